This design comes from an exercise in tuning for small area, a short achievable clock period and few clock cycles on the open sky130 flow, not from production work.
Where RTL was checked, it was by simulation tests only, not by an equivalence proof against the original.
The runs stand in the order in which they began. Some may have run side by side, so a run need not build on the results above it, and the first need not be the original design.
Some runs may be left out. An edit can pass the tests and still lose a function that they never use.
The RTL of runs 2 to 7, 9, 14, 15, 21, 23, 31, 32 and 37 was laid out without a check of its function.
The clock cells of runs 2 to 39 come from the design's own scripts or RTL, not from TritonCTS.
The flow treats the clock pin as an ideal source. Dropping or thinning the clock tree relies on that and would not hold on a real chip.

===== config.mk =====
export PLATFORM = sky130hd
export DESIGN_NAME = LZ77_Encoder
export DESIGN_NICKNAME = LZ77_Encoder
export VERILOG_FILES = /design/flow/design.v
export SDC_FILE = /design/flow/constraint.sdc
export NUM_CORES = 4
export LEC_CHECK = 0
export CAP_MARGIN = 20
export CORE_MARGIN = 2
export CORE_UTILIZATION = 50
export PLACE_DENSITY = 0.6
export SLEW_MARGIN = 20

===== constraint.sdc =====
create_clock -name core_clock -period 10.0 [get_ports {clk}]
set_input_delay 2.0000 -clock core_clock [delete_from_list [all_inputs] [get_ports {clk}]]
set_output_delay 2.0000 -clock core_clock [all_outputs]
set_load 0.01 [all_outputs]

===== design.v =====
module LZ77_Encoder(clk,reset,chardata,valid,encode,finish,offset,match_len,char_nxt);
input 				clk;
input 				reset;
input 		[7:0] 	chardata;
output  			valid;
output  			encode;
output  			finish;
output 		[3:0] 	offset;
output 		[2:0] 	match_len;
output 	 	[7:0] 	char_nxt;
reg					valid;
reg					finish;
reg			[3:0]	offset;
reg			[2:0]	match_len;
reg			[3:0]	ch;			 
reg					done;		 
reg			[3:0]	H [0:8];	 
reg			[6:0]	E [0:8];	 
reg			[11:0]	cnt;		 
reg			[2:0]	skip;		 
integer 	d, j;
assign encode = valid;
assign char_nxt = {2'b00, done, 1'b0, ch};
wire		inrange = ~cnt[11];			 
always @(posedge clk or posedge reset)
begin
	if (reset)
	begin
		cnt <= 12'd0;
		for (d = 0; d < 9; d = d + 1)
			H[d] <= 4'd3;
	end
	else
	begin
		cnt <= cnt + 12'd1;
		H[0] <= chardata[3:0];
		for (d = 1; d < 9; d = d + 1)
			H[d] <= H[d-1];
	end
end
always @(posedge clk)
begin
	for (d = 0; d < 9; d = d + 1)
		E[d] <= {E[d][5:0], inrange & (chardata[3:0] == H[d])};
end
reg			[7:0]	a [0:8];	 
reg			[7:0]	A;			 
reg			[3:0]	off [1:7];	 
reg			[2:0]	L;
reg			[3:0]	S;
reg			[3:0]	X;			 
wire		[3:0]	C [0:7];	 
reg					last;		 
assign C[7] = chardata[3:0];
assign C[6] = H[0];
assign C[5] = H[1];
assign C[4] = H[2];
assign C[3] = H[3];
assign C[2] = H[4];
assign C[1] = H[5];
assign C[0] = H[6];
always @(*)
begin
	for (d = 0; d < 9; d = d + 1)
	begin
		a[d][0] = 1'b1;
		for (j = 1; j < 8; j = j + 1)
			a[d][j] = a[d][j-1] & E[d][7-j];
	end
	for (j = 0; j < 8; j = j + 1)
	begin
		A[j] = 1'b0;
		for (d = 0; d < 9; d = d + 1)
			A[j] = A[j] | a[d][j];
	end
	for (j = 1; j < 8; j = j + 1)
	begin
		off[j] = 4'd0;
		for (d = 0; d < 9; d = d + 1)
			if (a[d][j]) off[j] = d;
	end
	L = 3'd0;
	S = 4'd0;
	X = C[0];
	for (j = 1; j < 8; j = j + 1)
		if (A[j])
		begin
			L = j;
			S = off[j];
			X = C[j];
		end
	last = cnt[11] & A[~cnt[2:0]];
end
wire		[2:0]	eff = valid ? match_len : skip;
wire				emit = (eff == 3'd0) & ~done;
always @(posedge clk)
begin
	offset <= S;
	match_len <= L;
	ch <= last ? 4'b0100 : X;
end
always @(posedge clk or posedge reset)
begin
	if (reset)
	begin
		skip <= 3'd7;
		valid <= 1'b0;
		done <= 1'b0;
		finish <= 1'b0;
	end
	else
	begin
		skip <= eff - 3'd1;
		valid <= emit;
		done <= done | (emit & last);
		finish <= done;
	end
end
endmodule

===== run.sh =====
#!/bin/bash
# synth_recipe.tcl (not shown) runs the flow's synth.tcl, then flattens the netlist and writes it again
# the make line also repeats each setting of config.mk as NAME=value (left out here)
make -C /OpenROAD-flow-scripts/flow DESIGN_CONFIG=/design/flow/config.mk WORK_HOME=/design/flow/orfs CLKGATE_MAP_FILE= SYNTH_SCRIPT=/design/flow/synth_recipe.tcl finish

==> results of run 1 <==
## cells by family (layout without fill, tap and decap cells)
logic type	after synthesis	in the layout	synth area share (%)
compound gates	108	108	14.6
xor+xnor	32	32	5.52
fa+ha+maj	3	3	0.740
buf+inv	37	68	3.80
flops	128	128	56.3
mux	9	9	1.80
other cells	1	3	0.0739
simple gates	162	162	17.2
## per-stage QoR
stage,hold WS (ps),utilization [%]
2_1_floorplan,324,-
3_3_place_gp,332,54.2
3_5_place_dp,334,54.2
4_1_cts,349,60.6
5_1_grt,357,60.6
6_report,345,60.6
## per-layer routing
metal / vias up / track usage (%)
met5: - / 0
met4: 0 / 10.4
met3: 24 / 5.24
met2: 95 / 37.0
met1: 1817 / 28.4
li1: 1815 / -
## flip-flops by register name, summed over array words and instances (netlist names)
signal and count:
skip 3, H 36, cnt 12, offset 4, valid 1, E 63, ch 4, finish 1
done 1, match_len 3
## area by class of cell
| type | instances | area [um^2] |
|---|---|---|
| fill | 840 | 3870 |
| sequential | 128 | 2860 |
| multi-input combinational | 317 | 2040 |
| clock buffer | 21 | 470 |
| timing repair buffer | 22 | 215 |
| tap | 133 | 166 |
| clock inverter | 11 | 153 |
| inverter | 14 | 52.6 |
## Yosys cell counts (3+ instances only)
cell type and n:
a21o_1 4, clkbuf_1 11, nor2_1 23, nor4_1 7, a22o_1 3, nand4_1 18, buf_4 6, a21oi_1 18
clkinv_1 3, and3_1 15, inv_1 10, a31oi_1 5, a22oi_1 12, mux2i_1 8, and2_1 3, nand2_1 37
dfxtp_1 74, dfrtp_1 33, nor3_1 12, and4_1 7, a211oi_1 7, a21boi_0 5, buf_6 4, o21ai_0 19
xor2_1 11, dfstp_2 21, o211ai_1 3, o22ai_1 13, nand3_1 29, xnor2_1 21, ha_1 3
## final timing paths
path,end,slack (ps),cells after the start
max,encode,6430,1
min,E[7][4],340,0
min in group asynchronous,cnt[8],1970,3
max in group asynchronous,H[1][2],7590,3
min reg2reg,E[7][4],340,0
max reg2reg,ch[2],6830,7
==> results.yml, run 1 <==
setup_path:
  slowest_delay_ps: 580
  reg2reg_from: "E[6][6]"
  critical_path_class: "flip-flop to primary output"
  arrival_ps: 1570
  critPathMaxFanout: 5
  crit_family: "buffers and inverters"
  slowest_stage: "clkdlybuf4s50_1"
  cp-start-kind: "flip-flop"
  crit_path_cell_trace: "clkdlybuf4s50_1"
  path_buf_inv: 1
  required_ps: 8000
  cp-end-kind: "primary output"
  crit_start: "valid"
placement:
  dpl.hpwl_um: 8070
  io_buffer_count: 20
  dpl_cell_area_um2: 5330
  dp_cells: 614
  pre_cts_slack_ps: 6050
  gp_congestion: 0.931
finish:
  final_net_count: 513
  diodes: 0
  design_area_um2: 5950
  area_delta_synth_final_pct: 17.3
  stdcell_count: 646
  layout_common_cells: "dfxtp_1 (74), nand2_1 (37), dfrtp_1 (33), nand3_1 (29), nor2_1 (23)"
  drive_gt1_share_pct: 13.5
  final_common_cell: "dfxtp_1"
floorplan:
  core_um2: 9820
  die_w_um: 105
  die_area_um2: 11000
  io_pins: 28
  initial_core_util_pct: 51.7
  fp-row-count: 36
  die_h_um: 105
synth:
  ys_ff_latch: 128
  syn-cell-area_um2: 5080
  synth-edff-count: 0
  ys_seq_area_share_pct: 56.3
  synth.distinct_cells: 61
  synth_top_area_share_pct: 29.2
  syn-mean-instance-area_um2: 10.6
  ys_warn_count: 5
  synthArstFlopShare_pct: 42.2
  ys.flop_type: "dfxtp_1"
  synthTopCellsByArea: "dfxtp_1 (29%), dfrtp_1 (16%), dfstp_2 (11%), xnor2_1 (3.6%), nand3_1 (2.9%)"
  synth_cells: 480
  synth_top_area_cell: "dfxtp_1"
timing:
  fin_crit_ps: 3570
  grt_setup_unrepaired: "no"
  finalCritPeriodShare_pct: 35.7
  worst_slack_ps: 6430
  fin_skew_ps: 6.11
  tightestPinTransition_ps: 1060
  slew_headroom_pct: 29.6
  maxSlewViolCount: 0
  max_freq_ghz: 0.280
  setup_violations: 0
  finalHoldViolCount: 0
  finalSetupTns_ps: 0
global_routing:
  track_usage_pct: 22.6
  antenna_found_initial: 0
  grt_max_degree: 55
  grt_pass1_wl_um: 19100
  overflow: 0
  grt_pass1_vias: 3732
hold_path:
  min_from: "E[7][3]"
  hp-class: "flip-flop to flip-flop"
clock_tree:
  postCtsSetupBuffers: 0
  worstSkewPairLatency_ps: 530
  clk_pin_slew_worst_paths_ps: 60
  cts_buffers: 17
  cts_sinks: 128
  cts_tree: "done"
  cts_hold_buffers: 0
  root_buffer: "clkbuf_8"
  htreeDepth: 4
  clockBufferDepth: 2
  ctsResizeCount: 0
detailed_routing:
  met3_length_um: 498
  drt-initial-drc-count: 211
  post_drt_wl_per_cell_um: 18.0
  met1_length_um: 5150
  drtPass1Iterations: 4
  drc: 0
  top_layer_used: "met4"
  drtAntennaViolNets: 0
  wl_um: 11700
  wl_met2_um: 5720
  vias: 3751
  routed_via_density: 5.81
outcome:
  status: "finished clean"
run:
  drv_cap: 0
Testbench counts, summed over its fixed seeds: cycles 12,332.
Power of run 1 is not shown: the default activity estimate is doubtful for this run.
==> run 2, diff against run 1 <==
--- a/design.v
+++ b/design.v
@@ -47,3 +47,3 @@
 reg			[7:0]	A;			 
-reg			[3:0]	off [1:7];	 
+reg			[8:0]	M;
 reg			[2:0]	L;
@@ -75,10 +75,13 @@
 	end
-	for (j = 1; j < 8; j = j + 1)
+	for (d = 0; d < 9; d = d + 1)
 	begin
-		off[j] = 4'd0;
-		for (d = 0; d < 9; d = d + 1)
-			if (a[d][j]) off[j] = d;
+		M[d] = 1'b1;
+		for (j = 1; j < 8; j = j + 1)
+			M[d] = M[d] & (a[d][j] | ~A[j]);
 	end
+	S = 4'd0;
+	for (d = 0; d < 9; d = d + 1)
+		if (M[d]) S = d;
+	if (~A[1]) S = 4'd0;
 	L = 3'd0;
-	S = 4'd0;
 	X = C[0];
@@ -88,3 +91,2 @@
 			L = j;
-			S = off[j];
 			X = C[j];
==> flow/run.sh (new file) <==
#!/bin/bash
# Own layout flow: the standard flow (standard.sh), with
#  - port buffers of buf_2 instead of the default clkdlybuf4s50_1,
#  - a larger setup target for ORFS's timing repair,
#  - a one-level clock tree (flow/cts.tcl) in place of TritonCTS.
# Each step's full output goes to a log file of its own in this folder.
set -euo pipefail
export FLOW_DIR_OWN=$PWD/flow
export MCT_COLS=${MCT_COLS:-2}
export MCT_ROWS=${MCT_ROWS:-2}
VARS=("BUFFER_PORTS_ARGS=-buffer_cell sky130_fd_sc_hd__buf_2" "SETUP_SLACK_MARGIN=7")
bash standard.sh "${VARS[@]}" place > flow_place.log 2>&1
bash standard.sh "${VARS[@]}" run RUN_SCRIPT=$PWD/flow/cts.tcl RUN_LOG_NAME_STEM=4_1_cts > flow_cts.log 2>&1
bash standard.sh "${VARS[@]}" finish > flow_finish.log 2>&1
==> flow/clkbuf.tcl (new file) <==
# Manual one-level clock tree: the clock port drives NBUF clkbuf cells, each
# driving the clock pins of one group of registers (split by position).
proc manual_clock_tree { cols rows cell } {
  set db [ord::get_db]
  set block [ord::get_db_block]
  set clk [$block findNet clk]
  set master [$db findMaster $cell]
  set sinks {}
  foreach it [$clk getITerms] {
    set inst [$it getInst]
    set loc [$inst getLocation]
    lappend sinks [list [lindex $loc 0] [lindex $loc 1] $it]
  }
  set n [llength $sinks]
  # split into cols x rows groups of nearly equal size: by x, then by y
  set sinks [lsort -integer -index 0 $sinks]
  set groups {}
  set per [expr {($n + $cols - 1) / $cols}]
  for {set c 0} {$c < $cols} {incr c} {
    set part [lsort -integer -index 1 [lrange $sinks [expr {$c * $per}] [expr {($c + 1) * $per - 1}]]]
    set m [llength $part]
    set per2 [expr {($m + $rows - 1) / $rows}]
    for {set r 0} {$r < $rows} {incr r} {
      lappend groups [lrange $part [expr {$r * $per2}] [expr {($r + 1) * $per2 - 1}]]
    }
  }
  set g 0
  foreach grp $groups {
    if { [llength $grp] == 0 } { continue }
    set sx 0; set sy 0
    foreach s $grp { incr sx [lindex $s 0]; incr sy [lindex $s 1] }
    set cx [expr {$sx / [llength $grp]}]
    set cy [expr {$sy / [llength $grp]}]
    set inst [odb::dbInst_create $block $master "clkbuf_m_$g"]
    set net [odb::dbNet_create $block "clknet_m_$g"]
    $net setSigType CLOCK
    foreach s $grp {
      set it [lindex $s 2]
      $it disconnect
      $it connect $net
    }
    [$inst findITerm A] connect $clk
    [$inst findITerm X] connect $net
    $inst setLocation $cx $cy
    $inst setPlacementStatus PLACED
    incr g
  }
  puts "manual_clock_tree: $n sinks, $g buffers of $cell"
}
==> flow/cts.tcl (new file) <==
# Clock tree step in place of ORFS's cts.tcl: the same steps, but the clock
# tree is one level of clock buffers (see clkbuf.tcl) instead of TritonCTS's
# two-level H-tree.
utl::set_metrics_stage "cts__{}"
source $::env(SCRIPTS_DIR)/load.tcl
set mct_cols $::env(MCT_COLS)
set mct_rows $::env(MCT_ROWS)
erase_non_stage_variables cts
load_design 3_place.odb 3_place.sdc
source $::env(FLOW_DIR_OWN)/clkbuf.tcl

set_dont_use $::env(DONT_USE_CELLS)
manual_clock_tree $mct_cols $mct_rows sky130_fd_sc_hd__clkbuf_16
set_propagated_clock [all_clocks]

estimate_parasitics -placement
set_placement_padding -global \
  -left $::env(CELL_PAD_IN_SITES_DETAIL_PLACEMENT) \
  -right $::env(CELL_PAD_IN_SITES_DETAIL_PLACEMENT)
detailed_placement
estimate_parasitics -placement
report_clock_latency
repair_timing_helper
detailed_placement
check_placement -verbose
report_metrics 4 "cts final"

orfs_write_db $::env(RESULTS_DIR)/4_1_cts.odb
orfs_write_sdc $::env(RESULTS_DIR)/4_cts.sdc
==> standard.sh (new file) <==
#!/bin/bash
# synth_recipe.tcl (not shown) runs the flow's synth.tcl, then flattens the netlist and writes it again
# the make line also repeats each setting of config.mk as NAME=value (left out here)
make -C /OpenROAD-flow-scripts/flow DESIGN_CONFIG=/design/flow/config.mk WORK_HOME=/design/flow/orfs CLKGATE_MAP_FILE= SYNTH_SCRIPT=/design/flow/synth_recipe.tcl "${@:-finish}"
removed: run.sh
==> run 2 against run 1 <==
  * Via count fell by 8.8%
  * Final cell count fell by 7.3%
  * First-iteration DRC count down 52%
  * Register-to-register slack improved by 450 ps
  * Utilization decreased by 6.1 points
  * Die area down 0.60%
  * Synthesized area decreased by 0.62%
  * Sequential cell count unchanged
  * Worst setup slack improved by 700 ps
  * Worst hold slack improved by 4.4 ps
  * Wire length shrank 6.5%
  * Critical path depth up 4
  * Largest cell class unchanged
==> results.yml, run 2 <==
finish:
  area_delta_synth_final_pct: 5.70
  largest_register: "E"
  fillers: 891
  drive_gt1_share_pct: 16.7
  stdcell_count: 599
  largest_reg_flops: 63
  largestRegisters: "E (63), H (36), cnt (12)"
  final_net_count: 481
  diodes: 0
  layout_common_cells: "dfxtp_1 (74), dfrtp_1 (33), nand3_1 (30), nor2_1 (30), inv_1 (22)"
  final_common_cell: "dfxtp_1"
floorplan:
  io_pins: 28
  die_area_um2: 10900
  fp-row-count: 36
  die_h_um: 104
  core_um2: 9770
  die_w_um: 104
  initial_core_util_pct: 51.6
timing:
  slew_headroom_pct: 45.6
  finalHoldViolCount: 0
  setup_violations: 0
  finalSetupTns_ps: 0
  fin_crit_ps: 2870
  maxSlewViolCount: 0
  max_freq_ghz: 0.348
  finalCritPeriodShare_pct: 28.7
  grt_setup_unrepaired: "yes"
  fin_skew_ps: 12.8
  tightestPinTransition_ps: 813
detailed_routing:
  drt-initial-drc-count: 101
  drtPass1Iterations: 5
  post_drt_wl_per_cell_um: 18.2
  drtAntennaViolNets: 0
  wl_um: 10900
  routed_via_density: 5.71
  drc: 0
  vias: 3422
placement:
  dp_cells: 595
  dpl.hpwl_um: 8050
  gp_congestion: 0.861
  io_buffer_count: 20
synth:
  synth_most_common_cell: "dfxtp_1"
  synthArstFlopShare_pct: 42.2
  synthTopCellsByArea: "dfxtp_1 (29%), dfrtp_1 (16%), dfstp_2 (11%), xnor2_1 (3.5%), nand3_1 (3.0%)"
  synth_cells: 456
  ys.flop_type: "dfxtp_1"
  synth_top_area_cell: "dfxtp_1"
  synthTopCellsByCount: "dfxtp_1 (74), dfrtp_1 (33), nand3_1 (30), nor2_1 (30), inv_1 (23)"
  synth_top_area_share_pct: 29.4
  ys_seq_area_share_pct: 56.7
  syn-mean-instance-area_um2: 11.1
  syn-cell-area_um2: 5040
  ys_warn_count: 4
  synth-edff-count: 0
  ys_ff_latch: 128
  synth.distinct_cells: 71
global_routing:
  grt_pass1_wl_um: 17700
  overflow: 0
  grt_max_degree: 55
  antenna_found_initial: 0
  track_usage_pct: 20.0
  grt_pass1_vias: 3439
setup_path:
  arrival_ps: 2990
  crit_start: "chardata[3]"
  required_ps: 10120
  cp-start-kind: "input port"
  cp-end-kind: "flip-flop"
  critical_path_class: "input port to flip-flop"
  critPathMaxFanout: 10
  reg2reg_from: "E[1][6]"
clock_tree:
  worstSkewPairLatency_ps: 180
  postCtsSetupBuffers: 0
  clk_pin_slew_worst_paths_ps: 120
  cts_hold_buffers: 0
run:
  drv_cap: 0
hold_path:
  hp-class: "flip-flop to flip-flop"
  min_from: "E[4][0]"
outcome:
  status: "finished clean"
-- run 2: kinds of logic after synthesis --
logic type / after synthesis / share of synthesized area (%)
xor gates and xnor gates: 32 / 5.56
and+or+nand+nor: 136 / 15.7
buffers and inverters: 42 / 4.07
DFF: 128 / 56.7
muxes: 9 / 2.03
adders and majority gates: 3 / 0.744
other: 1 / 0.0743
AOI/OAI and AO/OA: 105 / 15.1
-- run 2: repair_timing --
| action | CTS | global route |
|---|---|---|
| hold endpoints to repair | 0 | 0 |
| setup endpoints to repair | 2 | 2 |
| resized for setup | 1 | 2 |
-- run 2: final timing paths --
kind / endpoint / slack (ps) / cells after the start
max: E[1][0] / 7130 / 5
min: E[4][1] / 350 / 0
max reg2reg: offset[0] / 7280 / 9
min reg2reg: E[4][1] / 350 / 0
max in group asynchronous: done / 7560 / 3
min in group asynchronous: H[6][3] / 2010 / 3
-- run 2: layer usage --
metal	GRT usage [%]	up-vias	routed length (um)
li1	-	1673	-
met1	27.7	1655	4870
met2	34.1	70	5300
met3	0.877	24	391
met4	5.69	0	330
met5	0	-	0
-- run 2: layout make-up --
type                    instances  area [um^2]  share of cell area, %
flip-flops and latches        128         2860                   53.6
inverters                      25         98.8                   1.85
well taps                     133          166                   3.12
multi-input cells             288         2000                   37.5
plain buffers                   4          100                   1.88
repair buffers                 21          110                   2.06
-- run 2: critical path, cell delays in order --
cell and delay, ps:
buf_2 180, clkinv_2 160, o22ai_1 90, a2111oi_0 370, and2_1 190
-- run 2: through the flow --
step | setup WS, ps | hold slack (ps) | area [um^2] | utilization [%]
final | 7130 | 349 | 5330 | 54.6
after global routing | 6960 | 362 | 5330 | 54.6
after detailed placement | 6700 | 342 | 5220 | 53.4
after global placement | 6740 | 335 | 5220 | 53.4
after floorplan | 7010 | 331 | 5060 | -
Power of run 2 is not shown: the default activity estimate is doubtful for this run.
==> run 3, diff against run 2 <==
--- a/design.v
+++ b/design.v
@@ -15,3 +15,4 @@
 reg			[3:0]	ch;			 
-reg					done;		 
+reg					ch5;		 
+reg			[3:0]	R;			 
 reg			[3:0]	H [0:8];	 
@@ -19,6 +20,8 @@
 reg			[11:0]	cnt;		 
-reg			[2:0]	skip;		 
+reg			[3:0]	skip;		 
+reg					tok;		 
+reg					done;		 
 integer 	d, j;
 assign encode = valid;
-assign char_nxt = {2'b00, done, 1'b0, ch};
+assign char_nxt = {2'b00, ch5, 1'b0, ch};
 wire		inrange = ~cnt[11];			 
@@ -28,5 +31,6 @@
 	begin
-		cnt <= 12'd0;
+		cnt <= 12'hfff;
+		R <= 4'd0;
 		for (d = 0; d < 9; d = d + 1)
-			H[d] <= 4'd3;
+			H[d] <= 4'd0;
 	end
@@ -35,3 +39,4 @@
 		cnt <= cnt + 12'd1;
-		H[0] <= chardata[3:0];
+		R <= chardata[3:0] ^ 4'd3;
+		H[0] <= R;
 		for (d = 1; d < 9; d = d + 1)
@@ -43,3 +48,3 @@
 	for (d = 0; d < 9; d = d + 1)
-		E[d] <= {E[d][5:0], inrange & (chardata[3:0] == H[d])};
+		E[d] <= {E[d][5:0], inrange & (R == H[d])};
 end
@@ -47,3 +52,3 @@
 reg			[7:0]	A;			 
-reg			[8:0]	M;
+reg			[8:0]	M;			 
 reg			[2:0]	L;
@@ -53,3 +58,3 @@
 reg					last;		 
-assign C[7] = chardata[3:0];
+assign C[7] = R;
 assign C[6] = H[0];
@@ -95,4 +100,4 @@
 end
-wire		[2:0]	eff = valid ? match_len : skip;
-wire				emit = (eff == 3'd0) & ~done;
+wire		[3:0]	eff = tok ? {1'b0, match_len} : skip;
+wire				emit = (eff == 4'd0) & ~done;
 always @(posedge clk)
@@ -101,3 +106,4 @@
 	match_len <= L;
-	ch <= last ? 4'b0100 : X;
+	ch <= last ? 4'b0100 : X ^ 4'd3;
+	ch5 <= last;
 end
@@ -107,3 +113,4 @@
 	begin
-		skip <= 3'd7;
+		skip <= 4'd8;
+		tok <= 1'b0;
 		valid <= 1'b0;
@@ -114,3 +121,4 @@
 	begin
-		skip <= eff - 3'd1;
+		skip <= emit ? 4'd0 : eff - 4'd1;
+		tok <= emit & A[1];
 		valid <= emit;
==> run 3 against run 2 <==
  * Global-route usage shrank 0.14 points
  * Still clean
  * Via count grew 1.8%
  * Register-to-register slack got worse by 130 ps
==> results.yml, run 3 <==
timing:
  max_freq_ghz: 0.350
  fin_crit_ps: 2850
  finalCritPeriodShare_pct: 28.5
  tightestPinTransition_ps: 735
  whs_ps: 353
  fin_skew_ps: 12.6
  grt_setup_unrepaired: "no"
  slew_headroom_pct: 50.9
  maxSlewViolCount: 0
  setup_violations: 0
  finalSetupTns_ps: 0
  finalHoldViolCount: 0
clock_tree:
  clk_pin_slew_worst_paths_ps: 110
  worstSkewPairLatency_ps: 180
setup_path:
  crit_start: "E[3][6]"
  worstRegToRegCells: 9
  critPathMaxFanout: 10
  endpoint: "offset[0]"
  critical_path_class: "flip-flop to flip-flop"
  cp-start-kind: "flip-flop"
  slowest_stage: "a2111oi_1"
  reg2reg_from: "E[3][6]"
  cp-end-kind: "flip-flop"
  arrival_ps: 2930
  rrSetupSlack_ps: 7150
  required_ps: 10070
  slowest_delay_ps: 480
  r2r_end: "offset[0]"
  crit_path_cell_trace: "and4_4 -> nand4b_1 -> nor3_2 -> buf_4 -> inv_1 -> a2111oi_1 -> o22a_1 -> a211oi_1 -> o31a_1"
global_routing:
  met3_usage_pct: 1.10
  overflow: 0
  track_usage_pct: 19.8
  grt_use_met2_pct: 33.2
  grt_pass1_vias: 3431
  grt.busiest_layer: "met2"
  use_met1_pct: 28.2
  grt_pass1_wl_um: 17900
  antenna_found_initial: 0
  grt_max_degree: 61
synth:
  synth.distinct_cells: 63
  synth_most_common_cell: "dfxtp_1"
  syn-mean-instance-area_um2: 11.2
  synth_xor_xnor_area_share_pct: 8.07
  ys_seq_area_share_pct: 57.9
  synth_top_area_share_pct: 28.8
  synthArstFlopShare_pct: 44.4
  synth_cells: 465
  synth_top_area_cell: "dfxtp_1"
  synth_compound_area_share_pct: 12.9
  synth_top_family_by_area: "simple AND/OR/NAND/NOR gates"
  syn-cell-area_um2: 5210
  yosys.area_share.simple_pct: 14.8
  synthTopCellsByCount: "dfxtp_1 (75), dfrtp_1 (47), xnor2_1 (35)"
  synth-edff-count: 0
  synth_fa_ha_area_share_pct: 0.720
  ys_ff_latch: 135
  synthTopCellsByArea: "dfxtp_1 (29%), dfrtp_1 (23%), dfstp_2 (6.6%), xnor2_1 (5.9%), nand3_1 (3.1%)"
  ys.flop_type: "dfxtp_1"
  ys_warn_count: 4
  synth_mux_area_share_pct: 2.42
detailed_routing:
  drt-initial-drc-count: 195
  vias: 3482
  routed_via_density: 5.65
  wl_um: 10900
  drtPass1Iterations: 4
  post_drt_wl_per_cell_um: 17.7
  drc: 0
  drtAntennaViolNets: 0
floorplan:
  die_h_um: 106
  die_w_um: 106
  core_um2: 10200
  die_area_um2: 11300
  io_pins: 28
  fp-row-count: 37
  initial_core_util_pct: 50.9
finish:
  drive_gt1_share_pct: 14.8
  design_area_um2: 5570
  layout_common_cells: "dfxtp_1 (75), dfrtp_1 (47), xnor2_1 (35), nand3_1 (32), nor2_1 (28)"
  diodes: 0
  largest_reg_flops: 63
  register_area_um2: 3020
  multiInputGateArea_um2: 2070
  final_net_count: 495
  fillers: 921
  largestRegisters: "E (63), H (36), cnt (12)"
  largest_register: "E"
  final_common_cell: "dfxtp_1"
  area_delta_synth_final_pct: 6.89
outcome:
  status: "finished clean"
hold_path:
  hp-class: "flip-flop to flip-flop"
placement:
  dpl.hpwl_um: 7920
  dpl_cell_area_um2: 5420
  gp_congestion: 0.918
  io_buffer_count: 20
run:
  drv_cap: 0
## run 3: changes by cell type after synthesis, moves of 8 or more
cell | before | now
dfstp_2 | 21 | 13
inv_1 | 23 | 14
dfrtp_1 | 33 | 47
nor3_1 | 6 | 17
a211oi_1 | 13 | 4
xnor2_1 | 20 | 35
o22ai_1 | 16 | 7
## run 3: repair_timing
action / CTS / global route
setup buffers: 0 / 4
hold buffers: 0 / 0
setup endpoints to repair: 1 / 3
pin swaps: 0 / 1
resized for setup: 1 / 4
## run 3: critical path, delay by kind of cell, from the launching register on
| kind | cells | cell delay (ps) |
|---|---|---|
| AND/OR/NAND/NOR | 3 | 820 |
| buffers and inverters | 2 | 400 |
| AO/OA/AOI/OAI | 4 | 1120 |
| flip-flops | 1 | 390 |
## run 3: worst min path at each step
stage | start | end | cells past startpoint
after floorplan | E[8][3] | E[8][4] | 0
after global placement | E[8][3] | E[8][4] | 0
after detailed placement | E[8][3] | E[8][4] | 0
after CTS | E[8][3] | E[8][4] | 0
after global routing | E[0][3] | E[0][4] | 0
final | E[3][3] | E[3][4] | 0
## run 3: cells by family after synthesis
logic type / count (synthesis)
muxes: 11
buffers and inverters: 33
xor gates and xnor gates: 48
other: 1
adders and majority gates: 3
and+or+nand+nor: 145
AOI/OAI and AO/OA: 89
DFF: 135
## run 3: final cells by class
type	count	area share [%]
buffer	4	1.80
inverter	14	1.01
multi-input combinational	299	37.1
sequential	135	54.2
tap	136	3.05
timing repair buffer	28	2.87
## run 3: routing by layer
metal	wire length [um]	share of wire [%]
met4	282	2.6
met5	0	0
met1	5080	47
met2	5190	48
met3	335	3.1
## run 3: stage by stage
| stage | std cells | utilization, % | setup WS, ps |
|---|---|---|---|
| 3_3_place_gp | 608 | 52.9 | 7020 |
| 3_5_place_dp | 608 | 52.9 | 7000 |
| 2_1_floorplan | 467 | - | 7380 |
| 6_report | 616 | 54.5 | 7150 |
| 5_1_grt | 616 | 54.5 | 7000 |
Power of run 3 is not shown: the default activity estimate is doubtful for this run.
==> run 4, diff against run 3 <==
--- a/config.mk
+++ b/config.mk
@@ -9,4 +9,4 @@
 export CORE_MARGIN = 2
-export CORE_UTILIZATION = 50
-export PLACE_DENSITY = 0.6
+export CORE_UTILIZATION = 65
+export PLACE_DENSITY = 0.75
 export SLEW_MARGIN = 20
==> run 4 against run 3 <==
  * Still clean
  * Clock skew is 1.6 ps higher
  * Utilization is 16 points higher
  * Cell area is 1.1% lower
  * Via count is 2.1% higher
  * Critical path depth is 1 lower
  * Global-route usage is 5.9 points higher
  * Sequential share of layout area is 0.62 points higher
  * Worst hold slack better by 5.1 ps
  * Synthesized cell count stayed put
  * Maximum frequency hardly changed
  * Largest cell class unchanged
  * Highest routed layer unchanged
==> results.yml, run 4 <==
setup_path:
  path_depth: 8
  arrival_ps: 2930
  critPathMaxFanout: 10
  cp-end-kind: "flip-flop"
  crit_path_cell_trace: "and4_1 -> and3_1 -> nor3_1 -> and3_1 -> o22ai_1 -> a221oi_1 -> a211oi_1 -> o31a_1"
  crit_family: "simple AND/OR/NAND/NOR gates"
  critical_path_class: "flip-flop to flip-flop"
  crit_path_frequent_cell: "and3_1"
  slowest_stage: "and3_1"
  path_buf_inv: 0
  worstRegToRegCells: 8
  slowest_delay_ps: 530
  required_ps: 10080
  cp-start-kind: "flip-flop"
detailed_routing:
  vias: 3555
  drt-initial-drc-count: 204
  routed_via_density: 6.12
  drtAntennaViolNets: 0
  drtPass1Iterations: 4
  post_drt_wl_per_cell_um: 19.1
  drc: 0
  wl_um: 11100
run:
  drv_cap: 0
synth:
  synthArstFlopShare_pct: 44.4
  synth_top_area_share_pct: 28.8
  synthTopCellsByArea: "dfxtp_1 (29%), dfrtp_1 (23%), dfstp_2 (6.6%), xnor2_1 (5.9%), nand3_1 (3.1%)"
  syn-cell-area_um2: 5210
  yosys.area_share.simple_pct: 14.8
  ys.flop_type: "dfxtp_1"
  ys_seq_area_share_pct: 57.9
  ys_ff_latch: 135
  synth_compound_area_share_pct: 12.9
  ys_warn_count: 4
  synth.distinct_cells: 63
  synth_top_family_by_area: "simple AND/OR/NAND/NOR gates"
  synth-edff-count: 0
  syn-mean-instance-area_um2: 11.2
  synthTopCellsByCount: "dfxtp_1 (75), dfrtp_1 (47), xnor2_1 (35)"
  synth_xor_xnor_area_share_pct: 8.07
  synth_most_common_cell: "dfxtp_1"
  synth_mux_area_share_pct: 2.42
  synth_top_area_cell: "dfxtp_1"
  synth_fa_ha_area_share_pct: 0.720
  synth_cells: 465
finish:
  layout_common_cells: "dfxtp_1 (75), dfrtp_1 (47), xnor2_1 (35), nand3_1 (32), nor2_1 (28)"
  area_delta_synth_final_pct: 5.69
  diodes: 0
  drive_gt1_share_pct: 14.6
  largestRegisters: "E (63), H (36), cnt (12)"
  largest_reg_flops: 63
  final_net_count: 494
  final_common_cell: "dfxtp_1"
  largest_register: "E"
  fillers: 586
hold_path:
  hp-class: "flip-flop to flip-flop"
  min_path_cells: 0
global_routing:
  overflow: 0
  antenna_found_initial: 0
  grt_max_degree: 61
  grt_pass1_wl_um: 17800
  grt_pass1_vias: 3487
  track_usage_pct: 25.7
timing:
  finalHoldViolCount: 0
  grt_setup_unrepaired: "no"
  finalCritPeriodShare_pct: 28.5
  fin_skew_ps: 14.2
  setup_violations: 0
  slew_headroom_pct: 46.8
  maxSlewViolCount: 0
  tightestPinTransition_ps: 796
  max_freq_ghz: 0.351
  fin_crit_ps: 2850
  finalSetupTns_ps: 0
  whs_ps: 358
floorplan:
  core_um2: 7770
  initial_core_util_pct: 67.1
  die_h_um: 93.6
  die_area_um2: 8750
  fp-row-count: 32
  die_w_um: 93.6
  io_pins: 28
clock_tree:
  worstSkewPairLatency_ps: 180
  clk_pin_slew_worst_paths_ps: 120
outcome:
  status: "finished clean"
placement:
  gp_congestion: 0.946
  dpl.hpwl_um: 8040
  io_buffer_count: 20
-- run 4: cell counts after synthesis --
No cell type changed its count.
-- run 4: final timing paths --
check	slack [ps]	start	endpoint
setup / recovery	7150	E[5][6]	offset[0]
hold / removal	360	E[8][0]	E[8][1]
setup reg to reg	7150	E[5][6]	offset[0]
hold reg to reg	360	E[8][0]	E[8][1]
max in group asynchronous	7500	reset	tok
min in group asynchronous	2040	reset	H[3][1]
-- run 4: timing repair --
action | CTS | global route
setup buffers | 0 | 3
setup endpoints to repair | 0 | 3
gates resized for setup | 0 | 4
hold buffers | 0 | 0
-- run 4: layout make-up --
type                            instances  area (um^2)  share of cell area (%)
Tap cell                              102          128                    2.32
Multi-Input combinational cell        299         2050                    37.3
Buffer                                  4          100                    1.82
Sequential cell                       135         3020                    54.8
Inverter                               14         56.3                    1.02
Timing Repair Buffer                   27          153                    2.77
-- run 4: kinds of logic after synthesis --
group                      count (synthesis)
and+or+nand+nor                          145
DFF                                      135
AOI/OAI and AO/OA                         89
xor gates and xnor gates                  48
buffers and inverters                     33
muxes                                     11
adders and majority gates                  3
other                                      1
-- run 4: worst register-to-register path, delay by kind of cell, from the launching register on --
kind	cells	cell delay [ps]
DFF	1	380
AOI/OAI and AO/OA	4	1030
and+or+nand+nor	4	1330
-- run 4: routing by layer --
metal,wire length (um),track usage (%),up-vias
met5,0,0,-
met4,400,8.70,0
met3,521,1.13,22
met2,5220,42.1,114
met1,4990,37.3,1739
li1,-,-,1680
-- run 4: through the flow --
step	cells	util [%]	worst slack [ps]	area (um^2)
after floorplan	467	-	7380	5220
after global placement	574	69.2	7020	5370
after detailed placement	574	69.2	7030	5370
after global routing	581	70.9	7040	5510
final	581	70.9	7150	5510
Power of run 4 is not shown: the default activity estimate is doubtful for this run.
==> run 5, diff against run 4 <==
--- a/flow/run.sh
+++ b/flow/run.sh
@@ -10,3 +10,3 @@
 export MCT_ROWS=${MCT_ROWS:-2}
-VARS=("BUFFER_PORTS_ARGS=-buffer_cell sky130_fd_sc_hd__buf_2" "SETUP_SLACK_MARGIN=7")
+VARS=("BUFFER_PORTS_ARGS=-buffer_cell sky130_fd_sc_hd__buf_2" "SETUP_SLACK_MARGIN=7.4")
 bash standard.sh "${VARS[@]}" place > flow_place.log 2>&1
--- a/config.mk
+++ b/config.mk
@@ -9,4 +9,4 @@
 export CORE_MARGIN = 2
-export CORE_UTILIZATION = 65
-export PLACE_DENSITY = 0.75
+export CORE_UTILIZATION = 50
+export PLACE_DENSITY = 0.6
 export SLEW_MARGIN = 20
==> run 5 against run 4 <==
  * Register-to-register slack gained 230 ps
  * Cell area up 6.0%
  * Critical path depth is 7 lower
==> results.yml, run 5 <==
outcome:
  status: "finished clean"
timing:
  tightestPinTransition_ps: 754
  finalCritPeriodShare_pct: 27.0
  maxSlewViolCount: 0
  grt_setup_unrepaired: "yes"
  fin_crit_ps: 2700
  fin_skew_ps: 11.6
  finalSetupTns_ps: 0
  max_freq_ghz: 0.370
  finalHoldViolCount: 0
  slew_headroom_pct: 49.6
  setup_violations: 0
global_routing:
  track_usage_pct: 20.1
  grt_pass1_wl_um: 18200
  grt_pass1_vias: 3523
  overflow: 0
  antenna_found_initial: 0
  grt_max_degree: 61
finish:
  layout_common_cells: "dfxtp_1 (65), dfrtp_1 (47), xnor2_1 (35), nand3_1 (31), nor2_1 (28)"
  final_net_count: 511
  largest_register: "E"
  largest_reg_flops: 63
  area_delta_synth_final_pct: 12.1
  fillers: 899
  utilization_pct: 57.1
  design_area_um2: 5840
  largestRegisters: "E (63), H (36), cnt (12)"
  final_common_cell: "dfxtp_1"
  register_area_um2: 3030
  diodes: 0
  multiInputGateArea_um2: 2160
  drive_gt1_share_pct: 21.8
setup_path:
  cp-end-kind: "primary output"
  critical_path_class: "flip-flop to primary output"
  cp-start-kind: "flip-flop"
  required_ps: 8000
  arrival_ps: 700
  crit_path_cell_trace: "buf_2"
  critPathMaxFanout: 2
  slowest_delay_ps: 390
  crit_family: "flip-flops"
  path_buf_inv: 1
  slowest_stage: "dfrtp_1"
detailed_routing:
  routed_via_density: 5.69
  vias: 3598
  wl_um: 11400
  drt-initial-drc-count: 189
  drc: 0
  drtAntennaViolNets: 0
  drtPass1Iterations: 5
  post_drt_wl_per_cell_um: 18.0
placement:
  io_buffer_count: 20
  gp_congestion: 0.918
  dpl.hpwl_um: 7920
  dpl_cell_area_um2: 5420
clock_tree:
  cts_hold_buffers: 0
  clk_pin_slew_worst_paths_ps: 120
  worstSkewPairLatency_ps: 180
floorplan:
  die_area_um2: 11300
  die_h_um: 106
  die_w_um: 106
  io_pins: 28
  initial_core_util_pct: 50.9
  fp-row-count: 37
  core_um2: 10200
run:
  drv_cap: 0
synth:
  ys_warn_count: 4
  ys.flop_type: "dfxtp_1"
  ys_ff_latch: 135
  syn-cell-area_um2: 5210
  syn-mean-instance-area_um2: 11.2
  synth.distinct_cells: 63
  synthArstFlopShare_pct: 44.4
  synth_most_common_cell: "dfxtp_1"
  synth_cells: 465
  synth_top_area_share_pct: 28.8
  synth_top_area_cell: "dfxtp_1"
  synth-edff-count: 0
  synthTopCellsByArea: "dfxtp_1 (29%), dfrtp_1 (23%), dfstp_2 (6.6%), xnor2_1 (5.9%), nand3_1 (3.1%)"
  ys_seq_area_share_pct: 57.9
  synthTopCellsByCount: "dfxtp_1 (75), dfrtp_1 (47), xnor2_1 (35)"
hold_path:
  hp-class: "flip-flop to flip-flop"
-- run 5: cell counts after synthesis --
No cell type changed its count.
-- run 5: area by class of cell --
| cell class | count | share of cell area, % |
|---|---|---|
| plain buffers | 4 | 1.71 |
| repair buffers | 44 | 5.53 |
| multi-input cells | 299 | 36.9 |
| flip-flops and latches | 135 | 51.9 |
| inverters | 14 | 1.03 |
| well taps | 136 | 2.91 |
-- run 5: through the flow --
step                      hold slack [ps]  std cells  worst slack, ps
final                                 356        632             7300
after global routing                  362        632             7270
after detailed placement              330        608             7000
after global placement                331        608             7020
after floorplan                       324        467             7380
-- run 5: path summary, 6_finish.rpt --
| path | startpoint | end | slack, ps | cells after the start |
|---|---|---|---|---|
| min | E[8][3] | E[8][4] | 360 | 0 |
| max | valid | encode | 7300 | 1 |
| max in group asynchronous | reset | H[3][2] | 7660 | 3 |
| min reg2reg | E[8][3] | E[8][4] | 360 | 0 |
| max reg2reg | E[3][6] | offset[0] | 7380 | 9 |
| min in group asynchronous | reset | R[3] | 1950 | 3 |
-- run 5: metal layers --
metal / vias to the layer above / track usage, % / share of wire, % / wire [um]
met3: 22 / 1.29 / 3.8 / 437
met1: 1782 / 28.3 / 45 / 5100
met4: 0 / 5.36 / 3.0 / 338
met2: 83 / 34.0 / 48 / 5480
met5: - / 0 / 0 / 0
li1: 1711 / - / - / -
-- run 5: cell families (layout without fill, tap and decap cells) --
group           after synthesis  after routing  synth area share (%)
xor+xnor                     48             48                  8.07
compound gates               89             89                  12.9
flops                       135            135                  57.9
simple gates                145            145                  14.8
mux                          11             11                  2.42
other cells                   1              3                0.0719
fa+ha+maj                     3              3                 0.720
buf+inv                      33             62                  3.07
-- run 5: repair_timing --
action | in CTS | in global routing
buffers inserted | 8 | 12
pin swaps | 4 | 8
resized for setup | 18 | 22
endpoints found under the setup margin | 24 | 70
hold endpoints to repair | 0 | 0
Power of run 5 is not shown: the default activity estimate is doubtful for this run.
==> run 6, diff against run 5 <==
--- a/design.v
+++ b/design.v
@@ -52,3 +52,3 @@
 reg			[7:0]	A;			 
-reg			[8:0]	M;			 
+reg			[3:0]	off [1:7];	 
 reg			[2:0]	L;
@@ -80,13 +80,10 @@
 	end
-	for (d = 0; d < 9; d = d + 1)
+	for (j = 1; j < 8; j = j + 1)
 	begin
-		M[d] = 1'b1;
-		for (j = 1; j < 8; j = j + 1)
-			M[d] = M[d] & (a[d][j] | ~A[j]);
+		off[j] = 4'd0;
+		for (d = 0; d < 9; d = d + 1)
+			if (a[d][j]) off[j] = d;
 	end
+	L = 3'd0;
 	S = 4'd0;
-	for (d = 0; d < 9; d = d + 1)
-		if (M[d]) S = d;
-	if (~A[1]) S = 4'd0;
-	L = 3'd0;
 	X = C[0];
@@ -96,2 +93,3 @@
 			L = j;
+			S = off[j];
 			X = C[j];
==> run 6 against run 5 <==
  * Still clean
  * Maximum frequency increased by 0.20%
  * First-iteration DRC count is 7.9% lower
  * Worst hold slack hardly changed
  * Wire length is 1.5% lower
  * Cell area shrank 2.3%
  * Sequential share of layout area grew 1.1 points
  * Highest routed layer unchanged
==> results.yml, run 6 <==
outcome:
  status: "finished clean"
floorplan:
  die_w_um: 107
  io_pins: 28
  die_h_um: 107
  die_area_um2: 11500
  core_um2: 10300
  fp-row-count: 37
  initial_core_util_pct: 51.7
finish:
  diodes: 0
  layout_common_cells: "dfxtp_1 (71), dfrtp_1 (47), xnor2_1 (27), nand3_1 (26), nand2_1 (23)"
  largest_reg_flops: 63
  largest_register: "E"
  drive_gt1_share_pct: 13.3
  final_common_cell: "dfxtp_1"
  register_area_um2: 3020
  area_delta_synth_final_pct: 6.96
  final_net_count: 512
  largestRegisters: "E (63), H (36), cnt (12)"
  multiInputGateArea_um2: 2150
  fillers: 909
timing:
  max_freq_ghz: 0.371
  finalSetupTns_ps: 0
  finalHoldViolCount: 0
  grt_setup_unrepaired: "yes"
  maxSlewViolCount: 0
  fin_skew_ps: 9.68
  slew_headroom_pct: 49.0
  fin_crit_ps: 2700
  setup_violations: 0
  tightestPinTransition_ps: 763
  finalCritPeriodShare_pct: 27.0
setup_path:
  arrival_ps: 700
  rrSetupSlack_ps: 7500
  cp-start-kind: "flip-flop"
  path_buf_inv: 1
  slowest_delay_ps: 390
  critPathMaxFanout: 2
  worstRegToRegCells: 8
  required_ps: 8000
  r2r_end: "ch[3]"
  path_depth: 1
  slowest_stage: "dfrtp_1"
  cp-end-kind: "primary output"
  crit_family: "flip-flops"
  reg2reg_from: "E[6][6]"
  critical_path_class: "flip-flop to primary output"
  crit_path_cell_trace: "buf_2"
hold_path:
  min_path_cells: 0
  hp-class: "flip-flop to flip-flop"
  min_from: "E[0][1]"
  hold_path_end: "E[0][2]"
synth:
  synth_most_common_cell: "dfxtp_1"
  ys_seq_area_share_pct: 56.6
  synth_top_area_cell: "dfxtp_1"
  synthTopCellsByArea: "dfxtp_1 (28%), dfrtp_1 (22%), dfstp_2 (6.4%), xnor2_1 (4.4%), nand3_1 (2.5%)"
  synthTopCellsByCount: "dfxtp_1 (75), dfrtp_1 (47), nand3_1 (27), xnor2_1 (27), nand2_1 (23)"
  ys_warn_count: 5
  syn-mean-instance-area_um2: 11.0
  syn-cell-area_um2: 5340
  synth_cells: 487
  synth-edff-count: 0
  ys_ff_latch: 135
  synth_top_area_share_pct: 28.1
  synthArstFlopShare_pct: 44.4
  ys.flop_type: "dfxtp_1"
  synth.distinct_cells: 61
global_routing:
  grt_pass1_vias: 3453
  track_usage_pct: 19.7
  overflow: 0
  grt_pass1_wl_um: 18100
  grt_max_degree: 61
  antenna_found_initial: 0
placement:
  gp_congestion: 0.948
  dpl.hpwl_um: 8070
  io_buffer_count: 20
clock_tree:
  cts_hold_buffers: 0
  clk_pin_slew_worst_paths_ps: 120
  worstSkewPairLatency_ps: 180
detailed_routing:
  vias: 3625
  drtAntennaViolNets: 0
  drt-initial-drc-count: 174
  post_drt_wl_per_cell_um: 17.7
  drtPass1Iterations: 4
  routed_via_density: 5.73
  wl_um: 11200
  drc: 0
run:
  drv_cap: 0
-- run 6: through the flow --
| stage | instances | instance area [um^2] | util (%) | hold slack, ps | worst slack (ps) |
|---|---|---|---|---|---|
| after floorplan | 489 | 5350 | - | 324 | 7380 |
| after global placement | 624 | 5510 | 53.4 | 327 | 7000 |
| after detailed placement | 624 | 5510 | 53.4 | 334 | 6960 |
| after global routing | 633 | 5710 | 55.3 | 360 | 7270 |
| final | 633 | 5710 | 55.3 | 355 | 7300 |
-- run 6: worst max path at each step --
stage	startpoint	to	slack [ps]
2_1_floorplan	reset	H[0][0]	7380
6_report	valid	encode	7300
4_1_cts	valid	encode	7300
3_3_place_gp	E[3][6]	ch[3]	7000
5_1_grt	valid	encode	7270
3_5_place_dp	E[3][6]	ch[3]	6960
-- run 6: logic make-up after synthesis --
logic type                 count (synthesis)  synth area share, %
AOI/OAI and AO/OA                        102                 14.0
xor gates and xnor gates                  39                 6.40
adders and majority gates                  3                0.703
buffers and inverters                     44                 3.77
DFF                                      135                 56.6
muxes                                     11                 2.13
other                                      1               0.0703
and+or+nand+nor                          152                 16.4
-- run 6: final cells by class --
class                   instances  area share (%)
flip-flops and latches        135            53.0
inverters                      21            1.45
repair buffers                 27            3.18
plain buffers                   4            1.75
multi-input cells             310            37.7
well taps                     136            2.98
-- run 6: routing by layer --
metal	GRT usage [%]	routed length, um
met1	28.5	5220
met2	33.2	5370
met3	1.21	358
met4	3.80	236
met5	0	0
-- run 6: repair_timing --
| item | 4_1_cts | 5_1_grt |
|---|---|---|
| setup buffers | 4 | 1 |
| cloned | 0 | 0 |
| resized for setup | 9 | 8 |
| pin swaps | 1 | 0 |
| endpoints found under the setup margin | 22 | 68 |
-- run 6: worst register-to-register path, cell delays in order, from the launching register on --
cell,delay [ps]
dfxtp_1,390
a22o_1,290
or4_4,570
a21oi_4,220
buf_4,180
o21a_1,120
a211oi_1,80
o31a_1,320
a2111oi_4,260
Power of run 6 is not shown: the default activity estimate is doubtful for this run.
==> run 7, diff against run 6 <==
--- a/design.v
+++ b/design.v
@@ -11,2 +11,3 @@
 reg					valid;
+reg					encode;		 
 reg					finish;
@@ -19,3 +20,4 @@
 reg			[6:0]	E [0:8];	 
-reg			[11:0]	cnt;		 
+reg			[11:0]	lfsr;		 
+reg					ended;		 
 reg			[3:0]	skip;		 
@@ -24,5 +26,4 @@
 integer 	d, j;
-assign encode = valid;
 assign char_nxt = {2'b00, ch5, 1'b0, ch};
-wire		inrange = ~cnt[11];			 
+wire		inrange = ~ended;			 
 always @(posedge clk or posedge reset)
@@ -31,3 +32,4 @@
 	begin
-		cnt <= 12'hfff;
+		lfsr <= 12'he71;
+		ended <= 1'b0;
 		R <= 4'd0;
@@ -38,3 +40,4 @@
 	begin
-		cnt <= cnt + 12'd1;
+		lfsr <= {lfsr[10:0], lfsr[11] ^ lfsr[10]};
+		ended <= ended | (lfsr == 12'h800);
 		R <= chardata[3:0] ^ 4'd3;
@@ -96,3 +99,6 @@
 		end
-	last = cnt[11] & A[~cnt[2:0]];
+	last = 1'b0;
+	for (j = 0; j < 8; j = j + 1)
+		last = last | (lfsr[j] & A[7-j]);
+	last = last & ended;
 end
@@ -106,2 +112,5 @@
 	ch5 <= last;
+	valid <= emit;
+	finish <= done;
+	encode <= ~done;
 end
@@ -113,5 +122,3 @@
 		tok <= 1'b0;
-		valid <= 1'b0;
 		done <= 1'b0;
-		finish <= 1'b0;
 	end
@@ -121,5 +128,3 @@
 		tok <= emit & A[1];
-		valid <= emit;
 		done <= done | (emit & last);
-		finish <= done;
 	end
--- a/flow/run.sh
+++ b/flow/run.sh
@@ -10,3 +10,3 @@
 export MCT_ROWS=${MCT_ROWS:-2}
-VARS=("BUFFER_PORTS_ARGS=-buffer_cell sky130_fd_sc_hd__buf_2" "SETUP_SLACK_MARGIN=7.4")
+VARS=("BUFFER_PORTS_ARGS=-buffer_cell sky130_fd_sc_hd__buf_2" "SETUP_SLACK_MARGIN=7.35")
 bash standard.sh "${VARS[@]}" place > flow_place.log 2>&1
==> run 7 against run 6 <==
  * Critical path depth is the same
  * Final cell count shrank 2.2%
  * First-iteration DRC count grew 33%
  * Synthesized area shrank 3.1%
  * Die area shrank 3.0%
  * Worst setup slack gained 57 ps
  * Global-route usage grew 0.28 points
  * Synthesized cell count shrank 4.9%
  * Highest routed layer unchanged
==> results.yml, run 7 <==
synth:
  syn-cell-area_um2: 5170
  synth_cells: 463
  ys_warn_count: 5
  synth_top_area_share_pct: 30.2
  ys_seq_area_share_pct: 58.9
  ys_ff_latch: 137
  synth_top_area_cell: "dfxtp_1"
  synth.distinct_cells: 62
  synth-edff-count: 0
  synthArstFlopShare_pct: 43.1
  syn-mean-instance-area_um2: 11.2
  ys.flop_type: "dfxtp_1"
  synthTopCellsByCount: "dfxtp_1 (78), dfrtp_1 (51), xnor2_1 (28)"
  synth_most_common_cell: "dfxtp_1"
  synthTopCellsByArea: "dfxtp_1 (30%), dfrtp_1 (25%), xnor2_1 (4.7%), dfstp_2 (4.1%), nand3_1 (2.6%)"
setup_path:
  crit_family: "flip-flops"
  path_buf_inv: 1
  slowest_stage: "dfxtp_2"
  cp-end-kind: "primary output"
  cp-start-kind: "flip-flop"
  required_ps: 8000
  slowest_delay_ps: 370
  critPathMaxFanout: 2
  arrival_ps: 640
  crit_path_cell_trace: "buf_6"
  critical_path_class: "flip-flop to primary output"
clock_tree:
  clk_pin_slew_worst_paths_ps: 120
  worstSkewPairLatency_ps: 180
global_routing:
  antenna_found_initial: 0
  track_usage_pct: 20.0
  overflow: 0
  grt_pass1_wl_um: 18000
  grt_pass1_vias: 3403
  grt_max_degree: 60
finish:
  diodes: 0
  fillers: 911
  final_common_cell: "dfxtp_1"
  largestRegisters: "E (63), H (36), lfsr (12)"
  layout_common_cells: "dfxtp_1 (64), dfrtp_1 (51), xnor2_1 (28), nand3_1 (27), nor3_1 (20)"
  final_net_count: 498
  area_delta_synth_final_pct: 10.5
  largest_register: "E"
  drive_gt1_share_pct: 17.8
  largest_reg_flops: 63
timing:
  fin_crit_ps: 2640
  tightestPinTransition_ps: 583
  fin_skew_ps: 12.1
  maxSlewViolCount: 0
  slew_headroom_pct: 60.9
  max_freq_ghz: 0.379
  setup_violations: 0
  grt_setup_unrepaired: "yes"
  finalCritPeriodShare_pct: 26.4
  finalHoldViolCount: 0
  finalSetupTns_ps: 0
floorplan:
  die_h_um: 106
  io_pins: 28
  core_um2: 10200
  die_area_um2: 11200
  die_w_um: 106
  initial_core_util_pct: 50.8
  fp-row-count: 37
placement:
  gp_congestion: 0.844
  io_buffer_count: 20
  dpl.hpwl_um: 7920
run:
  drv_cap: 0
detailed_routing:
  drc: 0
  drt-initial-drc-count: 232
  vias: 3416
  drtPass1Iterations: 5
  routed_via_density: 5.52
  drtAntennaViolNets: 0
  wl_um: 11000
  post_drt_wl_per_cell_um: 17.7
outcome:
  status: "finished clean"
hold_path:
  hp-class: "flip-flop to flip-flop"
run 7: area by class of cell:
class | count | area (um^2) | area share (%)
well taps | 136 | 170 | 2.98
repair buffers | 34 | 259 | 4.53
flip-flops and latches | 137 | 3070 | 53.7
multi-input cells | 293 | 2060 | 36.0
inverters | 15 | 60.1 | 1.05
plain buffers | 4 | 100 | 1.75
run 7: worst paths after layout:
kind	start	end	slack (ps)	cells past startpoint
worst max-delay path	match_len[1]	match_len[1]	7360	1
worst min register to register	E[2][1]	E[2][2]	340	0
worst min-delay path	E[2][1]	E[2][2]	340	0
min in group asynchronous	reset	H[1][3]	1940	3
max in group asynchronous	reset	lfsr[5]	7680	3
worst max register to register	E[6][6]	ch[2]	7400	7
run 7: per-layer routing:
layer  up-vias  global-route usage, %  share of wire (%)
met5         -                      0                  0
met4         0                   3.38                1.9
met3        16                   1.55                3.4
met2        54                   34.0                 48
met1      1661                   28.7                 47
li1       1685                      -                  -
run 7: cell families after synthesis:
family | count (synthesis) | share of synthesized area (%)
multiplexers | 6 | 1.16
AND/OR/NAND/NOR | 155 | 17.0
adder cells (fa/ha/maj) | 3 | 0.726
buffers and inverters | 35 | 3.14
AO/OA/AOI/OAI | 88 | 12.5
flip-flops | 137 | 58.9
XOR/XNOR | 38 | 6.43
other | 1 | 0.0725
run 7: repair_timing:
item | CTS | global route
setup endpoints to repair | 10 | 63
setup buffers | 7 | 4
endpoints found under the hold margin | 0 | 0
gates resized for setup | 21 | 21
hold buffers | 0 | 0
pin swaps | 7 | 8
run 7: through the flow:
stage / setup WS, ps / std cells / area (um^2) / hold slack (ps) / utilization (%)
floorplan: 7370 / 465 / 5180 / 324 / -
global placement: 6710 / 604 / 5380 / 329 / 52.8
detailed placement: 6780 / 604 / 5380 / 331 / 52.8
global route: 7330 / 619 / 5720 / 363 / 56.1
finish: 7360 / 619 / 5720 / 341 / 56.1
Power of run 7 is not shown: the default activity estimate is doubtful for this run.
==> run 8, diff against run 7 <==
--- a/design.v
+++ b/design.v
@@ -110,3 +110,3 @@
 	match_len <= L;
-	ch <= last ? 4'b0100 : X ^ 4'd3;
+	ch <= X ^ 4'd3;
 	ch5 <= last;
==> run 8 against run 7 <==
  * Sequential share of layout area grew 2.3 points
  * Synthesized area fell by 0.90%
  * Cell area is 4.7% lower
  * Synthesized cell count increased by 1.1%
  * Die area decreased by 0.86%
  * Still clean on timing, DRC and antenna
  * Highest routed layer unchanged
  * Worst hold slack better by 4.8 ps
  * Final cell count is 2.1% lower
  * Sequential cell count stayed put
  * Global-route usage fell by 1.4 points
  * Via count is 0.35% higher
  * Critical endpoint is now match_len[2]
==> results.yml, run 8 <==
outcome:
  status: "finished clean"
setup_path:
  slowest_stage: "dfxtp_2"
  crit_family: "flip-flops"
  cp-end-kind: "primary output"
  path_buf_inv: 1
  slowest_delay_ps: 370
  cp-start-kind: "flip-flop"
  required_ps: 8000
  crit_path_cell_trace: "buf_6"
  critPathMaxFanout: 3
  critical_path_class: "flip-flop to primary output"
  arrival_ps: 640
detailed_routing:
  drtPass1Iterations: 4
  routed_via_density: 5.66
  vias: 3428
  drtAntennaViolNets: 0
  post_drt_wl_per_cell_um: 17.0
  drc: 0
  drt-initial-drc-count: 223
  wl_um: 10300
finish:
  drive_gt1_share_pct: 11.6
  layout_common_cells: "dfxtp_1 (74), dfrtp_1 (51), nand2_1 (35), nand3_1 (28), xnor2_1 (28)"
  largest_reg_flops: 63
  area_delta_synth_final_pct: 6.30
  final_common_cell: "dfxtp_1"
  largest_register: "E"
  diodes: 0
  largestRegisters: "E (63), H (36), lfsr (12)"
  fillers: 888
  final_net_count: 488
synth:
  ys_seq_area_share_pct: 59.5
  synth_fa_ha_area_share_pct: 0.732
  syn-cell-area_um2: 5130
  yosys.area_share.simple_pct: 18.7
  synth_cells: 468
  synth_mux_area_share_pct: 1.37
  synth.distinct_cells: 64
  synthArstFlopShare_pct: 43.1
  synth_compound_area_share_pct: 10.1
  syn-mean-instance-area_um2: 11.0
  synth_top_family_by_area: "simple AND/OR/NAND/NOR gates"
  synthTopCellsByCount: "dfxtp_1 (78), dfrtp_1 (51), nand2_1 (35)"
  ys.flop_type: "dfxtp_1"
  synthTopCellsByArea: "dfxtp_1 (30%), dfrtp_1 (25%), xnor2_1 (4.8%), dfstp_2 (4.1%), nand3_1 (2.7%)"
  ys_warn_count: 5
  synth_most_common_cell: "dfxtp_1"
  synth_top_area_cell: "dfxtp_1"
  ys_ff_latch: 137
  synth_xor_xnor_area_share_pct: 6.49
  synth_top_area_share_pct: 30.5
  synth-edff-count: 0
hold_path:
  hp-class: "flip-flop to flip-flop"
floorplan:
  fp-row-count: 36
  die_h_um: 105
  die_w_um: 105
  io_pins: 28
  initial_core_util_pct: 52.0
  core_um2: 9860
  die_area_um2: 11100
clock_tree:
  clk_pin_slew_worst_paths_ps: 120
  worstSkewPairLatency_ps: 180
  cts_hold_buffers: 0
global_routing:
  grt_pass1_wl_um: 16800
  overflow: 0
  grt_pass1_vias: 3270
  grt_max_degree: 60
  track_usage_pct: 18.6
  antenna_found_initial: 0
timing:
  tightestPinTransition_ps: 723
  finalHoldViolCount: 0
  finalCritPeriodShare_pct: 26.4
  max_freq_ghz: 0.379
  setup_violations: 0
  grt_setup_unrepaired: "yes"
  fin_crit_ps: 2640
  fin_skew_ps: 15.0
  maxSlewViolCount: 0
  finalSetupTns_ps: 0
  slew_headroom_pct: 51.8
placement:
  gp_congestion: 0.899
  io_buffer_count: 20
  dpl.hpwl_um: 7720
run:
  drv_cap: 0
==> run 8: layout make-up <==
class	count	area [um^2]	share of cell area [%]
Multi-Input combinational cell	299	1940	35.6
Timing Repair Buffer	22	140	2.57
Buffer	4	100	1.84
Inverter	11	47.5	0.873
Sequential cell	137	3050	56.0
Tap cell	133	166	3.05
==> run 8: cell families (layout without fill, tap and decap cells) <==
| logic type | count (synthesis) | count (layout) |
|---|---|---|
| adders and majority gates | 3 | 3 |
| and+or+nand+nor | 176 | 176 |
| other | 1 | 3 |
| muxes | 7 | 7 |
| buffers and inverters | 34 | 37 |
| AOI/OAI and AO/OA | 72 | 72 |
| xor gates and xnor gates | 38 | 38 |
| DFF | 137 | 137 |
==> run 8: worst paths after layout <==
| path | cells after the start | slack (ps) | endpoint | from |
|---|---|---|---|---|
| hold reg to reg | 0 | 350 | E[4][1] | E[4][0] |
| hold / removal | 0 | 350 | E[4][1] | E[4][0] |
| max in group asynchronous | 3 | 7500 | H[3][2] | reset |
| min in group asynchronous | 3 | 2030 | H[8][3] | reset |
| setup reg to reg | 6 | 7490 | ch[0] | E[7][6] |
| setup / recovery | 1 | 7360 | match_len[2] | match_len[2] |
==> run 8: repair_timing <==
action,4_1_cts,5_1_grt
hold endpoints to repair,0,0
endpoints found under the setup margin,7,14
resized for setup,5,8
pin swaps,1,0
buffers inserted,1,0
==> run 8: metal layers <==
metal,GRT usage [%],wire length [um],vias up
met2,31.2,4880,76
met5,0,0,-
met4,2.00,114,0
met1,27.7,4730,1663
met3,1.05,595,10
li1,-,-,1679
==> run 8: per-stage QoR <==
stage	instance area, um^2	util (%)	instances	hold slack, ps	setup WS [ps]
final	5450	55.2	606	346	7360
after floorplan	5140	-	470	323	7390
after global placement	5300	53.7	601	333	7230
after detailed placement	5300	53.7	601	338	7220
after global routing	5450	55.2	606	365	7330
Testbench counts for the RTL of run 8, summed over its fixed seeds: cycles 12,338.
Power of run 8 is not shown: the default activity estimate is doubtful for this run.
==> run 9, diff against run 8 <==
--- a/design.v
+++ b/design.v
@@ -23,3 +23,2 @@
 reg			[3:0]	skip;		 
-reg					tok;		 
 reg					done;		 
@@ -104,4 +103,3 @@
 end
-wire		[3:0]	eff = tok ? {1'b0, match_len} : skip;
-wire				emit = (eff == 4'd0) & ~done;
+wire				emit = (skip == 4'd0) & ~done;
 always @(posedge clk)
@@ -121,3 +119,2 @@
 		skip <= 4'd8;
-		tok <= 1'b0;
 		done <= 1'b0;
@@ -126,4 +123,3 @@
 	begin
-		skip <= emit ? 4'd0 : eff - 4'd1;
-		tok <= emit & A[1];
+		skip <= emit ? {1'b0, L} : skip - 4'd1;
 		done <= done | (emit & last);
==> run 9 against run 8 <==
  * Worst setup slack improved by 13 ps
  * Sequential share of layout area decreased by 1.6 points
  * Sequential cell count decreased by 1
  * Utilization decreased by 0.82 points
  * Via count increased by 2.6%
  * Critical path depth unchanged
  * First-iteration DRC count decreased by 9.0%
  * Highest routed layer unchanged
==> results.yml, run 9 <==
clock_tree:
  clk_pin_slew_worst_paths_ps: 120
  ctsResizeCount: 2
  worstSkewPairLatency_ps: 180
  cts_hold_buffers: 0
  postCtsSetupBuffers: 0
placement:
  dpl.hpwl_um: 7970
  gp_congestion: 0.870
  io_buffer_count: 20
synth:
  synthTopCellsByArea: "dfxtp_1 (30%), dfrtp_1 (24%), xnor2_1 (4.7%), dfstp_2 (4.0%), nand3_1 (2.6%)"
  synthTopCellsByCount: "dfxtp_1 (78), dfrtp_1 (50), xnor2_1 (28)"
  syn-mean-instance-area_um2: 11.3
  synth.distinct_cells: 74
  ys.flop_type: "dfxtp_1"
  ys_warn_count: 5
  syn-cell-area_um2: 5240
  synth_top_area_share_pct: 29.8
  synthArstFlopShare_pct: 42.6
  synth_top_area_cell: "dfxtp_1"
  synth_cells: 463
  ys_seq_area_share_pct: 57.7
  synth_most_common_cell: "dfxtp_1"
  ys_ff_latch: 136
  synth-edff-count: 0
detailed_routing:
  drt-initial-drc-count: 203
  wl_um: 10900
  vias: 3518
  drtPass1Iterations: 4
  post_drt_wl_per_cell_um: 18.0
  drc: 0
  routed_via_density: 5.81
  drtAntennaViolNets: 0
finish:
  layout_common_cells: "dfxtp_1 (72), dfrtp_1 (50), xnor2_1 (28), nand3_1 (27), nand2_1 (22)"
  largest_register: "E"
  area_delta_synth_final_pct: 6.28
  drive_gt1_share_pct: 13.0
  fillers: 875
  largestRegisters: "E (63), H (36), lfsr (12)"
  diodes: 0
  final_net_count: 484
  final_common_cell: "dfxtp_1"
  largest_reg_flops: 63
setup_path:
  arrival_ps: 630
  cp-end-kind: "primary output"
  r2r_end: "ch[2]"
  crit_path_cell_trace: "buf_6"
  slowest_stage: "dfxtp_2"
  rrSetupSlack_ps: 7460
  cp-start-kind: "flip-flop"
  crit_family: "flip-flops"
  required_ps: 8000
  path_buf_inv: 1
  critical_path_class: "flip-flop to primary output"
  worstRegToRegCells: 6
  reg2reg_from: "E[8][6]"
  critPathMaxFanout: 1
  slowest_delay_ps: 340
timing:
  max_freq_ghz: 0.381
  setup_violations: 0
  fin_crit_ps: 2630
  whs_ps: 352
  fin_skew_ps: 8.40
  finalHoldViolCount: 0
  grt_setup_unrepaired: "yes"
  maxSlewViolCount: 0
  finalSetupTns_ps: 0
  slew_headroom_pct: 58.4
  finalCritPeriodShare_pct: 26.3
  tightestPinTransition_ps: 620
global_routing:
  grt_pass1_vias: 3385
  antenna_found_initial: 0
  overflow: 0
  track_usage_pct: 19.4
  grt_max_degree: 59
  grt_pass1_wl_um: 17600
floorplan:
  die_w_um: 106
  die_h_um: 106
  initial_core_util_pct: 51.2
  io_pins: 28
  fp-row-count: 37
  core_um2: 10200
  die_area_um2: 11300
outcome:
  status: "finished clean"
hold_path:
  min_path_cells: 0
  hold_path_end: "E[6][2]"
  min_from: "E[6][1]"
  hp-class: "flip-flop to flip-flop"
run:
  drv_cap: 0
[run 9: changes by cell type in the layout (fill, tap and decap cells not counted), sizes merged, moves of 5 or more]
cell,before,now
a211o,1,6
a211oi,1,7
a21oi,9,20
a22o,1,6
a22oi,7,1
a31oi,5,10
and3,17,6
inv,10,17
nand2,35,24
nor2,27,17
[run 9: area by class of cell]
type	instances	area (um^2)	area share [%]
sequential	136	3030	54.4
inverter	18	71.3	1.28
buffer	4	100	1.80
timing repair buffer	22	156	2.81
multi-input combinational	289	2040	36.6
tap	136	170	3.06
[run 9: worst max path at each step]
stage,startpoint,endpoint,slack [ps],cells after the start
floorplan,reset,H[0][0],7400,1
global placement,reset,R[2],7250,3
detailed placement,reset,R[2],7240,3
CTS,offset[2],offset[2],7350,1
global route,match_len[1],match_len[1],7350,1
finish,offset[2],offset[2],7370,1
[run 9: logic make-up (layout without fill, tap and decap cells)]
logic type	Yosys count	count (layout)	synth area share, %
simple gates	138	138	15.5
flops	136	136	57.7
compound gates	101	101	14.7
buf+inv	40	44	3.77
xor+xnor	38	38	6.35
mux	6	6	1.17
fa+ha+maj	3	3	0.717
other cells	1	3	0.0716
[run 9: routing by layer]
layer | global-route usage (%) | part of all wire, % | vias up
li1 | - | - | 1700
met2 | 32.0 | 46 | 66
met5 | 0 | 0 | -
met3 | 1.53 | 4.3 | 19
met1 | 27.7 | 46 | 1733
met4 | 5.26 | 3.3 | 0
[run 9: through the flow]
stage	setup WS, ps	instances	cell area, um^2	utilization, %
2_1_floorplan	7400	465	5250	-
3_3_place_gp	7250	601	5410	52.8
3_5_place_dp	7240	601	5410	52.8
5_1_grt	7350	605	5570	54.4
6_report	7370	605	5570	54.4
Power of run 9 is not shown: the default activity estimate is doubtful for this run.
==> run 10, diff against run 9 <==
--- a/design.v
+++ b/design.v
@@ -23,2 +23,3 @@
 reg			[3:0]	skip;		 
+reg					tok;		 
 reg					done;		 
@@ -103,3 +104,4 @@
 end
-wire				emit = (skip == 4'd0) & ~done;
+wire		[3:0]	eff = tok ? {1'b0, match_len} : skip;
+wire				emit = (eff == 4'd0) & ~done;
 always @(posedge clk)
@@ -119,2 +121,3 @@
 		skip <= 4'd8;
+		tok <= 1'b0;
 		done <= 1'b0;
@@ -123,3 +126,4 @@
 	begin
-		skip <= emit ? {1'b0, L} : skip - 4'd1;
+		skip <= emit ? 4'd0 : eff - 4'd1;
+		tok <= emit & A[1];
 		done <= done | (emit & last);
--- a/flow/run.sh
+++ b/flow/run.sh
@@ -2,2 +2,4 @@
 # Own layout flow: the standard flow (standard.sh), with
+#  - synthesis by flow/synth.tcl: the standard synthesis script, but ABC
+#    maps the logic with an area-oriented script (flow/abc_area.script),
 #  - port buffers of buf_2 instead of the default clkdlybuf4s50_1,
@@ -8,5 +10,6 @@
 export FLOW_DIR_OWN=$PWD/flow
+export OWN_ABC_SCRIPT=$PWD/flow/abc_area.script
 export MCT_COLS=${MCT_COLS:-2}
 export MCT_ROWS=${MCT_ROWS:-2}
-VARS=("BUFFER_PORTS_ARGS=-buffer_cell sky130_fd_sc_hd__buf_2" "SETUP_SLACK_MARGIN=7.35")
+VARS=("SYNTH_SCRIPT=$PWD/flow/synth.tcl" "BUFFER_PORTS_ARGS=-buffer_cell sky130_fd_sc_hd__buf_2" "SETUP_SLACK_MARGIN=7.35")
 bash standard.sh "${VARS[@]}" place > flow_place.log 2>&1
==> flow/abc_area.script (new file) <==
strash
&get -n
&st
&dch -f
&nf -R 1000 -a
&put
topo
==> flow/synth.tcl (new file) <==
# The standard synthesis (synth_recipe.tcl), with one change: ABC maps the
# logic with flow/abc_area.script instead of ORFS's speed script. Registers are
# not touched by ABC, so they are the standard synthesis's.
proc synth {args} { yosys synth -nofsm -noshare {*}$args }
proc abc {args} {
  set i [lsearch -exact $args -script]
  if { $i >= 0 } { lset args [expr {$i + 1}] $::env(OWN_ABC_SCRIPT) }
  yosys abc {*}$args
}
source $::env(SCRIPTS_DIR)/synth.tcl
# left out here: clear keep_hierarchy, flatten, clean up, hide names made inside functions, write 1_2_yosys.v
==> run 10 against run 9 <==
  * Still clean
  * Via count shrank 6.6%
  * Worst setup slack worse by 13 ps
  * Worst hold slack improved by 2.0 ps
  * Die area is 6.9% lower
  * Utilization rose by 1.7 points
  * Cell area is 3.4% lower
  * Final cell count up 2.0%
  * Sequential cell count rose by 1
  * Wire length down 11%
  * Critical endpoint is now match_len[1]
==> results.yml, run 10 <==
hold_path:
  min_from: "E[8][4]"
  hp-class: "flip-flop to flip-flop"
  min_path_cells: 0
synth:
  synth_cells: 455
  synth-edff-count: 0
  synthTopCellsByCount: "dfxtp_1 (78), dfrtp_1 (51), nand2_1 (48)"
  ys_ff_latch: 137
  syn-mean-instance-area_um2: 10.7
  ys_seq_area_share_pct: 62.6
  ys.flop_type: "dfxtp_1"
  ys_warn_count: 5
  synth.distinct_cells: 38
  synthArstFlopShare_pct: 43.1
  synth_top_area_cell: "dfxtp_1"
  synthTopCellsByArea: "dfxtp_1 (32%), dfrtp_1 (26%), xnor2_1 (6.7%), dfstp_2 (4.3%), nand2_1 (3.7%)"
  synth_top_area_share_pct: 32.1
  synth_most_common_cell: "dfxtp_1"
  syn-cell-area_um2: 4870
timing:
  maxSlewViolCount: 0
  finalHoldViolCount: 0
  tightestPinTransition_ps: 653
  grt_setup_unrepaired: "yes"
  slew_headroom_pct: 56.1
  finalSetupTns_ps: 0
  fin_skew_ps: 11.8
  finalCritPeriodShare_pct: 26.4
  fin_crit_ps: 2640
  setup_violations: 0
  max_freq_ghz: 0.379
detailed_routing:
  drtPass1Iterations: 6
  drtAntennaViolNets: 0
  wl_um: 9680
  routed_via_density: 5.33
  drt-initial-drc-count: 153
  drc: 0
  vias: 3287
  post_drt_wl_per_cell_um: 15.7
clock_tree:
  clk_pin_slew_worst_paths_ps: 120
  cts_hold_buffers: 0
  worstSkewPairLatency_ps: 180
finish:
  area_delta_synth_final_pct: 10.6
  drive_gt1_share_pct: 11.0
  largestRegisters: "E (63), H (36), lfsr (12)"
  fillers: 841
  largest_register: "E"
  diodes: 0
  largest_reg_flops: 63
  final_common_cell: "dfxtp_1"
  layout_common_cells: "dfxtp_1 (71), dfrtp_1 (51), nand2_1 (47), nor2_1 (40), xnor2_1 (37)"
  multiInputGateArea_um2: 1790
  final_net_count: 499
  register_area_um2: 3060
setup_path:
  crit_family: "flip-flops"
  worstRegToRegCells: 12
  slowest_delay_ps: 350
  critPathMaxFanout: 2
  crit_start: "match_len[1]"
  required_ps: 8000
  cp-end-kind: "primary output"
  reg2reg_from: "E[4][6]"
  arrival_ps: 640
  path_depth: 1
  slowest_stage: "dfxtp_2"
  crit_path_cell_trace: "buf_6"
  critical_path_class: "flip-flop to primary output"
  path_buf_inv: 1
  cp-start-kind: "flip-flop"
floorplan:
  initial_core_util_pct: 50.7
  fp-row-count: 36
  die_w_um: 103
  core_um2: 9590
  io_pins: 28
  die_area_um2: 10500
  die_h_um: 103
placement:
  dpl.hpwl_um: 7050
  io_buffer_count: 20
  gp_congestion: 0.844
global_routing:
  grt_pass1_vias: 3066
  antenna_found_initial: 0
  grt_max_degree: 60
  grt_pass1_wl_um: 15200
  overflow: 0
  track_usage_pct: 18.1
run:
  drv_cap: 0
outcome:
  status: "finished clean"
-- run 10: cell count changes after synthesis, moves of 7 or more --
cell / previous run / this run
xor2_1: 10 / 1
inv_1: 17 / 0
and4_1: 8 / 1
o21ai_0: 8 / 18
a21oi_1: 20 / 35
clkinv_1: 0 / 15
xnor2_1: 28 / 37
clkbuf_1: 9 / 0
nor2_1: 17 / 40
nand2_1: 24 / 48
and3_1: 6 / 19
-- run 10: cells by family (layout without fill, tap and decap cells) --
kind of cell | Yosys count | count (layout) | share of synthesized area [%]
AO/OA/AOI/OAI | 77 | 77 | 9.33
XOR/XNOR | 38 | 38 | 6.84
multiplexers | 8 | 8 | 1.67
flip-flops | 137 | 137 | 62.6
other | 1 | 3 | 0.0771
AND/OR/NAND/NOR | 172 | 172 | 16.9
buffers and inverters | 19 | 46 | 1.77
adder cells (fa/ha/maj) | 3 | 3 | 0.771
-- run 10: through the flow --
step	instances	area, um^2	utilization [%]	worst slack, ps	hold WS (ps)
after floorplan	457	4870	-	7450	323
after global placement	609	5130	53.5	6650	329
after detailed placement	609	5130	53.5	6670	332
after global routing	617	5380	56.1	7340	364
final	617	5380	56.1	7360	354
-- run 10: final timing paths --
check	to	slack, ps
worst max-delay path	match_len[1]	7360
worst min-delay path	E[8][5]	350
worst max register to register	ch[0]	7560
worst min register to register	E[8][5]	350
max in group asynchronous	skip[3]	7780
min in group asynchronous	R[0]	1840
-- run 10: routing by layer --
layer	wire [um]	GRT usage, %
met4	73	1.44
met1	4470	25.7
met2	4800	31.9
met5	0	0
met3	329	1.08
-- run 10: repair_timing --
action,CTS,global route
pin swaps,0,1
setup endpoints to repair,24,21
buffers inserted,0,4
resized for setup,9,16
-- run 10: final cells by class --
class | count | area share [%]
tap | 133 | 3.09
sequential | 137 | 56.8
buffer | 4 | 1.86
inverter | 15 | 1.14
timing repair buffer | 27 | 3.88
multi-input combinational | 301 | 33.2
Testbench counts for the RTL of run 10, summed over its fixed seeds: cycles 12,338.
Power of run 10 is not shown: the default activity estimate is doubtful for this run.
==> run 11, diff against run 10 <==
--- a/config.mk
+++ b/config.mk
@@ -10,3 +10,3 @@
 export CORE_UTILIZATION = 50
-export PLACE_DENSITY = 0.6
+export PLACE_DENSITY = 0.85
 export SLEW_MARGIN = 20
==> run 11 against run 10 <==
  * Sequential cell count did not move
  * Sequential share of layout area is 0.082 points lower
  * First-iteration DRC count is 14% higher
  * Via count is 6.8% higher
  * Wire length grew 3.1%
  * Cell area up 0.35%
  * Worst setup slack better by 5.2 ps
  * Synthesized cell count unchanged
  * Critical path type unchanged
  * Highest routed layer unchanged
==> results.yml, run 11 <==
timing:
  fin_crit_ps: 2630
  setup_violations: 0
  grt_setup_unrepaired: "yes"
  finalHoldViolCount: 0
  slew_headroom_pct: 53.4
  fin_skew_ps: 8.86
  maxSlewViolCount: 0
  tightestPinTransition_ps: 699
  finalSetupTns_ps: 0
  max_freq_ghz: 0.380
  finalCritPeriodShare_pct: 26.3
setup_path:
  reg2reg_from: "E[2][6]"
  r2r_end: "ch[3]"
  crit_family: "flip-flops"
  arrival_ps: 630
  worstRegToRegCells: 9
  slowest_stage: "dfxtp_2"
  critical_path_class: "flip-flop to primary output"
  critPathMaxFanout: 2
  path_buf_inv: 1
  cp-end-kind: "primary output"
  required_ps: 8000
  rrSetupSlack_ps: 7530
  cp-start-kind: "flip-flop"
  crit_path_cell_trace: "buf_6"
  slowest_delay_ps: 350
hold_path:
  min_from: "E[0][4]"
  hp-class: "flip-flop to flip-flop"
  hold_path_end: "E[0][5]"
  min_path_cells: 0
finish:
  largest_reg_flops: 63
  final_common_cell: "dfxtp_1"
  diodes: 0
  drive_gt1_share_pct: 12.1
  final_net_count: 496
  fillers: 781
  layout_common_cells: "dfxtp_1 (66), dfrtp_1 (51), nand2_1 (47), nor2_1 (40), xnor2_1 (37)"
  largestRegisters: "E (63), H (36), lfsr (12)"
  largest_register: "E"
  area_delta_synth_final_pct: 11.0
placement:
  dpl.hpwl_um: 6890
  gp_congestion: 0.892
  io_buffer_count: 20
synth:
  ys_ff_latch: 137
  synthTopCellsByCount: "dfxtp_1 (78), dfrtp_1 (51), nand2_1 (48)"
  synth_top_area_share_pct: 32.1
  synth_cells: 455
  syn-mean-instance-area_um2: 10.7
  ys_seq_area_share_pct: 62.6
  synthTopCellsByArea: "dfxtp_1 (32%), dfrtp_1 (26%), xnor2_1 (6.7%), dfstp_2 (4.3%), nand2_1 (3.7%)"
  syn-cell-area_um2: 4870
  synth_most_common_cell: "dfxtp_1"
  synth-edff-count: 0
  synth_top_area_cell: "dfxtp_1"
  synth.distinct_cells: 38
  synthArstFlopShare_pct: 43.1
  ys.flop_type: "dfxtp_1"
  ys_warn_count: 5
floorplan:
  fp-row-count: 36
  io_pins: 28
  initial_core_util_pct: 50.7
  die_area_um2: 10500
  die_h_um: 103
  core_um2: 9590
  die_w_um: 103
global_routing:
  track_usage_pct: 19.0
  grt_max_degree: 60
  antenna_found_initial: 0
  overflow: 0
  grt_pass1_wl_um: 16100
  grt_pass1_vias: 3445
detailed_routing:
  drt-initial-drc-count: 175
  met1_length_um: 4060
  drc: 0
  vias: 3510
  drtPass1Iterations: 7
  drtAntennaViolNets: 0
  wl_um: 9980
  routed_via_density: 5.72
  post_drt_wl_per_cell_um: 16.3
  met3_length_um: 694
  wl_met2_um: 4940
  top_layer_used: "met4"
run:
  drv_cap: 0
clock_tree:
  clk_pin_slew_worst_paths_ps: 110
  worstSkewPairLatency_ps: 180
  cts_hold_buffers: 0
outcome:
  status: "finished clean"
run 11: cells by family (layout without fill, tap and decap cells):
group	Yosys count	in the layout	synth area share [%]
AOI/OAI and AO/OA	77	77	9.33
xor gates and xnor gates	38	38	6.84
adders and majority gates	3	3	0.771
buffers and inverters	19	43	1.77
DFF	137	137	62.6
muxes	8	8	1.67
other	1	3	0.0771
and+or+nand+nor	172	172	16.9
run 11: worst max path at each step:
| stage | from | end | depth (start not counted) |
|---|---|---|---|
| global placement | E[8][6] | ch[2] | 8 |
| CTS | ch[1] | char_nxt[1] | 1 |
| floorplan | E[4][6] | done | 10 |
| global route | match_len[1] | match_len[1] | 1 |
| finish | match_len[2] | match_len[2] | 1 |
| detailed placement | E[8][6] | ch[3] | 8 |
run 11: final cells by class:
| class | count | area (um^2) | area share, % |
|---|---|---|---|
| Sequential cell | 137 | 3060 | 56.7 |
| Multi-Input combinational cell | 301 | 1810 | 33.4 |
| Timing Repair Buffer | 24 | 205 | 3.80 |
| Tap cell | 133 | 166 | 3.08 |
| Buffer | 4 | 100 | 1.85 |
| Inverter | 15 | 58.8 | 1.09 |
run 11: repair_timing:
item	in CTS	in global routing
resized for setup	7	27
setup endpoints to repair	14	22
pin swaps	2	3
buffers inserted	2	1
run 11: through the flow:
step           hold WS [ps]  area, um^2  utilization [%]  std cells  worst slack, ps
6_report                352        5400             56.3        614             7370
5_1_grt                 359        5400             56.3        614             7340
3_5_place_dp            330        5120             53.4        607             6880
3_3_place_gp            327        5120             53.4        607             6930
2_1_floorplan           323        4870                -        457             7450
run 11: routing by layer:
metal  global-route usage [%]  vias to the layer above
met2                     33.7                      132
li1                         -                     1631
met4                     4.92                        0
met3                     1.97                       30
met5                        0                        -
met1                     25.0                     1717
Power of run 11 is not shown: the default activity estimate is doubtful for this run.
==> run 12, diff against run 11 <==
==> flow/abc_area.script (replaced) <==
strash
&get -n
&st
&deepsyn -T 20
&dch -f
&nf -R 1000 -a
&put
topo
==> run 12 against run 11 <==
  * Still clean
  * Wire length increased by 2.9%
  * Critical path depth rose by 10
  * Via count down 2.6%
  * Utilization is 2.6 points higher
  * Maximum frequency decreased by 4.5%
  * Register-to-register slack lost 290 ps
  * Synthesized area down 2.4%
  * Worst setup slack worse by 120 ps
  * Critical path type is now flip-flop to flip-flop
  * Largest cell class unchanged
  * Highest routed layer unchanged
==> results.yml, run 12 <==
finish:
  diodes: 0
  area_delta_synth_final_pct: 14.5
  multiInputGateArea_um2: 1780
  largest_reg_flops: 63
  largest_register: "E"
  final_net_count: 485
  largestRegisters: "E (63), H (36), lfsr (12)"
  fillers: 741
  layout_common_cells: "dfxtp_1 (63), nand2_1 (54), dfrtp_1 (51), xor2_1 (27), nor2_1 (24)"
  drive_gt1_share_pct: 18.5
  register_area_um2: 3080
  final_common_cell: "dfxtp_1"
  design_area_um2: 5440
detailed_routing:
  wl_um: 10300
  vias: 3418
  drc: 0
  drtPass1Iterations: 5
  routed_via_density: 5.71
  drtAntennaViolNets: 0
  drt-initial-drc-count: 152
  post_drt_wl_per_cell_um: 17.1
timing:
  slew_headroom_pct: 54.4
  finalHoldViolCount: 0
  whs_ps: 354
  tightestPinTransition_ps: 683
  finalSetupTns_ps: 0
  max_freq_ghz: 0.363
  fin_skew_ps: 15.3
  finalCritPeriodShare_pct: 27.6
  maxSlewViolCount: 0
  fin_crit_ps: 2760
  setup_violations: 0
  grt_setup_unrepaired: "yes"
global_routing:
  track_usage_pct: 19.6
  grt_max_degree: 60
  grt_pass1_wl_um: 16300
  overflow: 0
  grt_pass1_vias: 3375
  antenna_found_initial: 0
synth:
  syn-mean-instance-area_um2: 10.9
  ys_seq_area_share_pct: 64.2
  ys_ff_latch: 137
  syn-cell-area_um2: 4750
  synthTopCellsByArea: "dfxtp_1 (33%), dfrtp_1 (27%), xor2_1 (5.0%), dfstp_2 (4.4%), nand2_1 (4.3%)"
  ys_warn_count: 5
  synthArstFlopShare_pct: 43.1
  synth-edff-count: 0
  ys.flop_type: "dfxtp_1"
  synth_top_area_share_pct: 32.9
  synth_most_common_cell: "dfxtp_1"
  synth_top_area_cell: "dfxtp_1"
  synth.distinct_cells: 44
  synthTopCellsByCount: "dfxtp_1 (78), nand2_1 (55), dfrtp_1 (51)"
  synth_cells: 434
clock_tree:
  clk_pin_slew_worst_paths_ps: 120
  worstSkewPairLatency_ps: 180
placement:
  io_buffer_count: 20
  gp_congestion: 0.888
  dpl.hpwl_um: 7140
  dpl_cell_area_um2: 4990
hold_path:
  hp-class: "flip-flop to flip-flop"
outcome:
  status: "finished clean"
floorplan:
  io_pins: 28
  die_h_um: 101
  fp-row-count: 35
  die_w_um: 101
  die_area_um2: 10300
  initial_core_util_pct: 51.4
  core_um2: 9240
setup_path:
  critPathMaxFanout: 3
  critical_path_class: "flip-flop to flip-flop"
  cp-end-kind: "flip-flop"
  arrival_ps: 2890
  required_ps: 10130
  cp-start-kind: "flip-flop"
run:
  drv_cap: 0
## run 12: cell count changes after synthesis, moves of 4 or more
cell	change
xnor2_1	-36
xor2_1	+26
nand2_1	+7
a21oi_1	-14
nand3_1	-5
o22ai_1	+11
o21ai_0	+7
mux2i_1	-4
a31oi_1	-4
nor2_1	-15
nand4_1	-6
nor4_1	+11
## run 12: through the flow
| step | setup slack (ps) | std cells | util, % |
|---|---|---|---|
| finish | 7240 | 599 | 58.8 |
| global route | 7190 | 599 | 58.8 |
| detailed placement | 6920 | 581 | 54.1 |
| global placement | 6930 | 581 | 54.1 |
| floorplan | 7370 | 436 | - |
## run 12: cell families (layout without fill, tap and decap cells)
group | after synthesis | after routing | synth area share [%]
and+or+nand+nor | 161 | 161 | 16.5
DFF | 137 | 137 | 64.2
AOI/OAI and AO/OA | 85 | 85 | 11.1
xor gates and xnor gates | 28 | 28 | 5.16
buffers and inverters | 16 | 50 | 1.58
adders and majority gates | 3 | 3 | 0.790
muxes | 3 | 3 | 0.632
other | 1 | 3 | 0.0789
## run 12: cell type report
type	instances	area share, %
inverter	12	0.874
tap	129	2.97
sequential	137	56.6
buffer	4	1.84
multi-input combinational	283	32.8
timing repair buffer	34	4.95
## run 12: worst paths after layout
| path | from | to | slack [ps] | cells after the start |
|---|---|---|---|---|
| worst max-delay path | E[7][6] | offset[0] | 7240 | 11 |
| worst min-delay path | E[4][2] | E[4][3] | 350 | 0 |
| worst max register to register | E[7][6] | offset[0] | 7240 | 11 |
| worst min register to register | E[4][2] | E[4][3] | 350 | 0 |
| max in group asynchronous | reset | H[4][1] | 7630 | 2 |
| min in group asynchronous | reset | H[1][0] | 1930 | 2 |
## run 12: per-layer routing
metal | global-route usage (%) | routed length [um] | vias to the layer above
met5 | 0 | 0 | -
met4 | 5.61 | 272 | 0
met3 | 1.38 | 496 | 19
met2 | 35.9 | 5250 | 127
met1 | 25.2 | 4260 | 1678
li1 | - | - | 1594
## run 12: what timing repair did
| action | in CTS | in global routing |
|---|---|---|
| pin swaps | 11 | 16 |
| hold buffers | 0 | 0 |
| endpoints found under the setup margin | 14 | 71 |
| gates resized for setup | 39 | 34 |
| setup buffers | 8 | 6 |
## run 12: worst max-delay path, stage by stage, from the launching register on
cell      delay [ps]
dfxtp_4          360
and3_4           170
and3_4           170
or4_4            530
or4b_4           540
a21oi_4          150
buf_4            130
a222oi_1          80
o211ai_1         160
a222oi_1         140
a21oi_1          130
o21a_1           140
Power of run 12 is not shown: the default activity estimate is doubtful for this run.
==> run 13, diff against run 12 <==
==> flow/abc_area.script (replaced) <==
strash
&get -n
&st
&dch -f
&nf -R 1000
&put
topo
==> run 13 against run 12 <==
  * Worst hold slack worse by 1.9 ps
  * Wire length decreased by 2.8%
  * Synthesized area rose by 2.4%
  * Synthesized cell count is 4.8% higher
  * Critical path depth fell by 10
  * Via count is 2.7% higher
  * Global-route usage down 0.66 points
  * Highest routed layer unchanged
==> results.yml, run 13 <==
outcome:
  status: "finished clean"
synth:
  syn-mean-instance-area_um2: 10.7
  synth_cells: 455
  synth_top_area_cell: "dfxtp_1"
  ys_seq_area_share_pct: 62.6
  synth_most_common_cell: "dfxtp_1"
  synth_top_area_share_pct: 32.1
  ys_ff_latch: 137
  synthArstFlopShare_pct: 43.1
  syn-cell-area_um2: 4870
  synthTopCellsByArea: "dfxtp_1 (32%), dfrtp_1 (26%), xnor2_1 (6.7%), dfstp_2 (4.3%), nand2_1 (3.7%)"
  ys.flop_type: "dfxtp_1"
  synthTopCellsByCount: "dfxtp_1 (78), dfrtp_1 (51), nand2_1 (48)"
  synth.distinct_cells: 38
  synth-edff-count: 0
  ys_warn_count: 5
floorplan:
  die_area_um2: 10500
  die_w_um: 103
  core_um2: 9590
  io_pins: 28
  die_h_um: 103
  fp-row-count: 36
  initial_core_util_pct: 50.7
finish:
  largest_register: "E"
  drive_gt1_share_pct: 12.1
  largest_reg_flops: 63
  stdcell_count: 614
  design_area_um2: 5400
  area_delta_synth_final_pct: 11.0
  diodes: 0
  final_net_count: 496
  layout_common_cells: "dfxtp_1 (66), dfrtp_1 (51), nand2_1 (47), nor2_1 (40), xnor2_1 (37)"
  largestRegisters: "E (63), H (36), lfsr (12)"
  final_common_cell: "dfxtp_1"
timing:
  maxSlewViolCount: 0
  setup_violations: 0
  fin_crit_ps: 2630
  finalSetupTns_ps: 0
  max_freq_ghz: 0.380
  grt_setup_unrepaired: "yes"
  whs_ps: 352
  fin_skew_ps: 8.86
  finalCritPeriodShare_pct: 26.3
  slew_headroom_pct: 53.4
  finalHoldViolCount: 0
  tightestPinTransition_ps: 699
setup_path:
  crit_family: "flip-flops"
  slowest_delay_ps: 350
  arrival_ps: 630
  critical_path_class: "flip-flop to primary output"
  critPathMaxFanout: 2
  crit_path_cell_trace: "buf_6"
  worstRegToRegCells: 9
  path_buf_inv: 1
  slowest_stage: "dfxtp_2"
  reg2reg_from: "E[2][6]"
  path_depth: 1
  required_ps: 8000
  cp-end-kind: "primary output"
  cp-start-kind: "flip-flop"
  crit_start: "match_len[2]"
hold_path:
  min_path_cells: 0
  hp-class: "flip-flop to flip-flop"
  min_from: "E[0][4]"
detailed_routing:
  drc: 0
  post_drt_wl_per_cell_um: 16.3
  drtPass1Iterations: 7
  wl_um: 9980
  vias: 3510
  drt-initial-drc-count: 175
  routed_via_density: 5.72
  drtAntennaViolNets: 0
placement:
  dp_cells: 607
  gp_congestion: 0.892
  dpl.hpwl_um: 6890
  dpl_cell_area_um2: 5120
  io_buffer_count: 20
global_routing:
  grt_pass1_vias: 3445
  grt_max_degree: 60
  antenna_found_initial: 0
  grt_pass1_wl_um: 16100
  overflow: 0
  track_usage_pct: 19.0
clock_tree:
  clk_pin_slew_worst_paths_ps: 110
  cts_hold_buffers: 0
  worstSkewPairLatency_ps: 180
run:
  drv_cap: 0
## run 13: changes by cell type in the layout (fill, tap and decap cells not counted), sizes merged, moves of 11 or more
| cell | delta |
|---|---|
| xnor2 | +36 |
| xor2 | -26 |
| nor2 | +15 |
| a21oi | +14 |
| nor4 | -11 |
| o22ai | -11 |
## run 13: worst paths after layout
check,to,slack [ps]
max,match_len[2],7370
min,E[0][5],350
max reg2reg,ch[3],7530
min reg2reg,E[0][5],350
max in group asynchronous,tok,7610
min in group asynchronous,lfsr[7],1920
## run 13: cell families (layout without fill, tap and decap cells)
kind of cell	after synthesis	after routing	share of synthesized area [%]
AND/OR/NAND/NOR	172	172	16.9
flip-flops	137	137	62.6
AO/OA/AOI/OAI	77	77	9.33
XOR/XNOR	38	38	6.84
buffers and inverters	19	43	1.77
multiplexers	8	8	1.67
adder cells (fa/ha/maj)	3	3	0.771
other	1	3	0.0771
## run 13: per-stage QoR
step                utilization, %  setup slack (ps)
finish                        56.3              7370
global route                  56.3              7340
detailed placement            53.4              6880
global placement              53.4              6930
floorplan                        -              7450
## run 13: timing repair
action                                 CTS  global route
gates resized for setup                  7            27
setup buffers                            2             1
pin swaps                                2             3
setup endpoints to repair               14            22
endpoints found under the hold margin    0             0
## run 13: routing by layer
metal  track usage, %  vias up  routed length [um]
li1                 -     1631                   -
met3             1.97       30                 694
met1             25.0     1717                4060
met4             4.92        0                 293
met2             33.7      132                4940
met5                0        -                   0
## run 13: area by class of cell
type                            instances  area, um^2
Fill cell                             781        4200
Timing Repair Buffer                   24         205
Inverter                               15        58.8
Sequential cell                       137        3060
Multi-Input combinational cell        301        1810
Tap cell                              133         166
Buffer                                  4         100
Power of run 13 is not shown: the default activity estimate is doubtful for this run.
==> run 14, diff against run 13 <==
--- a/design.v
+++ b/design.v
@@ -11,3 +11,2 @@
 reg					valid;
-reg					encode;		 
 reg					finish;
@@ -26,2 +25,3 @@
 integer 	d, j;
+assign encode = valid;
 assign char_nxt = {2'b00, ch5, 1'b0, ch};
@@ -114,3 +114,2 @@
 	finish <= done;
-	encode <= ~done;
 end
==> flow/abc_area.script (replaced) <==
strash
&get -n
&st
&dch -f
&nf -R 1000 -a
&put
topo
==> run 14 against run 13 <==
  * Via count shrank 3.2%
  * Sequential cell count shrank 1
  * Die area shrank 0.50%
  * Worst hold slack lost 2.6 ps
  * Register-to-register slack lost 130 ps
  * Critical endpoint is now match_len[1]
==> results.yml, run 14 <==
timing:
  grt_setup_unrepaired: "yes"
  max_freq_ghz: 0.379
  finalSetupTns_ps: 0
  whs_ps: 349
  fin_skew_ps: 14.4
  finalHoldViolCount: 0
  tightestPinTransition_ps: 695
  setup_violations: 0
  fin_crit_ps: 2640
  slew_headroom_pct: 53.7
  finalCritPeriodShare_pct: 26.4
  maxSlewViolCount: 0
hold_path:
  hp-class: "flip-flop to flip-flop"
  min_from: "E[1][0]"
setup_path:
  crit_start: "match_len[1]"
  required_ps: 8000
  crit_family: "flip-flops"
  slowest_delay_ps: 350
  cp-start-kind: "flip-flop"
  slowest_stage: "dfxtp_2"
  critPathMaxFanout: 2
  arrival_ps: 640
  crit_path_cell_trace: "buf_6"
  reg2reg_from: "E[8][6]"
  path_buf_inv: 1
  cp-end-kind: "primary output"
  critical_path_class: "flip-flop to primary output"
synth:
  synth_top_area_share_pct: 31.8
  synth_compound_area_share_pct: 10.7
  synth_top_area_cell: "dfxtp_1"
  ys_warn_count: 5
  synth_most_common_cell: "dfxtp_1"
  ys_seq_area_share_pct: 62.5
  syn-cell-area_um2: 4840
  synthArstFlopShare_pct: 43.4
  synth_cells: 451
  synth_top_family_by_area: "simple AND/OR/NAND/NOR gates"
  synth_mux_area_share_pct: 1.50
  synth.distinct_cells: 42
  ys_ff_latch: 136
  synth_fa_ha_area_share_pct: 0.775
  syn-mean-instance-area_um2: 10.7
  synthTopCellsByArea: "dfxtp_1 (32%), dfrtp_1 (26%), xnor2_1 (6.0%), dfstp_2 (4.3%), nand2_1 (3.9%)"
  synthTopCellsByCount: "dfxtp_1 (77), dfrtp_1 (51), nand2_1 (50)"
  synth-edff-count: 0
  synth_xor_xnor_area_share_pct: 6.15
  yosys.area_share.simple_pct: 16.4
  ys.flop_type: "dfxtp_1"
floorplan:
  die_area_um2: 10500
  fp-row-count: 35
  core_um2: 9330
  initial_core_util_pct: 51.9
  die_w_um: 102
  die_h_um: 102
  io_pins: 28
placement:
  dp_cells: 599
  gp_congestion: 0.895
  io_buffer_count: 20
  dpl.hpwl_um: 6920
finish:
  layout_common_cells: "dfxtp_1 (71), dfrtp_1 (51), nand2_1 (49), nor2_1 (38), xnor2_1 (33)"
  largest_register: "E"
  final_net_count: 494
  fillers: 743
  area_delta_synth_final_pct: 10.2
  largestRegisters: "E (63), H (36), lfsr (12)"
  final_common_cell: "dfxtp_1"
  utilization_pct: 57.2
  largest_reg_flops: 63
  drive_gt1_share_pct: 10.9
  stdcell_count: 608
  diodes: 0
clock_tree:
  clk_pin_slew_worst_paths_ps: 120
  worstSkewPairLatency_ps: 180
global_routing:
  overflow: 0
  grt_pass1_vias: 3320
  grt_max_degree: 60
  grt_pass1_wl_um: 15700
  antenna_found_initial: 0
  track_usage_pct: 18.5
detailed_routing:
  post_drt_wl_per_cell_um: 15.7
  vias: 3399
  routed_via_density: 5.59
  drtAntennaViolNets: 0
  drc: 0
  drtPass1Iterations: 5
  drt-initial-drc-count: 261
  wl_um: 9560
run:
  drv_cap: 0
outcome:
  status: "finished clean"
run 14: layout make-up:
class	count	area, um^2	area share [%]
buffer	4	100	1.88
tap	129	161	3.02
timing repair buffer	27	196	3.68
sequential	136	3040	56.9
multi-input combinational	298	1790	33.5
inverter	14	55.1	1.03
run 14: timing repair:
item,4_1_cts,5_1_grt
hold endpoints to repair,0,0
resized for setup,8,16
hold buffers,0,0
setup buffers,3,2
setup endpoints to repair,14,17
pin swaps,1,1
run 14: worst paths after layout:
kind                                end  slack (ps)  cells past startpoint
min                             E[1][1]         350                      0
max reg2reg                        done        7400                     10
min reg2reg                     E[1][1]         350                      0
max                        match_len[1]        7360                      1
max in group asynchronous       H[2][0]        7610                      2
min in group asynchronous       lfsr[2]        1930                      2
run 14: metal layers:
metal / vias up / routed length [um] / part of all wire (%) / track usage, %
met1: 1642 / 4170 / 44 / 25.4
met3: 24 / 401 / 4.2 / 1.37
li1: 1627 / - / - / -
met5: - / 0 / 0 / 0
met4: 0 / 209 / 2.2 / 3.79
met2: 106 / 4790 / 50 / 32.6
run 14: per-stage QoR:
| step | setup slack (ps) | area [um^2] |
|---|---|---|
| 2_1_floorplan | 7380 | 4850 |
| 3_3_place_gp | 6850 | 5100 |
| 3_5_place_dp | 6650 | 5100 |
| 5_1_grt | 7270 | 5340 |
| 6_report | 7360 | 5340 |
run 14: cells by family after synthesis:
logic type,count (synthesis)
other,1
flip-flops,136
AO/OA/AOI/OAI,84
AND/OR/NAND/NOR,167
XOR/XNOR,34
multiplexers,7
buffers and inverters,19
adder cells (fa/ha/maj),3
run 14: worst reg2reg max path, cell delays in order (launching register included):
cell	delay (ps)
dfxtp_1	390
and3_1	280
and2_1	290
a2111oi_4	340
buf_4	200
nand2_4	130
a221oi_1	320
o21ai_0	120
a21oi_1	140
a21boi_0	130
a21o_1	190
Power of run 14 is not shown: the default activity estimate is doubtful for this run.
==> run 15, diff against run 14 <==
--- a/flow/run.sh
+++ b/flow/run.sh
@@ -13,3 +13,3 @@
 export MCT_ROWS=${MCT_ROWS:-2}
-VARS=("SYNTH_SCRIPT=$PWD/flow/synth.tcl" "BUFFER_PORTS_ARGS=-buffer_cell sky130_fd_sc_hd__buf_2" "SETUP_SLACK_MARGIN=7.35")
+VARS=("SYNTH_SCRIPT=$PWD/flow/synth.tcl" "BUFFER_PORTS_ARGS=-buffer_cell sky130_fd_sc_hd__buf_2" "SETUP_SLACK_MARGIN=7.3")
 bash standard.sh "${VARS[@]}" place > flow_place.log 2>&1
==> run 15 against run 14 <==
  * Cell area decreased by 0.94%
  * Worst setup slack got worse by 21 ps
  * Critical path type unchanged
  * Final cell count unchanged
  * Highest routed layer unchanged
  * Critical path depth unchanged
  * Clock skew decreased by 5.7 ps
  * Maximum frequency decreased by 0.79%
  * Die area unchanged
  * Sequential cell count unchanged
  * Still clean on timing, DRC and antenna
  * Synthesized area unchanged
  * Sequential share of layout area increased by 0.42 points
  * Critical endpoint is now match_len[2]
==> results.yml, run 15 <==
global_routing:
  grt_pass1_wl_um: 15700
  track_usage_pct: 18.5
  antenna_found_initial: 0
  grt_max_degree: 60
  grt_pass1_vias: 3320
  overflow: 0
setup_path:
  slowest_delay_ps: 350
  slowest_stage: "dfxtp_1"
  crit_family: "flip-flops"
  cp-start-kind: "flip-flop"
  cp-end-kind: "primary output"
  critical_path_class: "flip-flop to primary output"
  critPathMaxFanout: 2
  required_ps: 8000
  path_buf_inv: 1
  arrival_ps: 660
  crit_path_cell_trace: "buf_2"
timing:
  setup_violations: 0
  finalSetupTns_ps: 0
  finalCritPeriodShare_pct: 26.6
  grt_setup_unrepaired: "yes"
  fin_crit_ps: 2660
  maxSlewViolCount: 0
  tightestPinTransition_ps: 693
  finalHoldViolCount: 0
  whs_ps: 356
  max_freq_ghz: 0.376
  fin_skew_ps: 8.72
  worst_slack_ps: 7340
  slew_headroom_pct: 53.8
finish:
  diodes: 0
  final_net_count: 494
  final_common_cell: "dfxtp_1"
  area_delta_synth_final_pct: 9.20
  drive_gt1_share_pct: 9.81
  largest_register: "E"
  largest_reg_flops: 63
  fillers: 755
  largestRegisters: "E (63), H (36), lfsr (12)"
  utilization_pct: 56.7
  layout_common_cells: "dfxtp_1 (76), dfrtp_1 (51), nand2_1 (49), nor2_1 (38), xnor2_1 (33)"
detailed_routing:
  drc: 0
  drtPass1Iterations: 5
  drtAntennaViolNets: 0
  drt-initial-drc-count: 282
  post_drt_wl_per_cell_um: 15.8
  routed_via_density: 5.58
  vias: 3393
  wl_um: 9610
synth:
  ys_ff_latch: 136
  synthTopCellsByArea: "dfxtp_1 (32%), dfrtp_1 (26%), xnor2_1 (6.0%), dfstp_2 (4.3%), nand2_1 (3.9%)"
  synth_most_common_cell: "dfxtp_1"
  synth.distinct_cells: 42
  ys_warn_count: 5
  synthArstFlopShare_pct: 43.4
  synth-edff-count: 0
  synth_top_area_share_pct: 31.8
  synth_top_area_cell: "dfxtp_1"
  synth_cells: 451
  synthTopCellsByCount: "dfxtp_1 (77), dfrtp_1 (51), nand2_1 (50)"
  ys_seq_area_share_pct: 62.5
  syn-cell-area_um2: 4840
  ys.flop_type: "dfxtp_1"
  syn-mean-instance-area_um2: 10.7
clock_tree:
  worstSkewPairLatency_ps: 180
  clk_pin_slew_worst_paths_ps: 120
  cts_hold_buffers: 0
placement:
  io_buffer_count: 20
  dpl.hpwl_um: 6920
  pre_cts_slack_ps: 6650
  gp_congestion: 0.895
floorplan:
  initial_core_util_pct: 51.9
  io_pins: 28
  core_um2: 9330
  fp-row-count: 35
  die_area_um2: 10500
  die_h_um: 102
  die_w_um: 102
outcome:
  status: "finished clean"
hold_path:
  hp-class: "flip-flop to flip-flop"
run:
  drv_cap: 0
[run 15: logic make-up after synthesis]
family                     share of synthesized area [%]
adders and majority gates                          0.775
DFF                                                 62.5
and+or+nand+nor                                     16.4
xor gates and xnor gates                            6.15
buffers and inverters                               1.86
other                                             0.0775
muxes                                               1.50
AOI/OAI and AO/OA                                   10.7
[run 15: through the flow]
stage,cell area [um^2],std cells
after floorplan,4850,453
after global placement,5100,599
after detailed placement,5100,599
after global routing,5290,608
final,5290,608
[run 15: final timing paths]
| kind | start | to | slack, ps | depth (start not counted) |
|---|---|---|---|---|
| min in group asynchronous | reset | R[0] | 1930 | 2 |
| setup reg to reg | E[8][6] | done | 7400 | 10 |
| max in group asynchronous | reset | H[2][0] | 7620 | 2 |
| setup / recovery | match_len[2] | match_len[2] | 7340 | 1 |
| hold reg to reg | E[4][4] | E[4][5] | 360 | 0 |
| hold / removal | E[4][4] | E[4][5] | 360 | 0 |
[run 15: layer usage]
metal	GRT usage (%)	vias up	part of all wire (%)
met3	1.37	22	4.0
met1	25.4	1641	44
met2	32.6	98	50
met5	0	-	0
li1	-	1632	-
met4	3.79	0	2.0
[run 15: cell type report]
cell class	instances	area, um^2	area share, %
Buffer	4	100	1.89
Sequential cell	136	3030	57.3
Inverter	14	55.1	1.04
Tap cell	129	161	3.05
Multi-Input combinational cell	298	1790	33.8
Timing Repair Buffer	27	153	2.89
[run 15: timing repair]
item,CTS,global route
gates resized for setup,6,5
setup buffers,3,2
pin swaps,1,1
setup endpoints to repair,11,4
Power of run 15 is not shown: the default activity estimate is doubtful for this run.
==> run 16, diff against run 15 <==
--- a/design.v
+++ b/design.v
@@ -16,3 +16,2 @@
 reg					ch5;		 
-reg			[3:0]	R;			 
 reg			[3:0]	H [0:8];	 
@@ -21,3 +20,3 @@
 reg					ended;		 
-reg			[3:0]	skip;		 
+reg			[2:0]	skip;		 
 reg					tok;		 
@@ -32,5 +31,4 @@
 	begin
-		lfsr <= 12'he71;
+		lfsr <= 12'hce2;
 		ended <= 1'b0;
-		R <= 4'd0;
 		for (d = 0; d < 9; d = d + 1)
@@ -42,4 +40,3 @@
 		ended <= ended | (lfsr == 12'h800);
-		R <= chardata[3:0] ^ 4'd3;
-		H[0] <= R;
+		H[0] <= chardata[3:0] ^ 4'd3;
 		for (d = 1; d < 9; d = d + 1)
@@ -51,3 +48,3 @@
 	for (d = 0; d < 9; d = d + 1)
-		E[d] <= {E[d][5:0], inrange & (R == H[d])};
+		E[d] <= {E[d][5:0], inrange & ((chardata[3:0] ^ 4'd3) == H[d])};
 end
@@ -61,3 +58,3 @@
 reg					last;		 
-assign C[7] = R;
+assign C[7] = chardata[3:0] ^ 4'd3;
 assign C[6] = H[0];
@@ -104,4 +101,4 @@
 end
-wire		[3:0]	eff = tok ? {1'b0, match_len} : skip;
-wire				emit = (eff == 4'd0) & ~done;
+wire		[2:0]	eff = tok ? match_len : skip;
+wire				emit = (eff == 3'd0) & ~done;
 always @(posedge clk)
@@ -119,3 +116,3 @@
 	begin
-		skip <= 4'd8;
+		skip <= 3'd7;
 		tok <= 1'b0;
@@ -125,3 +122,3 @@
 	begin
-		skip <= emit ? 4'd0 : eff - 4'd1;
+		skip <= emit ? 3'd0 : eff - 3'd1;
 		tok <= emit & A[1];
--- a/flow/run.sh
+++ b/flow/run.sh
@@ -13,3 +13,3 @@
 export MCT_ROWS=${MCT_ROWS:-2}
-VARS=("SYNTH_SCRIPT=$PWD/flow/synth.tcl" "BUFFER_PORTS_ARGS=-buffer_cell sky130_fd_sc_hd__buf_2" "SETUP_SLACK_MARGIN=7.3")
+VARS=("SYNTH_SCRIPT=$PWD/flow/synth.tcl" "BUFFER_PORTS_ARGS=-buffer_cell sky130_fd_sc_hd__buf_2" "SETUP_SLACK_MARGIN=7.4")
 bash standard.sh "${VARS[@]}" place > flow_place.log 2>&1
==> run 16 against run 15 <==
  * Sequential cell count shrank 5
  * Wire length fell by 2.4%
  * Sequential share of layout area fell by 1.1 points
  * Synthesized area decreased by 3.0%
  * Synthesized cell count is 1.1% lower
  * Largest cell class unchanged
  * Critical endpoint is now match_len[0]
  * Highest routed layer unchanged
  * Worst hold slack worse by 1.7 ps
  * First-iteration DRC count decreased by 26%
==> results.yml, run 16 <==
detailed_routing:
  drtPass1Iterations: 4
  drtAntennaViolNets: 0
  post_drt_wl_per_cell_um: 16.0
  drt-initial-drc-count: 208
  vias: 3321
  routed_via_density: 5.68
  wl_um: 9380
  drc: 0
hold_path:
  min_path_cells: 0
  hp-class: "flip-flop to flip-flop"
setup_path:
  cp-start-kind: "flip-flop"
  cp-end-kind: "primary output"
  critical_path_class: "flip-flop to primary output"
  path_depth: 1
  arrival_ps: 630
  required_ps: 8000
  worstRegToRegCells: 12
  crit_family: "flip-flops"
  slowest_delay_ps: 350
  slowest_stage: "dfxtp_2"
  path_buf_inv: 1
  critPathMaxFanout: 2
  crit_path_cell_trace: "buf_6"
floorplan:
  io_pins: 28
  core_um2: 9200
  die_area_um2: 10200
  fp-row-count: 35
  die_w_um: 101
  die_h_um: 101
  initial_core_util_pct: 51.1
timing:
  fin_crit_ps: 2630
  tightestPinTransition_ps: 662
  finalHoldViolCount: 0
  slew_headroom_pct: 55.6
  worst_slack_ps: 7370
  finalCritPeriodShare_pct: 26.3
  finalSetupTns_ps: 0
  whs_ps: 354
  fin_skew_ps: 14.4
  max_freq_ghz: 0.381
  maxSlewViolCount: 0
  grt_setup_unrepaired: "yes"
  setup_violations: 0
synth:
  ys.flop_type: "dfxtp_1"
  synth.distinct_cells: 39
  synth-edff-count: 0
  synthTopCellsByArea: "dfxtp_1 (33%), dfrtp_1 (24%), dfstp_2 (5.0%), nand2_1 (4.6%), xor2_1 (3.5%)"
  synth_cells: 446
  synth_top_area_cell: "dfxtp_1"
  syn-cell-area_um2: 4700
  ys_ff_latch: 131
  synth_top_area_share_pct: 32.8
  ys_warn_count: 5
  synthArstFlopShare_pct: 41.2
  synth_most_common_cell: "dfxtp_1"
  synthTopCellsByCount: "dfxtp_1 (77), nand2_1 (57), dfrtp_1 (45)"
  ys_seq_area_share_pct: 61.8
  syn-mean-instance-area_um2: 10.5
finish:
  register_area_um2: 2920
  area_delta_synth_final_pct: 10.5
  largestRegisters: "E (63), H (36), lfsr (12)"
  diodes: 0
  drive_gt1_share_pct: 12.7
  fillers: 763
  largest_reg_flops: 63
  multiInputGateArea_um2: 1760
  design_area_um2: 5190
  final_net_count: 489
  largest_register: "E"
  layout_common_cells: "dfxtp_1 (67), nand2_1 (57), dfrtp_1 (45), a21oi_1 (32), nor2_1 (30)"
  final_common_cell: "dfxtp_1"
global_routing:
  grt_max_degree: 55
  grt_pass1_wl_um: 15300
  antenna_found_initial: 0
  overflow: 0
  track_usage_pct: 18.3
  grt_pass1_vias: 3205
placement:
  io_buffer_count: 20
  dpl.hpwl_um: 6570
  pre_cts_slack_ps: 7000
  dpl_cell_area_um2: 4920
  gp_congestion: 0.829
clock_tree:
  worstSkewPairLatency_ps: 180
  clk_pin_slew_worst_paths_ps: 110
outcome:
  status: "finished clean"
run:
  drv_cap: 0
-- run 16: cell count changes in the layout (fill, tap and decap cells not counted), moves of 9 or more --
cell     delta
xor2_1     +17
buf_2      -11
dfxtp_1     -9
dfxtp_2     +9
xnor2_1    -15
-- run 16: metrics by stage --
stage | utilization (%) | cells
after floorplan | - | 448
after global placement | 53.5 | 575
after detailed placement | 53.5 | 575
after global routing | 56.4 | 585
final | 56.4 | 585
-- run 16: cell type report --
type	count	area share, %
sequential	131	56.2
multi-input combinational	299	33.9
timing repair buffer	27	4.29
tap	111	2.68
buffer	4	1.93
inverter	13	0.988
-- run 16: kinds of logic (layout without fill, tap and decap cells) --
logic type | after synthesis | in the layout | synth area share, %
buffers and inverters | 18 | 44 | 1.84
other | 1 | 3 | 0.0798
xor gates and xnor gates | 37 | 37 | 6.90
adders and majority gates | 3 | 3 | 0.799
and+or+nand+nor | 166 | 166 | 16.9
muxes | 6 | 6 | 1.28
DFF | 131 | 131 | 61.8
AOI/OAI and AO/OA | 84 | 84 | 10.4
-- run 16: path summary, 6_finish.rpt --
kind,slack [ps],to,startpoint
worst max-delay path,7370,match_len[0],match_len[0]
worst min-delay path,350,E[2][2],E[2][1]
worst max register to register,7520,offset[3],E[5][6]
worst min register to register,350,E[2][2],E[2][1]
max in group asynchronous,7670,H[8][0],reset
min in group asynchronous,1900,H[0][2],reset
-- run 16: layer usage --
layer | vias up | part of all wire (%) | track usage, %
met3 | 9 | 4.3 | 1.87
met1 | 1651 | 43 | 24.3
met2 | 63 | 51 | 33.0
li1 | 1598 | - | -
met5 | - | 0 | 0
met4 | 0 | 1.4 | 2.81
-- run 16: repair_timing --
item,CTS,global route
hold endpoints to repair,0,0
hold buffers,0,0
gates cloned,0,0
gates resized for setup,17,16
setup endpoints to repair,28,69
pin swaps,2,4
buffers inserted,4,2
Testbench counts for the RTL of run 16, summed over its fixed seeds: cycles 12,332.
Power of run 16 is not shown: the default activity estimate is doubtful for this run.
==> run 17, diff against run 16 <==
--- a/flow/run.sh
+++ b/flow/run.sh
@@ -13,3 +13,3 @@
 export MCT_ROWS=${MCT_ROWS:-2}
-VARS=("SYNTH_SCRIPT=$PWD/flow/synth.tcl" "BUFFER_PORTS_ARGS=-buffer_cell sky130_fd_sc_hd__buf_2" "SETUP_SLACK_MARGIN=7.4")
+VARS=("SYNTH_SCRIPT=$PWD/flow/synth.tcl" "BUFFER_PORTS_ARGS=-buffer_cell sky130_fd_sc_hd__buf_2" "SETUP_SLACK_MARGIN=7.3")
 bash standard.sh "${VARS[@]}" place > flow_place.log 2>&1
==> run 17 against run 16 <==
  * Global-route usage up 0.21 points
  * Via count shrank 1.7%
  * Still clean
  * Sequential share of layout area rose by 0.83 points
  * Utilization fell by 1.1 points
  * Sequential cell count unchanged
  * Critical endpoint unchanged
  * Worst setup slack worse by 33 ps
  * Critical path depth unchanged
  * Critical path type unchanged
  * Worst hold slack improved by 0.67 ps
  * Final cell count is 0.34% higher
  * Synthesized area unchanged
==> results.yml, run 17 <==
outcome:
  status: "finished clean"
finish:
  largestRegisters: "E (63), H (36), lfsr (12)"
  area_delta_synth_final_pct: 8.42
  largest_reg_flops: 63
  largest_register: "E"
  drive_gt1_share_pct: 9.66
  final_net_count: 491
  final_common_cell: "dfxtp_1"
  layout_common_cells: "dfxtp_1 (77), nand2_1 (57), dfrtp_1 (45), a21oi_1 (33), nor2_1 (31)"
  diodes: 0
setup_path:
  critical_path_class: "flip-flop to primary output"
  path_buf_inv: 1
  cp-end-kind: "primary output"
  required_ps: 8000
  slowest_delay_ps: 360
  r2r_end: "ch[3]"
  slowest_stage: "dfxtp_1"
  crit_path_cell_trace: "buf_2"
  crit_family: "flip-flops"
  cp-start-kind: "flip-flop"
  arrival_ps: 660
  reg2reg_from: "E[4][6]"
  critPathMaxFanout: 2
  worstRegToRegCells: 9
  rrSetupSlack_ps: 7490
floorplan:
  die_w_um: 101
  die_area_um2: 10200
  io_pins: 28
  die_h_um: 101
  core_um2: 9200
  initial_core_util_pct: 51.1
  fp-row-count: 35
synth:
  synth.distinct_cells: 39
  synthTopCellsByArea: "dfxtp_1 (33%), dfrtp_1 (24%), dfstp_2 (5.0%), nand2_1 (4.6%), xor2_1 (3.5%)"
  synth-edff-count: 0
  ys_seq_area_share_pct: 61.8
  synth_top_area_cell: "dfxtp_1"
  synthTopCellsByCount: "dfxtp_1 (77), nand2_1 (57), dfrtp_1 (45)"
  synthArstFlopShare_pct: 41.2
  syn-cell-area_um2: 4700
  ys_warn_count: 5
  syn-mean-instance-area_um2: 10.5
  ys_ff_latch: 131
  synth_most_common_cell: "dfxtp_1"
  synth_top_area_share_pct: 32.8
  ys.flop_type: "dfxtp_1"
  synth_cells: 446
timing:
  finalCritPeriodShare_pct: 26.6
  finalHoldViolCount: 0
  maxSlewViolCount: 0
  slew_headroom_pct: 40.6
  tightestPinTransition_ps: 891
  grt_setup_unrepaired: "no"
  fin_crit_ps: 2660
  setup_violations: 0
  max_freq_ghz: 0.376
  finalSetupTns_ps: 0
  fin_skew_ps: 11.6
hold_path:
  min_from: "E[5][4]"
  hp-class: "flip-flop to flip-flop"
  min_path_cells: 0
  hold_path_end: "E[5][5]"
detailed_routing:
  drc: 0
  drt-initial-drc-count: 168
  drtAntennaViolNets: 0
  routed_via_density: 5.56
  drtPass1Iterations: 4
  vias: 3264
  post_drt_wl_per_cell_um: 15.5
  wl_um: 9100
placement:
  dpl.hpwl_um: 6770
  io_buffer_count: 20
  gp_congestion: 0.839
run:
  drv_cap: 0
global_routing:
  antenna_found_initial: 0
  grt_pass1_vias: 3290
  grt_pass1_wl_um: 15500
  overflow: 0
  grt_max_degree: 55
  track_usage_pct: 18.5
clock_tree:
  clk_pin_slew_worst_paths_ps: 110
  worstSkewPairLatency_ps: 180
  cts_hold_buffers: 0
## run 17: cell counts after synthesis
Identical to the previous run, type by type.
## run 17: worst max-delay path by stage
stage | start | end | slack [ps] | depth (start not counted)
CTS | match_len[1] | match_len[1] | 7330 | 1
global route | match_len[2] | match_len[2] | 7300 | 1
global placement | chardata[0] | E[7][0] | 7200 | 4
floorplan | E[4][6] | done | 7380 | 9
finish | match_len[0] | match_len[0] | 7340 | 1
detailed placement | chardata[1] | E[7][0] | 7170 | 4
## run 17: layer usage
layer / wire length, um / vias up / global-route usage [%]
met1: 3940 / 1559 / 24.4
met3: 411 / 10 / 1.25
met4: 129 / 0 / 4.26
met5: 0 / - / 0
li1: - / 1604 / -
met2: 4620 / 91 / 33.3
## run 17: cell families after synthesis
logic type	after synthesis	synth area share (%)
AOI/OAI and AO/OA	84	10.4
xor gates and xnor gates	37	6.90
adders and majority gates	3	0.799
buffers and inverters	18	1.84
DFF	131	61.8
muxes	6	1.28
other	1	0.0798
and+or+nand+nor	166	16.9
## run 17: what timing repair did
item / 4_1_cts / 5_1_grt
pin swaps: 1 / 1
gates resized for setup: 0 / 4
endpoints found under the setup margin: 6 / 9
setup buffers: 4 / 3
## run 17: layout make-up
class,instances,area [um^2]
timing repair buffer,29,170
tap,111,139
buffer,4,100
sequential,131,2900
multi-input combinational,299,1730
fill,780,4100
inverter,13,50.0
## run 17: through the flow
stage | utilization [%] | instance area, um^2 | worst slack, ps | hold slack [ps] | instances
2_1_floorplan | - | 4710 | 7380 | 323 | 448
3_3_place_gp | 53.5 | 4920 | 7200 | 328 | 576
3_5_place_dp | 53.5 | 4920 | 7170 | 331 | 576
5_1_grt | 55.4 | 5090 | 7300 | 362 | 587
6_report | 55.4 | 5090 | 7340 | 355 | 587
Power of run 17 is not shown: the default activity estimate is doubtful for this run.
==> run 18, diff against run 17 <==
--- a/design.v
+++ b/design.v
@@ -21,3 +21,2 @@
 reg			[2:0]	skip;		 
-reg					tok;		 
 reg					done;		 
@@ -101,4 +100,3 @@
 end
-wire		[2:0]	eff = tok ? match_len : skip;
-wire				emit = (eff == 3'd0) & ~done;
+wire				emit = (skip == 3'd0) & ~done;
 always @(posedge clk)
@@ -117,3 +115,2 @@
 		skip <= 3'd7;
-		tok <= 1'b0;
 		done <= 1'b0;
@@ -122,4 +119,3 @@
 	begin
-		skip <= emit ? 3'd0 : eff - 3'd1;
-		tok <= emit & A[1];
+		skip <= emit ? L : skip - 3'd1;
 		done <= done | (emit & last);
==> run 18 against run 17 <==
  * Final cell count fell by 2.9%
  * Synthesized cell count fell by 2.5%
  * Maximum frequency fell by 0.46%
  * Die area decreased by 1.3%
  * Global-route usage rose by 0.11 points
==> results.yml, run 18 <==
synth:
  synthArstFlopShare_pct: 40.8
  ys.flop_type: "dfxtp_1"
  synth_top_area_cell: "dfxtp_1"
  syn-mean-instance-area_um2: 10.7
  ys_warn_count: 5
  synth_cells: 435
  synth.distinct_cells: 40
  ys_ff_latch: 130
  synth-edff-count: 0
  ys_seq_area_share_pct: 62.1
  synthTopCellsByCount: "dfxtp_1 (77), nand2_1 (51), dfrtp_1 (44)"
  syn-cell-area_um2: 4630
  synthTopCellsByArea: "dfxtp_1 (33%), dfrtp_1 (24%), dfstp_2 (5.1%), nand2_1 (4.1%), xnor2_1 (3.6%)"
  synth_top_area_share_pct: 33.3
  synth_most_common_cell: "dfxtp_1"
detailed_routing:
  vias: 3289
  routed_via_density: 5.77
  drtAntennaViolNets: 0
  wl_um: 9300
  post_drt_wl_per_cell_um: 16.3
  drc: 0
  drt-initial-drc-count: 312
  drtPass1Iterations: 5
setup_path:
  critical_path_class: "input port to flip-flop"
  reg2reg_from: "E[8][6]"
  worstRegToRegCells: 10
  path_depth: 4
  crit_path_cell_trace: "buf_2 -> xnor2_1 -> nand4_1 -> nor2_1"
  crit_start: "chardata[3]"
  crit_family: "simple AND/OR/NAND/NOR gates"
  rrSetupSlack_ps: 7380
  slowest_stage: "buf_2"
  cp-start-kind: "input port"
  slowest_delay_ps: 280
  arrival_ps: 2750
  required_ps: 10080
  endpoint: "E[7][0]"
  critPathMaxFanout: 11
  cp-end-kind: "flip-flop"
  r2r_end: "done"
  path_buf_inv: 1
global_routing:
  antenna_found_initial: 0
  track_usage_pct: 18.6
  grt_pass1_wl_um: 15400
  grt_pass1_vias: 3309
  overflow: 0
  grt_max_degree: 54
finish:
  final_common_cell: "dfxtp_1"
  largest_register: "E"
  area_delta_synth_final_pct: 7.91
  diodes: 0
  drive_gt1_share_pct: 9.37
  largest_reg_flops: 63
  final_net_count: 474
  layout_common_cells: "dfxtp_1 (77), nand2_1 (51), dfrtp_1 (44), nor2_1 (28)"
  largestRegisters: "E (63), H (36), lfsr (12)"
timing:
  finalCritPeriodShare_pct: 26.7
  maxSlewViolCount: 0
  finalSetupTns_ps: 0
  fin_skew_ps: 7.69
  slew_headroom_pct: 43.1
  fin_crit_ps: 2670
  tightestPinTransition_ps: 852
  grt_setup_unrepaired: "yes"
  setup_violations: 0
  finalHoldViolCount: 0
  max_freq_ghz: 0.374
floorplan:
  die_h_um: 100
  initial_core_util_pct: 50.9
  die_w_um: 100
  core_um2: 9110
  die_area_um2: 10100
  io_pins: 28
  fp-row-count: 35
hold_path:
  hp-class: "flip-flop to flip-flop"
  min_path_cells: 0
placement:
  io_buffer_count: 20
  gp_congestion: 0.921
  dpl.hpwl_um: 6700
run:
  drv_cap: 0
clock_tree:
  worstSkewPairLatency_ps: 170
  clk_pin_slew_worst_paths_ps: 110
outcome:
  status: "finished clean"
## run 18: cell count changes after synthesis, moves of 3 or more
cell      before  now
a21oi_1       33   25
nand2_1       57   51
nand3_1       18   21
nor2b_1        3    0
o211ai_1       0    3
## run 18: logic make-up after synthesis
| kind of cell | after synthesis | synth area share [%] |
|---|---|---|
| AO/OA/AOI/OAI | 82 | 10.7 |
| XOR/XNOR | 37 | 6.99 |
| adder cells (fa/ha/maj) | 3 | 0.810 |
| buffers and inverters | 17 | 1.78 |
| flip-flops | 130 | 62.1 |
| multiplexers | 4 | 0.864 |
| other | 1 | 0.0809 |
| AND/OR/NAND/NOR | 161 | 16.6 |
## run 18: worst min path at each step
stage | startpoint | to | slack, ps
6_report | E[3][4] | E[3][5] | 350
5_1_grt | E[7][0] | E[7][1] | 360
2_1_floorplan | E[0][2] | E[0][3] | 320
3_3_place_gp | E[6][2] | E[6][3] | 330
3_5_place_dp | E[3][4] | E[3][5] | 330
4_1_cts | E[3][4] | E[3][5] | 350
## run 18: per-stage QoR
stage | util, % | hold slack, ps | area (um^2) | instances | worst slack (ps)
floorplan | - | 324 | 4640 | 437 | 7330
global placement | 53.4 | 325 | 4860 | 565 | 6960
detailed placement | 53.4 | 331 | 4860 | 565 | 6770
global route | 54.9 | 362 | 5000 | 570 | 7230
finish | 54.9 | 353 | 5000 | 570 | 7330
## run 18: routing by layer
metal	GRT usage (%)	wire (um)
met3	1.88	497
met4	4.64	219
met2	33.5	4640
met1	24.0	3950
met5	0	0
## run 18: cell type report
type	count	area (um^2)
fillers	752	4110
flip-flops and latches	130	2880
inverters	12	47.5
well taps	111	139
plain buffers	4	100
multi-input cells	290	1710
repair buffers	23	125
## run 18: worst register-to-register path: cells and delay by family (launching register included)
| family | cells | cell delay [ps] |
|---|---|---|
| simple gates | 7 | 1470 |
| flops | 1 | 480 |
| buf+inv | 1 | 190 |
| compound gates | 2 | 430 |
## run 18: repair_timing
action / in CTS / in global routing
hold buffers: 0 / 0
endpoints found under the setup margin: 10 / 10
setup buffers: 0 / 1
pin swaps: 0 / 1
resized for setup: 4 / 3
Testbench counts for the RTL of run 18, summed over its fixed seeds: cycles 12,332.
Power of run 18 is not shown: the default activity estimate is doubtful for this run.
==> run 19, diff against run 18 <==
--- a/flow/run.sh
+++ b/flow/run.sh
@@ -13,3 +13,3 @@
 export MCT_ROWS=${MCT_ROWS:-2}
-VARS=("SYNTH_SCRIPT=$PWD/flow/synth.tcl" "BUFFER_PORTS_ARGS=-buffer_cell sky130_fd_sc_hd__buf_2" "SETUP_SLACK_MARGIN=7.3")
+VARS=("SYNTH_SCRIPT=$PWD/flow/synth.tcl" "BUFFER_PORTS_ARGS=-buffer_cell sky130_fd_sc_hd__buf_4" "SETUP_SLACK_MARGIN=7.35")
 bash standard.sh "${VARS[@]}" place > flow_place.log 2>&1
==> run 19 against run 18 <==
  * First-iteration DRC count shrank 33%
  * Critical endpoint is now encode
  * Sequential cell count is the same
  * Clock skew grew 2.5 ps
  * Still clean
  * Worst setup slack gained 25 ps
==> results.yml, run 19 <==
floorplan:
  io_pins: 28
  die_h_um: 100
  die_w_um: 100
  fp-row-count: 35
  die_area_um2: 10100
  initial_core_util_pct: 50.9
  core_um2: 9110
placement:
  dpl.hpwl_um: 6780
  gp_congestion: 0.887
  io_buffer_count: 20
detailed_routing:
  wl_met2_um: 4780
  drtAntennaViolNets: 0
  drt-initial-drc-count: 208
  top_layer_used: "met4"
  vias: 3223
  wl_um: 9440
  routed_via_density: 5.65
  drtPass1Iterations: 4
  post_drt_wl_per_cell_um: 16.6
  drc: 0
  met3_length_um: 413
  met1_length_um: 4010
finish:
  layout_common_cells: "dfxtp_1 (69), nand2_1 (51), dfrtp_1 (44), nor2_1 (28)"
  final_common_cell: "dfxtp_1"
  area_delta_synth_final_pct: 10.3
  diodes: 0
  drive_gt1_share_pct: 11.8
  largest_reg_flops: 63
  largestRegisters: "E (63), H (36), lfsr (12)"
  final_net_count: 474
  largest_register: "E"
setup_path:
  rrSetupSlack_ps: 7470
  required_ps: 8000
  path_depth: 1
  critical_path_class: "flip-flop to primary output"
  cp-end-kind: "primary output"
  slowest_delay_ps: 340
  worstRegToRegCells: 8
  reg2reg_from: "E[8][6]"
  crit_start: "valid"
  critPathMaxFanout: 2
  r2r_end: "ch[3]"
  slowest_stage: "dfxtp_2"
  crit_path_cell_trace: "buf_4"
  endpoint: "encode"
  arrival_ps: 650
  crit_family: "flip-flops"
  cp-start-kind: "flip-flop"
  path_buf_inv: 1
timing:
  max_freq_ghz: 0.378
  slew_headroom_pct: 42.5
  maxSlewViolCount: 0
  tightestPinTransition_ps: 862
  fin_crit_ps: 2650
  finalSetupTns_ps: 0
  finalHoldViolCount: 0
  fin_skew_ps: 10.2
  finalCritPeriodShare_pct: 26.5
  setup_violations: 0
  grt_setup_unrepaired: "yes"
synth:
  synth_top_area_cell: "dfxtp_1"
  synth_most_common_cell: "dfxtp_1"
  synthTopCellsByCount: "dfxtp_1 (77), nand2_1 (51), dfrtp_1 (44)"
  ys_seq_area_share_pct: 62.1
  syn-cell-area_um2: 4630
  ys_warn_count: 5
  ys_ff_latch: 130
  synthTopCellsByArea: "dfxtp_1 (33%), dfrtp_1 (24%), dfstp_2 (5.1%), nand2_1 (4.1%), xnor2_1 (3.6%)"
  synthArstFlopShare_pct: 40.8
  ys.flop_type: "dfxtp_1"
  synth_cells: 435
  synth_top_area_share_pct: 33.3
  syn-mean-instance-area_um2: 10.7
  synth-edff-count: 0
  synth.distinct_cells: 40
hold_path:
  min_from: "E[6][0]"
  hp-class: "flip-flop to flip-flop"
global_routing:
  grt_pass1_vias: 3310
  grt_max_degree: 54
  track_usage_pct: 19.1
  grt_pass1_wl_um: 15700
  antenna_found_initial: 0
  overflow: 0
clock_tree:
  clk_pin_slew_worst_paths_ps: 120
  cts_hold_buffers: 0
  worstSkewPairLatency_ps: 180
run:
  drv_cap: 0
outcome:
  status: "finished clean"
## run 19: cell counts after synthesis
Identical to the previous run, type by type.
## run 19: cell families after synthesis
family | after synthesis | share of synthesized area (%)
adders and majority gates | 3 | 0.810
DFF | 130 | 62.1
AOI/OAI and AO/OA | 82 | 10.7
buffers and inverters | 17 | 1.78
muxes | 4 | 0.864
other | 1 | 0.0809
xor gates and xnor gates | 37 | 6.99
and+or+nand+nor | 161 | 16.6
## run 19: per-layer routing
layer | global-route usage, % | vias up
met2 | 35.0 | 83
met5 | 0 | -
met3 | 1.11 | 12
met1 | 24.9 | 1561
met4 | 4.53 | 0
li1 | - | 1567
## run 19: area by class of cell
class / count / area [um^2]
fill: 773 / 4000
tap: 111 / 139
buffer: 4 / 100
multi-input combinational: 290 / 1730
timing repair buffer: 23 / 203
inverter: 12 / 48.8
sequential: 130 / 2890
## run 19: repair_timing
| item | in CTS | in global routing |
|---|---|---|
| gates resized for setup | 5 | 23 |
| setup endpoints to repair | 12 | 17 |
| setup buffers | 0 | 1 |
| pin swaps | 0 | 1 |
## run 19: how the worst min path moves through the flow
| stage | to | slack (ps) | cells after the start |
|---|---|---|---|
| floorplan | E[0][3] | 320 | 0 |
| global placement | E[0][5] | 330 | 0 |
| detailed placement | E[3][5] | 330 | 0 |
| CTS | E[4][3] | 350 | 0 |
| global route | E[8][5] | 360 | 0 |
| finish | E[6][1] | 350 | 0 |
## run 19: worst reg2reg max path, stage by stage, from the launching register on
cell and delay (ps):
dfxtp_1 390, and3_2 280, and3_1 260, and2_0 260, a221o_1 320, or3_4 450
a21oi_1 170, o21ai_0 120, a31oi_1 200
## run 19: through the flow
stage / setup slack, ps / hold slack, ps / cell area (um^2) / utilization, % / cells
floorplan: 7510 / 324 / 4650 / - / 437
detailed placement: 6900 / 331 / 4910 / 54.0 / 565
finish: 7350 / 348 / 5110 / 56.1 / 570
global route: 7290 / 362 / 5110 / 56.1 / 570
global placement: 6960 / 328 / 4910 / 54.0 / 565
Power of run 19 is not shown: the default activity estimate is doubtful for this run.
==> run 20, diff against run 19 <==
--- a/flow/run.sh
+++ b/flow/run.sh
@@ -13,3 +13,3 @@
 export MCT_ROWS=${MCT_ROWS:-2}
-VARS=("SYNTH_SCRIPT=$PWD/flow/synth.tcl" "BUFFER_PORTS_ARGS=-buffer_cell sky130_fd_sc_hd__buf_4" "SETUP_SLACK_MARGIN=7.35")
+VARS=("SYNTH_SCRIPT=$PWD/flow/synth.tcl" "BUFFER_PORTS_ARGS=-buffer_cell sky130_fd_sc_hd__buf_2" "SETUP_SLACK_MARGIN=7.4")
 bash standard.sh "${VARS[@]}" place > flow_place.log 2>&1
==> run 20 against run 19 <==
  * Critical path depth unchanged
  * Clock skew up 5.2 ps
  * Still clean on timing, DRC and antenna
  * Largest cell class unchanged
  * Die area did not move
  * Critical endpoint is now valid
  * Global-route usage is 0.80 points lower
  * Worst hold slack better by 4.0 ps
  * Register-to-register slack got worse by 40 ps
  * Synthesized cell count unchanged
  * First-iteration DRC count grew 58%
  * Wire length fell by 1.8%
==> results.yml, run 20 <==
floorplan:
  die_h_um: 100
  die_area_um2: 10100
  initial_core_util_pct: 50.9
  die_w_um: 100
  io_pins: 28
  core_um2: 9110
  fp-row-count: 35
synth:
  synth_top_area_cell: "dfxtp_1"
  synth_cells: 435
  synth.distinct_cells: 40
  ys.flop_type: "dfxtp_1"
  syn-mean-instance-area_um2: 10.7
  synthArstFlopShare_pct: 40.8
  synth_top_area_share_pct: 33.3
  syn-cell-area_um2: 4630
  synthTopCellsByArea: "dfxtp_1 (33%), dfrtp_1 (24%), dfstp_2 (5.1%), nand2_1 (4.1%), xnor2_1 (3.6%)"
  synthTopCellsByCount: "dfxtp_1 (77), nand2_1 (51), dfrtp_1 (44)"
  synth-edff-count: 0
  ys_seq_area_share_pct: 62.1
  ys_warn_count: 5
  ys_ff_latch: 130
  synth_most_common_cell: "dfxtp_1"
detailed_routing:
  post_drt_wl_per_cell_um: 16.3
  vias: 3279
  routed_via_density: 5.75
  drtAntennaViolNets: 0
  drc: 0
  drt-initial-drc-count: 329
  drtPass1Iterations: 5
  wl_um: 9270
setup_path:
  slowest_stage: "dfxtp_2"
  cp-start-kind: "flip-flop"
  critPathMaxFanout: 2
  required_ps: 8000
  slowest_delay_ps: 370
  path_buf_inv: 1
  cp-end-kind: "primary output"
  arrival_ps: 650
  critical_path_class: "flip-flop to primary output"
  crit_family: "flip-flops"
  crit_path_cell_trace: "buf_6"
placement:
  dpl_cell_area_um2: 4860
  io_buffer_count: 20
  gp_congestion: 0.916
  dpl.hpwl_um: 6690
finish:
  largest_reg_flops: 63
  drive_gt1_share_pct: 10.5
  design_area_um2: 5060
  layout_common_cells: "dfxtp_1 (73), nand2_1 (51), dfrtp_1 (44), nor2_1 (28)"
  largest_register: "E"
  fillers: 762
  final_common_cell: "dfxtp_1"
  area_delta_synth_final_pct: 9.26
  diodes: 0
  final_net_count: 474
  largestRegisters: "E (63), H (36), lfsr (12)"
outcome:
  status: "finished clean"
timing:
  tightestPinTransition_ps: 794
  fin_crit_ps: 2650
  finalCritPeriodShare_pct: 26.5
  max_freq_ghz: 0.377
  maxSlewViolCount: 0
  fin_skew_ps: 15.4
  finalHoldViolCount: 0
  setup_violations: 0
  slew_headroom_pct: 46.9
  finalSetupTns_ps: 0
  grt_setup_unrepaired: "yes"
global_routing:
  overflow: 0
  grt_pass1_vias: 3214
  grt_pass1_wl_um: 15100
  antenna_found_initial: 0
  track_usage_pct: 18.3
  grt_max_degree: 54
run:
  drv_cap: 0
hold_path:
  hp-class: "flip-flop to flip-flop"
clock_tree:
  clk_pin_slew_worst_paths_ps: 120
  worstSkewPairLatency_ps: 180
  cts_hold_buffers: 0
-- run 20: changes by cell type in the layout (fill, tap and decap cells not counted) --
cell / change
buf_2: +11
buf_4: -9
dfxtp_1: +4
dfxtp_2: -4
buf_6: -2
a221oi_1: +1
a221oi_2: -1
and3_1: +1
and3_2: -1
nand3_1: -1
nand3_2: +1
or3_1: +1
or3_4: -1
-- run 20: area by class of cell --
| class | count | area (um^2) | area share [%] |
|---|---|---|---|
| repair buffers | 23 | 168 | 3.31 |
| plain buffers | 4 | 100 | 1.98 |
| flip-flops and latches | 130 | 2880 | 57.0 |
| well taps | 111 | 139 | 2.74 |
| inverters | 12 | 48.8 | 0.964 |
| multi-input cells | 290 | 1720 | 34.0 |
-- run 20: timing repair --
item                                    4_1_cts  5_1_grt
hold endpoints to repair                      0        0
endpoints found under the setup margin       32       66
gates resized for setup                      13       11
setup buffers                                 0        1
pin swaps                                     0        1
gates cloned                                  0        0
-- run 20: final timing paths --
kind / start / cells after the start / slack [ps] / to
worst max-delay path: valid / 1 / 7350 / valid
worst max register to register: E[7][6] / 8 / 7430 / done
worst min register to register: E[7][0] / 0 / 350 / E[7][1]
worst min-delay path: E[7][0] / 0 / 350 / E[7][1]
max in group asynchronous: reset / 2 / 7670 / H[4][2]
min in group asynchronous: reset / 2 / 1890 / lfsr[8]
-- run 20: routing by layer --
metal / up-vias / part of all wire, % / global-route usage (%)
met3: 20 / 5.9 / 2.09
li1: 1564 / - / -
met5: - / 0 / 0
met2: 109 / 49 / 33.2
met4: 0 / 2.2 / 4.00
met1: 1586 / 43 / 23.6
-- run 20: cells by family after synthesis --
| kind of cell | count (synthesis) | share of synthesized area, % |
|---|---|---|
| compound gates | 82 | 10.7 |
| xor+xnor | 37 | 6.99 |
| fa+ha+maj | 3 | 0.810 |
| buf+inv | 17 | 1.78 |
| flops | 130 | 62.1 |
| mux | 4 | 0.864 |
| other cells | 1 | 0.0809 |
| simple gates | 161 | 16.6 |
-- run 20: through the flow --
| stage | setup WS [ps] | std cells | hold slack (ps) | util (%) |
|---|---|---|---|---|
| after floorplan | 7510 | 437 | 324 | - |
| after global routing | 7300 | 570 | 361 | 55.6 |
| final | 7350 | 570 | 352 | 55.6 |
| after global placement | 6970 | 565 | 325 | 53.4 |
| after detailed placement | 6880 | 565 | 332 | 53.4 |
-- run 20: worst reg2reg max path: cells and delay by family, from the launching register on --
| family | cells | cell delay, ps |
|---|---|---|
| simple gates | 5 | 1450 |
| compound gates | 3 | 650 |
| flops | 1 | 370 |
Power of run 20 is not shown: the default activity estimate is doubtful for this run.
==> run 21, diff against run 20 <==
--- a/design.v
+++ b/design.v
@@ -25,3 +25,3 @@
 assign char_nxt = {2'b00, ch5, 1'b0, ch};
-wire		inrange = ~ended;			 
+wire		inrange1 = ~ended | lfsr[0];
 always @(posedge clk or posedge reset)
@@ -44,2 +44,6 @@
 end
+reg			[6:0]	Ev [0:8];	 
+always @(*)
+	for (d = 0; d < 9; d = d + 1)
+		Ev[d] = {E[d][6:1], E[d][0] & inrange1};
 always @(posedge clk)
@@ -47,3 +51,3 @@
 	for (d = 0; d < 9; d = d + 1)
-		E[d] <= {E[d][5:0], inrange & ((chardata[3:0] ^ 4'd3) == H[d])};
+		E[d] <= {Ev[d][5:0], (chardata[3:0] ^ 4'd3) == H[d]};
 end
@@ -71,3 +75,3 @@
 		for (j = 1; j < 8; j = j + 1)
-			a[d][j] = a[d][j-1] & E[d][7-j];
+			a[d][j] = a[d][j-1] & Ev[d][7-j];
 	end
==> run 21 against run 20 <==
  * First-iteration DRC count decreased by 22%
  * Final cell count increased by 1.2%
  * Sequential share of layout area decreased by 1.5 points
  * Maximum frequency increased by 0.69%
  * Largest cell class unchanged
  * Highest routed layer unchanged
==> results.yml, run 21 <==
setup_path:
  r2r_end: "offset[0]"
  cp-start-kind: "flip-flop"
  reg2reg_from: "E[4][6]"
  critPathMaxFanout: 2
  required_ps: 8000
  rrSetupSlack_ps: 7510
  crit_family: "flip-flops"
  slowest_stage: "dfxtp_2"
  crit_path_cell_trace: "buf_6"
  path_depth: 1
  endpoint: "encode"
  cp-end-kind: "primary output"
  slowest_delay_ps: 360
  arrival_ps: 630
  critical_path_class: "flip-flop to primary output"
  crit_start: "valid"
  path_buf_inv: 1
  worstRegToRegCells: 11
synth:
  synth.distinct_cells: 42
  synth_top_area_cell: "dfxtp_1"
  ys.flop_type: "dfxtp_1"
  ys_warn_count: 6
  synth_most_common_cell: "dfxtp_1"
  synthArstFlopShare_pct: 40.8
  synthTopCellsByArea: "dfxtp_1 (33%), dfrtp_1 (24%), dfstp_2 (5.1%), a21oi_1 (4.7%), xnor2_1 (3.6%)"
  syn-cell-area_um2: 4660
  synthTopCellsByCount: "dfxtp_1 (77), a21oi_1 (44), dfrtp_1 (44)"
  ys_seq_area_share_pct: 61.8
  synth_cells: 436
  synth_top_area_share_pct: 33.1
  ys_ff_latch: 130
  synth-edff-count: 0
  syn-mean-instance-area_um2: 10.7
timing:
  tightestPinTransition_ps: 740
  grt_setup_unrepaired: "yes"
  finalSetupTns_ps: 0
  fin_crit_ps: 2630
  fin_skew_ps: 13.0
  whs_ps: 355
  finalCritPeriodShare_pct: 26.3
  finalHoldViolCount: 0
  slew_headroom_pct: 50.3
  worst_slack_ps: 7370
  setup_violations: 0
  maxSlewViolCount: 0
  max_freq_ghz: 0.380
placement:
  gp_congestion: 0.850
  pre_cts_slack_ps: 7110
  dpl.hpwl_um: 6620
  io_buffer_count: 20
  dpl_cell_area_um2: 4880
finish:
  area_delta_synth_final_pct: 12.1
  largest_reg_flops: 63
  layout_common_cells: "dfxtp_1 (65), dfrtp_1 (44), a21oi_1 (42), nand2_1 (39), o21ai_0 (24)"
  drive_gt1_share_pct: 15.5
  fillers: 748
  final_common_cell: "dfxtp_1"
  final_net_count: 481
  largestRegisters: "E (63), H (36), lfsr (12)"
  diodes: 0
  largest_register: "E"
  design_area_um2: 5220
detailed_routing:
  drt-initial-drc-count: 255
  drtPass1Iterations: 5
  vias: 3370
  post_drt_wl_per_cell_um: 16.6
  drtAntennaViolNets: 0
  drc: 0
  wl_um: 9560
  routed_via_density: 5.84
global_routing:
  grt_pass1_vias: 3258
  overflow: 0
  antenna_found_initial: 0
  track_usage_pct: 18.9
  grt_pass1_wl_um: 15700
  grt_max_degree: 54
floorplan:
  io_pins: 28
  core_um2: 9150
  fp-row-count: 35
  initial_core_util_pct: 50.9
  die_area_um2: 10100
  die_w_um: 101
  die_h_um: 101
hold_path:
  hp-class: "flip-flop to flip-flop"
clock_tree:
  cts_hold_buffers: 0
  worstSkewPairLatency_ps: 170
  clk_pin_slew_worst_paths_ps: 120
run:
  drv_cap: 0
outcome:
  status: "finished clean"
## run 21: how the worst min path moves through the flow
stage | slack (ps) | start | cells past startpoint | to
6_report | 350 | E[4][4] | 0 | E[4][5]
4_1_cts | 350 | E[3][4] | 0 | E[3][5]
2_1_floorplan | 320 | E[4][2] | 0 | E[4][3]
5_1_grt | 360 | E[3][4] | 0 | E[3][5]
3_5_place_dp | 330 | E[3][4] | 0 | E[3][5]
3_3_place_gp | 330 | E[0][4] | 0 | E[0][5]
## run 21: area by class of cell
type | count | area (um^2) | share of cell area [%]
Multi-Input combinational cell | 286 | 1770 | 34.0
Sequential cell | 130 | 2900 | 55.4
Timing Repair Buffer | 29 | 248 | 4.74
Inverter | 17 | 66.3 | 1.27
Tap cell | 111 | 139 | 2.66
Buffer | 4 | 100 | 1.92
## run 21: through the flow
step / cells / utilization (%)
after floorplan: 438 / -
after global placement: 564 / 53.2
after detailed placement: 564 / 53.3
after global routing: 577 / 57.1
final: 577 / 57.1
## run 21: repair_timing
action	4_1_cts	5_1_grt
endpoints found under the setup margin	31	74
setup buffers	6	3
hold endpoints to repair	0	0
resized for setup	10	42
pin swaps	3	12
## run 21: cell families (layout without fill, tap and decap cells)
| logic type | count (synthesis) | count (layout) | synth area share, % |
|---|---|---|---|
| and+or+nand+nor | 140 | 140 | 14.9 |
| DFF | 130 | 130 | 61.8 |
| AOI/OAI and AO/OA | 99 | 99 | 12.5 |
| xor gates and xnor gates | 37 | 37 | 6.95 |
| buffers and inverters | 22 | 50 | 2.17 |
| muxes | 4 | 4 | 0.859 |
| adders and majority gates | 3 | 3 | 0.805 |
| other | 1 | 3 | 0.0805 |
## run 21: layer usage
layer | up-vias | track usage [%] | part of all wire [%]
met2 | 118 | 31.8 | 48
met4 | 0 | 4.00 | 2.4
met1 | 1633 | 26.8 | 44
met5 | - | 0 | 0
li1 | 1598 | - | -
met3 | 21 | 1.80 | 5.6
Power of run 21 is not shown: the default activity estimate is doubtful for this run.
==> run 22, diff against run 21 <==
--- a/design.v
+++ b/design.v
@@ -25,3 +25,3 @@
 assign char_nxt = {2'b00, ch5, 1'b0, ch};
-wire		inrange1 = ~ended | lfsr[0];
+wire		inrange = ~ended;			 
 always @(posedge clk or posedge reset)
@@ -44,6 +44,2 @@
 end
-reg			[6:0]	Ev [0:8];	 
-always @(*)
-	for (d = 0; d < 9; d = d + 1)
-		Ev[d] = {E[d][6:1], E[d][0] & inrange1};
 always @(posedge clk)
@@ -51,3 +47,3 @@
 	for (d = 0; d < 9; d = d + 1)
-		E[d] <= {Ev[d][5:0], (chardata[3:0] ^ 4'd3) == H[d]};
+		E[d] <= {E[d][5:0], inrange & ((chardata[3:0] ^ 4'd3) == H[d])};
 end
@@ -75,3 +71,3 @@
 		for (j = 1; j < 8; j = j + 1)
-			a[d][j] = a[d][j-1] & Ev[d][7-j];
+			a[d][j] = a[d][j-1] & E[d][7-j];
 	end
--- a/config.mk
+++ b/config.mk
@@ -9,4 +9,4 @@
 export CORE_MARGIN = 2
-export CORE_UTILIZATION = 50
-export PLACE_DENSITY = 0.85
+export CORE_UTILIZATION = 80
+export PLACE_DENSITY = 0.9
 export SLEW_MARGIN = 20
==> run 22 against run 21 <==
  * Highest routed layer unchanged
  * First-iteration DRC count rose by 140%
  * Register-to-register slack got worse by 360 ps
  * Sequential share of layout area up 0.63 points
  * Critical path depth up 7
  * Still clean
  * Clock skew is 3.5 ps lower
==> results.yml, run 22 <==
outcome:
  status: "finished clean"
placement:
  gp_congestion: 1.01
  io_buffer_count: 20
  dpl.hpwl_um: 7660
  dp_cells: 526
timing:
  maxSlewViolCount: 0
  slew_headroom_pct: 36.7
  finalSetupTns_ps: 0
  finalCritPeriodShare_pct: 28.5
  tightestPinTransition_ps: 947
  fin_crit_ps: 2850
  finalHoldViolCount: 0
  setup_violations: 0
  fin_skew_ps: 9.52
  grt_setup_unrepaired: "yes"
  max_freq_ghz: 0.350
setup_path:
  arrival_ps: 2850
  cp-start-kind: "flip-flop"
  slowest_delay_ps: 430
  worstRegToRegCells: 8
  cp-end-kind: "flip-flop"
  path_buf_inv: 0
  endpoint: "offset[1]"
  critPathMaxFanout: 10
  rrSetupSlack_ps: 7150
  path_depth: 8
  required_ps: 10000
  reg2reg_from: "E[8][6]"
  critical_path_class: "flip-flop to flip-flop"
  crit_family: "simple AND/OR/NAND/NOR gates"
  crit_path_cell_trace: "and3_2 -> and3_1 -> and2_1 -> a221o_1 -> or3_4 -> a21oi_1 -> o31ai_1 -> o21ai_0"
  r2r_end: "offset[1]"
  slowest_stage: "dfxtp_2"
  crit_start: "E[8][6]"
synth:
  syn-mean-instance-area_um2: 10.7
  synthTopCellsByArea: "dfxtp_1 (33%), dfrtp_1 (24%), dfstp_2 (5.1%), nand2_1 (4.1%), xnor2_1 (3.6%)"
  syn-cell-area_um2: 4630
  synth_top_area_share_pct: 33.3
  synth_most_common_cell: "dfxtp_1"
  synth_cells: 435
  ys_ff_latch: 130
  ys_seq_area_share_pct: 62.1
  ys.flop_type: "dfxtp_1"
  synth_top_area_cell: "dfxtp_1"
  synth-edff-count: 0
  synthTopCellsByCount: "dfxtp_1 (77), nand2_1 (51), dfrtp_1 (44)"
  ys_warn_count: 5
  synthArstFlopShare_pct: 40.8
  synth.distinct_cells: 40
finish:
  area_delta_synth_final_pct: 11.3
  stdcell_count: 532
  final_common_cell: "dfxtp_1"
  final_net_count: 475
  layout_common_cells: "dfxtp_1 (67), nand2_1 (50), dfrtp_1 (44), nor2_1 (26), o21ai_0 (25)"
  drive_gt1_share_pct: 15.0
  largest_register: "E"
  diodes: 0
  largest_reg_flops: 63
  largestRegisters: "E (63), H (36), lfsr (12)"
detailed_routing:
  drtPass1Iterations: 10
  post_drt_wl_per_cell_um: 27.2
  drtAntennaViolNets: 0
  wl_um: 14400
  vias: 3959
  routed_via_density: 7.44
  drt-initial-drc-count: 600
  drc: 0
floorplan:
  fp-row-count: 27
  die_area_um2: 6420
  core_um2: 5540
  die_w_um: 80.1
  initial_core_util_pct: 83.6
  io_pins: 28
  die_h_um: 80.1
global_routing:
  track_usage_pct: 39.4
  grt_pass1_wl_um: 19100
  overflow: 0
  grt_max_degree: 54
  grt_pass1_vias: 3750
  antenna_found_initial: 0
run:
  drv_cap: 0
clock_tree:
  clk_pin_slew_worst_paths_ps: 120
  cts_hold_buffers: 0
  worstSkewPairLatency_ps: 180
hold_path:
  hp-class: "flip-flop to flip-flop"
-- run 22: changes by cell type after synthesis, moves of 3 or more --
cell | previous run | this run
a21oi_1 | 44 | 25
nand2_1 | 40 | 51
and3_1 | 12 | 20
nor4_1 | 12 | 4
nor2_1 | 22 | 29
a31oi_1 | 3 | 8
clkinv_1 | 17 | 12
nand4_1 | 8 | 13
and2_0 | 8 | 4
nand3_1 | 18 | 21
o22ai_1 | 4 | 1
-- run 22: what timing repair did --
action	4_1_cts	5_1_grt
endpoints found under the setup margin	37	71
pin swaps	0	3
resized for setup	26	28
setup buffers	0	2
-- run 22: cell type report --
| cell class | count | area, um^2 |
|---|---|---|
| buffer | 4 | 100 |
| fill | 179 | 384 |
| inverter | 12 | 52.6 |
| multi-input combinational | 290 | 1810 |
| sequential | 130 | 2890 |
| tap | 72 | 90.1 |
| timing repair buffer | 24 | 213 |
-- run 22: cell families after synthesis --
| group | share of synthesized area [%] |
|---|---|
| AOI/OAI and AO/OA | 10.7 |
| xor gates and xnor gates | 6.99 |
| adders and majority gates | 0.810 |
| buffers and inverters | 1.78 |
| DFF | 62.1 |
| muxes | 0.864 |
| other | 0.0809 |
| and+or+nand+nor | 16.6 |
-- run 22: worst min path at each step --
stage	start	endpoint	slack, ps	depth (start not counted)
floorplan	E[0][2]	E[0][3]	320	0
global placement	E[0][4]	E[0][5]	330	0
detailed placement	E[1][2]	E[1][3]	330	0
CTS	E[1][2]	E[1][3]	350	0
global route	E[5][4]	E[5][5]	360	0
finish	E[5][4]	E[5][5]	360	0
-- run 22: routing by layer --
layer  global-route usage (%)  wire, um
met4                     18.5      1220
met2                     67.6      6770
met5                        0         0
met3                     8.31      1750
met1                     47.6      4700
-- run 22: worst register-to-register path, delay by kind of cell, from the launching register on --
| family | cells | cell delay, ps |
|---|---|---|
| AO/OA/AOI/OAI | 4 | 930 |
| flip-flops | 1 | 430 |
| AND/OR/NAND/NOR | 4 | 1320 |
-- run 22: metrics by stage --
step | instance area [um^2] | setup WS [ps] | hold WS (ps) | utilization [%]
6_report | 5160 | 7150 | 363 | 93.1
3_3_place_gp | 4820 | 6840 | 327 | 86.9
5_1_grt | 5160 | 6910 | 364 | 93.1
2_1_floorplan | 4650 | 7510 | 324 | -
3_5_place_dp | 4820 | 6670 | 332 | 86.9
Testbench counts for the RTL of run 22, summed over its fixed seeds: cycles 12,332.
Power of run 22 is not shown: the default activity estimate is doubtful for this run.
==> run 23, diff against run 22 <==
--- a/design.v
+++ b/design.v
@@ -51,3 +51,4 @@
 reg			[7:0]	A;			 
-reg			[3:0]	off [1:7];	 
+reg			[7:0]	sel;		 
+reg			[8:0]	M;			 
 reg			[2:0]	L;
@@ -79,10 +80,11 @@
 	end
-	for (j = 1; j < 8; j = j + 1)
-	begin
-		off[j] = 4'd0;
-		for (d = 0; d < 9; d = d + 1)
-			if (a[d][j]) off[j] = d;
-	end
+	for (j = 0; j < 8; j = j + 1)
+		sel[j] = A[j] & ~(j < 7 ? A[j+1] : 1'b0);
+	for (d = 0; d < 9; d = d + 1)
+		M[d] = |(a[d] & sel);
+	S = 4'd0;
+	for (d = 0; d < 9; d = d + 1)
+		if (M[d]) S = d;
+	if (~A[1]) S = 4'd0;
 	L = 3'd0;
-	S = 4'd0;
 	X = C[0];
@@ -92,3 +94,2 @@
 			L = j;
-			S = off[j];
 			X = C[j];
--- a/config.mk
+++ b/config.mk
@@ -9,4 +9,4 @@
 export CORE_MARGIN = 2
-export CORE_UTILIZATION = 80
-export PLACE_DENSITY = 0.9
+export CORE_UTILIZATION = 50
+export PLACE_DENSITY = 0.85
 export SLEW_MARGIN = 20
==> run 23 against run 22 <==
  * Highest routed layer unchanged
  * Via count decreased by 12%
  * Synthesized cell count down 6.2%
  * Wire length shrank 27%
  * Die area grew 52%
  * Global-route usage fell by 19 points
  * Final cell count rose by 7.1%
  * Sequential cell count is the same
  * Sequential share of layout area is 2.3 points lower
  * Maximum frequency is 5.3% higher
  * Critical path depth is 4 higher
  * Cell area increased by 4.4%
  * Still clean on timing, DRC and antenna
  * Clock skew is 1.9 ps higher
==> results.yml, run 23 <==
global_routing:
  grt_pass1_vias: 3385
  overflow: 0
  grt_max_degree: 54
  track_usage_pct: 20.7
  grt_pass1_wl_um: 16800
  antenna_found_initial: 0
setup_path:
  critPathMaxFanout: 7
  slowest_stage: "dfxtp_1"
  rrSetupSlack_ps: 7290
  r2r_end: "offset[1]"
  cp-end-kind: "flip-flop"
  required_ps: 10080
  crit_path_frequent_cell: "nand3_1"
  critical_path_class: "flip-flop to flip-flop"
  slowest_delay_ps: 360
  arrival_ps: 2790
  worstRegToRegCells: 12
  cp-start-kind: "flip-flop"
  reg2reg_from: "E[6][6]"
  crit_family: "simple AND/OR/NAND/NOR gates"
  crit_path_cell_trace: "and3_1 -> and3_4 -> a22oi_1 -> nand3_1 -> a211oi_2 -> and4_4 -> nor2_4 -> nand3_1 -> nand4_1 -> a211oi_1 -> nand2_1 -> o21a_1"
  path_buf_inv: 0
floorplan:
  die_h_um: 98.9
  core_um2: 8720
  die_w_um: 98.9
  io_pins: 28
  fp-row-count: 34
  die_area_um2: 9780
  initial_core_util_pct: 51.6
detailed_routing:
  drtPass1Iterations: 5
  routed_via_density: 6.12
  drt-initial-drc-count: 283
  post_drt_wl_per_cell_um: 18.6
  drtAntennaViolNets: 0
  vias: 3491
  drc: 0
  wl_um: 10600
synth:
  synth_cells: 408
  synthTopCellsByCount: "dfxtp_1 (77), dfrtp_1 (44), nand2_1 (41)"
  syn-mean-instance-area_um2: 11.0
  ys_ff_latch: 130
  synth-edff-count: 0
  ys_seq_area_share_pct: 64.0
  syn-cell-area_um2: 4500
  synth.distinct_cells: 42
  ys_warn_count: 4
  synth_most_common_cell: "dfxtp_1"
  ys.flop_type: "dfxtp_1"
  synth_top_area_cell: "dfxtp_1"
  synthArstFlopShare_pct: 40.8
  synthTopCellsByArea: "dfxtp_1 (34%), dfrtp_1 (24%), dfstp_2 (5.3%), a21oi_1 (3.4%), nand2_1 (3.4%)"
  synth_top_area_share_pct: 34.2
hold_path:
  min_path_cells: 0
  hold_path_end: "E[0][1]"
  hp-class: "flip-flop to flip-flop"
  min_from: "E[0][0]"
timing:
  fin_skew_ps: 11.4
  tightestPinTransition_ps: 736
  grt_setup_unrepaired: "yes"
  maxSlewViolCount: 0
  finalHoldViolCount: 0
  setup_violations: 0
  finalSetupTns_ps: 0
  fin_crit_ps: 2710
  finalCritPeriodShare_pct: 27.1
  slew_headroom_pct: 50.8
  max_freq_ghz: 0.369
finish:
  drive_gt1_share_pct: 26.8
  final_net_count: 477
  layout_common_cells: "dfxtp_1 (65), dfrtp_1 (44), nand2_1 (40), buf_4 (30), a21oi_1 (26)"
  largestRegisters: "E (63), H (36), lfsr (12)"
  largest_reg_flops: 63
  final_common_cell: "dfxtp_1"
  largest_register: "E"
  diodes: 0
  area_delta_synth_final_pct: 19.6
outcome:
  status: "finished clean"
run:
  drv_cap: 0
clock_tree:
  clk_pin_slew_worst_paths_ps: 110
  worstSkewPairLatency_ps: 170
placement:
  dpl.hpwl_um: 6820
  gp_congestion: 0.908
  io_buffer_count: 20
## run 23: area by class of cell
cell class,instances,area [um^2]
inverter,15,68.8
timing repair buffer,52,423
fill,680,3340
timing repair inverter,1,5.00
sequential,130,2890
multi-input combinational,260,1760
buffer,4,100
tap,108,135
## run 23: repair_timing
action / CTS / global route
resized for setup: 43 / 41
pin swaps: 9 / 19
endpoints found under the setup margin: 35 / 72
setup buffers: 17 / 13
hold buffers: 0 / 0
cloned: 1 / 0
## run 23: cells by family (layout without fill, tap and decap cells)
group | Yosys count | in the layout | synth area share [%]
DFF | 130 | 130 | 64.0
and+or+nand+nor | 127 | 127 | 13.7
AOI/OAI and AO/OA | 112 | 112 | 16.2
buffers and inverters | 20 | 72 | 2.08
xor gates and xnor gates | 10 | 10 | 1.95
muxes | 5 | 5 | 1.20
adders and majority gates | 3 | 3 | 0.834
other | 1 | 3 | 0.0833
## run 23: how the worst max path moves through the flow
stage / startpoint / to / slack (ps) / cells past startpoint
after floorplan: E[2][6] / offset[1] / 7360 / 11
after global placement: E[6][6] / offset[0] / 6800 / 15
after detailed placement: E[6][4] / offset[0] / 6830 / 15
after CTS: E[5][6] / offset[0] / 7200 / 14
after global routing: E[2][6] / offset[1] / 7190 / 14
final: E[6][6] / offset[1] / 7290 / 12
## run 23: per-stage QoR
step           cells  util, %  hold WS [ps]  instance area [um^2]  setup slack, ps
6_report         570     61.7           353                  5380             7290
5_1_grt          570     61.7           364                  5380             7190
3_5_place_dp     535     54.7           332                  4770             6830
3_3_place_gp     535     54.7           328                  4770             6800
2_1_floorplan    410        -           324                  4560             7360
## run 23: routing by layer
layer / up-vias / track usage [%] / routed length [um]
li1: 1604 / - / -
met1: 1677 / 28.3 / 4420
met2: 167 / 35.0 / 5050
met3: 43 / 1.84 / 673
met4: 0 / 6.95 / 448
met5: - / 0 / 0
Power of run 23 is not shown: the default activity estimate is doubtful for this run.
==> run 24, diff against run 23 <==
--- a/design.v
+++ b/design.v
@@ -51,4 +51,3 @@
 reg			[7:0]	A;			 
-reg			[7:0]	sel;		 
-reg			[8:0]	M;			 
+reg			[3:0]	off [1:7];	 
 reg			[2:0]	L;
@@ -80,11 +79,10 @@
 	end
-	for (j = 0; j < 8; j = j + 1)
-		sel[j] = A[j] & ~(j < 7 ? A[j+1] : 1'b0);
-	for (d = 0; d < 9; d = d + 1)
-		M[d] = |(a[d] & sel);
+	for (j = 1; j < 8; j = j + 1)
+	begin
+		off[j] = 4'd0;
+		for (d = 0; d < 9; d = d + 1)
+			if (a[d][j]) off[j] = d;
+	end
+	L = 3'd0;
 	S = 4'd0;
-	for (d = 0; d < 9; d = d + 1)
-		if (M[d]) S = d;
-	if (~A[1]) S = 4'd0;
-	L = 3'd0;
 	X = C[0];
@@ -94,2 +92,3 @@
 			L = j;
+			S = off[j];
 			X = C[j];
--- a/config.mk
+++ b/config.mk
@@ -9,4 +9,4 @@
 export CORE_MARGIN = 2
-export CORE_UTILIZATION = 50
-export PLACE_DENSITY = 0.85
+export CORE_UTILIZATION = 70
+export PLACE_DENSITY = 0.75
 export SLEW_MARGIN = 20
==> run 24 against run 23 <==
  * Sequential cell count is the same
  * Wire length shrank 12%
  * Clock skew shrank 1.3 ps
==> results.yml, run 24 <==
hold_path:
  min_path_cells: 0
  hold_path_end: "E[0][5]"
  min_from: "E[0][4]"
  hp-class: "flip-flop to flip-flop"
setup_path:
  r2r_end: "done"
  crit_family: "flip-flops"
  cp-start-kind: "flip-flop"
  crit_path_cell_trace: "buf_6"
  cp-end-kind: "primary output"
  slowest_delay_ps: 350
  critical_path_class: "flip-flop to primary output"
  arrival_ps: 630
  reg2reg_from: "E[7][6]"
  worstRegToRegCells: 8
  rrSetupSlack_ps: 7400
  critPathMaxFanout: 2
  path_buf_inv: 1
  slowest_stage: "dfxtp_2"
  required_ps: 8000
global_routing:
  track_usage_pct: 25.9
  antenna_found_initial: 0
  use_met1_pct: 34.5
  grt.busiest_layer: "met2"
  met3_usage_pct: 1.07
  grt_pass1_wl_um: 15100
  grt_pass1_vias: 3162
  overflow: 0
  grt_max_degree: 54
  grt_use_met2_pct: 46.8
finish:
  final_net_count: 473
  utilization_pct: 78.8
  layout_common_cells: "dfxtp_1 (69), nand2_1 (51), dfrtp_1 (44), nor2_1 (26)"
  area_delta_synth_final_pct: 8.59
  drive_gt1_share_pct: 11.8
  largest_reg_flops: 63
  diodes: 0
  fillers: 423
  design_area_um2: 5030
  largestRegisters: "E (63), H (36), lfsr (12)"
  final_common_cell: "dfxtp_1"
  largest_register: "E"
timing:
  fin_skew_ps: 10.2
  tightestPinTransition_ps: 758
  slew_headroom_pct: 49.4
  finalHoldViolCount: 0
  setup_violations: 0
  maxSlewViolCount: 0
  fin_crit_ps: 2630
  finalCritPeriodShare_pct: 26.3
  grt_setup_unrepaired: "yes"
  max_freq_ghz: 0.380
  finalSetupTns_ps: 0
clock_tree:
  worstSkewPairLatency_ps: 170
  cts_hold_buffers: 0
  clk_pin_slew_worst_paths_ps: 110
  postCtsSetupBuffers: 0
synth:
  ys_ff_latch: 130
  synthTopCellsByCount: "dfxtp_1 (77), nand2_1 (51), dfrtp_1 (44)"
  syn-cell-area_um2: 4630
  ys.flop_type: "dfxtp_1"
  synth_top_area_cell: "dfxtp_1"
  synth_most_common_cell: "dfxtp_1"
  ys_seq_area_share_pct: 62.1
  synth.distinct_cells: 40
  synthArstFlopShare_pct: 40.8
  ys_warn_count: 5
  synthTopCellsByArea: "dfxtp_1 (33%), dfrtp_1 (24%), dfstp_2 (5.1%), nand2_1 (4.1%), xnor2_1 (3.6%)"
  synth_top_area_share_pct: 33.3
  synth-edff-count: 0
  synth_cells: 435
  syn-mean-instance-area_um2: 10.7
detailed_routing:
  drtAntennaViolNets: 0
  vias: 3203
  drt-initial-drc-count: 261
  drc: 0
  wl_um: 9340
  post_drt_wl_per_cell_um: 17.5
  drtPass1Iterations: 5
  routed_via_density: 5.99
floorplan:
  io_pins: 28
  die_w_um: 85.4
  die_h_um: 85.4
  core_um2: 6390
  initial_core_util_pct: 72.6
  fp-row-count: 29
  die_area_um2: 7290
placement:
  dpl_cell_area_um2: 4820
  io_buffer_count: 20
  gp_congestion: 0.933
  dpl.hpwl_um: 6630
run:
  drv_cap: 0
outcome:
  status: "finished clean"
run 24: cell types whose count changed after synthesis, moves of 7 or more:
cell	before	now
xor2_1	0	18
xnor2_1	10	19
a22oi_1	16	0
o2111ai_1	10	0
nand2_1	41	51
o22ai_1	11	1
o21ai_0	18	25
run 24: cell families after synthesis:
kind of cell               synth area share (%)
and+or+nand+nor                            16.6
DFF                                        62.1
AOI/OAI and AO/OA                          10.7
xor gates and xnor gates                   6.99
buffers and inverters                      1.78
muxes                                     0.864
adders and majority gates                 0.810
other                                    0.0809
run 24: layout make-up:
| cell class | instances | area [um^2] | area share [%] |
|---|---|---|---|
| Sequential cell | 130 | 2890 | 57.4 |
| Multi-Input combinational cell | 290 | 1720 | 34.2 |
| Timing Repair Buffer | 22 | 175 | 3.48 |
| Buffer | 4 | 100 | 1.99 |
| Tap cell | 77 | 96.3 | 1.91 |
| Inverter | 12 | 50.0 | 0.995 |
run 24: worst max path at each step:
stage / startpoint / to / slack, ps / depth (start not counted)
final: valid / valid / 7370 / 1
after global routing: E[7][6] / done / 7230 / 8
after CTS: valid / valid / 7370 / 1
after detailed placement: E[1][6] / done / 6840 / 9
after global placement: E[4][6] / done / 6990 / 9
after floorplan: valid / valid / 7510 / 1
run 24: routing by layer:
layer  vias to the layer above  wire length (um)
met3                        16               411
met4                         0               206
li1                       1563                 -
met2                        77              4880
met5                         -                 0
met1                      1547              3840
run 24: metrics by stage:
| stage | setup WS (ps) | std cells | hold slack (ps) |
|---|---|---|---|
| 2_1_floorplan | 7510 | 437 | 324 |
| 3_3_place_gp | 6990 | 531 | 328 |
| 3_5_place_dp | 6840 | 531 | 329 |
| 5_1_grt | 7230 | 535 | 357 |
| 6_report | 7370 | 535 | 353 |
run 24: timing repair:
item	CTS	global route
setup endpoints to repair	32	68
pin swaps	0	0
resized for setup	14	18
cloned	0	0
Testbench counts for the RTL of run 24, summed over its fixed seeds: cycles 12,332.
Power of run 24 is not shown: the default activity estimate is doubtful for this run.
==> run 25, diff against run 24 <==
--- a/config.mk
+++ b/config.mk
@@ -9,4 +9,4 @@
 export CORE_MARGIN = 2
-export CORE_UTILIZATION = 70
-export PLACE_DENSITY = 0.75
+export CORE_UTILIZATION = 60
+export PLACE_DENSITY = 0.85
 export SLEW_MARGIN = 20
==> run 25 against run 24 <==
  * Critical path type unchanged
  * Still clean
  * Highest routed layer unchanged
  * Clock skew grew 1.1 ps
  * Synthesized area stayed put
  * Global-route usage down 3.7 points
  * Critical path depth unchanged
  * Final cell count is 5.2% higher
  * Register-to-register slack better by 90 ps
  * Die area grew 16%
==> results.yml, run 25 <==
synth:
  synth_cells: 435
  syn-mean-instance-area_um2: 10.7
  ys_seq_area_share_pct: 62.1
  synth-edff-count: 0
  syn-cell-area_um2: 4630
  synth.distinct_cells: 40
  synth_top_area_share_pct: 33.3
  synthArstFlopShare_pct: 40.8
  synth_most_common_cell: "dfxtp_1"
  ys.flop_type: "dfxtp_1"
  ys_warn_count: 5
  synth_top_area_cell: "dfxtp_1"
  ys_ff_latch: 130
  synthTopCellsByArea: "dfxtp_1 (33%), dfrtp_1 (24%), dfstp_2 (5.1%), nand2_1 (4.1%), xnor2_1 (3.6%)"
  synthTopCellsByCount: "dfxtp_1 (77), nand2_1 (51), dfrtp_1 (44)"
placement:
  dpl.hpwl_um: 6680
  io_buffer_count: 20
  pre_cts_slack_ps: 6820
  gp_congestion: 0.880
  dp_cells: 556
detailed_routing:
  drtAntennaViolNets: 0
  drc: 0
  post_drt_wl_per_cell_um: 17.0
  drt-initial-drc-count: 257
  vias: 3370
  routed_via_density: 5.99
  wl_um: 9600
  drtPass1Iterations: 5
clock_tree:
  clk_pin_slew_worst_paths_ps: 110
  cts_hold_buffers: 0
  worstSkewPairLatency_ps: 180
timing:
  finalSetupTns_ps: 0
  worst_slack_ps: 7370
  finalHoldViolCount: 0
  fin_skew_ps: 11.3
  slew_headroom_pct: 46.5
  maxSlewViolCount: 0
  finalCritPeriodShare_pct: 26.3
  setup_violations: 0
  grt_setup_unrepaired: "yes"
  max_freq_ghz: 0.380
  tightestPinTransition_ps: 801
  fin_crit_ps: 2630
global_routing:
  overflow: 0
  grt_max_degree: 54
  antenna_found_initial: 0
  track_usage_pct: 22.2
  grt_pass1_vias: 3341
  grt_pass1_wl_um: 15400
finish:
  fillers: 583
  final_net_count: 476
  diodes: 0
  largest_reg_flops: 63
  stdcell_count: 563
  layout_common_cells: "dfxtp_1 (70), nand2_1 (51), dfrtp_1 (44), nor2_1 (27)"
  register_area_um2: 2890
  utilization_pct: 67.1
  largestRegisters: "E (63), H (36), lfsr (12)"
  area_delta_synth_final_pct: 10.2
  largest_register: "E"
  multiInputGateArea_um2: 1750
  final_common_cell: "dfxtp_1"
  drive_gt1_share_pct: 12.6
setup_path:
  worstRegToRegCells: 8
  crit_path_cell_trace: "buf_2"
  crit_family: "flip-flops"
  reg2reg_from: "E[6][6]"
  path_depth: 1
  endpoint: "valid"
  path_buf_inv: 1
  cp-end-kind: "primary output"
  slowest_delay_ps: 330
  arrival_ps: 630
  required_ps: 8000
  critPathMaxFanout: 2
  critical_path_class: "flip-flop to primary output"
  r2r_end: "done"
  cp-start-kind: "flip-flop"
  rrSetupSlack_ps: 7490
  crit_start: "valid"
  slowest_stage: "dfxtp_2"
floorplan:
  die_w_um: 91.9
  die_h_um: 91.9
  io_pins: 28
  fp-row-count: 32
  die_area_um2: 8440
  initial_core_util_pct: 60.9
  core_um2: 7610
outcome:
  status: "finished clean"
run:
  drv_cap: 0
hold_path:
  hp-class: "flip-flop to flip-flop"
run 25: cell count changes in the layout (fill, tap and decap cells not counted), sizes merged:
| cell | change |
|---|---|
| buf | +3 |
run 25: worst min-delay path by stage:
stage / startpoint / endpoint / cells after the start
global placement: E[6][2] / E[6][3] / 0
detailed placement: E[4][2] / E[4][3] / 0
finish: E[0][0] / E[0][1] / 0
floorplan: E[0][2] / E[0][3] / 0
CTS: E[0][0] / E[0][1] / 0
global route: E[6][2] / E[6][3] / 0
run 25: logic make-up after synthesis:
group,synth area share (%)
buf+inv,1.78
xor+xnor,6.99
fa+ha+maj,0.810
mux,0.864
other cells,0.0809
simple gates,16.6
compound gates,10.7
flops,62.1
run 25: through the flow:
stage                     hold WS [ps]  area [um^2]
final                              349         5110
after global placement             327         4850
after global routing               359         5110
after floorplan                    324         4650
after detailed placement           332         4850
run 25: area by class of cell:
cell class,instances,area share (%)
sequential,130,56.6
buffer,4,1.96
inverter,12,0.980
tap,102,2.50
multi-input combinational,290,34.3
timing repair buffer,25,3.70
run 25: repair_timing:
item                       4_1_cts  5_1_grt
setup buffers                    0        3
setup endpoints to repair       30       69
resized for setup               14       23
pin swaps                        0        3
run 25: metal layers:
layer	track usage, %	up-vias	wire [um]
li1	-	1578	-
met1	28.6	1627	3900
met2	40.0	132	4860
met3	1.23	33	523
met4	8.21	0	312
met5	0	-	0
Power of run 25 is not shown: the default activity estimate is doubtful for this run.
==> run 26, diff against run 25 <==
--- a/config.mk
+++ b/config.mk
@@ -9,3 +9,3 @@
 export CORE_MARGIN = 2
-export CORE_UTILIZATION = 60
+export CORE_UTILIZATION = 70
 export PLACE_DENSITY = 0.85
==> run 26 against run 25 <==
  * Wire length decreased by 2.9%
  * Synthesized cell count unchanged
  * Global-route usage increased by 3.8 points
  * Maximum frequency about the same
  * First-iteration DRC count decreased by 14%
  * Register-to-register slack got worse by 20 ps
  * Via count decreased by 1.5%
==> results.yml, run 26 <==
outcome:
  status: "finished clean"
detailed_routing:
  met1_length_um: 3950
  drtPass1Iterations: 4
  routed_via_density: 6.18
  met3_length_um: 395
  post_drt_wl_per_cell_um: 17.3
  top_layer_used: "met4"
  drc: 0
  wl_met2_um: 4660
  drt-initial-drc-count: 222
  wl_um: 9310
  drtAntennaViolNets: 0
  vias: 3318
timing:
  fin_skew_ps: 10.6
  finalCritPeriodShare_pct: 26.3
  max_freq_ghz: 0.381
  finalHoldViolCount: 0
  grt_setup_unrepaired: "yes"
  setup_violations: 0
  tightestPinTransition_ps: 713
  maxSlewViolCount: 0
  fin_crit_ps: 2630
  slew_headroom_pct: 52.4
  finalSetupTns_ps: 0
global_routing:
  grt_pass1_wl_um: 15300
  grt_max_degree: 54
  overflow: 0
  grt_pass1_vias: 3242
  antenna_found_initial: 0
  track_usage_pct: 26.0
finish:
  layout_common_cells: "dfxtp_1 (75), nand2_1 (51), dfrtp_1 (44), nor2_1 (28)"
  largest_register: "E"
  area_delta_synth_final_pct: 8.13
  largestRegisters: "E (63), H (36), lfsr (12)"
  largest_reg_flops: 63
  diodes: 0
  final_common_cell: "dfxtp_1"
  drive_gt1_share_pct: 10.9
  final_net_count: 475
setup_path:
  cp-start-kind: "flip-flop"
  path_depth: 1
  cp-end-kind: "primary output"
  required_ps: 8000
  arrival_ps: 630
  path_buf_inv: 1
  critPathMaxFanout: 2
  crit_family: "flip-flops"
  critical_path_class: "flip-flop to primary output"
  rrSetupSlack_ps: 7470
  slowest_delay_ps: 350
  slowest_stage: "dfxtp_2"
  worstRegToRegCells: 8
  crit_path_cell_trace: "buf_6"
clock_tree:
  worstSkewPairLatency_ps: 170
  clk_pin_slew_worst_paths_ps: 110
  cts_hold_buffers: 0
hold_path:
  min_path_cells: 0
  hp-class: "flip-flop to flip-flop"
synth:
  ys_seq_area_share_pct: 62.1
  syn-cell-area_um2: 4630
  synthTopCellsByCount: "dfxtp_1 (77), nand2_1 (51), dfrtp_1 (44)"
  synthTopCellsByArea: "dfxtp_1 (33%), dfrtp_1 (24%), dfstp_2 (5.1%), nand2_1 (4.1%), xnor2_1 (3.6%)"
  syn-mean-instance-area_um2: 10.7
  synth.distinct_cells: 40
  ys_ff_latch: 130
  synth_most_common_cell: "dfxtp_1"
  synth-edff-count: 0
  ys_warn_count: 5
  synth_cells: 435
  ys.flop_type: "dfxtp_1"
  synthArstFlopShare_pct: 40.8
  synth_top_area_share_pct: 33.3
  synth_top_area_cell: "dfxtp_1"
placement:
  io_buffer_count: 20
  dpl.hpwl_um: 6620
  gp_congestion: 0.942
floorplan:
  io_pins: 28
  fp-row-count: 29
  initial_core_util_pct: 72.6
  core_um2: 6390
  die_h_um: 85.4
  die_area_um2: 7290
  die_w_um: 85.4
run:
  drv_cap: 0
[run 26: timing repair]
action / CTS / global route
buffers inserted: 0 / 2
pin swaps: 0 / 1
cloned: 0 / 0
endpoints found under the setup margin: 29 / 71
resized for setup: 10 / 12
[run 26: routing by layer]
layer	vias up	GRT usage, %
met1	1625	34.8
met5	-	0
met4	0	8.37
met2	96	45.2
li1	1571	-
met3	26	2.33
[run 26: metrics by stage]
stage          cells  worst slack (ps)  util [%]  cell area [um^2]  hold WS (ps)
6_report         537              7370      78.4              5010           348
2_1_floorplan    437              7510         -              4650           324
3_5_place_dp     531              6830      75.5              4820           330
5_1_grt          537              7350      78.4              5010           357
3_3_place_gp     531              6910      75.5              4820           327
[run 26: logic make-up (layout without fill, tap and decap cells)]
kind of cell,Yosys count,count (layout),synth area share [%]
simple gates,161,161,16.6
mux,4,4,0.864
compound gates,82,82,10.7
other cells,1,3,0.0809
buf+inv,17,40,1.78
fa+ha+maj,3,3,0.810
xor+xnor,37,37,6.99
flops,130,130,62.1
[run 26: final timing paths]
check,startpoint,endpoint
max,valid,encode
min,E[3][2],E[3][3]
max reg2reg,E[8][6],ch[2]
min reg2reg,E[3][2],E[3][3]
max in group asynchronous,reset,lfsr[0]
min in group asynchronous,reset,H[0][0]
[run 26: area by class of cell]
type | count | area [um^2]
Buffer | 4 | 100
Fill cell | 419 | 1380
Inverter | 12 | 50.0
Multi-Input combinational cell | 290 | 1720
Sequential cell | 130 | 2880
Tap cell | 77 | 96.3
Timing Repair Buffer | 24 | 159
Power of run 26 is not shown: the default activity estimate is doubtful for this run.
==> run 27, diff against run 26 <==
--- a/design.v
+++ b/design.v
@@ -16,4 +16,4 @@
 reg					ch5;		 
-reg			[3:0]	H [0:8];	 
-reg			[6:0]	E [0:8];	 
+reg			[3:0]	H [0:9];	 
+reg			[5:0]	E [0:8];	 
 reg			[11:0]	lfsr;		 
@@ -25,3 +25,3 @@
 assign char_nxt = {2'b00, ch5, 1'b0, ch};
-wire		inrange = ~ended;			 
+wire		inrange1 = ~ended | lfsr[0];
 always @(posedge clk or posedge reset)
@@ -32,3 +32,3 @@
 		ended <= 1'b0;
-		for (d = 0; d < 9; d = d + 1)
+		for (d = 0; d < 10; d = d + 1)
 			H[d] <= 4'd0;
@@ -40,3 +40,3 @@
 		H[0] <= chardata[3:0] ^ 4'd3;
-		for (d = 1; d < 9; d = d + 1)
+		for (d = 1; d < 10; d = d + 1)
 			H[d] <= H[d-1];
@@ -44,2 +44,6 @@
 end
+reg			[8:0]	En;
+always @(*)
+	for (d = 0; d < 9; d = d + 1)
+		En[d] = inrange1 & (H[0] == H[d+1]);
 always @(posedge clk)
@@ -47,3 +51,3 @@
 	for (d = 0; d < 9; d = d + 1)
-		E[d] <= {E[d][5:0], inrange & ((chardata[3:0] ^ 4'd3) == H[d])};
+		E[d] <= {E[d][4:0], En[d]};
 end
@@ -70,4 +74,5 @@
 		a[d][0] = 1'b1;
-		for (j = 1; j < 8; j = j + 1)
-			a[d][j] = a[d][j-1] & E[d][7-j];
+		for (j = 1; j < 7; j = j + 1)
+			a[d][j] = a[d][j-1] & E[d][6-j];
+		a[d][7] = a[d][6] & En[d];
 	end
==> run 27 against run 26 <==
  * Final cell count decreased by 0.74%
  * Critical endpoint is now valid
  * Clock skew decreased by 4.7 ps
  * Die area decreased by 1.3%
  * First-iteration DRC count increased by 27%
  * Critical path type unchanged
  * Synthesized cell count decreased by 1.1%
  * Sequential cell count decreased by 5
  * Global-route usage about the same
==> results.yml, run 27 <==
detailed_routing:
  wl_um: 9390
  vias: 3281
  drtAntennaViolNets: 0
  post_drt_wl_per_cell_um: 17.6
  routed_via_density: 6.16
  drc: 0
  drtPass1Iterations: 5
  drt-initial-drc-count: 281
setup_path:
  crit_family: "flip-flops"
  path_buf_inv: 1
  critPathMaxFanout: 2
  critical_path_class: "flip-flop to primary output"
  cp-start-kind: "flip-flop"
  arrival_ps: 630
  cp-end-kind: "primary output"
  slowest_delay_ps: 330
  required_ps: 8000
  slowest_stage: "dfxtp_2"
  crit_path_cell_trace: "buf_2"
global_routing:
  use_met1_pct: 35.4
  grt_pass1_vias: 3215
  grt.busiest_layer: "met2"
  grt_pass1_wl_um: 15300
  grt_max_degree: 58
  grt_use_met2_pct: 45.7
  track_usage_pct: 26.1
  overflow: 0
  antenna_found_initial: 0
  met3_usage_pct: 2.56
placement:
  gp_congestion: 0.950
  dpl.hpwl_um: 6720
  io_buffer_count: 20
finish:
  largest_register: "E"
  multiInputGateArea_um2: 1740
  final_common_cell: "dfxtp_1"
  diodes: 0
  largest_reg_flops: 54
  drive_gt1_share_pct: 12.7
  fillers: 423
  final_net_count: 471
  largestRegisters: "E (54), H (40), lfsr (12)"
  register_area_um2: 2810
  layout_common_cells: "dfxtp_1 (61), nand2_1 (51), dfrtp_1 (45), xnor2_1 (37), o21ai_0 (27)"
  area_delta_synth_final_pct: 9.01
synth:
  synthTopCellsByArea: "dfxtp_1 (30%), dfrtp_1 (26%), xnor2_1 (7.1%), dfstp_2 (5.2%), nand2_1 (4.2%)"
  synth.distinct_cells: 40
  synthTopCellsByCount: "dfxtp_1 (68), nand2_1 (51), dfrtp_1 (48)"
  synth_cells: 430
  synth_top_area_share_pct: 29.8
  synth-edff-count: 0
  synth_top_area_cell: "dfxtp_1"
  synthArstFlopShare_pct: 45.6
  syn-cell-area_um2: 4570
  syn-mean-instance-area_um2: 10.6
  ys_warn_count: 5
  ys.flop_type: "dfxtp_1"
  ys_seq_area_share_pct: 61.3
  synth_most_common_cell: "dfxtp_1"
  ys_ff_latch: 125
timing:
  setup_violations: 0
  finalHoldViolCount: 0
  maxSlewViolCount: 0
  grt_setup_unrepaired: "yes"
  tightestPinTransition_ps: 714
  fin_skew_ps: 5.83
  fin_crit_ps: 2630
  slew_headroom_pct: 52.3
  finalSetupTns_ps: 0
  max_freq_ghz: 0.381
  finalCritPeriodShare_pct: 26.3
floorplan:
  die_area_um2: 7190
  initial_core_util_pct: 72.4
  die_h_um: 84.8
  fp-row-count: 29
  core_um2: 6310
  die_w_um: 84.8
  io_pins: 28
clock_tree:
  worstSkewPairLatency_ps: 170
  clk_pin_slew_worst_paths_ps: 110
  cts_hold_buffers: 0
hold_path:
  hp-class: "flip-flop to flip-flop"
outcome:
  status: "finished clean"
run:
  drv_cap: 0
[run 27: through the flow]
step	hold slack [ps]	cells	util, %	setup WS [ps]	instance area (um^2)
2_1_floorplan	324	432	-	7510	4580
3_3_place_gp	329	525	75.2	7140	4750
3_5_place_dp	332	525	75.2	7020	4750
5_1_grt	360	533	78.9	7340	4980
6_report	351	533	78.9	7370	4980
[run 27: cell type report]
cell class                 count  area share [%]
sequential                   125            56.4
multi-input combinational    289            34.9
timing repair buffer          25            3.64
buffer                         4            2.01
tap                           77            1.93
inverter                      13            1.03
[run 27: path summary, 6_finish.rpt]
kind / from / endpoint / slack [ps] / cells after the start
worst max-delay path: valid / valid / 7370 / 1
worst min-delay path: E[6][1] / E[6][2] / 350 / 0
worst max register to register: E[4][5] / offset[1] / 7520 / 12
worst min register to register: E[6][1] / E[6][2] / 350 / 0
max in group asynchronous: reset / lfsr[5] / 7630 / 3
min in group asynchronous: reset / ended / 1800 / 2
[run 27: repair_timing]
| action | 4_1_cts | 5_1_grt |
|---|---|---|
| gates resized for setup | 11 | 15 |
| setup endpoints to repair | 24 | 22 |
| setup buffers | 3 | 0 |
| pin swaps | 2 | 0 |
[run 27: metal layers]
layer,up-vias,share of wire [%]
met4,0,2.0
met2,119,50
met1,1586,42
met5,-,0
li1,1561,-
met3,15,5.6
[run 27: logic make-up after synthesis]
group           synth area share [%]
buf+inv                         1.89
mux                            0.876
xor+xnor                        7.09
other cells                   0.0821
fa+ha+maj                      0.822
simple gates                    16.7
compound gates                  11.3
flops                           61.3
Testbench counts for the RTL of run 27, summed over its fixed seeds: cycles 12,332.
Power of run 27 is not shown: the default activity estimate is doubtful for this run.
==> run 28, diff against run 27 <==
--- a/flow/run.sh
+++ b/flow/run.sh
@@ -13,3 +13,3 @@
 export MCT_ROWS=${MCT_ROWS:-2}
-VARS=("SYNTH_SCRIPT=$PWD/flow/synth.tcl" "BUFFER_PORTS_ARGS=-buffer_cell sky130_fd_sc_hd__buf_2" "SETUP_SLACK_MARGIN=7.4")
+VARS=("SYNTH_SCRIPT=$PWD/flow/synth.tcl" "BUFFER_PORTS_ARGS=-buffer_cell sky130_fd_sc_hd__buf_2" "SETUP_SLACK_MARGIN=7.47")
 bash standard.sh "${VARS[@]}" place > flow_place.log 2>&1
==> run 28 against run 27 <==
  * Still clean on timing, DRC and antenna
  * Clock skew grew 6.7 ps
  * First-iteration DRC count grew 18%
  * Sequential cell count is the same
  * Maximum frequency shrank 0.22%
  * Synthesized cell count is the same
  * Final cell count grew 0.19%
  * Worst hold slack lost 2.6 ps
  * Die area is the same
  * Utilization grew 0.52 points
  * Critical endpoint is now encode
==> results.yml, run 28 <==
hold_path:
  hp-class: "flip-flop to flip-flop"
synth:
  syn-mean-instance-area_um2: 10.6
  ys.flop_type: "dfxtp_1"
  ys_warn_count: 5
  synthTopCellsByArea: "dfxtp_1 (30%), dfrtp_1 (26%), xnor2_1 (7.1%), dfstp_2 (5.2%), nand2_1 (4.2%)"
  ys_seq_area_share_pct: 61.3
  synthArstFlopShare_pct: 45.6
  ys_ff_latch: 125
  synth_cells: 430
  synth_top_area_cell: "dfxtp_1"
  synth_most_common_cell: "dfxtp_1"
  synth-edff-count: 0
  synth.distinct_cells: 40
  synth_top_area_share_pct: 29.8
  syn-cell-area_um2: 4570
  synthTopCellsByCount: "dfxtp_1 (68), nand2_1 (51), dfrtp_1 (48)"
finish:
  diodes: 0
  design_area_um2: 5010
  fillers: 415
  drive_gt1_share_pct: 14.0
  register_area_um2: 2810
  largestRegisters: "E (54), H (40), lfsr (12)"
  final_net_count: 472
  multiInputGateArea_um2: 1760
  layout_common_cells: "dfxtp_1 (61), nand2_1 (51), dfrtp_1 (44), xnor2_1 (37), o21ai_0 (27)"
  area_delta_synth_final_pct: 9.72
  final_common_cell: "dfxtp_1"
  largest_register: "E"
  largest_reg_flops: 54
floorplan:
  initial_core_util_pct: 72.4
  die_area_um2: 7190
  io_pins: 28
  die_w_um: 84.8
  die_h_um: 84.8
  core_um2: 6310
  fp-row-count: 29
detailed_routing:
  drtPass1Iterations: 4
  drt-initial-drc-count: 332
  post_drt_wl_per_cell_um: 17.6
  routed_via_density: 6.22
  drtAntennaViolNets: 0
  vias: 3320
  drc: 0
  wl_um: 9420
clock_tree:
  worstSkewPairLatency_ps: 170
  cts_hold_buffers: 0
  clk_pin_slew_worst_paths_ps: 110
setup_path:
  critPathMaxFanout: 2
  path_buf_inv: 1
  rrSetupSlack_ps: 7500
  path_depth: 1
  worstRegToRegCells: 8
  cp-start-kind: "flip-flop"
  cp-end-kind: "primary output"
  crit_start: "valid"
  crit_family: "flip-flops"
  required_ps: 8000
  endpoint: "encode"
  slowest_stage: "dfxtp_2"
  reg2reg_from: "E[4][5]"
  crit_path_cell_trace: "buf_6"
  arrival_ps: 630
  slowest_delay_ps: 350
  r2r_end: "done"
  critical_path_class: "flip-flop to primary output"
timing:
  slew_headroom_pct: 52.7
  worst_slack_ps: 7370
  max_freq_ghz: 0.380
  fin_crit_ps: 2630
  grt_setup_unrepaired: "yes"
  setup_violations: 0
  tightestPinTransition_ps: 708
  maxSlewViolCount: 0
  finalSetupTns_ps: 0
  finalHoldViolCount: 0
  fin_skew_ps: 12.5
  finalCritPeriodShare_pct: 26.3
outcome:
  status: "finished clean"
placement:
  dpl.hpwl_um: 6720
  io_buffer_count: 20
  gp_congestion: 0.950
  dpl_cell_area_um2: 4750
  pre_cts_slack_ps: 7020
global_routing:
  antenna_found_initial: 0
  grt_max_degree: 58
  grt_pass1_wl_um: 15300
  track_usage_pct: 26.1
  grt_pass1_vias: 3230
  overflow: 0
run:
  drv_cap: 0
-- run 28: what timing repair did --
| action | 4_1_cts | 5_1_grt |
|---|---|---|
| setup endpoints to repair | 75 | 26 |
| resized for setup | 12 | 24 |
| buffers inserted | 3 | 2 |
| pin swaps | 2 | 2 |
-- run 28: cell type report --
| cell class | count | area share (%) |
|---|---|---|
| multi-input combinational | 289 | 35.1 |
| inverter | 13 | 1.12 |
| buffer | 4 | 2.00 |
| sequential | 125 | 56.1 |
| timing repair buffer | 26 | 3.72 |
| tap | 77 | 1.92 |
-- run 28: worst reg2reg max path: cells and delay by family (launching register included) --
| kind | cells | cell delay (ps) |
|---|---|---|
| AND/OR/NAND/NOR | 6 | 1670 |
| flip-flops | 1 | 390 |
| AO/OA/AOI/OAI | 2 | 360 |
-- run 28: per-stage QoR --
stage / cells / hold slack (ps) / util, %
floorplan: 432 / 324 / -
global placement: 525 / 329 / 75.2
detailed placement: 525 / 332 / 75.2
global route: 534 / 360 / 79.4
finish: 534 / 348 / 79.4
-- run 28: routing by layer --
layer | share of wire [%] | vias to the layer above | global-route usage [%]
met5 | 0 | - | 0
met4 | 2.2 | 0 | 6.93
met3 | 5.5 | 16 | 2.65
met2 | 50 | 116 | 45.6
met1 | 42 | 1621 | 35.4
li1 | - | 1567 | -
-- run 28: kinds of logic after synthesis --
family | count (synthesis) | synth area share, %
simple gates | 158 | 16.7
flops | 125 | 61.3
compound gates | 84 | 11.3
xor+xnor | 37 | 7.09
buf+inv | 18 | 1.89
mux | 4 | 0.876
fa+ha+maj | 3 | 0.822
other cells | 1 | 0.0821
-- run 28: worst min-delay path by stage --
stage          startpoint  endpoint  slack, ps  cells after the start
6_report          E[6][1]   E[6][2]        350                      0
5_1_grt           E[6][1]   E[6][2]        360                      0
4_1_cts           E[7][1]   E[7][2]        360                      0
3_5_place_dp      E[7][1]   E[7][2]        330                      0
3_3_place_gp      E[8][3]   E[8][4]        330                      0
2_1_floorplan     E[0][0]   E[0][1]        320                      0
Power of run 28 is not shown: the default activity estimate is doubtful for this run.
==> run 29, diff against run 28 <==
--- a/flow/run.sh
+++ b/flow/run.sh
@@ -13,3 +13,3 @@
 export MCT_ROWS=${MCT_ROWS:-2}
-VARS=("SYNTH_SCRIPT=$PWD/flow/synth.tcl" "BUFFER_PORTS_ARGS=-buffer_cell sky130_fd_sc_hd__buf_2" "SETUP_SLACK_MARGIN=7.47")
+VARS=("SYNTH_SCRIPT=$PWD/flow/synth.tcl" "BUFFER_PORTS_ARGS=-buffer_cell sky130_fd_sc_hd__buf_2" "SETUP_SLACK_MARGIN=7.33")
 bash standard.sh "${VARS[@]}" place > flow_place.log 2>&1
==> run 29 against run 28 <==
  * Still clean on timing, DRC and antenna
  * Clock skew about the same
  * Register-to-register slack worse by 90 ps
  * Final cell count fell by 0.56%
  * Via count decreased by 1.4%
  * Sequential share of layout area up 1.1 points
  * Synthesized cell count unchanged
==> results.yml, run 29 <==
placement:
  dpl.hpwl_um: 6750
  pre_cts_slack_ps: 7170
  gp_congestion: 0.881
  io_buffer_count: 20
  dpl_cell_area_um2: 4750
setup_path:
  critPathMaxFanout: 1
  path_depth: 1
  r2r_end: "done"
  crit_family: "flip-flops"
  path_buf_inv: 1
  crit_path_cell_trace: "buf_2"
  slowest_stage: "dfxtp_1"
  critical_path_class: "flip-flop to primary output"
  arrival_ps: 610
  cp-end-kind: "primary output"
  reg2reg_from: "E[5][5]"
  worstRegToRegCells: 10
  rrSetupSlack_ps: 7410
  crit_start: "ch[1]"
  required_ps: 8000
  cp-start-kind: "flip-flop"
  slowest_delay_ps: 330
global_routing:
  grt_pass1_vias: 3281
  grt_use_met2_pct: 47.3
  antenna_found_initial: 0
  grt.busiest_layer: "met2"
  met3_usage_pct: 2.36
  use_met1_pct: 35.6
  grt_pass1_wl_um: 15500
  overflow: 0
  track_usage_pct: 26.5
  grt_max_degree: 58
synth:
  yosys.area_share.simple_pct: 16.7
  synth-edff-count: 0
  syn-cell-area_um2: 4570
  synth_top_family_by_area: "simple AND/OR/NAND/NOR gates"
  synth_top_area_cell: "dfxtp_1"
  syn-mean-instance-area_um2: 10.6
  synth_most_common_cell: "dfxtp_1"
  ys_seq_area_share_pct: 61.3
  synth_compound_area_share_pct: 11.3
  ys.flop_type: "dfxtp_1"
  synth.distinct_cells: 40
  synth_cells: 430
  ys_warn_count: 5
  synthTopCellsByArea: "dfxtp_1 (30%), dfrtp_1 (26%), xnor2_1 (7.1%), dfstp_2 (5.2%), nand2_1 (4.2%)"
  synth_mux_area_share_pct: 0.876
  ys_ff_latch: 125
  synth_top_area_share_pct: 29.8
  synth_fa_ha_area_share_pct: 0.821
  synthArstFlopShare_pct: 45.6
  synthTopCellsByCount: "dfxtp_1 (68), nand2_1 (51), dfrtp_1 (48)"
  synth_xor_xnor_area_share_pct: 7.09
finish:
  largestRegisters: "E (54), H (40), lfsr (12)"
  final_net_count: 469
  drive_gt1_share_pct: 10.1
  largest_reg_flops: 54
  design_area_um2: 4900
  largest_register: "E"
  layout_common_cells: "dfxtp_1 (68), nand2_1 (51), dfrtp_1 (46), xnor2_1 (37), o21ai_0 (27)"
  area_delta_synth_final_pct: 7.20
  diodes: 0
  final_common_cell: "dfxtp_1"
detailed_routing:
  routed_via_density: 6.16
  drc: 0
  drtPass1Iterations: 5
  post_drt_wl_per_cell_um: 17.5
  wl_um: 9310
  drt-initial-drc-count: 225
  vias: 3272
  drtAntennaViolNets: 0
timing:
  fin_crit_ps: 2610
  fin_skew_ps: 12.8
  tightestPinTransition_ps: 766
  worst_slack_ps: 7390
  grt_setup_unrepaired: "yes"
  whs_ps: 345
  finalHoldViolCount: 0
  maxSlewViolCount: 0
  slew_headroom_pct: 48.8
  max_freq_ghz: 0.383
  setup_violations: 0
  finalCritPeriodShare_pct: 26.1
  finalSetupTns_ps: 0
floorplan:
  die_w_um: 84.8
  fp-row-count: 29
  die_area_um2: 7190
  core_um2: 6310
  die_h_um: 84.8
  io_pins: 28
  initial_core_util_pct: 72.4
hold_path:
  min_from: "E[1][3]"
  hp-class: "flip-flop to flip-flop"
  hold_path_end: "E[1][4]"
  min_path_cells: 0
outcome:
  status: "finished clean"
clock_tree:
  clk_pin_slew_worst_paths_ps: 110
  worstSkewPairLatency_ps: 170
run:
  drv_cap: 0
==> run 29: cell counts after synthesis <==
Identical to the previous run, type by type.
==> run 29: cells by family (layout without fill, tap and decap cells) <==
logic type / Yosys count / in the layout
adders and majority gates: 3 / 3
DFF: 125 / 125
xor gates and xnor gates: 37 / 37
other: 1 / 3
buffers and inverters: 18 / 40
AOI/OAI and AO/OA: 84 / 84
muxes: 4 / 4
and+or+nand+nor: 158 / 158
==> run 29: how the worst max path moves through the flow <==
stage | endpoint | slack, ps
after CTS | done | 7350
after floorplan | done | 7350
final | char_nxt[1] | 7390
after detailed placement | done | 7170
after global placement | H[9][1] | 7230
after global routing | done | 7200
==> run 29: per-stage QoR <==
| step | utilization [%] | std cells |
|---|---|---|
| 2_1_floorplan | - | 432 |
| 3_3_place_gp | 75.3 | 526 |
| 3_5_place_dp | 75.3 | 526 |
| 5_1_grt | 77.6 | 531 |
| 6_report | 77.6 | 531 |
==> run 29: area by class of cell <==
cell class                      instances  area, um^2
Sequential cell                       125        2800
Multi-Input combinational cell        289        1720
Fill cell                             408        1420
Timing Repair Buffer                   23         123
Buffer                                  4         100
Tap cell                               77        96.3
Inverter                               13        55.1
==> run 29: routing by layer <==
layer	share of wire, %	vias to the layer above
li1	-	1557
met1	41	1581
met2	51	119
met3	6.1	15
met4	1.9	0
met5	0	-
==> run 29: repair_timing <==
| item | CTS | global route |
|---|---|---|
| setup endpoints to repair | 2 | 55 |
| hold buffers | 0 | 0 |
| pin swaps | 0 | 1 |
| hold endpoints to repair | 0 | 0 |
| resized for setup | 3 | 9 |
| buffers inserted | 0 | 1 |
Power of run 29 is not shown: the default activity estimate is doubtful for this run.
==> run 30, diff against run 29 <==
--- a/flow/run.sh
+++ b/flow/run.sh
@@ -13,3 +13,3 @@
 export MCT_ROWS=${MCT_ROWS:-2}
-VARS=("SYNTH_SCRIPT=$PWD/flow/synth.tcl" "BUFFER_PORTS_ARGS=-buffer_cell sky130_fd_sc_hd__buf_2" "SETUP_SLACK_MARGIN=7.33")
+VARS=("SYNTH_SCRIPT=$PWD/flow/synth.tcl" "BUFFER_PORTS_ARGS=-buffer_cell sky130_fd_sc_hd__buf_2" "SETUP_SLACK_MARGIN=7.25")
 bash standard.sh "${VARS[@]}" place > flow_place.log 2>&1
==> run 30 against run 29 <==
  * Still clean on timing, DRC and antenna
  * Sequential share of layout area up 0.10 points
  * Register-to-register slack got worse by 20 ps
  * Synthesized area unchanged
  * Worst hold slack better by 3.5 ps
  * Final cell count shrank 0.19%
  * Worst setup slack worse by 2.2 ps
  * Synthesized cell count did not move
  * Wire length grew 0.11%
  * Clock skew fell by 2.3 ps
  * Critical path type unchanged
==> results.yml, run 30 <==
finish:
  final_net_count: 468
  largest_reg_flops: 54
  design_area_um2: 4890
  largest_register: "E"
  largestRegisters: "E (54), H (40), lfsr (12)"
  diodes: 0
  drive_gt1_share_pct: 9.93
  area_delta_synth_final_pct: 7.01
  final_common_cell: "dfxtp_1"
  layout_common_cells: "dfxtp_1 (68), nand2_1 (51), dfrtp_1 (46), xnor2_1 (37), o21ai_0 (27)"
clock_tree:
  cts_hold_buffers: 0
  worstSkewPairLatency_ps: 170
  clk_pin_slew_worst_paths_ps: 110
  postCtsSetupBuffers: 0
synth:
  synth_cells: 430
  synthTopCellsByArea: "dfxtp_1 (30%), dfrtp_1 (26%), xnor2_1 (7.1%), dfstp_2 (5.2%), nand2_1 (4.2%)"
  syn-mean-instance-area_um2: 10.6
  ys_warn_count: 5
  synth_top_area_share_pct: 29.8
  synth_top_area_cell: "dfxtp_1"
  synthTopCellsByCount: "dfxtp_1 (68), nand2_1 (51), dfrtp_1 (48)"
  synth-edff-count: 0
  synth.distinct_cells: 40
  ys.flop_type: "dfxtp_1"
  ys_seq_area_share_pct: 61.3
  syn-cell-area_um2: 4570
  ys_ff_latch: 125
  synth_most_common_cell: "dfxtp_1"
  synthArstFlopShare_pct: 45.6
global_routing:
  grt_max_degree: 58
  antenna_found_initial: 0
  track_usage_pct: 26.5
  grt_pass1_wl_um: 15500
  overflow: 0
  grt_pass1_vias: 3281
setup_path:
  critPathMaxFanout: 2
  cp-end-kind: "primary output"
  slowest_delay_ps: 330
  crit_family: "flip-flops"
  cp-start-kind: "flip-flop"
  required_ps: 8000
  crit_path_cell_trace: "buf_2"
  path_buf_inv: 1
  slowest_stage: "dfxtp_1"
  arrival_ps: 620
  critical_path_class: "flip-flop to primary output"
detailed_routing:
  routed_via_density: 6.14
  drt-initial-drc-count: 218
  post_drt_wl_per_cell_um: 17.6
  vias: 3253
  wl_um: 9320
  drc: 0
  drtPass1Iterations: 5
  drtAntennaViolNets: 0
timing:
  finalCritPeriodShare_pct: 26.2
  tightestPinTransition_ps: 934
  slew_headroom_pct: 37.7
  max_freq_ghz: 0.382
  maxSlewViolCount: 0
  fin_skew_ps: 10.4
  grt_setup_unrepaired: "yes"
  finalHoldViolCount: 0
  setup_violations: 0
  finalSetupTns_ps: 0
  fin_crit_ps: 2620
placement:
  io_buffer_count: 20
  gp_congestion: 0.881
  dpl_cell_area_um2: 4750
  dpl.hpwl_um: 6750
floorplan:
  die_h_um: 84.8
  fp-row-count: 29
  io_pins: 28
  die_area_um2: 7190
  core_um2: 6310
  die_w_um: 84.8
  initial_core_util_pct: 72.4
hold_path:
  hp-class: "flip-flop to flip-flop"
outcome:
  status: "finished clean"
run:
  drv_cap: 0
## run 30: changes by cell type in the layout (fill, tap and decap cells not counted), sizes merged
cell	change
buf	-1
clkinv	+1
inv	-1
## run 30: repair_timing
| item | CTS | global route |
|---|---|---|
| endpoints found under the hold margin | 0 | 0 |
| setup endpoints to repair | 1 | 5 |
| gates resized for setup | 2 | 9 |
## run 30: final cells by class
type | count | area [um^2]
fillers | 407 | 1420
well taps | 77 | 96.3
inverters | 13 | 53.8
repair buffers | 22 | 115
flip-flops and latches | 125 | 2800
multi-input cells | 289 | 1720
plain buffers | 4 | 100
## run 30: metal layers
metal	wire length (um)	track usage, %	part of all wire, %	vias up
met5	0	0	0	-
met2	4820	47.3	52	105
li1	-	-	-	1557
met1	3780	35.6	41	1580
met3	563	2.36	6.0	11
met4	164	5.92	1.8	0
## run 30: kinds of logic after synthesis
family / synth area share, %
AOI/OAI and AO/OA: 11.3
and+or+nand+nor: 16.7
other: 0.0821
DFF: 61.3
buffers and inverters: 1.89
muxes: 0.876
xor gates and xnor gates: 7.09
adders and majority gates: 0.822
## run 30: worst paths after layout
check                             start   endpoint  slack [ps]  cells past startpoint
worst max-delay path              valid      valid        7380                      1
worst min-delay path            E[1][3]    E[1][4]         350                      0
worst max register to register  E[4][5]  offset[1]        7390                     12
worst min register to register  E[1][3]    E[1][4]         350                      0
max in group asynchronous         reset    H[0][2]        7410                      2
min in group asynchronous         reset    H[1][1]        2000                      2
## run 30: stage by stage
stage / hold slack, ps / util (%) / worst slack (ps) / std cells
3_3_place_gp: 329 / 75.3 / 7230 / 526
3_5_place_dp: 329 / 75.3 / 7170 / 526
2_1_floorplan: 324 / - / 7350 / 432
6_report: 348 / 77.4 / 7380 / 530
5_1_grt: 363 / 77.4 / 7190 / 530
Power of run 30 is not shown: the default activity estimate is doubtful for this run.
==> run 31, diff against run 30 <==
--- a/design.v
+++ b/design.v
@@ -105,3 +105,4 @@
 end
-wire				emit = (skip == 3'd0) & ~done;
+wire				lasttok = valid & ch5;		 
+wire				emit = (skip == 3'd0) & ~done & ~lasttok;
 always @(posedge clk)
@@ -113,3 +114,3 @@
 	valid <= emit;
-	finish <= done;
+	finish <= done | (lasttok & ended);
 end
@@ -125,3 +126,3 @@
 		skip <= emit ? L : skip - 3'd1;
-		done <= done | (emit & last);
+		done <= done | lasttok;
 	end
--- a/flow/run.sh
+++ b/flow/run.sh
@@ -13,3 +13,3 @@
 export MCT_ROWS=${MCT_ROWS:-2}
-VARS=("SYNTH_SCRIPT=$PWD/flow/synth.tcl" "BUFFER_PORTS_ARGS=-buffer_cell sky130_fd_sc_hd__buf_2" "SETUP_SLACK_MARGIN=7.25")
+VARS=("SYNTH_SCRIPT=$PWD/flow/synth.tcl" "BUFFER_PORTS_ARGS=-buffer_cell sky130_fd_sc_hd__buf_2" "SETUP_SLACK_MARGIN=7.33")
 bash standard.sh "${VARS[@]}" place > flow_place.log 2>&1
==> run 31 against run 30 <==
  * Highest routed layer unchanged
  * Cell area increased by 4.1%
  * Wire length increased by 7.6%
  * Sequential share of layout area decreased by 1.9 points
  * Critical endpoint unchanged
  * Die area increased by 0.28%
  * Via count increased by 4.3%
  * Global-route usage decreased by 0.15 points
  * Worst setup slack got worse by 36 ps
  * Critical path type unchanged
  * Still clean
  * Final cell count increased by 3.0%
  * Worst hold slack improved by 4.3 ps
  * First-iteration DRC count increased by 4.6%
==> results.yml, run 31 <==
synth:
  synthTopCellsByCount: "dfxtp_1 (68), dfrtp_1 (48), nand2_1 (43)"
  synth_top_area_share_pct: 29.7
  synthTopCellsByArea: "dfxtp_1 (30%), dfrtp_1 (26%), xnor2_1 (6.9%), dfstp_2 (5.2%), a21oi_1 (3.8%)"
  ys.flop_type: "dfxtp_1"
  synth-edff-count: 0
  ys_warn_count: 5
  synth_top_area_cell: "dfxtp_1"
  synth.distinct_cells: 42
  synth_cells: 433
  syn-cell-area_um2: 4580
  ys_ff_latch: 125
  synthArstFlopShare_pct: 45.6
  ys_seq_area_share_pct: 61.1
  syn-mean-instance-area_um2: 10.6
  synth_most_common_cell: "dfxtp_1"
global_routing:
  grt_max_degree: 58
  antenna_found_initial: 0
  grt_pass1_vias: 3310
  overflow: 0
  grt_pass1_wl_um: 15500
  track_usage_pct: 26.4
detailed_routing:
  post_drt_wl_per_cell_um: 18.4
  routed_via_density: 6.22
  drtAntennaViolNets: 0
  drtPass1Iterations: 5
  drt-initial-drc-count: 228
  vias: 3394
  wl_um: 10000
  drc: 0
floorplan:
  fp-row-count: 29
  core_um2: 6350
  io_pins: 28
  die_area_um2: 7210
  die_w_um: 84.9
  initial_core_util_pct: 72.2
  die_h_um: 84.9
finish:
  stdcell_count: 546
  register_area_um2: 2820
  layout_common_cells: "dfxtp_1 (61), dfrtp_1 (44), nand2_1 (37), xnor2_1 (36), a21oi_1 (34)"
  diodes: 0
  largest_register: "E"
  final_net_count: 484
  fillers: 388
  largest_reg_flops: 54
  area_delta_synth_final_pct: 11.1
  design_area_um2: 5090
  drive_gt1_share_pct: 17.9
  multiInputGateArea_um2: 1800
  final_common_cell: "dfxtp_1"
  largestRegisters: "E (54), H (40), lfsr (12)"
timing:
  slew_headroom_pct: 58.1
  worst_slack_ps: 7350
  fin_skew_ps: 9.42
  finalHoldViolCount: 0
  setup_violations: 0
  finalCritPeriodShare_pct: 26.5
  max_freq_ghz: 0.377
  fin_crit_ps: 2650
  tightestPinTransition_ps: 623
  maxSlewViolCount: 0
  grt_setup_unrepaired: "yes"
  finalSetupTns_ps: 0
clock_tree:
  cts_hold_buffers: 0
  worstSkewPairLatency_ps: 170
  clk_pin_slew_worst_paths_ps: 110
setup_path:
  arrival_ps: 650
  slowest_delay_ps: 350
  crit_family: "flip-flops"
  path_buf_inv: 1
  required_ps: 8000
  cp-end-kind: "primary output"
  slowest_stage: "dfxtp_2"
  worstRegToRegCells: 9
  crit_path_cell_trace: "buf_2"
  critPathMaxFanout: 3
  path_depth: 1
  cp-start-kind: "flip-flop"
  critical_path_class: "flip-flop to primary output"
placement:
  io_buffer_count: 20
  gp_congestion: 0.868
  pre_cts_slack_ps: 6780
  dp_cells: 529
  dpl.hpwl_um: 6770
  dpl_cell_area_um2: 4770
hold_path:
  hp-class: "flip-flop to flip-flop"
  min_path_cells: 0
outcome:
  status: "finished clean"
run:
  drv_cap: 0
run 31: changes by cell type after synthesis, moves of 2 or more:
| cell | change |
|---|---|
| and3_1 | -5 |
| o22ai_1 | +3 |
| o22a_1 | -4 |
| a22oi_1 | +3 |
| a21oi_1 | +12 |
| nand2_1 | -8 |
| nor3_1 | +2 |
| nor2b_1 | +4 |
| o21a_1 | +2 |
| a221oi_1 | -2 |
| a22o_1 | -3 |
run 31: repair_timing:
item | 4_1_cts | 5_1_grt
gates resized for setup | 15 | 28
pin swaps | 4 | 9
buffers inserted | 2 | 10
endpoints found under the setup margin | 4 | 9
endpoints found under the hold margin | 0 | 0
run 31: cells by family after synthesis:
kind of cell    synth area share [%]
compound gates                  11.7
xor+xnor                        7.07
fa+ha+maj                      0.819
buf+inv                         1.88
flops                           61.1
mux                             1.12
other cells                   0.0818
simple gates                    16.3
run 31: layer usage:
layer  GRT usage, %  vias to the layer above  wire length [um]  part of all wire (%)
met3           3.11                       20               498                   5.0
met2           48.8                      114              5200                    52
met1           33.8                     1668              4100                    41
met5              0                        -                 0                     0
li1               -                     1592                 -                     -
met4           4.76                        0               233                   2.3
run 31: metrics by stage:
step / hold WS, ps / util (%)
after floorplan: 324 / -
after global placement: 330 / 75.1
final: 353 / 80.2
after global routing: 362 / 80.2
after detailed placement: 330 / 75.1
run 31: path summary, 6_finish.rpt:
kind | to | from | slack [ps]
worst max-delay path | valid | valid | 7350
worst min-delay path | E[3][1] | E[3][0] | 350
worst max register to register | ch5 | E[8][5] | 7400
worst min register to register | E[3][1] | E[3][0] | 350
max in group asynchronous | H[9][3] | reset | 7700
min in group asynchronous | H[0][0] | reset | 1790
run 31: worst register-to-register path: stages (launching register included):
cell      delay (ps)
dfxtp_4          380
and3_4           190
and3_4           210
nand2_4           90
nand2_2           80
or4_4            560
a222oi_1         400
nand3_1          140
a221o_1          280
o21a_1           180
run 31: cell type report:
type                       instances  share of cell area [%]
buffer                             4                    1.97
inverter                          13                   0.983
multi-input combinational        292                    35.4
tap                               77                    1.89
sequential                       125                    55.4
timing repair buffer              35                    4.42
Power of run 31 is not shown: the default activity estimate is doubtful for this run.
==> run 32, diff against run 31 <==
--- a/design.v
+++ b/design.v
@@ -18,4 +18,4 @@
 reg			[5:0]	E [0:8];	 
-reg			[11:0]	lfsr;		 
 reg					ended;		 
+reg			[2:0]	k;			 
 reg			[2:0]	skip;		 
@@ -25,3 +25,4 @@
 assign char_nxt = {2'b00, ch5, 1'b0, ch};
-wire		inrange1 = ~ended | lfsr[0];
+wire		term = (chardata == 8'h24) & ~ended;
+wire		inrange1 = ~ended;			 
 always @(posedge clk or posedge reset)
@@ -30,3 +31,2 @@
 	begin
-		lfsr <= 12'hce2;
 		ended <= 1'b0;
@@ -37,4 +37,3 @@
 	begin
-		lfsr <= {lfsr[10:0], lfsr[11] ^ lfsr[10]};
-		ended <= ended | (lfsr == 12'h800);
+		ended <= ended | term;
 		H[0] <= chardata[3:0] ^ 4'd3;
@@ -52,2 +51,3 @@
 		E[d] <= {E[d][4:0], En[d]};
+	k <= ended ? k + 3'd1 : 3'd0;
 end
@@ -100,9 +100,7 @@
 		end
-	last = 1'b0;
-	for (j = 0; j < 8; j = j + 1)
-		last = last | (lfsr[j] & A[7-j]);
-	last = last & ended;
+	last = term & A[7];
+	for (j = 0; j < 7; j = j + 1)
+		last = last | (ended & (k == j) & A[6-j]);
 end
-wire				lasttok = valid & ch5;		 
-wire				emit = (skip == 3'd0) & ~done & ~lasttok;
+wire				emit = (skip == 3'd0) & ~done;
 always @(posedge clk)
@@ -114,3 +112,3 @@
 	valid <= emit;
-	finish <= done | (lasttok & ended);
+	finish <= done;
 end
@@ -126,3 +124,3 @@
 		skip <= emit ? L : skip - 3'd1;
-		done <= done | lasttok;
+		done <= done | (emit & last);
 	end
==> run 32 against run 31 <==
  * Via count grew 4.0%
  * Critical path type is now input port to flip-flop
  * Synthesized cell count rose by 2.8%
  * First-iteration DRC count increased by 52%
  * Clock skew rose by 3.3 ps
  * Still clean on timing, DRC and antenna
  * Maximum frequency is 7.9% lower
  * Critical path depth increased by 4
  * Sequential cell count is 9 lower
  * Final cell count increased by 2.7%
==> results.yml, run 32 <==
outcome:
  status: "finished clean"
synth:
  synth.distinct_cells: 41
  synth_top_area_cell: "dfxtp_1"
  ys_ff_latch: 116
  synth_most_common_cell: "dfxtp_1"
  synth_top_area_share_pct: 32.2
  synth-edff-count: 0
  synth_cells: 445
  synthTopCellsByCount: "dfxtp_1 (71), nand2_1 (46), dfrtp_1 (42)"
  ys_warn_count: 5
  syn-mean-instance-area_um2: 9.91
  synthTopCellsByArea: "dfxtp_1 (32%), dfrtp_1 (24%), xnor2_1 (5.8%), a21oi_1 (4.2%), nand2_1 (3.9%)"
  ys_seq_area_share_pct: 57.9
  syn-cell-area_um2: 4410
  ys.flop_type: "dfxtp_1"
  synthArstFlopShare_pct: 38.8
timing:
  setup_violations: 0
  finalCritPeriodShare_pct: 28.8
  grt_setup_unrepaired: "yes"
  tightestPinTransition_ps: 747
  maxSlewViolCount: 0
  whs_ps: 352
  finalHoldViolCount: 0
  slew_headroom_pct: 50.1
  finalSetupTns_ps: 0
  max_freq_ghz: 0.348
  fin_skew_ps: 12.7
  fin_crit_ps: 2880
placement:
  dpl_cell_area_um2: 4640
  gp_congestion: 0.899
  dpl.hpwl_um: 7250
  io_buffer_count: 24
setup_path:
  slowest_stage: "o31ai_2"
  path_depth: 5
  cp-start-kind: "input port"
  rrSetupSlack_ps: 7130
  endpoint: "done"
  crit_family: "compound AO/OA/AOI/OAI gates"
  critPathMaxFanout: 2
  reg2reg_from: "E[8][5]"
  worstRegToRegCells: 9
  arrival_ps: 2990
  required_ps: 10120
  cp-end-kind: "flip-flop"
  crit_start: "chardata[7]"
  r2r_end: "done"
  crit_path_cell_trace: "buf_6 -> nor4b_4 -> nand4_1 -> o31ai_2 -> a21o_1"
  slowest_delay_ps: 320
  path_buf_inv: 1
  critical_path_class: "input port to flip-flop"
floorplan:
  io_pins: 28
  die_h_um: 83.4
  core_um2: 5990
  die_w_um: 83.4
  initial_core_util_pct: 73.6
  die_area_um2: 6950
  fp-row-count: 28
clock_tree:
  cts_hold_buffers: 0
  worstSkewPairLatency_ps: 170
  clk_pin_slew_worst_paths_ps: 110
global_routing:
  grt_max_degree: 46
  grt_pass1_wl_um: 16400
  grt_pass1_vias: 3384
  overflow: 0
  track_usage_pct: 28.5
  antenna_found_initial: 0
finish:
  layout_common_cells: "dfxtp_1 (70), nand2_1 (46), dfrtp_1 (38), a21oi_1 (37), nor2_1 (33)"
  diodes: 0
  area_delta_synth_final_pct: 10.6
  largestRegisters: "E (54), H (40)"
  drive_gt1_share_pct: 11.9
  largest_register: "E"
  design_area_um2: 4870
  fillers: 381
  final_common_cell: "dfxtp_1"
  final_net_count: 505
  largest_reg_flops: 54
detailed_routing:
  drtPass1Iterations: 5
  wl_um: 10500
  drtAntennaViolNets: 0
  vias: 3531
  drc: 0
  post_drt_wl_per_cell_um: 18.8
  routed_via_density: 6.29
  drt-initial-drc-count: 347
hold_path:
  hp-class: "flip-flop to flip-flop"
run:
  drv_cap: 0
[run 32: changes by cell type after synthesis, moves of 3 or more]
cell      before  now
clkinv_1      13   23
dfrtp_1       48   42
dfstp_2        9    3
dfxtp_1       68   71
ha_1           3    7
nand2_1       43   46
nand3_1       16   21
nand4_1       14   11
nor2_1        28   33
o21ai_0       26   30
o22a_1         0    4
xnor2_1       36   29
[run 32: cells by family after synthesis]
logic type,Yosys count,synth area share [%]
simple gates,160,17.4
flops,116,57.9
compound gates,102,13.7
xor+xnor,29,5.76
buf+inv,28,2.81
fa+ha+maj,7,1.99
mux,2,0.454
other cells,1,0.0850
[run 32: stage by stage]
| step | std cells | setup slack (ps) | util (%) |
|---|---|---|---|
| detailed placement | 545 | 6890 | 77.5 |
| global placement | 545 | 6980 | 77.5 |
| floorplan | 447 | 7170 | - |
| finish | 561 | 7120 | 81.4 |
| global route | 561 | 6990 | 81.4 |
[run 32: worst min path at each step]
stage,startpoint,to,slack (ps),cells after the start
6_report,E[0][3],E[0][4],350,0
3_3_place_gp,E[5][1],E[5][2],330,0
5_1_grt,E[8][3],E[8][4],370,0
4_1_cts,E[0][3],E[0][4],350,0
3_5_place_dp,E[0][3],E[0][4],330,0
2_1_floorplan,E[0][1],E[0][2],320,0
[run 32: layout make-up]
class / instances / area, um^2 / area share (%)
Buffer: 4 / 100 / 2.05
Multi-Input combinational cell: 303 / 1780 / 36.6
Inverter: 23 / 86.3 / 1.77
Sequential cell: 116 / 2560 / 52.5
Tap cell: 75 / 93.8 / 1.93
Timing Repair Buffer: 40 / 253 / 5.18
[run 32: per-layer routing]
| metal | wire [um] | vias up | share of wire, % | track usage [%] |
|---|---|---|---|---|
| li1 | - | 1638 | - | - |
| met1 | 4220 | 1665 | 40 | 37.1 |
| met2 | 5310 | 193 | 50 | 52.8 |
| met3 | 700 | 35 | 6.6 | 1.99 |
| met4 | 304 | 0 | 2.9 | 4.92 |
| met5 | 0 | - | 0 | 0 |
[run 32: repair_timing]
action / 4_1_cts / 5_1_grt
buffers inserted: 0 / 12
setup endpoints to repair: 10 / 6
gates resized for setup: 8 / 4
pin swaps: 3 / 3
[run 32: worst reg2reg max path: stages, from the launching register on]
cell	delay (ps)
dfxtp_1	390
and3_1	280
and3_1	270
or3_1	450
or3_1	530
nand3_1	150
nand2_1	60
a311oi_1	330
o31ai_2	140
a21o_1	180
Power of run 32 is not shown: the default activity estimate is doubtful for this run.
==> run 33, diff against run 32 <==
--- a/design.v
+++ b/design.v
@@ -18,4 +18,4 @@
 reg			[5:0]	E [0:8];	 
+reg			[6:0]	T;			 
 reg					ended;		 
-reg			[2:0]	k;			 
 reg			[2:0]	skip;		 
@@ -25,3 +25,2 @@
 assign char_nxt = {2'b00, ch5, 1'b0, ch};
-wire		term = (chardata == 8'h24) & ~ended;
 wire		inrange1 = ~ended;			 
@@ -37,3 +36,3 @@
 	begin
-		ended <= ended | term;
+		ended <= ended | chardata[5];
 		H[0] <= chardata[3:0] ^ 4'd3;
@@ -51,3 +50,3 @@
 		E[d] <= {E[d][4:0], En[d]};
-	k <= ended ? k + 3'd1 : 3'd0;
+	T <= {T[5:0], chardata[5]};
 end
@@ -58,13 +57,13 @@
 reg			[3:0]	S;
-reg			[3:0]	X;			 
-wire		[3:0]	C [0:7];	 
+reg			[4:0]	X;			 
+wire		[4:0]	C [0:7];	 
 reg					last;		 
-assign C[7] = chardata[3:0] ^ 4'd3;
-assign C[6] = H[0];
-assign C[5] = H[1];
-assign C[4] = H[2];
-assign C[3] = H[3];
-assign C[2] = H[4];
-assign C[1] = H[5];
-assign C[0] = H[6];
+assign C[7] = {chardata[5], chardata[3:0] ^ 4'd3};
+assign C[6] = {T[0], H[0]};
+assign C[5] = {T[1], H[1]};
+assign C[4] = {T[2], H[2]};
+assign C[3] = {T[3], H[3]};
+assign C[2] = {T[4], H[4]};
+assign C[1] = {T[5], H[5]};
+assign C[0] = {T[6], H[6]};
 always @(*)
@@ -100,5 +99,3 @@
 		end
-	last = term & A[7];
-	for (j = 0; j < 7; j = j + 1)
-		last = last | (ended & (k == j) & A[6-j]);
+	last = X[4];
 end
@@ -109,3 +106,3 @@
 	match_len <= L;
-	ch <= X ^ 4'd3;
+	ch <= X[3:0] ^ 4'd3;
 	ch5 <= last;
==> run 33 against run 32 <==
  * First-iteration DRC count shrank 28%
  * Critical endpoint is now char_nxt[2]
  * Critical path type is now flip-flop to primary output
  * Register-to-register slack gained 320 ps
  * Synthesized cell count shrank 6.1%
  * Still clean
==> results.yml, run 33 <==
timing:
  max_freq_ghz: 0.378
  finalCritPeriodShare_pct: 26.4
  whs_ps: 349
  maxSlewViolCount: 0
  finalHoldViolCount: 0
  finalSetupTns_ps: 0
  fin_skew_ps: 10.4
  fin_crit_ps: 2640
  tightestPinTransition_ps: 694
  grt_setup_unrepaired: "yes"
  slew_headroom_pct: 53.6
  setup_violations: 0
detailed_routing:
  vias: 3247
  drtPass1Iterations: 4
  drt-initial-drc-count: 250
  drc: 0
  routed_via_density: 6.26
  wl_um: 9520
  drtAntennaViolNets: 0
  post_drt_wl_per_cell_um: 18.4
finish:
  drive_gt1_share_pct: 11.0
  register_area_um2: 2640
  multiInputGateArea_um2: 1710
  largest_reg_flops: 54
  fillers: 407
  layout_common_cells: "dfxtp_1 (74), nand2_1 (43), dfrtp_1 (38), xnor2_1 (37), o21ai_0 (36)"
  design_area_um2: 4710
  largest_register: "E"
  largestRegisters: "E (54), H (40), T (7)"
  stdcell_count: 519
  final_common_cell: "dfxtp_1"
  diodes: 0
  area_delta_synth_final_pct: 8.16
  final_net_count: 458
synth:
  syn-cell-area_um2: 4350
  synthArstFlopShare_pct: 37.5
  ys_seq_area_share_pct: 60.4
  syn-mean-instance-area_um2: 10.4
  synth.distinct_cells: 37
  synth_top_area_share_pct: 34.5
  ys_ff_latch: 120
  synthTopCellsByCount: "dfxtp_1 (75), nand2_1 (43), dfrtp_1 (42)"
  synthTopCellsByArea: "dfxtp_1 (34%), dfrtp_1 (24%), xnor2_1 (7.4%), o21ai_0 (4.1%), nand2_1 (3.7%)"
  ys_warn_count: 5
  synth_most_common_cell: "dfxtp_1"
  synth-edff-count: 0
  ys.flop_type: "dfxtp_1"
  synth_cells: 418
  synth_top_area_cell: "dfxtp_1"
floorplan:
  core_um2: 5960
  initial_core_util_pct: 73.1
  die_h_um: 82.9
  io_pins: 28
  die_area_um2: 6860
  die_w_um: 82.9
  fp-row-count: 28
setup_path:
  path_buf_inv: 1
  crit_family: "flip-flops"
  slowest_delay_ps: 350
  required_ps: 8000
  crit_path_cell_trace: "buf_2"
  critical_path_class: "flip-flop to primary output"
  arrival_ps: 640
  worstRegToRegCells: 10
  critPathMaxFanout: 1
  cp-end-kind: "primary output"
  cp-start-kind: "flip-flop"
  path_depth: 1
  slowest_stage: "dfxtp_1"
placement:
  dpl_cell_area_um2: 4540
  dp_cells: 514
  gp_congestion: 0.869
  io_buffer_count: 21
  dpl.hpwl_um: 6720
hold_path:
  min_path_cells: 0
  hp-class: "flip-flop to flip-flop"
global_routing:
  grt_pass1_vias: 3203
  grt_max_degree: 46
  grt_pass1_wl_um: 15900
  overflow: 0
  antenna_found_initial: 0
  track_usage_pct: 28.3
clock_tree:
  clk_pin_slew_worst_paths_ps: 110
  cts_hold_buffers: 0
  worstSkewPairLatency_ps: 170
run:
  drv_cap: 0
outcome:
  status: "finished clean"
==> run 33: changes by cell type in the layout (fill, tap and decap cells not counted), moves of 4 or more <==
cell / change
nand4_1: +4
buf_4: -12
o21ai_0: +6
o22a_1: -4
nand3_1: -7
a21oi_1: -14
xnor2_1: +8
ha_1: -5
dfxtp_1: +4
nor2_1: -6
clkinv_1: -15
==> run 33: layout make-up <==
cell class,instances,share of cell area [%]
Inverter,8,0.691
Multi-Input combinational cell,287,36.3
Tap cell,75,1.99
Sequential cell,120,56.0
Timing Repair Buffer,25,2.87
Buffer,4,2.13
==> run 33: repair_timing <==
action / 4_1_cts / 5_1_grt
buffers inserted: 0 / 1
gates resized for setup: 4 / 15
endpoints found under the setup margin: 6 / 9
pin swaps: 0 / 2
==> run 33: cell families after synthesis <==
| logic type | share of synthesized area [%] |
|---|---|
| muxes | 1.15 |
| and+or+nand+nor | 16.6 |
| buffers and inverters | 1.55 |
| xor gates and xnor gates | 7.44 |
| AOI/OAI and AO/OA | 12.2 |
| adders and majority gates | 0.575 |
| other | 0.0861 |
| DFF | 60.4 |
==> run 33: final timing paths <==
check | slack (ps) | end | start
worst max-delay path | 7360 | char_nxt[2] | ch[2]
worst min-delay path | 350 | E[3][1] | E[3][0]
worst max register to register | 7450 | ch[0] | E[4][5]
worst min register to register | 350 | E[3][1] | E[3][0]
max in group asynchronous | 7660 | H[0][3] | reset
min in group asynchronous | 1930 | H[3][0] | reset
==> run 33: per-layer routing <==
metal / vias up / share of wire [%] / track usage, %
met2: 123 / 51 / 47.9
met4: 0 / 4.8 / 12.2
met3: 37 / 4.9 / 2.58
li1: 1528 / - / -
met1: 1559 / 39 / 37.4
met5: - / 0 / 0
==> run 33: metrics by stage <==
step / setup slack (ps) / util (%)
floorplan: 7360 / -
global placement: 7080 / 76.3
detailed placement: 6990 / 76.3
global route: 7250 / 79.1
finish: 7360 / 79.1
Testbench counts for the RTL of run 33, summed over its fixed seeds: cycles 12,332.
Power of run 33 is not shown: the default activity estimate is doubtful for this run.
==> run 34, diff against run 33 <==
--- a/flow/run.sh
+++ b/flow/run.sh
@@ -13,3 +13,3 @@
 export MCT_ROWS=${MCT_ROWS:-2}
-VARS=("SYNTH_SCRIPT=$PWD/flow/synth.tcl" "BUFFER_PORTS_ARGS=-buffer_cell sky130_fd_sc_hd__buf_2" "SETUP_SLACK_MARGIN=7.33")
+VARS=("SYNTH_SCRIPT=$PWD/flow/synth.tcl" "BUFFER_PORTS_ARGS=-buffer_cell sky130_fd_sc_hd__buf_2" "SETUP_SLACK_MARGIN=7.4")
 bash standard.sh "${VARS[@]}" place > flow_place.log 2>&1
==> run 34 against run 33 <==
  * Worst setup slack improved by 8.3 ps
  * Wire length rose by 2.8%
  * Highest routed layer unchanged
  * Critical path type is now flip-flop to flip-flop
  * Worst hold slack improved by 2.4 ps
  * Still clean on timing, DRC and antenna
  * Die area did not move
==> results.yml, run 34 <==
clock_tree:
  cts_hold_buffers: 0
  worstSkewPairLatency_ps: 170
  clk_pin_slew_worst_paths_ps: 110
timing:
  slew_headroom_pct: 50.8
  worst_slack_ps: 7360
  grt_setup_unrepaired: "yes"
  finalCritPeriodShare_pct: 26.4
  fin_skew_ps: 8.54
  finalSetupTns_ps: 0
  maxSlewViolCount: 0
  finalHoldViolCount: 0
  max_freq_ghz: 0.379
  setup_violations: 0
  fin_crit_ps: 2640
  tightestPinTransition_ps: 738
finish:
  largest_reg_flops: 54
  fillers: 389
  final_common_cell: "dfxtp_1"
  largest_register: "E"
  final_net_count: 459
  diodes: 0
  layout_common_cells: "dfxtp_1 (71), nand2_1 (43), dfrtp_1 (40), xnor2_1 (37), o21ai_0 (36)"
  area_delta_synth_final_pct: 8.94
  design_area_um2: 4740
  drive_gt1_share_pct: 11.2
  largestRegisters: "E (54), H (40), T (7)"
setup_path:
  critical_path_class: "flip-flop to flip-flop"
  critPathMaxFanout: 12
  required_ps: 10070
  r2r_end: "done"
  worstRegToRegCells: 12
  reg2reg_from: "E[5][5]"
  rrSetupSlack_ps: 7360
  cp-start-kind: "flip-flop"
  cp-end-kind: "flip-flop"
  arrival_ps: 2710
detailed_routing:
  wl_um: 9790
  drt-initial-drc-count: 194
  routed_via_density: 6.27
  drtAntennaViolNets: 0
  drc: 0
  drtPass1Iterations: 6
  post_drt_wl_per_cell_um: 18.8
  vias: 3261
floorplan:
  fp-row-count: 28
  die_area_um2: 6860
  die_w_um: 82.9
  core_um2: 5960
  die_h_um: 82.9
  io_pins: 28
  initial_core_util_pct: 73.1
synth:
  ys_ff_latch: 120
  syn-cell-area_um2: 4350
  synth_most_common_cell: "dfxtp_1"
  synth_top_area_cell: "dfxtp_1"
  ys_seq_area_share_pct: 60.4
  synth-edff-count: 0
  synth.distinct_cells: 37
  synthTopCellsByCount: "dfxtp_1 (75), nand2_1 (43), dfrtp_1 (42)"
  synth_top_area_share_pct: 34.5
  ys.flop_type: "dfxtp_1"
  syn-mean-instance-area_um2: 10.4
  synth_cells: 418
  synthArstFlopShare_pct: 37.5
  ys_warn_count: 5
  synthTopCellsByArea: "dfxtp_1 (34%), dfrtp_1 (24%), xnor2_1 (7.4%), o21ai_0 (4.1%), nand2_1 (3.7%)"
global_routing:
  grt_pass1_vias: 3427
  track_usage_pct: 29.0
  grt_max_degree: 46
  overflow: 0
  antenna_found_initial: 0
  grt_pass1_wl_um: 16200
placement:
  dpl.hpwl_um: 6840
  dpl_cell_area_um2: 4550
  io_buffer_count: 21
  pre_cts_slack_ps: 7190
  gp_congestion: 0.902
hold_path:
  hp-class: "flip-flop to flip-flop"
  min_from: "T[0]"
  hold_path_end: "T[1]"
  min_path_cells: 0
run:
  drv_cap: 0
outcome:
  status: "finished clean"
run 34: kinds of logic after synthesis:
logic type,count (synthesis),share of synthesized area [%]
buf+inv,13,1.55
mux,5,1.15
xor+xnor,37,7.44
simple gates,149,16.6
flops,120,60.4
fa+ha+maj,2,0.575
compound gates,91,12.2
other cells,1,0.0861
run 34: worst max path at each step:
stage | from | to | slack, ps | depth (start not counted)
2_1_floorplan | E[5][5] | done | 7440 | 11
3_3_place_gp | E[5][5] | done | 7270 | 12
3_5_place_dp | E[5][5] | done | 7190 | 12
4_1_cts | ch[1] | char_nxt[1] | 7380 | 1
5_1_grt | E[5][5] | done | 7180 | 12
6_report | E[5][5] | done | 7360 | 12
run 34: layout make-up:
type	count	area (um^2)	area share (%)
well taps	75	93.8	1.98
multi-input cells	287	1700	35.8
flip-flops and latches	120	2640	55.6
inverters	8	36.3	0.765
repair buffers	26	174	3.67
plain buffers	4	100	2.11
run 34: worst max-delay path: stages, from the launching register on:
cell	delay (ps)
dfxtp_1	350
and3_1	230
and2_0	200
a21oi_1	180
nand3b_1	170
nor3_1	250
buf_4	200
clkinv_4	120
a211oi_1	200
o21ai_0	130
a21oi_1	140
o22ai_1	150
a21o_1	210
run 34: metrics by stage:
step,hold WS [ps],util [%],std cells
after floorplan,324,-,420
after global placement,329,76.3,514
after detailed placement,332,76.3,514
after global routing,357,79.6,520
final,352,79.6,520
run 34: layer usage:
layer | GRT usage (%) | vias to the layer above | share of wire, %
li1 | - | 1530 | -
met1 | 36.2 | 1566 | 38
met2 | 51.5 | 127 | 52
met3 | 2.88 | 38 | 6.3
met4 | 11.9 | 0 | 4.5
met5 | 0 | - | 0
run 34: repair_timing:
action,in CTS,in global routing
resized for setup,8,15
setup buffers,0,2
pin swaps,0,1
setup endpoints to repair,17,24
Power of run 34 is not shown: the default activity estimate is doubtful for this run.
==> run 35, diff against run 34 <==
--- a/flow/run.sh
+++ b/flow/run.sh
@@ -13,3 +13,3 @@
 export MCT_ROWS=${MCT_ROWS:-2}
-VARS=("SYNTH_SCRIPT=$PWD/flow/synth.tcl" "BUFFER_PORTS_ARGS=-buffer_cell sky130_fd_sc_hd__buf_2" "SETUP_SLACK_MARGIN=7.4")
+VARS=("SYNTH_SCRIPT=$PWD/flow/synth.tcl" "BUFFER_PORTS_ARGS=-buffer_cell sky130_fd_sc_hd__buf_2" "SETUP_SLACK_MARGIN=7.33")
 bash standard.sh "${VARS[@]}" place > flow_place.log 2>&1
--- a/config.mk
+++ b/config.mk
@@ -9,3 +9,3 @@
 export CORE_MARGIN = 2
-export CORE_UTILIZATION = 70
+export CORE_UTILIZATION = 60
 export PLACE_DENSITY = 0.85
==> run 35 against run 34 <==
  * Synthesized area did not move
  * Synthesized cell count did not move
  * Critical path depth fell by 11
  * Still clean on timing, DRC and antenna
  * Largest cell class unchanged
  * Critical path type is now flip-flop to primary output
  * Clock skew barely moved
==> results.yml, run 35 <==
finish:
  final_common_cell: "dfxtp_1"
  largest_register: "E"
  final_net_count: 457
  area_delta_synth_final_pct: 8.31
  layout_common_cells: "dfxtp_1 (74), nand2_1 (43), dfrtp_1 (40), xnor2_1 (37), o21ai_0 (36)"
  largestRegisters: "E (54), H (40), T (7)"
  diodes: 0
  largest_reg_flops: 54
  multiInputGateArea_um2: 1700
  drive_gt1_share_pct: 9.26
  register_area_um2: 2640
  fillers: 574
run:
  drv_cap: 0
floorplan:
  die_h_um: 89.2
  io_pins: 28
  initial_core_util_pct: 61.0
  fp-row-count: 31
  die_w_um: 89.2
  core_um2: 7140
  die_area_um2: 7950
timing:
  grt_setup_unrepaired: "no"
  fin_skew_ps: 8.81
  finalHoldViolCount: 0
  setup_violations: 0
  max_freq_ghz: 0.382
  slew_headroom_pct: 53.0
  tightestPinTransition_ps: 704
  fin_crit_ps: 2620
  maxSlewViolCount: 0
  finalCritPeriodShare_pct: 26.2
  finalSetupTns_ps: 0
synth:
  syn-cell-area_um2: 4350
  synthTopCellsByArea: "dfxtp_1 (34%), dfrtp_1 (24%), xnor2_1 (7.4%), o21ai_0 (4.1%), nand2_1 (3.7%)"
  synth-edff-count: 0
  synth_cells: 418
  synthTopCellsByCount: "dfxtp_1 (75), nand2_1 (43), dfrtp_1 (42)"
  ys.flop_type: "dfxtp_1"
  synth_top_area_share_pct: 34.5
  synthArstFlopShare_pct: 37.5
  synth_most_common_cell: "dfxtp_1"
  ys_ff_latch: 120
  synth_top_area_cell: "dfxtp_1"
  synth.distinct_cells: 37
  ys_seq_area_share_pct: 60.4
  ys_warn_count: 5
  syn-mean-instance-area_um2: 10.4
detailed_routing:
  post_drt_wl_per_cell_um: 16.1
  drtPass1Iterations: 5
  wl_um: 8710
  drc: 0
  vias: 3114
  drt-initial-drc-count: 258
  drtAntennaViolNets: 0
  routed_via_density: 5.75
setup_path:
  arrival_ps: 620
  reg2reg_from: "E[3][5]"
  crit_family: "flip-flops"
  cp-end-kind: "primary output"
  crit_start: "valid"
  crit_path_cell_trace: "buf_2"
  slowest_delay_ps: 330
  critPathMaxFanout: 2
  cp-start-kind: "flip-flop"
  required_ps: 8000
  path_buf_inv: 1
  critical_path_class: "flip-flop to primary output"
  slowest_stage: "dfxtp_2"
placement:
  gp_congestion: 0.889
  dpl.hpwl_um: 6300
  io_buffer_count: 21
global_routing:
  grt_pass1_wl_um: 14000
  overflow: 0
  grt_pass1_vias: 2832
  track_usage_pct: 22.5
  antenna_found_initial: 0
  grt_max_degree: 46
hold_path:
  hp-class: "flip-flop to flip-flop"
  min_from: "T[0]"
clock_tree:
  clk_pin_slew_worst_paths_ps: 100
  postCtsSetupBuffers: 0
  cts_hold_buffers: 0
  worstSkewPairLatency_ps: 170
outcome:
  status: "finished clean"
==> run 35: changes by cell type in the layout (fill, tap and decap cells not counted), moves of 2 or more <==
cell	delta
dfxtp_1	+3
buf_6	-5
and3_1	+2
dfxtp_2	-3
buf_2	+5
buf_4	-2
and3_2	-2
==> run 35: layout make-up <==
cell class	count	share of cell area, %
inverters	8	0.690
flip-flops and latches	120	55.9
plain buffers	4	2.12
multi-input cells	287	36.0
well taps	99	2.63
repair buffers	24	2.71
==> run 35: cell families (layout without fill, tap and decap cells) <==
| kind of cell | count (synthesis) | count (layout) | share of synthesized area (%) |
|---|---|---|---|
| simple gates | 149 | 149 | 16.6 |
| flops | 120 | 120 | 60.4 |
| compound gates | 91 | 91 | 12.2 |
| xor+xnor | 37 | 37 | 7.44 |
| buf+inv | 13 | 36 | 1.55 |
| mux | 5 | 5 | 1.15 |
| fa+ha+maj | 2 | 2 | 0.575 |
| other cells | 1 | 3 | 0.0861 |
==> run 35: worst reg2reg max path, stage by stage (launching register included) <==
cell and delay, ps:
dfxtp_1 340, and2_0 180, a21oi_1 180, nor2b_1 230, nand4_1 360, nor3_1 280
a21oi_1 70, o22ai_1 150, a22oi_1 120, o22ai_1 180, a22o_1 160, nand2_1 50
o21ai_0 100
==> run 35: what timing repair did <==
action,CTS,global route
gates resized for setup,2,10
hold endpoints to repair,0,0
endpoints found under the setup margin,3,10
==> run 35: per-layer routing <==
layer | routed length (um) | vias up | GRT usage [%]
met3 | 392 | 21 | 0.923
met4 | 183 | 0 | 3.80
li1 | - | 1530 | -
met2 | 4360 | 90 | 40.0
met5 | 0 | - | 0
met1 | 3780 | 1473 | 31.3
==> run 35: path summary, 6_finish.rpt <==
kind                                   to  slack, ps  cells past startpoint
max in group asynchronous         H[0][3]       7650                      3
min in group asynchronous         H[7][1]       1940                      3
worst max register to register  offset[1]       7530                     12
worst min-delay path                 T[1]        350                      0
worst min register to register       T[1]        350                      0
worst max-delay path               encode       7380                      1
==> run 35: per-stage QoR <==
stage / hold slack (ps) / instance area (um^2) / util (%) / cells / setup WS [ps]
after global placement: 327 / 4570 / 64.1 / 538 / 7270
after global routing: 365 / 4710 / 66.1 / 542 / 7330
final: 348 / 4710 / 66.1 / 542 / 7380
after floorplan: 324 / 4360 / - / 420 / 7360
after detailed placement: 330 / 4570 / 64.1 / 538 / 7260
Power of run 35 is not shown: the default activity estimate is doubtful for this run.
==> run 36, diff against run 35 <==
==> flow/abc_area.script (replaced) <==
strash
&get -n
&st
&dch -f
&nf -R 1000
&st
&dch -f
&nf -R 1000
&put
topo
==> run 36 against run 35 <==
  * Critical path type unchanged
  * Utilization increased by 1.1 points
  * Via count is 6.5% higher
  * Critical path depth stayed put
  * Worst hold slack better by 3.1 ps
  * Die area is the same
  * Critical endpoint is now char_nxt[3]
  * Final cell count rose by 3.1%
  * Cell area up 1.7%
  * Worst setup slack got worse by 35 ps
  * Synthesized area unchanged
  * First-iteration DRC count shrank 12%
  * Synthesized cell count is 2.6% higher
==> results.yml, run 36 <==
outcome:
  status: "finished clean"
setup_path:
  rrSetupSlack_ps: 7400
  cp-start-kind: "flip-flop"
  path_buf_inv: 1
  crit_start: "ch[3]"
  required_ps: 8000
  path_depth: 1
  crit_path_cell_trace: "buf_2"
  crit_family: "flip-flops"
  worstRegToRegCells: 9
  slowest_delay_ps: 350
  arrival_ps: 650
  critical_path_class: "flip-flop to primary output"
  critPathMaxFanout: 1
  endpoint: "char_nxt[3]"
  reg2reg_from: "E[4][5]"
  cp-end-kind: "primary output"
  slowest_stage: "dfxtp_1"
  r2r_end: "done"
finish:
  largestRegisters: "E (54), H (40), T (7)"
  final_common_cell: "dfxtp_1"
  design_area_um2: 4790
  stdcell_count: 559
  area_delta_synth_final_pct: 10.1
  largest_reg_flops: 54
  largest_register: "E"
  utilization_pct: 67.2
  diodes: 0
  final_net_count: 474
  drive_gt1_share_pct: 11.7
  fillers: 564
  layout_common_cells: "dfxtp_1 (74), nand2_1 (48), dfrtp_1 (39), o21ai_0 (34), nor2_1 (34)"
floorplan:
  initial_core_util_pct: 61.0
  die_h_um: 89.2
  core_um2: 7140
  fp-row-count: 31
  die_area_um2: 7950
  die_w_um: 89.2
  io_pins: 28
timing:
  fin_skew_ps: 8.12
  finalSetupTns_ps: 0
  finalCritPeriodShare_pct: 26.5
  setup_violations: 0
  finalHoldViolCount: 0
  slew_headroom_pct: 49.6
  maxSlewViolCount: 0
  tightestPinTransition_ps: 755
  fin_crit_ps: 2650
  grt_setup_unrepaired: "no"
  max_freq_ghz: 0.377
synth:
  syn-mean-instance-area_um2: 10.1
  ys_seq_area_share_pct: 60.4
  synthTopCellsByArea: "dfxtp_1 (34%), dfrtp_1 (24%), nand2_1 (4.1%), o21ai_0 (3.9%), xnor2_1 (3.6%)"
  synthTopCellsByCount: "dfxtp_1 (75), nand2_1 (48), dfrtp_1 (42)"
  synth_most_common_cell: "dfxtp_1"
  ys_ff_latch: 120
  synth_cells: 429
  synth_top_area_share_pct: 34.5
  synthArstFlopShare_pct: 37.5
  ys.flop_type: "dfxtp_1"
  synth-edff-count: 0
  ys_warn_count: 5
  synth.distinct_cells: 39
  syn-cell-area_um2: 4350
  synth_top_area_cell: "dfxtp_1"
placement:
  dpl_cell_area_um2: 4570
  gp_congestion: 0.966
  dp_cells: 548
  io_buffer_count: 21
  dpl.hpwl_um: 6570
detailed_routing:
  vias: 3315
  drtPass1Iterations: 5
  drtAntennaViolNets: 0
  wl_um: 9200
  routed_via_density: 5.93
  drt-initial-drc-count: 228
  post_drt_wl_per_cell_um: 16.5
  drc: 0
global_routing:
  grt_max_degree: 46
  track_usage_pct: 22.5
  antenna_found_initial: 0
  grt_pass1_vias: 3005
  grt_pass1_wl_um: 14200
  overflow: 0
run:
  drv_cap: 0
clock_tree:
  clk_pin_slew_worst_paths_ps: 110
  cts_hold_buffers: 0
  worstSkewPairLatency_ps: 170
hold_path:
  hp-class: "flip-flop to flip-flop"
[run 36: cell count changes in the layout (fill, tap and decap cells not counted), moves of 4 or more]
cell,before,now
nor2_1,27,34
o2111ai_1,0,6
buf_4,3,9
xnor2_1,37,18
nand3_1,13,21
a221oi_1,0,11
and3_1,16,11
o211ai_1,4,0
clkinv_1,7,21
nand2_1,43,48
a22oi_1,2,6
nor3_1,15,5
nand4_1,15,5
[run 36: how the worst min path moves through the flow]
stage | startpoint | to | cells past startpoint
floorplan | E[1][1] | E[1][2] | 0
global placement | E[7][3] | E[7][4] | 0
detailed placement | E[0][3] | E[0][4] | 0
CTS | E[0][3] | E[0][4] | 0
global route | E[7][2] | E[7][3] | 0
finish | T[0] | T[1] | 0
[run 36: what timing repair did]
action / CTS / global route
pin swaps: 1 / 1
gates resized for setup: 9 / 13
setup endpoints to repair: 14 / 16
setup buffers: 3 / 4
[run 36: per-stage QoR]
| stage | hold slack [ps] | worst slack [ps] |
|---|---|---|
| after detailed placement | 331 | 6570 |
| final | 352 | 7350 |
| after floorplan | 324 | 7360 |
| after global placement | 328 | 6700 |
| after global routing | 362 | 7310 |
[run 36: logic make-up (layout without fill, tap and decap cells)]
family	after synthesis	after routing	share of synthesized area [%]
AOI/OAI and AO/OA	108	108	15.7
xor gates and xnor gates	19	19	3.82
adders and majority gates	2	2	0.575
buffers and inverters	29	58	2.93
DFF	120	120	60.4
muxes	7	7	1.61
other	1	3	0.0861
and+or+nand+nor	143	143	14.8
[run 36: layout make-up]
type                       instances  area (um^2)  area share [%]
buffer                             4          100            2.09
inverter                          24         96.3            2.01
multi-input combinational        282         1660            34.7
sequential                       120         2640            55.0
tap                               99          124            2.58
timing repair buffer              30          173            3.60
[run 36: per-layer routing]
metal	vias to the layer above	GRT usage [%]	wire length (um)	share of wire [%]
met5	-	0	0	0
met2	107	37.6	4510	49
met3	23	1.48	420	4.6
met4	0	6.11	282	3.1
met1	1607	32.1	3980	43
li1	1578	-	-	-
Power of run 36 is not shown: the default activity estimate is doubtful for this run.
==> run 37, diff against run 36 <==
--- a/design.v
+++ b/design.v
@@ -18,3 +18,3 @@
 reg			[5:0]	E [0:8];	 
-reg			[6:0]	T;			 
+reg			[2:0]	k;			 
 reg					ended;		 
@@ -50,3 +50,3 @@
 		E[d] <= {E[d][4:0], En[d]};
-	T <= {T[5:0], chardata[5]};
+	k <= ended ? k + 3'd1 : 3'd0;
 end
@@ -57,13 +57,13 @@
 reg			[3:0]	S;
-reg			[4:0]	X;			 
-wire		[4:0]	C [0:7];	 
+reg			[3:0]	X;			 
+wire		[3:0]	C [0:7];	 
 reg					last;		 
-assign C[7] = {chardata[5], chardata[3:0] ^ 4'd3};
-assign C[6] = {T[0], H[0]};
-assign C[5] = {T[1], H[1]};
-assign C[4] = {T[2], H[2]};
-assign C[3] = {T[3], H[3]};
-assign C[2] = {T[4], H[4]};
-assign C[1] = {T[5], H[5]};
-assign C[0] = {T[6], H[6]};
+assign C[7] = chardata[3:0] ^ 4'd3;
+assign C[6] = H[0];
+assign C[5] = H[1];
+assign C[4] = H[2];
+assign C[3] = H[3];
+assign C[2] = H[4];
+assign C[1] = H[5];
+assign C[0] = H[6];
 always @(*)
@@ -99,3 +99,5 @@
 		end
-	last = X[4];
+	last = chardata[5] & ~ended & A[7];
+	for (j = 0; j < 7; j = j + 1)
+		last = last | (ended & (k == j) & A[6-j]);
 end
@@ -106,3 +108,3 @@
 	match_len <= L;
-	ch <= X[3:0] ^ 4'd3;
+	ch <= X ^ 4'd3;
 	ch5 <= last;
==> flow/abc_area.script (replaced) <==
strash
&get -n
&st
&dch -f
&nf -R 1000 -a
&put
topo
==> run 37 against run 36 <==
  * First-iteration DRC count is 23% higher
  * Worst setup slack gained 15 ps
  * Final cell count down 0.72%
  * Register-to-register slack is essentially flat
  * Clock skew rose by 1.7 ps
  * Cell area is 1.1% lower
  * Utilization decreased by 1.1 points
  * Die area is 0.52% higher
  * Critical path type unchanged
  * Highest routed layer unchanged
==> results.yml, run 37 <==
outcome:
  status: "finished clean"
timing:
  setup_violations: 0
  max_freq_ghz: 0.379
  finalSetupTns_ps: 0
  finalHoldViolCount: 0
  finalCritPeriodShare_pct: 26.4
  tightestPinTransition_ps: 714
  fin_crit_ps: 2640
  slew_headroom_pct: 52.3
  maxSlewViolCount: 0
  whs_ps: 353
  grt_setup_unrepaired: "yes"
  fin_skew_ps: 9.79
run:
  drv_cap: 0
synth:
  syn-cell-area_um2: 4380
  syn-mean-instance-area_um2: 10.2
  synth-edff-count: 0
  ys.flop_type: "dfxtp_1"
  synth_top_area_share_pct: 32.5
  synthTopCellsByCount: "dfxtp_1 (71), nand2_1 (45), dfrtp_1 (42)"
  ys_seq_area_share_pct: 58.3
  ys_ff_latch: 116
  synth_top_area_cell: "dfxtp_1"
  synthArstFlopShare_pct: 38.8
  synth.distinct_cells: 41
  synthTopCellsByArea: "dfxtp_1 (32%), dfrtp_1 (24%), xnor2_1 (6.6%), nand2_1 (3.9%), a21oi_1 (3.4%)"
  synth_cells: 430
  synth_most_common_cell: "dfxtp_1"
  ys_warn_count: 5
finish:
  diodes: 0
  largestRegisters: "E (54), H (40)"
  largest_register: "E"
  final_common_cell: "dfxtp_1"
  largest_reg_flops: 54
  final_net_count: 475
  layout_common_cells: "dfxtp_1 (70), nand2_1 (45), dfrtp_1 (41), xnor2_1 (33), o21ai_0 (30)"
  drive_gt1_share_pct: 9.43
  area_delta_synth_final_pct: 8.32
global_routing:
  met3_usage_pct: 3.14
  track_usage_pct: 22.8
  grt_use_met2_pct: 38.8
  grt_pass1_vias: 3088
  use_met1_pct: 31.1
  grt.busiest_layer: "met2"
  overflow: 0
  grt_max_degree: 46
  grt_pass1_wl_um: 14400
  antenna_found_initial: 0
setup_path:
  crit_path_cell_trace: "buf_2"
  critPathMaxFanout: 1
  path_depth: 1
  path_buf_inv: 1
  arrival_ps: 640
  slowest_delay_ps: 340
  worstRegToRegCells: 8
  cp-end-kind: "primary output"
  required_ps: 8000
  critical_path_class: "flip-flop to primary output"
  crit_family: "flip-flops"
  slowest_stage: "dfxtp_1"
  cp-start-kind: "flip-flop"
detailed_routing:
  vias: 3311
  routed_via_density: 5.97
  drtAntennaViolNets: 0
  post_drt_wl_per_cell_um: 16.6
  drc: 0
  wl_um: 9190
  drt-initial-drc-count: 280
  drtPass1Iterations: 5
floorplan:
  die_h_um: 89.4
  core_um2: 7180
  die_area_um2: 7990
  initial_core_util_pct: 61.0
  io_pins: 28
  fp-row-count: 31
  die_w_um: 89.4
clock_tree:
  worstSkewPairLatency_ps: 170
  cts_hold_buffers: 0
  clk_pin_slew_worst_paths_ps: 100
placement:
  dpl.hpwl_um: 6610
  gp_congestion: 0.939
  io_buffer_count: 21
hold_path:
  hp-class: "flip-flop to flip-flop"
  min_path_cells: 0
[run 37: routing by layer]
layer	vias to the layer above	wire length, um
met5	-	0
met3	18	643
met4	0	218
met2	117	4420
li1	1568	-
met1	1608	3910
[run 37: per-stage QoR]
step	instances	util, %	cell area [um^2]	worst slack (ps)
2_1_floorplan	432	-	4380	7360
3_3_place_gp	550	64.1	4600	7360
3_5_place_dp	550	64.1	4600	7290
5_1_grt	555	66.1	4740	7300
6_report	555	66.1	4740	7360
[run 37: area by class of cell]
class | instances | area (um^2)
buffer | 4 | 100
sequential | 116 | 2550
fill | 561 | 2430
timing repair buffer | 25 | 135
multi-input combinational | 294 | 1760
tap | 99 | 124
inverter | 17 | 65.1
[run 37: kinds of logic (layout without fill, tap and decap cells)]
family | after synthesis | count (layout) | synth area share (%)
AO/OA/AOI/OAI | 92 | 92 | 12.6
XOR/XNOR | 33 | 33 | 6.60
adder cells (fa/ha/maj) | 7 | 7 | 2.00
buffers and inverters | 22 | 46 | 2.32
flip-flops | 116 | 116 | 58.3
multiplexers | 4 | 4 | 0.915
other | 1 | 3 | 0.0857
AND/OR/NAND/NOR | 155 | 155 | 17.2
[run 37: what timing repair did]
item | in CTS | in global routing
gates resized for setup | 4 | 7
setup endpoints to repair | 2 | 12
hold endpoints to repair | 0 | 0
buffers inserted | 0 | 1
pin swaps | 0 | 1
[run 37: final timing paths]
kind	start	end	slack [ps]
max reg2reg	E[8][5]	done	7390
max in group asynchronous	reset	H[0][1]	7640
min in group asynchronous	reset	H[9][2]	1950
min	E[6][2]	E[6][3]	350
max	ch5	char_nxt[5]	7360
min reg2reg	E[6][2]	E[6][3]	350
Power of run 37 is not shown: the default activity estimate is doubtful for this run.
==> run 38, diff against run 37 <==
--- a/design.v
+++ b/design.v
@@ -18,3 +18,3 @@
 reg			[5:0]	E [0:8];	 
-reg			[2:0]	k;			 
+reg			[6:0]	T;			 
 reg					ended;		 
@@ -50,3 +50,3 @@
 		E[d] <= {E[d][4:0], En[d]};
-	k <= ended ? k + 3'd1 : 3'd0;
+	T <= {T[5:0], chardata[5]};
 end
@@ -57,13 +57,13 @@
 reg			[3:0]	S;
-reg			[3:0]	X;			 
-wire		[3:0]	C [0:7];	 
+reg			[4:0]	X;			 
+wire		[4:0]	C [0:7];	 
 reg					last;		 
-assign C[7] = chardata[3:0] ^ 4'd3;
-assign C[6] = H[0];
-assign C[5] = H[1];
-assign C[4] = H[2];
-assign C[3] = H[3];
-assign C[2] = H[4];
-assign C[1] = H[5];
-assign C[0] = H[6];
+assign C[7] = {chardata[5], chardata[3:0] ^ 4'd3};
+assign C[6] = {T[0], H[0]};
+assign C[5] = {T[1], H[1]};
+assign C[4] = {T[2], H[2]};
+assign C[3] = {T[3], H[3]};
+assign C[2] = {T[4], H[4]};
+assign C[1] = {T[5], H[5]};
+assign C[0] = {T[6], H[6]};
 always @(*)
@@ -99,5 +99,3 @@
 		end
-	last = chardata[5] & ~ended & A[7];
-	for (j = 0; j < 7; j = j + 1)
-		last = last | (ended & (k == j) & A[6-j]);
+	last = X[4];
 end
@@ -108,3 +106,3 @@
 	match_len <= L;
-	ch <= X ^ 4'd3;
+	ch <= X[3:0] ^ 4'd3;
 	ch5 <= last;
--- a/config.mk
+++ b/config.mk
@@ -9,4 +9,4 @@
 export CORE_MARGIN = 2
-export CORE_UTILIZATION = 60
-export PLACE_DENSITY = 0.85
+export CORE_UTILIZATION = 65
+export PLACE_DENSITY = 0.8
 export SLEW_MARGIN = 20
==> run 38 against run 37 <==
  * Wire length shrank 7.9%
  * Still clean on timing, DRC and antenna
  * Clock skew shrank 1.2 ps
  * Critical endpoint is now valid
  * Critical path depth is the same
==> results.yml, run 38 <==
floorplan:
  core_um2: 6420
  die_area_um2: 7370
  die_w_um: 85.8
  die_h_um: 85.8
  initial_core_util_pct: 67.8
  fp-row-count: 29
  io_pins: 28
clock_tree:
  worstSkewPairLatency_ps: 170
  clk_pin_slew_worst_paths_ps: 100
  cts_hold_buffers: 0
synth:
  syn-mean-instance-area_um2: 10.4
  synthArstFlopShare_pct: 37.5
  synth_top_area_cell: "dfxtp_1"
  synth-edff-count: 0
  ys_warn_count: 5
  ys_ff_latch: 120
  synthTopCellsByCount: "dfxtp_1 (75), nand2_1 (43), dfrtp_1 (42)"
  synth.distinct_cells: 37
  synth_top_area_share_pct: 34.5
  ys.flop_type: "dfxtp_1"
  synth_most_common_cell: "dfxtp_1"
  synth_cells: 418
  ys_seq_area_share_pct: 60.4
  synthTopCellsByArea: "dfxtp_1 (34%), dfrtp_1 (24%), xnor2_1 (7.4%), o21ai_0 (4.1%), nand2_1 (3.7%)"
  syn-cell-area_um2: 4350
detailed_routing:
  wl_um: 8460
  drtPass1Iterations: 6
  drt-initial-drc-count: 204
  post_drt_wl_per_cell_um: 16.3
  drc: 0
  routed_via_density: 5.92
  vias: 3080
  drtAntennaViolNets: 0
global_routing:
  track_usage_pct: 23.7
  grt_pass1_vias: 2972
  antenna_found_initial: 0
  grt_max_degree: 46
  overflow: 0
  grt_pass1_wl_um: 14200
setup_path:
  r2r_end: "done"
  arrival_ps: 620
  cp-end-kind: "primary output"
  worstRegToRegCells: 9
  slowest_delay_ps: 330
  cp-start-kind: "flip-flop"
  crit_path_cell_trace: "buf_2"
  required_ps: 8000
  crit_family: "flip-flops"
  path_buf_inv: 1
  reg2reg_from: "E[4][5]"
  slowest_stage: "dfxtp_1"
  critPathMaxFanout: 2
  rrSetupSlack_ps: 7510
  critical_path_class: "flip-flop to primary output"
finish:
  register_area_um2: 2630
  final_common_cell: "dfxtp_1"
  final_net_count: 457
  multiInputGateArea_um2: 1710
  largest_reg_flops: 54
  layout_common_cells: "dfxtp_1 (75), nand2_1 (43), dfrtp_1 (42), xnor2_1 (37), o21ai_0 (36)"
  largest_register: "E"
  drive_gt1_share_pct: 9.03
  design_area_um2: 4700
  largestRegisters: "E (54), H (40), T (7)"
  fillers: 474
  area_delta_synth_final_pct: 7.88
  diodes: 0
placement:
  dpl.hpwl_um: 6170
  io_buffer_count: 21
  gp_congestion: 0.876
  dpl_cell_area_um2: 4540
timing:
  setup_violations: 0
  grt_setup_unrepaired: "no"
  maxSlewViolCount: 0
  fin_crit_ps: 2620
  finalSetupTns_ps: 0
  finalHoldViolCount: 0
  slew_headroom_pct: 51.2
  whs_ps: 347
  tightestPinTransition_ps: 730
  finalCritPeriodShare_pct: 26.2
  fin_skew_ps: 8.55
  max_freq_ghz: 0.382
hold_path:
  min_path_cells: 0
  hold_path_end: "E[7][2]"
  min_from: "E[7][1]"
  hp-class: "flip-flop to flip-flop"
run:
  drv_cap: 0
outcome:
  status: "finished clean"
[run 38: worst max path at each step]
| stage | startpoint | to | slack (ps) | cells past startpoint |
|---|---|---|---|---|
| 2_1_floorplan | reset | H[0][0] | 7360 | 1 |
| 3_3_place_gp | E[5][5] | done | 6620 | 11 |
| 3_5_place_dp | E[5][5] | done | 6550 | 11 |
| 4_1_cts | E[4][5] | done | 7350 | 8 |
| 5_1_grt | E[7][5] | done | 7340 | 10 |
| 6_report | valid | valid | 7380 | 1 |
[run 38: layer usage]
metal | up-vias | share of wire (%) | global-route usage, %
met5 | - | 0 | 0
met1 | 1464 | 45 | 33.1
met4 | 0 | 1.4 | 3.32
met3 | 13 | 3.6 | 0.770
met2 | 78 | 50 | 42.5
li1 | 1525 | - | -
[run 38: what timing repair did]
| action | in CTS | in global routing |
|---|---|---|
| setup endpoints to repair | 15 | 8 |
| setup buffers | 1 | 0 |
| gates resized for setup | 4 | 8 |
| pin swaps | 1 | 0 |
[run 38: area by class of cell]
class | instances | area share, %
plain buffers | 4 | 2.13
inverters | 8 | 0.693
multi-input cells | 287 | 36.4
flip-flops and latches | 120 | 56.0
well taps | 77 | 2.05
repair buffers | 24 | 2.72
[run 38: cells by family after synthesis]
family | after synthesis | synth area share (%)
AND/OR/NAND/NOR | 149 | 16.6
adder cells (fa/ha/maj) | 2 | 0.575
multiplexers | 5 | 1.15
AO/OA/AOI/OAI | 91 | 12.2
other | 1 | 0.0861
flip-flops | 120 | 60.4
buffers and inverters | 13 | 1.55
XOR/XNOR | 37 | 7.44
[run 38: through the flow]
stage,util (%),cells,worst slack [ps]
final,73.1,520,7380
after detailed placement,70.7,515,6550
after floorplan,-,420,7360
after global routing,73.1,520,7340
after global placement,70.7,515,6620
Testbench counts for the RTL of run 38, summed over its fixed seeds: cycles 12,332.
Power of run 38 is not shown: the default activity estimate is doubtful for this run.
==> run 39, diff against run 38 <==
--- a/config.mk
+++ b/config.mk
@@ -9,4 +9,4 @@
 export CORE_MARGIN = 2
-export CORE_UTILIZATION = 65
-export PLACE_DENSITY = 0.8
+export CORE_UTILIZATION = 55
+export PLACE_DENSITY = 0.9
 export SLEW_MARGIN = 20
==> run 39 against run 38 <==
  * Register-to-register slack got worse by 30 ps
  * Worst setup slack got worse by 21 ps
  * Utilization fell by 12 points
  * Worst hold slack improved by 2.9 ps
  * Critical endpoint is now match_len[0]
  * First-iteration DRC count rose by 43%
  * Critical path depth did not move
  * Critical path type unchanged
  * Maximum frequency fell by 0.79%
  * Final cell count rose by 5.0%
  * Still clean on timing, DRC and antenna
  * Die area rose by 17%
==> results.yml, run 39 <==
outcome:
  status: "finished clean"
setup_path:
  crit_start: "match_len[0]"
  cp-start-kind: "flip-flop"
  reg2reg_from: "E[4][5]"
  slowest_stage: "dfxtp_1"
  critPathMaxFanout: 1
  required_ps: 8000
  path_buf_inv: 1
  cp-end-kind: "primary output"
  crit_path_cell_trace: "buf_2"
  slowest_delay_ps: 340
  arrival_ps: 640
  critical_path_class: "flip-flop to primary output"
  crit_family: "flip-flops"
finish:
  fillers: 612
  stdcell_count: 546
  layout_common_cells: "dfxtp_1 (75), nand2_1 (43), dfrtp_1 (42), xnor2_1 (37), o21ai_0 (36)"
  largestRegisters: "E (54), H (40), T (7)"
  drive_gt1_share_pct: 9.23
  largest_reg_flops: 54
  final_net_count: 458
  design_area_um2: 4720
  area_delta_synth_final_pct: 8.54
  largest_register: "E"
  diodes: 0
  final_common_cell: "dfxtp_1"
synth:
  synthTopCellsByArea: "dfxtp_1 (34%), dfrtp_1 (24%), xnor2_1 (7.4%), o21ai_0 (4.1%), nand2_1 (3.7%)"
  syn-mean-instance-area_um2: 10.4
  synth_most_common_cell: "dfxtp_1"
  synth_top_area_share_pct: 34.5
  ys_warn_count: 5
  synthArstFlopShare_pct: 37.5
  ys_seq_area_share_pct: 60.4
  synthTopCellsByCount: "dfxtp_1 (75), nand2_1 (43), dfrtp_1 (42)"
  synth-edff-count: 0
  synth.distinct_cells: 37
  ys_ff_latch: 120
  ys.flop_type: "dfxtp_1"
  synth_cells: 418
  synth_top_area_cell: "dfxtp_1"
  syn-cell-area_um2: 4350
placement:
  io_buffer_count: 21
  pre_cts_slack_ps: 7130
  dpl_cell_area_um2: 4580
  dpl.hpwl_um: 6550
  gp_congestion: 0.880
  dp_cells: 541
floorplan:
  fp-row-count: 32
  die_area_um2: 8640
  die_h_um: 93.0
  die_w_um: 93.0
  core_um2: 7690
  io_pins: 28
  initial_core_util_pct: 56.6
detailed_routing:
  drtAntennaViolNets: 0
  drt-initial-drc-count: 292
  drtPass1Iterations: 5
  routed_via_density: 5.91
  wl_um: 9320
  vias: 3228
  drc: 0
  post_drt_wl_per_cell_um: 17.1
hold_path:
  min_from: "E[6][3]"
  hp-class: "flip-flop to flip-flop"
clock_tree:
  cts_hold_buffers: 0
  clk_pin_slew_worst_paths_ps: 100
  worstSkewPairLatency_ps: 170
global_routing:
  track_usage_pct: 21.7
  antenna_found_initial: 0
  grt_max_degree: 46
  grt_pass1_vias: 3212
  overflow: 0
  grt_pass1_wl_um: 15300
timing:
  setup_violations: 0
  finalCritPeriodShare_pct: 26.4
  worst_slack_ps: 7360
  fin_crit_ps: 2640
  max_freq_ghz: 0.379
  finalHoldViolCount: 0
  tightestPinTransition_ps: 928
  fin_skew_ps: 7.44
  slew_headroom_pct: 38.0
  finalSetupTns_ps: 0
  maxSlewViolCount: 0
  grt_setup_unrepaired: "yes"
run:
  drv_cap: 0
## run 39: layer usage
metal,share of wire (%),global-route usage [%],vias to the layer above
met5,0,0,-
met4,2.7,6.13,0
met3,5.9,1.46,28
met2,51,38.8,132
met1,41,28.6,1543
li1,-,-,1525
## run 39: cells by family (layout without fill, tap and decap cells)
family	count (synthesis)	in the layout	synth area share, %
adder cells (fa/ha/maj)	2	2	0.575
flip-flops	120	120	60.4
XOR/XNOR	37	37	7.44
buffers and inverters	13	37	1.55
AND/OR/NAND/NOR	149	149	16.6
multiplexers	5	5	1.15
other	1	3	0.0861
AO/OA/AOI/OAI	91	91	12.2
## run 39: cell type report
class / count / area (um^2) / area share, %
buffer: 4 / 100 / 2.12
inverter: 8 / 32.5 / 0.689
tap: 102 / 128 / 2.70
multi-input combinational: 287 / 1700 / 35.9
sequential: 120 / 2630 / 55.7
timing repair buffer: 25 / 135 / 2.86
## run 39: per-stage QoR
stage	utilization [%]	hold WS, ps
floorplan	-	324
global placement	59.6	329
detailed placement	59.6	329
global route	61.5	358
finish	61.5	350
## run 39: worst register-to-register path, stage by stage (launching register included)
cell and delay [ps]:
dfxtp_1 370, nor4_1 550, nand3_2 400, mux2i_1 250, a21oi_1 80, a211oi_1 220, o21ai_0 120, a21oi_1 130
o22ai_1 120, a21o_1 190
## run 39: worst paths after layout
kind | to | slack (ps) | depth (start not counted)
max | match_len[0] | 7360 | 1
min | E[6][4] | 350 | 0
max reg2reg | done | 7480 | 9
min reg2reg | E[6][4] | 350 | 0
max in group asynchronous | skip[2] | 7680 | 3
min in group asynchronous | H[9][2] | 1940 | 3
## run 39: repair_timing
action | 4_1_cts | 5_1_grt
resized for setup | 2 | 9
setup buffers | 0 | 1
endpoints found under the setup margin | 6 | 8
pin swaps | 0 | 2
Power of run 39 is not shown: the default activity estimate is doubtful for this run.

## separate check: timing with driven ports
In the flow no input, the clock included, has a driving cell. The finished layouts below were timed again as built, in two steps.
Step 1: set_driving_cell puts a clkbuf_16 on clk and a buf_2 on each other input, an assumption about the parent block.
Step 2, shift: input delay + t, output delay - t, t = (earliest + latest rising clock arrival at the registers) / 2. This alone moves slack from input paths to output paths.
Three values: ideal ports, drivers, drivers and shift; two values: the first two.
run | t, ns | slack for setup (ns) | worst setup path after step 2 | clock arrival spread, ns | pins driven straight from the clock port
run 1 | 0.559 | 6.431 / 6.398 / 5.932 | input to register | 0.006 / 0.006 | 1
run 2 | 0.253 | 7.129 / 7.089 / 6.937 | input to register | 0.013 / 0.013 | 4
run 3 | 0.251 | 7.145 / 7.145 / 7.145 | register to register | 0.014 / 0.014 | 4
run 4 | 0.256 | 7.147 / 7.147 / 7.147 | register to register | 0.014 / 0.014 | 4
run 5 | 0.250 | 7.299 / 7.219 / 7.382 | register to register | 0.012 / 0.012 | 4
run 6 | 0.257 | 7.305 / 7.224 / 7.464 | input, reset recovery | 0.012 / 0.012 | 4
run 7 | 0.264 | 7.361 / 7.274 / 7.405 | register to register | 0.013 / 0.013 | 4
run 8 | 0.254 | 7.361 / 7.280 / 7.305 | input, reset recovery | 0.015 / 0.015 | 4
run 9 | 0.260 | 7.374 / 7.290 / 7.461 | register to register | 0.010 / 0.010 | 4
run 10 | 0.253 | 7.361 / 7.283 / 7.536 | register to output | 0.014 / 0.014 | 4
run 11 | 0.254 | 7.366 / 7.284 / 7.423 | input, reset recovery | 0.009 / 0.009 | 4
run 12 | 0.259 | 7.242 / 7.242 / 7.242 | register to register | 0.018 / 0.018 | 4
run 13 | 0.254 | 7.366 / 7.284 / 7.423 | input, reset recovery | 0.009 / 0.009 | 4
run 14 | 0.249 | 7.364 / 7.285 / 7.399 | register to register | 0.017 / 0.016 | 4
run 15 | 0.251 | 7.343 / 7.264 / 7.399 | register to register | 0.010 / 0.011 | 4
run 16 | 0.253 | 7.372 / 7.292 / 7.250 | input to register | 0.015 / 0.015 | 4
run 17 | 0.249 | 7.339 / 7.260 / 7.177 | input to register | 0.012 / 0.013 | 4
run 18 | 0.251 | 7.327 / 7.281 / 7.129 | input to register | 0.008 / 0.009 | 4
run 19 | 0.251 | 7.352 / 7.271 / 7.201 | input to register | 0.010 / 0.011 | 4
run 20 | 0.247 | 7.347 / 7.267 / 7.258 | input to register | 0.015 / 0.016 | 4
run 21 | 0.246 | 7.365 / 7.288 / 7.222 | input to register | 0.013 / 0.013 | 4
run 22 | 0.256 | 7.145 / 7.145 / 7.145 | register to register | 0.010 / 0.010 | 4
run 23 | 0.246 | 7.288 / 7.287 / 7.178 | input to register | 0.011 / 0.011 | 4
run 24 | 0.250 | 7.366 / 7.284 / 7.271 | input to register | 0.010 / 0.010 | 4
run 25 | 0.251 | 7.371 / 7.290 / 7.218 | input to register | 0.011 / 0.011 | 4
run 26 | 0.247 | 7.372 / 7.292 / 7.271 | input to register | 0.012 / 0.011 | 4
run 27 | 0.247 | 7.374 / 7.294 / 7.447 | input, reset recovery | 0.006 / 0.006 | 4
run 28 | 0.247 | 7.369 / 7.288 / 7.497 | register to register | 0.013 / 0.012 | 4
run 29 | 0.241 | 7.387 / 7.309 / 7.408 | register to register | 0.012 / 0.012 | 4
run 30 | 0.243 | 7.385 / 7.307 / 7.220 | input, reset recovery | 0.011 / 0.011 | 4
run 31 | 0.247 | 7.349 / 7.268 / 7.398 | register to register | 0.010 / 0.010 | 4
run 32 | 0.242 | 7.122 / 7.134 / 6.921 | input to register | 0.013 / 0.013 | 4
run 33 | 0.247 | 7.356 / 7.274 / 7.371 | input to register | 0.011 / 0.010 | 4
run 34 | 0.245 | 7.365 / 7.292 / 7.334 | input to register | 0.009 / 0.009 | 4
run 35 | 0.241 | 7.382 / 7.305 / 7.413 | input to register | 0.008 / 0.008 | 4
run 36 | 0.240 | 7.347 / 7.271 / 7.402 | input to register | 0.008 / 0.008 | 4
run 37 | 0.242 | 7.362 / 7.282 / 7.347 | input to register | 0.010 / 0.010 | 4
run 38 | 0.240 | 7.382 / 7.302 / 7.365 | input to register | 0.009 / 0.008 | 4
run 39 | 0.245 | 7.361 / 7.277 / 7.414 | input to register | 0.008 / 0.007 | 4
After both steps setup and hold are still met in every run listed. The setup slack of run 1, which loses most, moves by -0.033 ns with the drivers and by -0.499 ns with both steps. The worst setup slack also covers recovery checks on asynchronous resets.
